Source: an optimization exercise on an open RTL-to-GDS flow (aim: small area). Production flows keep margins and buffers that such runs may drop.
RTL that was checked went through simulation tests only; none was proved equivalent to the original.
Order is by start time. A run may have started before the one above it ended, and the first run may already hold edits.
Not every run is shown, and edits may drop behaviour that the tests do not exercise.
No functional check of the RTL was part of runs 1 and 2.
Power figures rest on the tool's default switching activity, not on a simulated workload.

==> design.v <==
`timescale 1ps / 1ps
module tv80_alu ( 
  Q, F_Out, 
  Arith16, Z16, ALU_Op, IR, ISet, BusA, BusB, F_In
  );
  parameter		Mode   = 0;
  parameter		Flag_C = 0;
  parameter		Flag_N = 1;
  parameter		Flag_P = 2;
  parameter		Flag_X = 3;
  parameter		Flag_H = 4;
  parameter		Flag_Y = 5;
  parameter		Flag_Z = 6;
  parameter		Flag_S = 7;
  input 		Arith16;
  input 		Z16;
  input [3:0]           ALU_Op ;
  input [5:0]           IR;
  input [1:0]           ISet;
  input [7:0]           BusA;
  input [7:0]           BusB;
  input [7:0]           F_In;
  output [7:0]          Q;
  output [7:0]          F_Out;
  reg [7:0]             Q;
  reg [7:0]             F_Out;
  function [4:0] AddSub4;
    input [3:0] A;
    input [3:0] B;
    input Sub;
    input Carry_In;
    begin
      AddSub4 = { 1'b0, A } + { 1'b0, (Sub)?~B:B } + {4'h0,Carry_In};
    end
  endfunction  
  function [3:0] AddSub3;
    input [2:0] A;
    input [2:0] B;
    input Sub;
    input Carry_In;
    begin
      AddSub3 = { 1'b0, A } + { 1'b0, (Sub)?~B:B } + {3'h0,Carry_In};
    end
  endfunction  
  function [1:0] AddSub1;
    input A;
    input B;
    input Sub;
    input Carry_In;
    begin
      AddSub1 = { 1'b0, A } + { 1'b0, (Sub)?~B:B } + {1'h0,Carry_In};
    end
  endfunction  
  reg UseCarry;
  reg Carry7_v;
  reg OverFlow_v;
  reg HalfCarry_v;
  reg Carry_v;
  reg [7:0] Q_v;
  reg [7:0] BitMask;
  always @( ALU_Op or BusA or BusB or F_In or IR)
    begin
      case (IR[5:3])
        3'b000 : BitMask = 8'b00000001;
        3'b001 : BitMask = 8'b00000010;
        3'b010 : BitMask = 8'b00000100; 
        3'b011 : BitMask = 8'b00001000; 
        3'b100 : BitMask = 8'b00010000; 
        3'b101 : BitMask = 8'b00100000; 
        3'b110 : BitMask = 8'b01000000; 
        default: BitMask = 8'b10000000; 
      endcase  
      UseCarry = ~ ALU_Op[2] && ALU_Op[0];
      { HalfCarry_v, Q_v[3:0] } = AddSub4(BusA[3:0], BusB[3:0], ALU_Op[1], ALU_Op[1] ^ (UseCarry && F_In[Flag_C]) );
      { Carry7_v, Q_v[6:4]  } = AddSub3(BusA[6:4], BusB[6:4], ALU_Op[1], HalfCarry_v);
      { Carry_v, Q_v[7] } = AddSub1(BusA[7], BusB[7], ALU_Op[1], Carry7_v);
      OverFlow_v = Carry_v ^ Carry7_v;
    end  
  reg [7:0] Q_t;
  reg [8:0] DAA_Q;
  always @ ( ALU_Op or Arith16 or BitMask or BusA or BusB
	    or Carry_v or F_In or HalfCarry_v or IR or ISet
	    or OverFlow_v or Q_v or Z16)
    begin
      Q_t = 8'hxx;
      DAA_Q = {9{1'bx}};
      F_Out = F_In;
      case (ALU_Op)
	4'b0000, 4'b0001,  4'b0010, 4'b0011, 4'b0100, 4'b0101, 4'b0110, 4'b0111 :
          begin
	    F_Out[Flag_N] = 1'b0;
	    F_Out[Flag_C] = 1'b0;
	    case (ALU_Op[2:0])
	      3'b000, 3'b001 :  
                begin
		  Q_t = Q_v;
		  F_Out[Flag_C] = Carry_v;
		  F_Out[Flag_H] = HalfCarry_v;
		  F_Out[Flag_P] = OverFlow_v;
                end
	      3'b010, 3'b011, 3'b111 :  
                begin
		  Q_t = Q_v;
		  F_Out[Flag_N] = 1'b1;
		  F_Out[Flag_C] = ~ Carry_v;
		  F_Out[Flag_H] = ~ HalfCarry_v;
		  F_Out[Flag_P] = OverFlow_v;
                end
	      3'b100 :  
                begin
		  Q_t[7:0] = BusA & BusB;
		  F_Out[Flag_H] = 1'b1;
                end
	      3'b101 :  
                begin
		  Q_t[7:0] = BusA ^ BusB;
		  F_Out[Flag_H] = 1'b0;
                end
	      default :  
                begin
		  Q_t[7:0] = BusA | BusB;
		  F_Out[Flag_H] = 1'b0;
                end
	    endcase  
	    if (ALU_Op[2:0] == 3'b111 ) 
              begin  
		F_Out[Flag_X] = BusB[3];
		F_Out[Flag_Y] = BusB[5];
	      end 
            else 
              begin
		F_Out[Flag_X] = Q_t[3];
		F_Out[Flag_Y] = Q_t[5];
	      end
	    if (Q_t[7:0] == 8'b00000000 ) 
              begin
		F_Out[Flag_Z] = 1'b1;
		if (Z16 == 1'b1 ) 
                  begin
		    F_Out[Flag_Z] = F_In[Flag_Z];	 
		  end
	      end 
            else 
              begin
		F_Out[Flag_Z] = 1'b0;
	      end  
	    F_Out[Flag_S] = Q_t[7];
	    case (ALU_Op[2:0])
	      3'b000, 3'b001, 3'b010, 3'b011, 3'b111 :  
                ;
	      default :
	        F_Out[Flag_P] = ~(^Q_t);                    
	    endcase  
	    if (Arith16 == 1'b1 ) 
              begin
		F_Out[Flag_S] = F_In[Flag_S];
		F_Out[Flag_Z] = F_In[Flag_Z];
		F_Out[Flag_P] = F_In[Flag_P];
	      end
          end  
	4'b1100 :
          begin
	    F_Out[Flag_H] = F_In[Flag_H];
	    F_Out[Flag_C] = F_In[Flag_C];
	    DAA_Q[7:0] = BusA;
	    DAA_Q[8] = 1'b0;
	    if (F_In[Flag_N] == 1'b0 ) 
              begin
		if (DAA_Q[3:0] > 9 || F_In[Flag_H] == 1'b1 ) 
                  begin
		    if ((DAA_Q[3:0] > 9) ) 
                      begin
			F_Out[Flag_H] = 1'b1;
		      end 
                    else 
                      begin
			F_Out[Flag_H] = 1'b0;
		      end
		    DAA_Q = DAA_Q + 6;
		  end  
		if (DAA_Q[8:4] > 9 || F_In[Flag_C] == 1'b1 ) 
                  begin
		    DAA_Q = DAA_Q + 96;  
		  end
	      end 
            else 
              begin
		if (DAA_Q[3:0] > 9 || F_In[Flag_H] == 1'b1 ) 
                  begin
		    if (DAA_Q[3:0] > 5 ) 
                      begin
			F_Out[Flag_H] = 1'b0;
		      end
		    DAA_Q[7:0] = DAA_Q[7:0] - 6;
		  end
		if (BusA > 153 || F_In[Flag_C] == 1'b1 ) 
                  begin
		    DAA_Q = DAA_Q - 352;  
		  end
	      end  
	    F_Out[Flag_X] = DAA_Q[3];
	    F_Out[Flag_Y] = DAA_Q[5];
	    F_Out[Flag_C] = F_In[Flag_C] || DAA_Q[8];
	    Q_t = DAA_Q[7:0];
	    if (DAA_Q[7:0] == 8'b00000000 ) 
              begin
		F_Out[Flag_Z] = 1'b1;
	      end 
            else 
              begin
		F_Out[Flag_Z] = 1'b0;
	      end
	    F_Out[Flag_S] = DAA_Q[7];
	    F_Out[Flag_P] = ~ (^DAA_Q);
          end  
	4'b1101, 4'b1110 :
          begin
	    Q_t[7:4] = BusA[7:4];
	    if (ALU_Op[0] == 1'b1 ) 
              begin
		Q_t[3:0] = BusB[7:4];
	      end 
            else 
              begin
		Q_t[3:0] = BusB[3:0];
	      end
	    F_Out[Flag_H] = 1'b0;
	    F_Out[Flag_N] = 1'b0;
	    F_Out[Flag_X] = Q_t[3];
	    F_Out[Flag_Y] = Q_t[5];
	    if (Q_t[7:0] == 8'b00000000 ) 
              begin
		F_Out[Flag_Z] = 1'b1;
	      end 
            else 
              begin
		F_Out[Flag_Z] = 1'b0;
	      end
	    F_Out[Flag_S] = Q_t[7];
            F_Out[Flag_P] = ~(^Q_t);
          end  
	4'b1001 :
          begin
	    Q_t[7:0] = BusB & BitMask;
	    F_Out[Flag_S] = Q_t[7];
	    if (Q_t[7:0] == 8'b00000000 ) 
              begin
		F_Out[Flag_Z] = 1'b1;
		F_Out[Flag_P] = 1'b1;
	      end 
            else 
              begin
		F_Out[Flag_Z] = 1'b0;
		F_Out[Flag_P] = 1'b0;
	      end
	    F_Out[Flag_H] = 1'b1;
	    F_Out[Flag_N] = 1'b0;
	    F_Out[Flag_X] = 1'b0;
	    F_Out[Flag_Y] = 1'b0;
	    if (IR[2:0] != 3'b110 ) 
              begin
		F_Out[Flag_X] = BusB[3];
		F_Out[Flag_Y] = BusB[5];
	      end
          end  
	4'b1010 :
	  Q_t[7:0] = BusB | BitMask;
	4'b1011 :
	  Q_t[7:0] = BusB & ~ BitMask;
	4'b1000 :
          begin
	    case (IR[5:3])
	      3'b000 :  
                begin
		  Q_t[7:1] = BusA[6:0];
		  Q_t[0] = BusA[7];
		  F_Out[Flag_C] = BusA[7];
                end
	      3'b010 :  
                begin
		  Q_t[7:1] = BusA[6:0];
		  Q_t[0] = F_In[Flag_C];
		  F_Out[Flag_C] = BusA[7];
                end
	      3'b001 :  
                begin
		  Q_t[6:0] = BusA[7:1];
		  Q_t[7] = BusA[0];
		  F_Out[Flag_C] = BusA[0];
                end
	      3'b011 :  
                begin                        
		  Q_t[6:0] = BusA[7:1];
		  Q_t[7] = F_In[Flag_C];
		  F_Out[Flag_C] = BusA[0];
                end
	      3'b100 :  
                begin
		  Q_t[7:1] = BusA[6:0];
		  Q_t[0] = 1'b0;
		  F_Out[Flag_C] = BusA[7];
                end
	      3'b110 :  
                begin
		  if (Mode == 3 ) 
                    begin
		      Q_t[7:4] = BusA[3:0];
		      Q_t[3:0] = BusA[7:4];
		      F_Out[Flag_C] = 1'b0;                            
		    end 
                  else 
                    begin
		      Q_t[7:1] = BusA[6:0];
		      Q_t[0] = 1'b1;
		      F_Out[Flag_C] = BusA[7];
		    end  
                end  
	      3'b101 :  
                begin
		  Q_t[6:0] = BusA[7:1];
		  Q_t[7] = BusA[7];
		  F_Out[Flag_C] = BusA[0];
                end
	      default :  
                begin
		  Q_t[6:0] = BusA[7:1];
		  Q_t[7] = 1'b0;
		  F_Out[Flag_C] = BusA[0];
                end
	    endcase  
	    F_Out[Flag_H] = 1'b0;
	    F_Out[Flag_N] = 1'b0;
	    F_Out[Flag_X] = Q_t[3];
	    F_Out[Flag_Y] = Q_t[5];
	    F_Out[Flag_S] = Q_t[7];
	    if (Q_t[7:0] == 8'b00000000 ) 
              begin
		F_Out[Flag_Z] = 1'b1;
	      end 
            else 
              begin
		F_Out[Flag_Z] = 1'b0;
	      end
            F_Out[Flag_P] = ~(^Q_t);
	    if (ISet == 2'b00 ) 
              begin
		F_Out[Flag_P] = F_In[Flag_P];
		F_Out[Flag_S] = F_In[Flag_S];
		F_Out[Flag_Z] = F_In[Flag_Z];
	      end
          end  
	default :
	  ;
      endcase  
      Q = Q_t;
    end  
endmodule  
`timescale 1ps / 1ps
module tv80_mcode 
  ( 
  MCycles, TStates, Prefix, Inc_PC, Inc_WZ, IncDec_16, Read_To_Reg, 
  Read_To_Acc, Set_BusA_To, Set_BusB_To, ALU_Op, Save_ALU, PreserveC, 
  Arith16, Set_Addr_To, IORQ, Jump, JumpE, JumpXY, Call, RstP, LDZ, 
  LDW, LDSPHL, Special_LD, ExchangeDH, ExchangeRp, ExchangeAF, 
  ExchangeRS, I_DJNZ, I_CPL, I_CCF, I_SCF, I_RETN, I_BT, I_BC, I_BTR, 
  I_RLD, I_RRD, I_INRC, SetDI, SetEI, IMode, Halt, NoRead, Write, 
  IR, ISet, MCycle, F, NMICycle, IntCycle
  );
  parameter             Mode   = 0;
  parameter             Flag_C = 0;
  parameter             Flag_N = 1;
  parameter             Flag_P = 2;
  parameter             Flag_X = 3;
  parameter             Flag_H = 4;
  parameter             Flag_Y = 5;
  parameter             Flag_Z = 6;
  parameter             Flag_S = 7;
  input [7:0]           IR;
  input [1:0]           ISet                    ;
  input [6:0]           MCycle                  ;
  input [7:0]           F                       ;
  input                 NMICycle                ;
  input                 IntCycle                ;
  output [2:0]          MCycles                 ;
  output [2:0]          TStates                 ;
  output [1:0]          Prefix                  ;  
  output                Inc_PC                  ;
  output                Inc_WZ                  ;
  output [3:0]          IncDec_16               ;  
  output                Read_To_Reg             ;
  output                Read_To_Acc             ;
  output [3:0]          Set_BusA_To     ;  
  output [3:0]          Set_BusB_To     ;  
  output [3:0]          ALU_Op                  ;
  output                Save_ALU                ;
  output                PreserveC               ;
  output                Arith16                 ;
  output [2:0]          Set_Addr_To             ;  
  output                IORQ                    ;
  output                Jump                    ;
  output                JumpE                   ;
  output                JumpXY                  ;
  output                Call                    ;
  output                RstP                    ;
  output                LDZ                     ;
  output                LDW                     ;
  output                LDSPHL                  ;
  output [2:0]          Special_LD              ;  
  output                ExchangeDH              ;
  output                ExchangeRp              ;
  output                ExchangeAF              ;
  output                ExchangeRS              ;
  output                I_DJNZ                  ;
  output                I_CPL                   ;
  output                I_CCF                   ;
  output                I_SCF                   ;
  output                I_RETN                  ;
  output                I_BT                    ;
  output                I_BC                    ;
  output                I_BTR                   ;
  output                I_RLD                   ;
  output                I_RRD                   ;
  output                I_INRC                  ;
  output                SetDI                   ;
  output                SetEI                   ;
  output [1:0]          IMode                   ;
  output                Halt                    ;
  output                NoRead                  ;
  output                Write   ;                
  reg [2:0]             MCycles                 ;
  reg [2:0]             TStates                 ;
  reg [1:0]             Prefix                  ;  
  reg                   Inc_PC                  ;
  reg                   Inc_WZ                  ;
  reg [3:0]             IncDec_16               ;  
  reg                   Read_To_Reg             ;
  reg                   Read_To_Acc             ;
  reg [3:0]             Set_BusA_To     ;  
  reg [3:0]             Set_BusB_To     ;  
  reg [3:0]             ALU_Op                  ;
  reg                   Save_ALU                ;
  reg                   PreserveC               ;
  reg                   Arith16                 ;
  reg [2:0]             Set_Addr_To             ;  
  reg                   IORQ                    ;
  reg                   Jump                    ;
  reg                   JumpE                   ;
  reg                   JumpXY                  ;
  reg                   Call                    ;
  reg                   RstP                    ;
  reg                   LDZ                     ;
  reg                   LDW                     ;
  reg                   LDSPHL                  ;
  reg [2:0]             Special_LD              ;  
  reg                   ExchangeDH              ;
  reg                   ExchangeRp              ;
  reg                   ExchangeAF              ;
  reg                   ExchangeRS              ;
  reg                   I_DJNZ                  ;
  reg                   I_CPL                   ;
  reg                   I_CCF                   ;
  reg                   I_SCF                   ;
  reg                   I_RETN                  ;
  reg                   I_BT                    ;
  reg                   I_BC                    ;
  reg                   I_BTR                   ;
  reg                   I_RLD                   ;
  reg                   I_RRD                   ;
  reg                   I_INRC                  ;
  reg                   SetDI                   ;
  reg                   SetEI                   ;
  reg [1:0]             IMode                   ;
  reg                   Halt                    ;
  reg                   NoRead                  ;
  reg                   Write   ;                
  parameter             aNone   = 3'b111;
  parameter             aBC     = 3'b000;
  parameter             aDE     = 3'b001;
  parameter             aXY     = 3'b010;
  parameter             aIOA    = 3'b100;
  parameter             aSP     = 3'b101;
  parameter             aZI     = 3'b110;
  function is_cc_true;
    input [7:0] FF;
    input [2:0] cc;
    begin
      if (Mode == 3 ) 
        begin
          case (cc)
            3'b000  : is_cc_true = FF[7] == 1'b0;  
            3'b001  : is_cc_true = FF[7] == 1'b1;  
            3'b010  : is_cc_true = FF[4] == 1'b0;  
            3'b011  : is_cc_true = FF[4] == 1'b1;  
            3'b100  : is_cc_true = 0;
            3'b101  : is_cc_true = 0;
            3'b110  : is_cc_true = 0;
            3'b111  : is_cc_true = 0;
          endcase
        end 
      else 
        begin
          case (cc)
            3'b000  : is_cc_true = FF[6] == 1'b0;  
            3'b001  : is_cc_true = FF[6] == 1'b1;  
            3'b010  : is_cc_true = FF[0] == 1'b0;  
            3'b011  : is_cc_true = FF[0] == 1'b1;  
            3'b100  : is_cc_true = FF[2] == 1'b0;  
            3'b101  : is_cc_true = FF[2] == 1'b1;  
            3'b110  : is_cc_true = FF[7] == 1'b0;  
            3'b111  : is_cc_true = FF[7] == 1'b1;  
          endcase
        end
    end
  endfunction  
  reg [2:0] DDD;
  reg [2:0] SSS;
  reg [1:0] DPAIR;
  always @ ( F or IR or ISet or IntCycle or MCycle
            or NMICycle)
    begin
      DDD = IR[5:3];
      SSS = IR[2:0];
      DPAIR = IR[5:4];
      MCycles = 3'b001;
      if (MCycle[0] ) 
        begin
          TStates = 3'b100;
        end 
      else 
        begin
          TStates = 3'b011;
        end
      Prefix = 2'b00;
      Inc_PC = 1'b0;
      Inc_WZ = 1'b0;
      IncDec_16 = 4'b0000;
      Read_To_Acc = 1'b0;
      Read_To_Reg = 1'b0;
      Set_BusB_To = 4'b0000;
      Set_BusA_To = 4'b0000;
      ALU_Op = { 1'b0, IR[5:3] };
      Save_ALU = 1'b0;
      PreserveC = 1'b0;
      Arith16 = 1'b0;
      IORQ = 1'b0;
      Set_Addr_To = aNone;
      Jump = 1'b0;
      JumpE = 1'b0;
      JumpXY = 1'b0;
      Call = 1'b0;
      RstP = 1'b0;
      LDZ = 1'b0;
      LDW = 1'b0;
      LDSPHL = 1'b0;
      Special_LD = 3'b000;
      ExchangeDH = 1'b0;
      ExchangeRp = 1'b0;
      ExchangeAF = 1'b0;
      ExchangeRS = 1'b0;
      I_DJNZ = 1'b0;
      I_CPL = 1'b0;
      I_CCF = 1'b0;
      I_SCF = 1'b0;
      I_RETN = 1'b0;
      I_BT = 1'b0;
      I_BC = 1'b0;
      I_BTR = 1'b0;
      I_RLD = 1'b0;
      I_RRD = 1'b0;
      I_INRC = 1'b0;
      SetDI = 1'b0;
      SetEI = 1'b0;
      IMode = 2'b11;
      Halt = 1'b0;
      NoRead = 1'b0;
      Write = 1'b0;
      case (ISet)
        2'b00  :
          begin
            casez (IR)
              8'b01zzzzzz :
                begin
                  if (IR[5:0] == 6'b110110)
                    Halt = 1'b1;
                  else if (IR[2:0] == 3'b110)
                    begin
                      MCycles = 3'b010;
                      if (MCycle[0])
                        Set_Addr_To = aXY;
                      if (MCycle[1])
                        begin
                          Set_BusA_To[2:0] = DDD;
                          Read_To_Reg = 1'b1;
                        end
                    end  
                  else if (IR[5:3] == 3'b110)
                    begin
                      MCycles = 3'b010;
                      if (MCycle[0])
                        begin
                          Set_Addr_To = aXY;
                          Set_BusB_To[2:0] = SSS;
                          Set_BusB_To[3] = 1'b0;
                        end
                      if (MCycle[1])
                        Write = 1'b1;
                    end  
                  else
                    begin
                      Set_BusB_To[2:0] = SSS;
                      ExchangeRp = 1'b1;
                      Set_BusA_To[2:0] = DDD;
                      Read_To_Reg = 1'b1;
                    end  
                end  
              8'b00zzz110 :
                begin
                  if (IR[5:3] == 3'b110)
                    begin
                      MCycles = 3'b011;
                      if (MCycle[1])
                        begin
                          Inc_PC = 1'b1;
                          Set_Addr_To = aXY;
                          Set_BusB_To[2:0] = SSS;
                          Set_BusB_To[3] = 1'b0;
                        end
                      if (MCycle[2])
                        Write = 1'b1;
                    end  
                  else
                    begin
                      MCycles = 3'b010;
                      if (MCycle[1])
                        begin
                          Inc_PC = 1'b1;
                          Set_BusA_To[2:0] = DDD;
                          Read_To_Reg = 1'b1;
                        end
                    end
                end
              8'b00001010  :
                begin
                  MCycles = 3'b010;
                  if (MCycle[0])
                    Set_Addr_To = aBC;
                  if (MCycle[1])
                    Read_To_Acc = 1'b1;
                end  
              8'b00011010  :
                begin
                  MCycles = 3'b010;
                  if (MCycle[0])
                    Set_Addr_To = aDE;
                  if (MCycle[1])
                    Read_To_Acc = 1'b1;
                end  
              8'b00111010  :
                begin
                  if (Mode == 3 ) 
                    begin
                      MCycles = 3'b010;
                      if (MCycle[0])
                        Set_Addr_To = aXY;
                      if (MCycle[1])
                        begin
                          Read_To_Acc = 1'b1;
                          IncDec_16 = 4'b1110;
                        end
                    end 
                  else 
                    begin
                      MCycles = 3'b100;
                      if (MCycle[1])
                        begin
                          Inc_PC = 1'b1;
                          LDZ = 1'b1;
                        end
                      if (MCycle[2])
                        begin
                          Set_Addr_To = aZI;
                          Inc_PC = 1'b1;
                        end
                      if (MCycle[3])
                        begin
                          Read_To_Acc = 1'b1;
                        end
                    end  
                end  
              8'b00000010  :
                begin
                  MCycles = 3'b010;
                  if (MCycle[0])
                    begin
                      Set_Addr_To = aBC;
                      Set_BusB_To = 4'b0111;
                    end
                  if (MCycle[1])
                    begin
                      Write = 1'b1;
                    end
                end  
              8'b00010010  :
                begin
                  MCycles = 3'b010;
                  case (1'b1)  
                    MCycle[0] :
                      begin
                        Set_Addr_To = aDE;
                        Set_BusB_To = 4'b0111;
                      end
                    MCycle[1] :
                      Write = 1'b1;
                    default :;
                  endcase  
                end  
              8'b00110010  :
                begin
                  if (Mode == 3 ) 
                    begin
                      MCycles = 3'b010;
                      case (1'b1)  
                        MCycle[0] :
                          begin
                            Set_Addr_To = aXY;
                            Set_BusB_To = 4'b0111;
                          end
                        MCycle[1] :
                          begin
                            Write = 1'b1;
                            IncDec_16 = 4'b1110;
                          end
                        default :;
                      endcase  
                    end 
                  else 
                    begin
                      MCycles = 3'b100;
                      case (1'b1)  
                        MCycle[1] :
                          begin
                            Inc_PC = 1'b1;
                            LDZ = 1'b1;
                          end
                        MCycle[2] :
                          begin
                            Set_Addr_To = aZI;
                            Inc_PC = 1'b1;
                            Set_BusB_To = 4'b0111;
                          end
                        MCycle[3] :
                          begin
                            Write = 1'b1;
                          end
                        default :;
                      endcase
                    end  
                end  
              8'b00000001,8'b00010001,8'b00100001,8'b00110001  :
                begin
                  MCycles = 3'b011;
                  case (1'b1)  
                    MCycle[1] :
                      begin
                        Inc_PC = 1'b1;
                        Read_To_Reg = 1'b1;
                        if (DPAIR == 2'b11 ) 
                          begin
                            Set_BusA_To[3:0] = 4'b1000;
                          end 
                        else 
                          begin
                            Set_BusA_To[2:1] = DPAIR;
                            Set_BusA_To[0] = 1'b1;
                          end
                      end  
                    MCycle[2] :
                      begin
                        Inc_PC = 1'b1;
                        Read_To_Reg = 1'b1;
                        if (DPAIR == 2'b11 ) 
                          begin
                            Set_BusA_To[3:0] = 4'b1001;
                          end 
                        else 
                          begin
                            Set_BusA_To[2:1] = DPAIR;
                            Set_BusA_To[0] = 1'b0;
                          end
                      end  
                    default :;
                  endcase  
                end  
              8'b00101010  :
                begin
                  if (Mode == 3 ) 
                    begin
                      MCycles = 3'b010;
                      case (1'b1)  
                        MCycle[0] :
                          Set_Addr_To = aXY;
                        MCycle[1] :
                          begin
                            Read_To_Acc = 1'b1;
                            IncDec_16 = 4'b0110;
                          end
                        default :;
                      endcase
                    end 
                  else 
                    begin
                      MCycles = 3'b101;
                      case (1'b1)  
                        MCycle[1] :
                          begin
                            Inc_PC = 1'b1;
                            LDZ = 1'b1;
                          end
                        MCycle[2] :
                          begin
                            Set_Addr_To = aZI;
                            Inc_PC = 1'b1;
                            LDW = 1'b1;
                          end
                        MCycle[3] :
                          begin
                            Set_BusA_To[2:0] = 3'b101;  
                            Read_To_Reg = 1'b1;
                            Inc_WZ = 1'b1;
                            Set_Addr_To = aZI;
                          end
                        MCycle[4] :
                          begin
                            Set_BusA_To[2:0] = 3'b100;  
                            Read_To_Reg = 1'b1;
                          end
                        default :;
                      endcase
                    end  
                end  
              8'b00100010  :
                begin
                  if (Mode == 3 ) 
                    begin
                      MCycles = 3'b010;
                      case (1'b1)  
                        MCycle[0] :
                          begin
                            Set_Addr_To = aXY;
                            Set_BusB_To = 4'b0111;
                          end
                        MCycle[1] :
                          begin
                            Write = 1'b1;
                            IncDec_16 = 4'b0110;
                          end
                        default :;
                      endcase
                    end 
                  else 
                    begin
                      MCycles = 3'b101;
                      case (1'b1)  
                        MCycle[1] :
                          begin
                            Inc_PC = 1'b1;
                            LDZ = 1'b1;
                          end
                        MCycle[2] :
                          begin
                            Set_Addr_To = aZI;
                            Inc_PC = 1'b1;
                            LDW = 1'b1;
                            Set_BusB_To = 4'b0101;  
                          end
                        MCycle[3] :
                          begin
                            Inc_WZ = 1'b1;
                            Set_Addr_To = aZI;
                            Write = 1'b1;
                            Set_BusB_To = 4'b0100;  
                          end
                        MCycle[4] :                          
                          Write = 1'b1;
                        default :;
                      endcase
                    end  
                end  
              8'b11111001  :
                begin
                  TStates = 3'b110;
                  LDSPHL = 1'b1;
                end
              8'b11zz0101 :
                begin
                  MCycles = 3'b011;
                  case (1'b1)  
                    MCycle[0] :
                      begin
                        TStates = 3'b101;
                        IncDec_16 = 4'b1111;
                        Set_Addr_To = aSP;
                        if (DPAIR == 2'b11 ) 
                          begin
                            Set_BusB_To = 4'b0111;
                          end 
                        else
                          begin
                            Set_BusB_To[2:1] = DPAIR;
                            Set_BusB_To[0] = 1'b0;
                            Set_BusB_To[3] = 1'b0;
                          end
                      end  
                    MCycle[1] :
                      begin
                        IncDec_16 = 4'b1111;
                        Set_Addr_To = aSP;
                        if (DPAIR == 2'b11 ) 
                          begin
                            Set_BusB_To = 4'b1011;
                          end 
                        else 
                          begin
                            Set_BusB_To[2:1] = DPAIR;
                            Set_BusB_To[0] = 1'b1;
                            Set_BusB_To[3] = 1'b0;
                          end
                        Write = 1'b1;
                      end  
                    MCycle[2] :
                      Write = 1'b1;
                    default :;
                  endcase  
                end  
              8'b11zz0001 :
                begin
                  MCycles = 3'b011;
                  case (1'b1)  
                    MCycle[0] :
                      Set_Addr_To = aSP;
                    MCycle[1] :
                      begin
                        IncDec_16 = 4'b0111;
                        Set_Addr_To = aSP;
                        Read_To_Reg = 1'b1;
                        if (DPAIR == 2'b11 ) 
                          begin
                            Set_BusA_To[3:0] = 4'b1011;
                          end 
                        else 
                          begin
                            Set_BusA_To[2:1] = DPAIR;
                            Set_BusA_To[0] = 1'b1;
                          end
                      end  
                    MCycle[2] :
                      begin
                        IncDec_16 = 4'b0111;
                        Read_To_Reg = 1'b1;
                        if (DPAIR == 2'b11 ) 
                          begin
                            Set_BusA_To[3:0] = 4'b0111;
                          end 
                        else 
                          begin
                            Set_BusA_To[2:1] = DPAIR;
                            Set_BusA_To[0] = 1'b0;
                          end
                      end  
                    default :;
                  endcase  
                end  
              8'b11101011  :
                begin
                  if (Mode != 3 ) 
                    begin
                      ExchangeDH = 1'b1;
                    end
                end
              8'b00001000  :
                begin
                  if (Mode == 3 ) 
                    begin
                      MCycles = 3'b101;
                      case (1'b1)  
                        MCycle[1] :
                          begin
                            Inc_PC = 1'b1;
                            LDZ = 1'b1;
                          end
                        MCycle[2] :
                          begin
                            Set_Addr_To = aZI;
                            Inc_PC = 1'b1;
                            LDW = 1'b1;
                            Set_BusB_To = 4'b1000;
                          end
                        MCycle[3] :
                          begin
                            Inc_WZ = 1'b1;
                            Set_Addr_To = aZI;
                            Write = 1'b1;
                            Set_BusB_To = 4'b1001;
                          end
                        MCycle[4] :
                          Write = 1'b1;
                        default :;
                      endcase
                    end 
                  else if (Mode < 2 ) 
                    begin
                      ExchangeAF = 1'b1;
                    end
                end  
              8'b11011001  :
                begin
                  if (Mode == 3 ) 
                    begin
                      MCycles = 3'b011;
                      case (1'b1)  
                        MCycle[0] :
                          Set_Addr_To = aSP;
                        MCycle[1] :
                          begin
                            IncDec_16 = 4'b0111;
                            Set_Addr_To = aSP;
                            LDZ = 1'b1;
                          end
                        MCycle[2] :
                          begin
                            Jump = 1'b1;
                            IncDec_16 = 4'b0111;
                            I_RETN = 1'b1;
                            SetEI = 1'b1;
                          end
                        default :;
                      endcase
                    end 
                  else if (Mode < 2 ) 
                    begin
                      ExchangeRS = 1'b1;
                    end
                end  
              8'b11100011  :
                begin
                  if (Mode != 3 ) 
                    begin
                      MCycles = 3'b101;
                      case (1'b1)  
                        MCycle[0] :
                          Set_Addr_To = aSP;
                        MCycle[1] :
                          begin
                            Read_To_Reg = 1'b1;
                            Set_BusA_To = 4'b0101;
                            Set_BusB_To = 4'b0101;
                            Set_Addr_To = aSP;
                          end
                        MCycle[2] :
                          begin
                            IncDec_16 = 4'b0111;
                            Set_Addr_To = aSP;
                            TStates = 3'b100;
                            Write = 1'b1;
                          end
                        MCycle[3] :
                          begin
                            Read_To_Reg = 1'b1;
                            Set_BusA_To = 4'b0100;
                            Set_BusB_To = 4'b0100;
                            Set_Addr_To = aSP;
                          end
                        MCycle[4] :
                          begin
                            IncDec_16 = 4'b1111;
                            TStates = 3'b101;
                            Write = 1'b1;
                          end
                        default :;
                      endcase
                    end  
                end  
              8'b10zzzzzz :
                begin
                  if (IR[2:0] == 3'b110)
                    begin
                      MCycles = 3'b010;
                      case (1'b1)  
                        MCycle[0] :
                          Set_Addr_To = aXY;
                        MCycle[1] :
                          begin
                            Read_To_Reg = 1'b1;
                            Save_ALU = 1'b1;
                            Set_BusB_To[2:0] = SSS;
                            Set_BusA_To[2:0] = 3'b111;
                          end
                        default :;
                      endcase  
                    end  
                  else
                    begin
                      Set_BusB_To[2:0] = SSS;
                      Set_BusA_To[2:0] = 3'b111;
                      Read_To_Reg = 1'b1;
                      Save_ALU = 1'b1;
                    end  
                end  
              8'b11zzz110 :
                begin
                  MCycles = 3'b010;
                  if (MCycle[1] ) 
                    begin
                      Inc_PC = 1'b1;
                      Read_To_Reg = 1'b1;
                      Save_ALU = 1'b1;
                      Set_BusB_To[2:0] = SSS;
                      Set_BusA_To[2:0] = 3'b111;
                    end
                end
              8'b00zzz100 :
                begin
                  if (IR[5:3] == 3'b110)
                    begin
                      MCycles = 3'b011;
                      case (1'b1)  
                        MCycle[0] :
                          Set_Addr_To = aXY;
                        MCycle[1] :
                          begin
                            TStates = 3'b100;
                            Set_Addr_To = aXY;
                            Read_To_Reg = 1'b1;
                            Save_ALU = 1'b1;
                            PreserveC = 1'b1;
                            ALU_Op = 4'b0000;
                            Set_BusB_To = 4'b1010;
                            Set_BusA_To[2:0] = DDD;
                          end  
                        MCycle[2] :
                          Write = 1'b1;
                        default :;
                      endcase  
                    end  
                  else
                    begin
                      Set_BusB_To = 4'b1010;
                      Set_BusA_To[2:0] = DDD;
                      Read_To_Reg = 1'b1;
                      Save_ALU = 1'b1;
                      PreserveC = 1'b1;
                      ALU_Op = 4'b0000;
                    end
                end
              8'b00zzz101 :
                begin               
                  if (IR[5:3] == 3'b110)
                    begin
                      MCycles = 3'b011;
                      case (1'b1)  
                        MCycle[0] :
                          Set_Addr_To = aXY;
                        MCycle[1] :
                          begin
                            TStates = 3'b100;
                            Set_Addr_To = aXY;
                            ALU_Op = 4'b0010;
                            Read_To_Reg = 1'b1;
                            Save_ALU = 1'b1;
                            PreserveC = 1'b1;
                            Set_BusB_To = 4'b1010;
                            Set_BusA_To[2:0] = DDD;
                          end  
                        MCycle[2] :
                          Write = 1'b1;
                        default :;
                      endcase  
                    end
                  else
                    begin
                      Set_BusB_To = 4'b1010;
                      Set_BusA_To[2:0] = DDD;
                      Read_To_Reg = 1'b1;
                      Save_ALU = 1'b1;
                      PreserveC = 1'b1;
                      ALU_Op = 4'b0010;
                    end
                end
              8'b00100111  :
                begin
                  Set_BusA_To[2:0] = 3'b111;
                  Read_To_Reg = 1'b1;
                  ALU_Op = 4'b1100;
                  Save_ALU = 1'b1;
                end
              8'b00101111  :
                I_CPL = 1'b1;
              8'b00111111  :
                I_CCF = 1'b1;
              8'b00110111  :
                I_SCF = 1'b1;
              8'b00000000  :
                begin
                  if (NMICycle == 1'b1 ) 
                    begin
                      MCycles = 3'b011;
                      case (1'b1)  
                        MCycle[0] :
                          begin
                            TStates = 3'b101;
                            IncDec_16 = 4'b1111;
                            Set_Addr_To = aSP;
                            Set_BusB_To = 4'b1101;
                          end
                        MCycle[1] :
                          begin
                            TStates = 3'b100;
                            Write = 1'b1;
                            IncDec_16 = 4'b1111;
                            Set_Addr_To = aSP;
                            Set_BusB_To = 4'b1100;
                          end
                        MCycle[2] :
                          begin
                            TStates = 3'b100;
                            Write = 1'b1;
                          end
                        default :;
                      endcase  
                    end 
                  else if (IntCycle == 1'b1 ) 
                    begin
                      MCycles = 3'b101;
                      case (1'b1)  
                        MCycle[0] :
                          begin
                            LDZ = 1'b1;
                            TStates = 3'b101;
                            IncDec_16 = 4'b1111;
                            Set_Addr_To = aSP;
                            Set_BusB_To = 4'b1101;
                          end
                        MCycle[1] :
                          begin
                            TStates = 3'b100;
                            Write = 1'b1;
                            IncDec_16 = 4'b1111;
                            Set_Addr_To = aSP;
                            Set_BusB_To = 4'b1100;
                          end
                        MCycle[2] :
                          begin
                            TStates = 3'b100;
                            Write = 1'b1;
                          end
                        MCycle[3] :
                          begin
                            Inc_PC = 1'b1;
                            LDZ = 1'b1;
                          end
                        MCycle[4] :
                          Jump = 1'b1;
                        default :;
                      endcase
                    end
                end  
              8'b11110011  :
                SetDI = 1'b1;
              8'b11111011  :
                SetEI = 1'b1;
              8'b00zz1001  :
                begin
                  MCycles = 3'b011;
                  case (1'b1)  
                    MCycle[1] :
                      begin
                        NoRead = 1'b1;
                        ALU_Op = 4'b0000;
                        Read_To_Reg = 1'b1;
                        Save_ALU = 1'b1;
                        Set_BusA_To[2:0] = 3'b101;
                        case (IR[5:4])
                          0,1,2  :
                            begin
                              Set_BusB_To[2:1] = IR[5:4];
                              Set_BusB_To[0] = 1'b1;
                            end
                          default :
                            Set_BusB_To = 4'b1000;
                        endcase  
                        TStates = 3'b100;
                        Arith16 = 1'b1;
                      end  
                    MCycle[2] :
                      begin
                        NoRead = 1'b1;
                        Read_To_Reg = 1'b1;
                        Save_ALU = 1'b1;
                        ALU_Op = 4'b0001;
                        Set_BusA_To[2:0] = 3'b100;
                        case (IR[5:4])
                          0,1,2  :
                            Set_BusB_To[2:1] = IR[5:4];
                          default :
                            Set_BusB_To = 4'b1001;
                        endcase
                        Arith16 = 1'b1;
                      end  
                    default :;
                  endcase  
                end  
              8'b00zz0011 :
                begin
                  TStates = 3'b110;
                  IncDec_16[3:2] = 2'b01;
                  IncDec_16[1:0] = DPAIR;
                end
              8'b00zz1011 :
                begin
                  TStates = 3'b110;
                  IncDec_16[3:2] = 2'b11;
                  IncDec_16[1:0] = DPAIR;
                end
              8'b00000111,
                  8'b00010111,
                  8'b00001111,
                  8'b00011111 :
                    begin
                      Set_BusA_To[2:0] = 3'b111;
                      ALU_Op = 4'b1000;
                      Read_To_Reg = 1'b1;
                      Save_ALU = 1'b1;
                    end  
              8'b11000011  :
                begin
                  MCycles = 3'b011;
                  if (MCycle[1])
                    begin
                      Inc_PC = 1'b1;
                      LDZ = 1'b1;
                    end
                  if (MCycle[2])
                    begin
                      Inc_PC = 1'b1;
                      Jump = 1'b1;
                    end
                end  
              8'b11zzz010  :
                begin
                  if (IR[5] == 1'b1 && Mode == 3 ) 
                    begin
                      case (IR[4:3])
                        2'b00  :
                          begin
                            MCycles = 3'b010;
                            case (1'b1)  
                              MCycle[0] :
                                begin
                                  Set_Addr_To = aBC;
                                  Set_BusB_To   = 4'b0111;
                                end
                              MCycle[1] :
                                begin
                                  Write = 1'b1;
                                  IORQ = 1'b1;
                                end
                              default :;
                            endcase  
                          end  
                        2'b01  :
                          begin
                            MCycles = 3'b100;
                            case (1'b1)  
                              MCycle[1] :
                                begin
                                  Inc_PC = 1'b1;
                                  LDZ = 1'b1;
                                end
                              MCycle[2] :
                                begin
                                  Set_Addr_To = aZI;
                                  Inc_PC = 1'b1;
                                  Set_BusB_To = 4'b0111;
                                end
                              MCycle[3] :
                                Write = 1'b1;
                              default :;
                            endcase  
                          end  
                        2'b10  :
                          begin
                            MCycles = 3'b010;
                            case (1'b1)  
                              MCycle[0] :
                                Set_Addr_To = aBC;
                              MCycle[1] :
                                begin
                                  Read_To_Acc = 1'b1;
                                  IORQ = 1'b1;
                                end
                              default :;
                            endcase  
                          end  
                        2'b11  :
                          begin
                            MCycles = 3'b100;
                            case (1'b1)  
                              MCycle[1] :
                                begin
                                  Inc_PC = 1'b1;
                                  LDZ = 1'b1;
                                end
                              MCycle[2] :
                                begin
                                  Set_Addr_To = aZI;
                                  Inc_PC = 1'b1;
                                end
                              MCycle[3] :
                                Read_To_Acc = 1'b1;
                              default :;
                            endcase  
                          end
                      endcase
                    end 
                  else 
                    begin
                      MCycles = 3'b011;
                      case (1'b1)  
                        MCycle[1] :
                          begin
                            Inc_PC = 1'b1;
                            LDZ = 1'b1;
                          end
                        MCycle[2] :
                          begin
                            Inc_PC = 1'b1;
                            if (is_cc_true(F, IR[5:3]) ) 
                              begin
                                Jump = 1'b1;
                              end
                          end
                        default :;
                      endcase
                    end  
                end  
              8'b00011000  :
                begin
                  if (Mode != 2 ) 
                    begin
                      MCycles = 3'b011;
                      case (1'b1)  
                        MCycle[1] :
                          Inc_PC = 1'b1;
                        MCycle[2] :
                          begin
                            NoRead = 1'b1;
                            JumpE = 1'b1;
                            TStates = 3'b101;
                          end
                        default :;
                      endcase
                    end  
                end  
              8'b001zz000  :
                begin
                  if (Mode != 2 ) 
                    begin
                      MCycles = 3'd3;
                      case (1'b1)  
                        MCycle[1] :
                          begin
                            Inc_PC = 1'b1;
                            case (IR[4:3])
                              0 : MCycles = (F[Flag_Z]) ? 3'd2 : 3'd3;
                              1 : MCycles = (!F[Flag_Z]) ? 3'd2 : 3'd3;
                              2 : MCycles = (F[Flag_C]) ? 3'd2 : 3'd3;
                              3 : MCycles = (!F[Flag_C]) ? 3'd2 : 3'd3;
                            endcase
                          end
                        MCycle[2] :
                          begin
                            NoRead = 1'b1;
                            JumpE = 1'b1;
                            TStates = 3'd5;
                          end
                        default :;
                      endcase
                    end  
                end  
              8'b11101001  :
                JumpXY = 1'b1;
              8'b00010000  :
                begin
                  if (Mode == 3 ) 
                    begin
                      I_DJNZ = 1'b1;
                    end 
                  else if (Mode < 2 ) 
                    begin
                      MCycles = 3'b011;
                      case (1'b1)  
                        MCycle[0] :
                          begin
                            TStates = 3'b101;
                            I_DJNZ = 1'b1;
                            Set_BusB_To = 4'b1010;
                            Set_BusA_To[2:0] = 3'b000;
                            Read_To_Reg = 1'b1;
                            Save_ALU = 1'b1;
                            ALU_Op = 4'b0010;
                          end
                        MCycle[1] :
                          begin
                            I_DJNZ = 1'b1;
                            Inc_PC = 1'b1;
                          end
                        MCycle[2] :
                          begin
                            NoRead = 1'b1;
                            JumpE = 1'b1;
                            TStates = 3'b101;
                          end
                        default :;
                      endcase
                    end  
                end  
              8'b11001101  :
                begin
                  MCycles = 3'b101;
                  case (1'b1)  
                    MCycle[1] :
                      begin
                        Inc_PC = 1'b1;
                        LDZ = 1'b1;
                      end
                    MCycle[2] :
                      begin
                        IncDec_16 = 4'b1111;
                        Inc_PC = 1'b1;
                        TStates = 3'b100;
                        Set_Addr_To = aSP;
                        LDW = 1'b1;
                        Set_BusB_To = 4'b1101;
                      end
                    MCycle[3] :
                      begin
                        Write = 1'b1;
                        IncDec_16 = 4'b1111;
                        Set_Addr_To = aSP;
                        Set_BusB_To = 4'b1100;
                      end
                    MCycle[4] :
                      begin
                        Write = 1'b1;
                        Call = 1'b1;
                      end
                    default :;
                  endcase  
                end  
              8'b11zzz100  :
                begin
                  if (IR[5] == 1'b0 || Mode != 3 ) 
                    begin
                      MCycles = 3'b101;
                      case (1'b1)  
                        MCycle[1] :
                          begin
                            Inc_PC = 1'b1;
                            LDZ = 1'b1;
                          end
                        MCycle[2] :
                          begin
                            Inc_PC = 1'b1;
                            LDW = 1'b1;
                            if (is_cc_true(F, IR[5:3]) ) 
                              begin
                                IncDec_16 = 4'b1111;
                                Set_Addr_To = aSP;
                                TStates = 3'b100;
                                Set_BusB_To = 4'b1101;
                              end 
                            else 
                              begin
                                MCycles = 3'b011;
                              end  
                          end  
                        MCycle[3] :
                          begin
                            Write = 1'b1;
                            IncDec_16 = 4'b1111;
                            Set_Addr_To = aSP;
                            Set_BusB_To = 4'b1100;
                          end
                        MCycle[4] :
                          begin
                            Write = 1'b1;
                            Call = 1'b1;
                          end
                        default :;
                      endcase
                    end  
                end  
              8'b11001001  :
                begin
                  MCycles = 3'b011;
                  case (1'b1)  
                    MCycle[0] :
                      begin
                        TStates = 3'b101;
                        Set_Addr_To = aSP;
                      end
                    MCycle[1] :
                      begin
                        IncDec_16 = 4'b0111;
                        Set_Addr_To = aSP;
                        LDZ = 1'b1;
                      end
                    MCycle[2] :
                      begin
                        Jump = 1'b1;
                        IncDec_16 = 4'b0111;
                      end
                    default :;
                  endcase  
                end  
              8'b11000000,8'b11001000,8'b11010000,8'b11011000,8'b11100000,8'b11101000,8'b11110000,8'b11111000  :
                begin                  
                  if (IR[5] == 1'b1 && Mode == 3 ) 
                    begin
                      case (IR[4:3])
                        2'b00  :
                          begin
                            MCycles = 3'b011;
                            case (1'b1)  
                              MCycle[1] :
                                begin
                                  Inc_PC = 1'b1;
                                  Set_Addr_To = aIOA;
                                  Set_BusB_To   = 4'b0111;
                                end
                              MCycle[2] :
                                Write = 1'b1;
                              default :;
                            endcase  
                          end  
                        2'b01  :
                          begin
                            MCycles = 3'b011;
                            case (1'b1)  
                              MCycle[1] :
                                begin
                                  ALU_Op = 4'b0000;
                                  Inc_PC = 1'b1;
                                  Read_To_Reg = 1'b1;
                                  Save_ALU = 1'b1;
                                  Set_BusA_To = 4'b1000;
                                  Set_BusB_To = 4'b0110;
                                end
                              MCycle[2] :
                                begin
                                  NoRead = 1'b1;
                                  Read_To_Reg = 1'b1;
                                  Save_ALU = 1'b1;
                                  ALU_Op = 4'b0001;
                                  Set_BusA_To = 4'b1001;
                                  Set_BusB_To = 4'b1110;         
                                end
                              default :;
                            endcase  
                          end  
                        2'b10  :
                          begin
                            MCycles = 3'b011;
                            case (1'b1)  
                              MCycle[1] :
                                begin
                                  Inc_PC = 1'b1;
                                  Set_Addr_To = aIOA;
                                end
                              MCycle[2] :
                                Read_To_Acc = 1'b1;
                              default :;
                            endcase  
                          end  
                        2'b11  :
                          begin
                            MCycles = 3'b101;
                            case (1'b1)  
                              MCycle[1] :
                                begin
                                  Inc_PC = 1'b1;
                                  LDZ = 1'b1;
                                end
                              MCycle[2] :
                                begin
                                  Set_Addr_To = aZI;
                                  Inc_PC = 1'b1;
                                  LDW = 1'b1;
                                end
                              MCycle[3] :
                                begin
                                  Set_BusA_To[2:0] = 3'b101;  
                                  Read_To_Reg = 1'b1;
                                  Inc_WZ = 1'b1;
                                  Set_Addr_To = aZI;
                                end
                              MCycle[4] :
                                begin
                                  Set_BusA_To[2:0] = 3'b100;  
                                  Read_To_Reg = 1'b1;
                                end
                              default :;
                            endcase  
                          end  
                      endcase  
                    end 
                  else 
                    begin
                      MCycles = 3'b011;
                      case (1'b1)  
                        MCycle[0] :
                          begin
                            if (is_cc_true(F, IR[5:3]) )                              
                              begin
                                Set_Addr_To = aSP;
                              end 
                            else 
                              begin
                                MCycles = 3'b001;
                              end
                            TStates = 3'b101;
                          end  
                        MCycle[1] :
                          begin
                            IncDec_16 = 4'b0111;
                            Set_Addr_To = aSP;
                            LDZ = 1'b1;
                          end
                        MCycle[2] :
                          begin
                            Jump = 1'b1;
                            IncDec_16 = 4'b0111;
                          end
                        default :;
                      endcase
                    end  
                end  
              8'b11000111,8'b11001111,8'b11010111,8'b11011111,8'b11100111,8'b11101111,8'b11110111,8'b11111111  :
                begin
                  MCycles = 3'b011;
                  case (1'b1)  
                    MCycle[0] :
                      begin
                        TStates = 3'b101;
                        IncDec_16 = 4'b1111;
                        Set_Addr_To = aSP;
                        Set_BusB_To = 4'b1101;
                      end
                    MCycle[1] :
                      begin
                        Write = 1'b1;
                        IncDec_16 = 4'b1111;
                        Set_Addr_To = aSP;
                        Set_BusB_To = 4'b1100;
                      end
                    MCycle[2] :
                      begin
                        Write = 1'b1;
                        RstP = 1'b1;
                      end
                    default :;
                  endcase  
                end  
              8'b11011011  :
                begin
                  if (Mode != 3 ) 
                    begin
                      MCycles = 3'b011;
                      case (1'b1)  
                        MCycle[1] :
                          begin
                            Inc_PC = 1'b1;
                            Set_Addr_To = aIOA;
                          end
                        MCycle[2] :
                          begin
                            Read_To_Acc = 1'b1;
                            IORQ = 1'b1;
                          end
                        default :;
                      endcase
                    end  
                end  
              8'b11010011  :
                begin
                  if (Mode != 3 ) 
                    begin
                      MCycles = 3'b011;
                      case (1'b1)  
                        MCycle[1] :
                          begin
                            Inc_PC = 1'b1;
                            Set_Addr_To = aIOA;
                            Set_BusB_To = 4'b0111;
                          end
                        MCycle[2] :
                          begin
                            Write = 1'b1;
                            IORQ = 1'b1;
                          end
                        default :;
                      endcase
                    end  
                end  
              8'b11001011  :
                begin
                  if (Mode != 2 ) 
                    begin
                      Prefix = 2'b01;
                    end
                end              
              8'b11101101  :
                begin
                  if (Mode < 2 ) 
                    begin
                      Prefix = 2'b10;
                    end
                end
              8'b11011101,8'b11111101  :
                begin
                  if (Mode < 2 ) 
                    begin
                      Prefix = 2'b11;
                    end
                end
            endcase  
          end  
        2'b01  :
          begin
            Set_BusA_To[2:0] = IR[2:0];
            Set_BusB_To[2:0] = IR[2:0];
            casez (IR)
              8'b00000000,8'b00000001,8'b00000010,8'b00000011,8'b00000100,8'b00000101,8'b00000111,
              8'b00010000,8'b00010001,8'b00010010,8'b00010011,8'b00010100,8'b00010101,8'b00010111,
              8'b00001000,8'b00001001,8'b00001010,8'b00001011,8'b00001100,8'b00001101,8'b00001111,
              8'b00011000,8'b00011001,8'b00011010,8'b00011011,8'b00011100,8'b00011101,8'b00011111,
              8'b00100000,8'b00100001,8'b00100010,8'b00100011,8'b00100100,8'b00100101,8'b00100111,
              8'b00101000,8'b00101001,8'b00101010,8'b00101011,8'b00101100,8'b00101101,8'b00101111,
              8'b00110000,8'b00110001,8'b00110010,8'b00110011,8'b00110100,8'b00110101,8'b00110111,
              8'b00111000,8'b00111001,8'b00111010,8'b00111011,8'b00111100,8'b00111101,8'b00111111 :
                begin
                  if (MCycle[0] ) begin
                    ALU_Op = 4'b1000;
                    Read_To_Reg = 1'b1;
                    Save_ALU = 1'b1;
                  end
                end  
              8'b00zzz110  :
                begin
                  MCycles = 3'b011;
                  case (1'b1)  
                    MCycle[0], MCycle[6] :
                      Set_Addr_To = aXY;
                    MCycle[1] :
                      begin
                        ALU_Op = 4'b1000;
                        Read_To_Reg = 1'b1;
                        Save_ALU = 1'b1;
                        Set_Addr_To = aXY;
                        TStates = 3'b100;
                      end
                    MCycle[2] :
                      Write = 1'b1;
                    default :;
                  endcase  
                end  
              8'b01000000,8'b01000001,8'b01000010,8'b01000011,8'b01000100,8'b01000101,8'b01000111,
                  8'b01001000,8'b01001001,8'b01001010,8'b01001011,8'b01001100,8'b01001101,8'b01001111,
                  8'b01010000,8'b01010001,8'b01010010,8'b01010011,8'b01010100,8'b01010101,8'b01010111,
                  8'b01011000,8'b01011001,8'b01011010,8'b01011011,8'b01011100,8'b01011101,8'b01011111,
                  8'b01100000,8'b01100001,8'b01100010,8'b01100011,8'b01100100,8'b01100101,8'b01100111,
                  8'b01101000,8'b01101001,8'b01101010,8'b01101011,8'b01101100,8'b01101101,8'b01101111,
                  8'b01110000,8'b01110001,8'b01110010,8'b01110011,8'b01110100,8'b01110101,8'b01110111,
                  8'b01111000,8'b01111001,8'b01111010,8'b01111011,8'b01111100,8'b01111101,8'b01111111 :
                    begin
                      if (MCycle[0] )
                        begin
                          Set_BusB_To[2:0] = IR[2:0];
                          ALU_Op = 4'b1001;
                        end
                    end  
              8'b01000110,8'b01001110,8'b01010110,8'b01011110,8'b01100110,8'b01101110,8'b01110110,8'b01111110  :
                begin
                  MCycles = 3'b010;
                  case (1'b1)  
                    MCycle[0], MCycle[6] :
                      Set_Addr_To = aXY;
                    MCycle[1] :
                      begin
                        ALU_Op = 4'b1001;
                        TStates = 3'b100;
                      end
                    default :;
                  endcase  
                end  
              8'b11000000,8'b11000001,8'b11000010,8'b11000011,8'b11000100,8'b11000101,8'b11000111,
                  8'b11001000,8'b11001001,8'b11001010,8'b11001011,8'b11001100,8'b11001101,8'b11001111,
                  8'b11010000,8'b11010001,8'b11010010,8'b11010011,8'b11010100,8'b11010101,8'b11010111,
                  8'b11011000,8'b11011001,8'b11011010,8'b11011011,8'b11011100,8'b11011101,8'b11011111,
                  8'b11100000,8'b11100001,8'b11100010,8'b11100011,8'b11100100,8'b11100101,8'b11100111,
                  8'b11101000,8'b11101001,8'b11101010,8'b11101011,8'b11101100,8'b11101101,8'b11101111,
                  8'b11110000,8'b11110001,8'b11110010,8'b11110011,8'b11110100,8'b11110101,8'b11110111,
                  8'b11111000,8'b11111001,8'b11111010,8'b11111011,8'b11111100,8'b11111101,8'b11111111 :
                    begin
                      if (MCycle[0] ) 
                        begin
                          ALU_Op = 4'b1010;
                          Read_To_Reg = 1'b1;
                          Save_ALU = 1'b1;
                        end
                    end  
              8'b11000110,8'b11001110,8'b11010110,8'b11011110,8'b11100110,8'b11101110,8'b11110110,8'b11111110  :
                begin
                  MCycles = 3'b011;
                  case (1'b1)  
                    MCycle[0], MCycle[6] :
                      Set_Addr_To = aXY;
                    MCycle[1] :
                      begin
                        ALU_Op = 4'b1010;
                        Read_To_Reg = 1'b1;
                        Save_ALU = 1'b1;
                        Set_Addr_To = aXY;
                        TStates = 3'b100;
                      end
                    MCycle[2] :
                      Write = 1'b1;
                    default :;
                  endcase  
                end  
              8'b10000000,8'b10000001,8'b10000010,8'b10000011,8'b10000100,8'b10000101,8'b10000111,
                  8'b10001000,8'b10001001,8'b10001010,8'b10001011,8'b10001100,8'b10001101,8'b10001111,
                  8'b10010000,8'b10010001,8'b10010010,8'b10010011,8'b10010100,8'b10010101,8'b10010111,
                  8'b10011000,8'b10011001,8'b10011010,8'b10011011,8'b10011100,8'b10011101,8'b10011111,
                  8'b10100000,8'b10100001,8'b10100010,8'b10100011,8'b10100100,8'b10100101,8'b10100111,
                  8'b10101000,8'b10101001,8'b10101010,8'b10101011,8'b10101100,8'b10101101,8'b10101111,
                  8'b10110000,8'b10110001,8'b10110010,8'b10110011,8'b10110100,8'b10110101,8'b10110111,
                  8'b10111000,8'b10111001,8'b10111010,8'b10111011,8'b10111100,8'b10111101,8'b10111111 :
                    begin
                      if (MCycle[0] ) 
                        begin
                          ALU_Op = 4'b1011;
                          Read_To_Reg = 1'b1;
                          Save_ALU = 1'b1;
                        end
                    end  
              8'b10000110,8'b10001110,8'b10010110,8'b10011110,8'b10100110,8'b10101110,8'b10110110,8'b10111110  :
                begin
                  MCycles = 3'b011;
                  case (1'b1)  
                    MCycle[0], MCycle[6] :
                      Set_Addr_To = aXY;
                    MCycle[1] :
                      begin
                        ALU_Op = 4'b1011;
                        Read_To_Reg = 1'b1;
                        Save_ALU = 1'b1;
                        Set_Addr_To = aXY;
                        TStates = 3'b100;
                      end
                    MCycle[2] :
                      Write = 1'b1;
                    default :;
                  endcase  
                end  
            endcase  
          end  
        default :
          begin : default_ed_block
            casez (IR)
              8'b01010111  :
                begin
                  Special_LD = 3'b100;
                  TStates = 3'b101;
                end
              8'b01011111  :
                begin
                  Special_LD = 3'b101;
                  TStates = 3'b101;
                end
              8'b01000111  :
                begin
                  Special_LD = 3'b110;
                  TStates = 3'b101;
                end
              8'b01001111  :
                begin
                  Special_LD = 3'b111;
                  TStates = 3'b101;
                end
              8'b01001011,8'b01011011,8'b01101011,8'b01111011  :
                begin
                  MCycles = 3'b101;
                  case (1'b1)  
                    MCycle[1] :
                      begin
                        Inc_PC = 1'b1;
                        LDZ = 1'b1;
                      end
                    MCycle[2] :
                      begin
                        Set_Addr_To = aZI;
                        Inc_PC = 1'b1;
                        LDW = 1'b1;
                      end
                    MCycle[3] :
                      begin
                        Read_To_Reg = 1'b1;
                        if (IR[5:4] == 2'b11 ) 
                          begin
                            Set_BusA_To = 4'b1000;
                          end 
                        else 
                          begin
                            Set_BusA_To[2:1] = IR[5:4];
                            Set_BusA_To[0] = 1'b1;
                          end
                        Inc_WZ = 1'b1;
                        Set_Addr_To = aZI;
                      end  
                    MCycle[4] :
                      begin
                        Read_To_Reg = 1'b1;
                        if (IR[5:4] == 2'b11 ) 
                          begin
                            Set_BusA_To = 4'b1001;
                          end 
                        else 
                          begin
                            Set_BusA_To[2:1] = IR[5:4];
                            Set_BusA_To[0] = 1'b0;
                          end
                      end  
                    default :;
                  endcase  
                end  
              8'b01000011,8'b01010011,8'b01100011,8'b01110011  :
                begin
                  MCycles = 3'b101;
                  case (1'b1)  
                    MCycle[1] :
                      begin
                        Inc_PC = 1'b1;
                        LDZ = 1'b1;
                      end
                    MCycle[2] :
                      begin
                        Set_Addr_To = aZI;
                        Inc_PC = 1'b1;
                        LDW = 1'b1;
                        if (IR[5:4] == 2'b11 ) 
                          begin
                            Set_BusB_To = 4'b1000;
                          end 
                        else 
                          begin
                            Set_BusB_To[2:1] = IR[5:4];
                            Set_BusB_To[0] = 1'b1;
                            Set_BusB_To[3] = 1'b0;
                          end
                      end  
                    MCycle[3] :
                      begin
                        Inc_WZ = 1'b1;
                        Set_Addr_To = aZI;
                        Write = 1'b1;
                        if (IR[5:4] == 2'b11 ) 
                          begin
                            Set_BusB_To = 4'b1001;
                          end 
                        else 
                          begin
                            Set_BusB_To[2:1] = IR[5:4];
                            Set_BusB_To[0] = 1'b0;
                            Set_BusB_To[3] = 1'b0;
                          end
                      end  
                    MCycle[4] :
                      begin
                        Write = 1'b1;
                      end
                    default :;
                  endcase  
                end  
              8'b10100000 , 8'b10101000 , 8'b10110000 , 8'b10111000  :
                begin
                  MCycles = 3'b100;
                  case (1'b1)  
                    MCycle[0] :
                      begin
                        Set_Addr_To = aXY;
                        IncDec_16 = 4'b1100;  
                      end
                    MCycle[1] :
                      begin
                        Set_BusB_To = 4'b0110;
                        Set_BusA_To[2:0] = 3'b111;
                        ALU_Op = 4'b0000;
                        Set_Addr_To = aDE;
                        if (IR[3] == 1'b0 ) 
                          begin
                            IncDec_16 = 4'b0110;  
                          end 
                        else 
                          begin
                            IncDec_16 = 4'b1110;
                          end
                      end  
                    MCycle[2] :
                      begin
                        I_BT = 1'b1;
                        TStates = 3'b101;
                        Write = 1'b1;
                        if (IR[3] == 1'b0 ) 
                          begin
                            IncDec_16 = 4'b0101;  
                          end 
                        else 
                          begin
                            IncDec_16 = 4'b1101;
                          end
                      end  
                    MCycle[3] :
                      begin
                        NoRead = 1'b1;
                        TStates = 3'b101;
                      end
                    default :;
                  endcase  
                end  
              8'b10100001 , 8'b10101001 , 8'b10110001 , 8'b10111001  :
                begin
                  MCycles = 3'b100;
                  case (1'b1)  
                    MCycle[0] :
                      begin
                        Set_Addr_To = aXY;
                        IncDec_16 = 4'b1100;  
                      end
                    MCycle[1] :
                      begin
                        Set_BusB_To = 4'b0110;
                        Set_BusA_To[2:0] = 3'b111;
                        ALU_Op = 4'b0111;
                        Save_ALU = 1'b1;
                        PreserveC = 1'b1;
                        if (IR[3] == 1'b0 ) 
                          begin
                            IncDec_16 = 4'b0110;
                          end 
                        else 
                          begin
                            IncDec_16 = 4'b1110;
                          end
                      end  
                    MCycle[2] :
                      begin
                        NoRead = 1'b1;
                        I_BC = 1'b1;
                        TStates = 3'b101;
                      end
                    MCycle[3] :
                      begin
                        NoRead = 1'b1;
                        TStates = 3'b101;
                      end
                    default :;
                  endcase  
                end  
              8'b01000100,8'b01001100,8'b01010100,8'b01011100,8'b01100100,8'b01101100,8'b01110100,8'b01111100  :
                begin
                  ALU_Op = 4'b0010;
                  Set_BusB_To = 4'b0111;
                  Set_BusA_To = 4'b1010;
                  Read_To_Acc = 1'b1;
                  Save_ALU = 1'b1;
                end
              8'b01000110,8'b01001110,8'b01100110,8'b01101110  :
                begin
                  IMode = 2'b00;
                end
              8'b01010110,8'b01110110  :
                IMode = 2'b01;
              8'b01011110,8'b01110111  :
                IMode = 2'b10;
              8'b01001010,8'b01011010,8'b01101010,8'b01111010  :
                begin
                  MCycles = 3'b011;
                  case (1'b1)  
                    MCycle[1] :
                      begin
                        NoRead = 1'b1;
                        ALU_Op = 4'b0001;
                        Read_To_Reg = 1'b1;
                        Save_ALU = 1'b1;
                        Set_BusA_To[2:0] = 3'b101;
                        case (IR[5:4])
                          0,1,2  :
                            begin
                              Set_BusB_To[2:1] = IR[5:4];
                              Set_BusB_To[0] = 1'b1;
                            end
                          default :
                            Set_BusB_To = 4'b1000;
                        endcase
                        TStates = 3'b100;
                      end  
                    MCycle[2] :
                      begin
                        NoRead = 1'b1;
                        Read_To_Reg = 1'b1;
                        Save_ALU = 1'b1;
                        ALU_Op = 4'b0001;
                        Set_BusA_To[2:0] = 3'b100;
                        case (IR[5:4])
                          0,1,2  :
                            begin
                              Set_BusB_To[2:1] = IR[5:4];
                              Set_BusB_To[0] = 1'b0;
                            end
                          default :
                            Set_BusB_To = 4'b1001;
                        endcase  
                      end  
                    default :;
                  endcase  
                end  
              8'b01000010,8'b01010010,8'b01100010,8'b01110010  :
                begin
                  MCycles = 3'b011;
                  case (1'b1)  
                    MCycle[1] :
                      begin
                        NoRead = 1'b1;
                        ALU_Op = 4'b0011;
                        Read_To_Reg = 1'b1;
                        Save_ALU = 1'b1;
                        Set_BusA_To[2:0] = 3'b101;
                        case (IR[5:4])
                          0,1,2  :
                            begin
                              Set_BusB_To[2:1] = IR[5:4];
                              Set_BusB_To[0] = 1'b1;
                            end
                          default :
                            Set_BusB_To = 4'b1000;
                        endcase
                        TStates = 3'b100;
                      end  
                    MCycle[2] :
                      begin
                        NoRead = 1'b1;
                        ALU_Op = 4'b0011;
                        Read_To_Reg = 1'b1;
                        Save_ALU = 1'b1;
                        Set_BusA_To[2:0] = 3'b100;
                        case (IR[5:4])
                          0,1,2  :
                            Set_BusB_To[2:1] = IR[5:4];
                          default :
                            Set_BusB_To = 4'b1001;
                        endcase
                      end  
                    default :;
                  endcase  
                end  
              8'b01101111  :
                begin
                  MCycles = 3'b100;
                  case (1'b1)  
                    MCycle[1] :
                      begin
                        NoRead = 1'b1;
                        Set_Addr_To = aXY;
                      end
                    MCycle[2] :
                      begin
                        Read_To_Reg = 1'b1;
                        Set_BusB_To[2:0] = 3'b110;
                        Set_BusA_To[2:0] = 3'b111;
                        ALU_Op = 4'b1101;
                        TStates = 3'b100;
                        Set_Addr_To = aXY;
                        Save_ALU = 1'b1;
                      end
                    MCycle[3] :
                      begin
                        I_RLD = 1'b1;
                        Write = 1'b1;
                      end
                    default :;
                  endcase  
                end  
              8'b01100111  :
                begin
                  MCycles = 3'b100;
                  case (1'b1)  
                    MCycle[1] :
                      Set_Addr_To = aXY;
                    MCycle[2] :
                      begin
                        Read_To_Reg = 1'b1;
                        Set_BusB_To[2:0] = 3'b110;
                        Set_BusA_To[2:0] = 3'b111;
                        ALU_Op = 4'b1110;
                        TStates = 3'b100;
                        Set_Addr_To = aXY;
                        Save_ALU = 1'b1;
                      end
                    MCycle[3] :
                      begin
                        I_RRD = 1'b1;
                        Write = 1'b1;
                      end
                    default :;
                  endcase  
                end  
              8'b01000101,8'b01001101,8'b01010101,8'b01011101,8'b01100101,8'b01101101,8'b01110101,8'b01111101  :
                begin
                  MCycles = 3'b011;
                  case (1'b1)  
                    MCycle[0] :
                      Set_Addr_To = aSP;
                    MCycle[1] :
                      begin
                        IncDec_16 = 4'b0111;
                        Set_Addr_To = aSP;
                        LDZ = 1'b1;
                      end
                    MCycle[2] :
                      begin
                        Jump = 1'b1;
                        IncDec_16 = 4'b0111;
                        I_RETN = 1'b1;
                      end
                    default :;
                  endcase  
                end  
              8'b01000000,8'b01001000,8'b01010000,8'b01011000,8'b01100000,8'b01101000,8'b01110000,8'b01111000  :
                begin
                  MCycles = 3'b010;
                  case (1'b1)  
                    MCycle[0] :
                      Set_Addr_To = aBC;
                    MCycle[1] :
                      begin
                        IORQ = 1'b1;
                        if (IR[5:3] != 3'b110 ) 
                          begin
                            Read_To_Reg = 1'b1;
                            Set_BusA_To[2:0] = IR[5:3];
                          end
                        I_INRC = 1'b1;
                      end
                    default :;
                  endcase  
                end  
              8'b01000001,8'b01001001,8'b01010001,8'b01011001,8'b01100001,8'b01101001,8'b01110001,8'b01111001  :
                begin
                  MCycles = 3'b010;
                  case (1'b1)  
                    MCycle[0] :
                      begin
                        Set_Addr_To = aBC;
                        Set_BusB_To[2:0]        = IR[5:3];
                        if (IR[5:3] == 3'b110 ) 
                          begin
                            Set_BusB_To[3] = 1'b1;
                          end
                      end
                    MCycle[1] :
                      begin
                        Write = 1'b1;
                        IORQ = 1'b1;
                      end
                    default :;
                  endcase  
                end  
              8'b10100010 , 8'b10101010 , 8'b10110010 , 8'b10111010  :
                begin
                  MCycles = 3'b100;
                  case (1'b1)  
                    MCycle[0] :
                      begin
                        Set_Addr_To = aBC;
                        Set_BusB_To = 4'b1010;
                        Set_BusA_To = 4'b0000;
                        Read_To_Reg = 1'b1;
                        Save_ALU = 1'b1;
                        ALU_Op = 4'b0010;
                      end
                    MCycle[1] :
                      begin
                        IORQ = 1'b1;
                        Set_BusB_To = 4'b0110;
                        Set_Addr_To = aXY;
                      end
                    MCycle[2] :
                      begin
                        if (IR[3] == 1'b0 ) 
                          begin
			    IncDec_16 = 4'b0110;
                          end 
                        else 
                          begin
			    IncDec_16 = 4'b1110;
                          end
                        TStates = 3'b100;
                        Write = 1'b1;
                        I_BTR = 1'b1;
                      end  
                    MCycle[3] :
                      begin
                        NoRead = 1'b1;
                        TStates = 3'b101;
                      end
                    default :;
                  endcase  
                end  
              8'b10100011 , 8'b10101011 , 8'b10110011 , 8'b10111011  :
                begin
                  MCycles = 3'b100;
                  case (1'b1)  
                    MCycle[0] :
                      begin
                        TStates = 3'b101;
                        Set_Addr_To = aXY;
                        Set_BusB_To = 4'b1010;
                        Set_BusA_To = 4'b0000;
                        Read_To_Reg = 1'b1;
                        Save_ALU = 1'b1;
                        ALU_Op = 4'b0010;
                      end
                    MCycle[1] :
                      begin
                        Set_BusB_To = 4'b0110;
                        Set_Addr_To = aBC;
                        if (IR[3] == 1'b0 ) 
                          begin
                            IncDec_16 = 4'b0110;
                          end 
                        else 
                          begin
                            IncDec_16 = 4'b1110;
                          end
                      end
                    MCycle[2] :
                      begin
                        if (IR[3] == 1'b0 ) 
                          begin
                            IncDec_16 = 4'b0010;
                          end 
                        else 
                          begin
                            IncDec_16 = 4'b1010;
                          end
                        IORQ = 1'b1;
                        Write = 1'b1;
                        I_BTR = 1'b1;
                      end  
                    MCycle[3] :
                      begin
                        NoRead = 1'b1;
                        TStates = 3'b101;
                      end
                    default :;
                  endcase  
                end  
              default : ;
            endcase  
          end  
      endcase  
      if (Mode == 1 ) 
        begin
          if (MCycle[0] ) 
            begin
            end 
          else 
            begin
              TStates = 3'b011;
            end
        end
      if (Mode == 3 ) 
        begin
          if (MCycle[0] ) 
            begin
            end 
          else 
            begin
              TStates = 3'b100;
            end
        end
      if (Mode < 2 ) 
        begin
          if (MCycle[5] ) 
            begin
              Inc_PC = 1'b1;
              if (Mode == 1 ) 
                begin
                  Set_Addr_To = aXY;
                  TStates = 3'b100;
                  Set_BusB_To[2:0] = SSS;
                  Set_BusB_To[3] = 1'b0;
                end
              if (IR == 8'b00110110 || IR == 8'b11001011 ) 
                begin
                  Set_Addr_To = aNone;
                end
            end
          if (MCycle[6] ) 
            begin
              if (Mode == 0 ) 
                begin
                  TStates = 3'b101;
                end
              if (ISet != 2'b01 ) 
                begin
                  Set_Addr_To = aXY;
                end
              Set_BusB_To[2:0] = SSS;
              Set_BusB_To[3] = 1'b0;
              if (IR == 8'b00110110 || ISet == 2'b01 ) 
                begin
                  Inc_PC = 1'b1;
                end 
              else 
                begin
                  NoRead = 1'b1;
                end
            end
        end  
    end  
endmodule  
`timescale 1ps / 1ps
module tv80_reg ( 
  DOBH, DOAL, DOCL, DOBL, DOCH, DOAH, 
  AddrC, AddrA, AddrB, DIH, DIL, clk, CEN, WEH, WEL
  );
    input  [2:0] AddrC;
    output [7:0] DOBH;
    input  [2:0] AddrA;
    input  [2:0] AddrB;
    input  [7:0] DIH;
    output [7:0] DOAL;
    output [7:0] DOCL;
    input  [7:0] DIL;
    output [7:0] DOBL;
    output [7:0] DOCH;
    output [7:0] DOAH;
    input  clk, CEN, WEH, WEL;
  reg [7:0] RegsH [0:7];
  reg [7:0] RegsL [0:7];
  always @(posedge clk)
    begin
      if (CEN)
        begin
          if (WEH) RegsH[AddrA] <= DIH;
          if (WEL) RegsL[AddrA] <= DIL;
        end
    end
  assign DOAH = RegsH[AddrA];
  assign DOAL = RegsL[AddrA];
  assign DOBH = RegsH[AddrB];
  assign DOBL = RegsL[AddrB];
  assign DOCH = RegsH[AddrC];
  assign DOCL = RegsL[AddrC];
  wire [7:0] B = RegsH[0];
  wire [7:0] C = RegsL[0];
  wire [7:0] D = RegsH[1];
  wire [7:0] E = RegsL[1];
  wire [7:0] H = RegsH[2];
  wire [7:0] L = RegsL[2];
  wire [15:0] IX = { RegsH[3], RegsL[3] };
  wire [15:0] IY = { RegsH[7], RegsL[7] };
endmodule
`timescale 1ps / 1ps
module tv80_core ( 
  m1_n, iorq, no_read, write, rfsh_n, halt_n, busak_n, A, dout, mc,
  ts, intcycle_n, IntE, stop,
  reset_n, clk, cen, wait_n, int_n, nmi_n, busrq_n, dinst, di
  );
  parameter Mode = 1;    
  parameter IOWait = 1;  
  parameter Flag_C = 0;
  parameter Flag_N = 1;
  parameter Flag_P = 2;
  parameter Flag_X = 3;
  parameter Flag_H = 4;
  parameter Flag_Y = 5;
  parameter Flag_Z = 6;
  parameter Flag_S = 7;
  input     reset_n;            
  input     clk;                
  input     cen;                
  input     wait_n;             
  input     int_n;              
  input     nmi_n;              
  input     busrq_n;            
  output    m1_n;               
  output    iorq;               
  output    no_read;            
  output    write;              
  output    rfsh_n;             
  output    halt_n;             
  output    busak_n;            
  output [15:0] A; 
  input [7:0]   dinst;  
  input [7:0]   di;     
  output [7:0]  dout;     
  output [6:0]  mc;     
  output [6:0]  ts;     
  output        intcycle_n;     
  output        IntE;           
  output        stop;           
  reg    m1_n;          
  reg    iorq; 
  reg    halt_n;                
  reg    busak_n;               
  reg [15:0] A; 
  reg [7:0]  dout;        
  reg [6:0]  mc;        
  reg [6:0]  ts;        
  reg   intcycle_n;     
  reg   IntE;           
  reg   stop;           
  parameter     aNone    = 3'b111;
  parameter     aBC      = 3'b000;
  parameter     aDE      = 3'b001;
  parameter     aXY      = 3'b010;
  parameter     aIOA     = 3'b100;
  parameter     aSP      = 3'b101;
  parameter     aZI      = 3'b110;
  reg [7:0]     ACC, F;
  reg [7:0]     Ap, Fp;
  reg [7:0]     I;
  reg [15:0]    SP, PC;
  reg [7:0]     RegDIH;
  reg [7:0]     RegDIL;
  wire [15:0]   RegBusA;
  wire [15:0]   RegBusB;
  wire [15:0]   RegBusC;
  reg [2:0]     RegAddrA_r;
  reg [2:0]     RegAddrA;
  reg [2:0]     RegAddrB_r;
  reg [2:0]     RegAddrB;
  reg [2:0]     RegAddrC;
  reg           RegWEH;
  reg           RegWEL;
  reg           Alternate;
  reg [15:0]    TmpAddr;         
  reg [7:0]     IR;              
  reg [1:0]     ISet;            
  reg [15:0]    RegBusA_r;
  reg [15:0]    ID16;
  reg [7:0]     Save_Mux;
  reg [6:0]     tstate;
  reg [6:0]     mcycle;
  reg           last_mcycle, last_tstate;
  reg           IntE_FF1;
  reg           IntE_FF2;
  reg           Halt_FF;
  reg           BusReq_s;
  reg           BusAck;
  reg           ClkEn;
  reg           NMI_s;
  reg           INT_s;
  reg [1:0]     IStatus;
  reg [7:0]     DI_Reg;
  reg           T_Res;
  reg [1:0]     XY_State;
  reg [2:0]     Pre_XY_F_M;
  reg           NextIs_XY_Fetch;
  reg           XY_Ind;
  reg           No_BTR;
  reg           BTR_r;
  reg           Auto_Wait;
  reg           Auto_Wait_t1;
  reg           Auto_Wait_t2;
  reg           IncDecZ;
  reg [7:0]     BusB;
  reg [7:0]     BusA;
  wire [7:0]    ALU_Q;
  wire [7:0]    F_Out;
  reg [4:0]     Read_To_Reg_r;
  reg           Arith16_r;
  reg           Z16_r;
  reg [3:0]     ALU_Op_r;
  reg           Save_ALU_r;
  reg           PreserveC_r;
  reg [2:0]     mcycles;
  wire [2:0]    mcycles_d;
  wire [2:0]    tstates;
  reg           IntCycle;
  reg           NMICycle;
  wire          Inc_PC;
  wire          Inc_WZ;
  wire [3:0]    IncDec_16;
  wire [1:0]    Prefix;
  wire          Read_To_Acc;
  wire          Read_To_Reg;
  wire [3:0]     Set_BusB_To;
  wire [3:0]     Set_BusA_To;
  wire [3:0]     ALU_Op;
  wire           Save_ALU;
  wire           PreserveC;
  wire           Arith16;
  wire [2:0]     Set_Addr_To;
  wire           Jump;
  wire           JumpE;
  wire           JumpXY;
  wire           Call;
  wire           RstP;
  wire           LDZ;
  wire           LDW;
  wire           LDSPHL;
  wire           iorq_i;
  wire [2:0]     Special_LD;
  wire           ExchangeDH;
  wire           ExchangeRp;
  wire           ExchangeAF;
  wire           ExchangeRS;
  wire           I_DJNZ;
  wire           I_CPL;
  wire           I_CCF;
  wire           I_SCF;
  wire           I_RETN;
  wire           I_BT;
  wire           I_BC;
  wire           I_BTR;
  wire           I_RLD;
  wire           I_RRD;
  wire           I_INRC;
  wire           SetDI;
  wire           SetEI;
  wire [1:0]     IMode;
  wire           Halt;
  reg [15:0]     PC16;
  reg [15:0]     PC16_B;
  reg [15:0]     SP16, SP16_A, SP16_B;
  reg [15:0]     ID16_B;
  reg            Oldnmi_n;
  tv80_mcode #(Mode, Flag_C, Flag_N, Flag_P, Flag_X, Flag_H, Flag_Y, Flag_Z, Flag_S) i_mcode
    (
     .IR                   (IR),
     .ISet                 (ISet),
     .MCycle               (mcycle),
     .F                    (F),
     .NMICycle             (NMICycle),
     .IntCycle             (IntCycle),
     .MCycles              (mcycles_d),
     .TStates              (tstates),
     .Prefix               (Prefix),
     .Inc_PC               (Inc_PC),
     .Inc_WZ               (Inc_WZ),
     .IncDec_16            (IncDec_16),
     .Read_To_Acc          (Read_To_Acc),
     .Read_To_Reg          (Read_To_Reg),
     .Set_BusB_To          (Set_BusB_To),
     .Set_BusA_To          (Set_BusA_To),
     .ALU_Op               (ALU_Op),
     .Save_ALU             (Save_ALU),
     .PreserveC            (PreserveC),
     .Arith16              (Arith16),
     .Set_Addr_To          (Set_Addr_To),
     .IORQ                 (iorq_i),
     .Jump                 (Jump),
     .JumpE                (JumpE),
     .JumpXY               (JumpXY),
     .Call                 (Call),
     .RstP                 (RstP),
     .LDZ                  (LDZ),
     .LDW                  (LDW),
     .LDSPHL               (LDSPHL),
     .Special_LD           (Special_LD),
     .ExchangeDH           (ExchangeDH),
     .ExchangeRp           (ExchangeRp),
     .ExchangeAF           (ExchangeAF),
     .ExchangeRS           (ExchangeRS),
     .I_DJNZ               (I_DJNZ),
     .I_CPL                (I_CPL),
     .I_CCF                (I_CCF),
     .I_SCF                (I_SCF),
     .I_RETN               (I_RETN),
     .I_BT                 (I_BT),
     .I_BC                 (I_BC),
     .I_BTR                (I_BTR),
     .I_RLD                (I_RLD),
     .I_RRD                (I_RRD),
     .I_INRC               (I_INRC),
     .SetDI                (SetDI),
     .SetEI                (SetEI),
     .IMode                (IMode),
     .Halt                 (Halt),
     .NoRead               (no_read),
     .Write                (write)
     );
  tv80_alu #(Mode, Flag_C, Flag_N, Flag_P, Flag_X, Flag_H, Flag_Y, Flag_Z, Flag_S) i_alu
    (
     .Arith16              (Arith16_r),
     .Z16                  (Z16_r),
     .ALU_Op               (ALU_Op_r),
     .IR                   (IR[5:0]),
     .ISet                 (ISet),
     .BusA                 (BusA),
     .BusB                 (BusB),
     .F_In                 (F),
     .Q                    (ALU_Q),
     .F_Out                (F_Out)
     );
  function [6:0] number_to_bitvec;
    input [2:0] num;
    begin
      case (num)
        1 : number_to_bitvec = 7'b0000001;
        2 : number_to_bitvec = 7'b0000010;
        3 : number_to_bitvec = 7'b0000100;
        4 : number_to_bitvec = 7'b0001000;
        5 : number_to_bitvec = 7'b0010000;
        6 : number_to_bitvec = 7'b0100000;
        7 : number_to_bitvec = 7'b1000000;
        default : number_to_bitvec = 7'bx;
      endcase  
    end
  endfunction  
  function [2:0] mcyc_to_number;
    input [6:0] mcyc;
    begin
      casez (mcyc)
        7'b1zzzzzz : mcyc_to_number = 3'h7;
        7'b01zzzzz : mcyc_to_number = 3'h6;
        7'b001zzzz : mcyc_to_number = 3'h5;
        7'b0001zzz : mcyc_to_number = 3'h4;
        7'b00001zz : mcyc_to_number = 3'h3;
        7'b000001z : mcyc_to_number = 3'h2;
        7'b0000001 : mcyc_to_number = 3'h1;
        default : mcyc_to_number = 3'h1;
      endcase
    end
  endfunction
  always @( mcycle or mcycles or tstate or tstates)
    begin
      case (mcycles)
        1 : last_mcycle = mcycle[0];
        2 : last_mcycle = mcycle[1];
        3 : last_mcycle = mcycle[2];
        4 : last_mcycle = mcycle[3];
        5 : last_mcycle = mcycle[4];
        6 : last_mcycle = mcycle[5];
        7 : last_mcycle = mcycle[6];
        default : last_mcycle = 1'bx;
      endcase  
      case (tstates)
        0 : last_tstate = tstate[0];
        1 : last_tstate = tstate[1];
        2 : last_tstate = tstate[2];
        3 : last_tstate = tstate[3];
        4 : last_tstate = tstate[4];
        5 : last_tstate = tstate[5];
        6 : last_tstate = tstate[6];
        default : last_tstate = 1'bx;
      endcase
    end  
  always @( ALU_Q or BusAck or BusB or DI_Reg
	   or ExchangeRp or IR or Save_ALU_r or Set_Addr_To or XY_Ind
	   or XY_State or cen or last_tstate or mcycle)
    begin
      ClkEn = cen && ~ BusAck;
      if (last_tstate)
        T_Res = 1'b1;
      else T_Res = 1'b0;
      if (XY_State != 2'b00 && XY_Ind == 1'b0 &&
          ((Set_Addr_To == aXY) ||
           (mcycle[0] && IR == 8'b11001011) ||
           (mcycle[0] && IR == 8'b00110110)))
        NextIs_XY_Fetch = 1'b1;
      else 
        NextIs_XY_Fetch = 1'b0;
      if (ExchangeRp)
        Save_Mux = BusB;
      else if (!Save_ALU_r)
        Save_Mux = DI_Reg;
      else
        Save_Mux = ALU_Q;
    end  
  always @ (posedge clk or negedge reset_n)
    begin
      if (reset_n == 1'b0 ) 
        begin
          PC <= 0;   
          A <= 0;
          TmpAddr <= 0;
          IR <= 8'b00000000;
          ISet <= 2'b00;
          XY_State <= 2'b00;
          IStatus <= 2'b00;
          mcycles <= 3'b000;
          dout <= 8'b00000000;
          ACC <= 8'hFF;
          F <= 8'hFF;
          Ap <= 8'hFF;
          Fp <= 8'hFF;
          I <= 0;
          SP <= 16'hFFFF;
          Alternate <= 1'b0;
          Read_To_Reg_r <= 5'b00000;
          Arith16_r <= 1'b0;
          BTR_r <= 1'b0;
          Z16_r <= 1'b0;
          ALU_Op_r <= 4'b0000;
          Save_ALU_r <= 1'b0;
          PreserveC_r <= 1'b0;
          XY_Ind <= 1'b0;
        end 
      else 
        begin
          if (ClkEn == 1'b1 ) 
            begin
              ALU_Op_r <= 4'b0000;
              Save_ALU_r <= 1'b0;
              Read_To_Reg_r <= 5'b00000;
              mcycles <= mcycles_d;
              if (IMode != 2'b11 ) 
                begin
                  IStatus <= IMode;
                end
              Arith16_r <= Arith16;
              PreserveC_r <= PreserveC;
              if (ISet == 2'b10 && ALU_Op[2] == 1'b0 && ALU_Op[0] == 1'b1 && mcycle[2] ) 
                begin
                  Z16_r <= 1'b1;
                end 
              else 
                begin
                  Z16_r <= 1'b0;
                end
              if (mcycle[0] && (tstate[1] | tstate[2] | tstate[3] )) 
                begin
                  if (tstate[2] && wait_n == 1'b1 ) 
                    begin
                      if (Jump == 1'b0 && Call == 1'b0 && NMICycle == 1'b0 && IntCycle == 1'b0 && ~ (Halt_FF == 1'b1 || Halt == 1'b1) ) 
                        begin
                          PC <= PC16;
                        end
                      if (IntCycle == 1'b1 && IStatus == 2'b01 ) 
                        begin
                          IR <= 8'b11111111;
                        end 
                      else if (Halt_FF == 1'b1 || (IntCycle == 1'b1 && IStatus == 2'b10) || NMICycle == 1'b1 ) 
                        begin
                          IR <= 8'b00000000;
			  TmpAddr[7:0] <= dinst;  
                        end 
                      else 
                        begin
                          IR <= dinst;
                        end
                      ISet <= 2'b00;
                      if (Prefix != 2'b00 ) 
                        begin
                          if (Prefix == 2'b11 ) 
                            begin
                              if (IR[5] == 1'b1 ) 
                                begin
                                  XY_State <= 2'b10;
                                end 
                              else 
                                begin
                                  XY_State <= 2'b01;
                                end
                            end 
                          else 
                            begin
                              if (Prefix == 2'b10 ) 
                                begin
                                  XY_State <= 2'b00;
                                  XY_Ind <= 1'b0;
                                end
                              ISet <= Prefix;
                            end
                        end 
                      else 
                        begin
                          XY_State <= 2'b00;
                          XY_Ind <= 1'b0;
                        end
                    end  
                end 
              else 
                begin
                  if (mcycle[5] ) 
                    begin
                      XY_Ind <= 1'b1;
                      if (Prefix == 2'b01 ) 
                        begin
                          ISet <= 2'b01;
                        end
                    end
                  if (T_Res == 1'b1 ) 
                    begin
                      BTR_r <= (I_BT || I_BC || I_BTR) && ~ No_BTR;
                      if (Jump == 1'b1 ) 
                        begin
                          A[15:8] <= DI_Reg;
                          A[7:0] <= TmpAddr[7:0];
                          PC[15:8] <= DI_Reg;
                          PC[7:0] <= TmpAddr[7:0];
                        end 
                      else if (JumpXY == 1'b1 ) 
                        begin
                          A <= RegBusC;
                          PC <= RegBusC;
                        end else if (Call == 1'b1 || RstP == 1'b1 ) 
                          begin
                            A <= TmpAddr;
                            PC <= TmpAddr;
                          end 
                        else if (last_mcycle && NMICycle == 1'b1 ) 
                          begin
                            A <= 16'b0000000001100110;
                            PC <= 16'b0000000001100110;
                          end 
                        else if (mcycle[2] && IntCycle == 1'b1 && IStatus == 2'b10 ) 
                          begin
                            A[15:8] <= I;
                            A[7:0] <= TmpAddr[7:0];
                            PC[15:8] <= I;
                            PC[7:0] <= TmpAddr[7:0];
                          end 
                        else 
                          begin
                            case (Set_Addr_To)
                              aXY :
                                begin
                                  if (XY_State == 2'b00 ) 
                                    begin
                                      A <= RegBusC;
                                    end 
                                  else 
                                    begin
                                      if (NextIs_XY_Fetch == 1'b1 )
                                        begin
                                          A <= PC;
                                        end 
                                      else 
                                        begin
                                          A <= TmpAddr;
                                        end
                                    end  
                                end  
                              aIOA :
                                begin
                                  if (Mode == 3 ) 
                                    begin
                                      A[15:8] <= 8'hFF;
                                    end 
                                  else if (Mode == 2 ) 
                                    begin
                                      A[15:8] <= DI_Reg;
                                    end 
                                  else 
                                    begin
                                      A[15:8] <= ACC;
                                    end
                                  A[7:0] <= DI_Reg;
                                end  
                              aSP :
                                begin
                                  A <= SP;
                                end
                              aBC :
                                begin
                                  if (Mode == 3 && iorq_i == 1'b1 ) 
                                    begin
                                      A[15:8] <= 8'hFF;
                                      A[7:0] <= RegBusC[7:0];
                                    end 
                                  else 
                                    begin
                                      A <= RegBusC;
                                    end
                                end  
                              aDE :
                                begin
                                  A <= RegBusC;
                                end
                              aZI :
                                begin                                  
                                  if (Inc_WZ == 1'b1 ) 
                                    begin
                                      A <= TmpAddr + 1;
                                    end 
                                  else 
                                    begin
                                      A[15:8] <= DI_Reg;
                                      A[7:0] <= TmpAddr[7:0];
                                    end
                                end  
                              default   :
                                begin                                    
                                  A <= PC;
                                end
                            endcase  
                          end  
                      Save_ALU_r <= Save_ALU;
                      ALU_Op_r <= ALU_Op;
                      if (I_CPL == 1'b1 ) 
                        begin
                          ACC <= ~ ACC;
                          F[Flag_Y] <= ~ ACC[5];
                          F[Flag_H] <= 1'b1;
                          F[Flag_X] <= ~ ACC[3];
                          F[Flag_N] <= 1'b1;
                        end
                      if (I_CCF == 1'b1 ) 
                        begin
                          F[Flag_C] <= ~ F[Flag_C];
                          F[Flag_Y] <= ACC[5];
                          F[Flag_H] <= F[Flag_C];
                          F[Flag_X] <= ACC[3];
                          F[Flag_N] <= 1'b0;
                        end
                      if (I_SCF == 1'b1 ) 
                        begin
                          F[Flag_C] <= 1'b1;
                          F[Flag_Y] <= ACC[5];
                          F[Flag_H] <= 1'b0;
                          F[Flag_X] <= ACC[3];
                          F[Flag_N] <= 1'b0;
                        end
                    end  
                  if (tstate[2] && wait_n == 1'b1 ) 
                    begin
                      if (ISet == 2'b01 && mcycle[6] ) 
                        begin
                          IR <= dinst;
                        end
                      if (JumpE == 1'b1 ) 
                        begin
                          PC <= PC16;
                        end 
                      else if (Inc_PC == 1'b1 ) 
                        begin
                          PC <= PC16;
                        end
                      if (BTR_r == 1'b1 ) 
                        begin
                          PC <= PC16;
                        end
                      if (RstP == 1'b1 ) 
                        begin
                          TmpAddr <= { 10'h0, IR[5:3], 3'h0 };
                        end
                    end
                  if (tstate[3] && mcycle[5] ) 
                    begin
                      TmpAddr <= SP16;
                    end
                  if ((tstate[2] && wait_n == 1'b1) || (tstate[4] && mcycle[0]) ) 
                    begin
                      if (IncDec_16[2:0] == 3'b111 ) 
                        begin
                          SP <= SP16;
                        end
                    end
                  if (LDSPHL == 1'b1 ) 
                    begin
                      SP <= RegBusC;
                    end
                  if (ExchangeAF == 1'b1 ) 
                    begin
                      Ap <= ACC;
                      ACC <= Ap;
                      Fp <= F;
                      F <= Fp;
                    end
                  if (ExchangeRS == 1'b1 ) 
                    begin
                      Alternate <= ~ Alternate;
                    end
                end  
              if (tstate[3] ) 
                begin
                  if (LDZ == 1'b1 ) 
                    begin
                      TmpAddr[7:0] <= DI_Reg;
                    end
                  if (LDW == 1'b1 ) 
                    begin
                      TmpAddr[15:8] <= DI_Reg;
                    end
                  if (Special_LD[2] == 1'b1 ) 
                    begin
                      case (Special_LD[1:0])
                        2'b00 :
                          begin
                            ACC <= I;
                            F[Flag_P] <= IntE_FF2;
			    F[Flag_Z] <= (I == 0);
			    F[Flag_S] <= I[7];
			    F[Flag_H] <= 0;
			    F[Flag_N] <= 0; 
                          end
                        2'b01 :
                          begin
                            ACC <= 0;
                            F[Flag_P] <= IntE_FF2;
			    F[Flag_Z] <= (I == 0);
			    F[Flag_S] <= I[7];
			    F[Flag_H] <= 0;
			    F[Flag_N] <= 0; 
                          end
                        2'b10 :
                          I <= ACC;
                        default : ;
                      endcase
                    end
                end  
              if ((I_DJNZ == 1'b0 && Save_ALU_r == 1'b1) || ALU_Op_r == 4'b1001 ) 
                begin
                  if (Mode == 3 ) 
                    begin
                      F[6] <= F_Out[6];
                      F[5] <= F_Out[5];
                      F[7] <= F_Out[7];
                      if (PreserveC_r == 1'b0 ) 
                        begin
                          F[4] <= F_Out[4];
                        end
                    end 
                  else 
                    begin
                      F[7:1] <= F_Out[7:1];
                      if (PreserveC_r == 1'b0 ) 
                        begin
                          F[Flag_C] <= F_Out[0];
                        end
                    end
                end  
              if (T_Res == 1'b1 && I_INRC == 1'b1 ) 
                begin
                  F[Flag_H] <= 1'b0;
                  F[Flag_N] <= 1'b0;
                  if (DI_Reg[7:0] == 8'b00000000 ) 
                    begin
                      F[Flag_Z] <= 1'b1;
                    end 
                  else 
                    begin
                      F[Flag_Z] <= 1'b0;
                    end
                  F[Flag_S] <= DI_Reg[7];
                  F[Flag_P] <= ~ (^DI_Reg[7:0]);
                end  
              if (tstate[1] && Auto_Wait_t1 == 1'b0 ) 
                begin
                  dout <= BusB;
                  if (I_RLD == 1'b1 ) 
                    begin
                      dout[3:0] <= BusA[3:0];
                      dout[7:4] <= BusB[3:0];
                    end
                  if (I_RRD == 1'b1 ) 
                    begin
                      dout[3:0] <= BusB[7:4];
                      dout[7:4] <= BusA[3:0];
                    end
                end
              if (T_Res == 1'b1 ) 
                begin
                  Read_To_Reg_r[3:0] <= Set_BusA_To;
                  Read_To_Reg_r[4] <= Read_To_Reg;
                  if (Read_To_Acc == 1'b1 ) 
                    begin
                      Read_To_Reg_r[3:0] <= 4'b0111;
                      Read_To_Reg_r[4] <= 1'b1;
                    end
                end
              if (tstate[1] && I_BT == 1'b1 ) 
                begin
                  F[Flag_X] <= ALU_Q[3];
                  F[Flag_Y] <= ALU_Q[1];
                  F[Flag_H] <= 1'b0;
                  F[Flag_N] <= 1'b0;
                end
              if (I_BC == 1'b1 || I_BT == 1'b1 ) 
                begin
                  F[Flag_P] <= IncDecZ;
                end
              if ((tstate[1] && Save_ALU_r == 1'b0 && Auto_Wait_t1 == 1'b0) ||
                  (Save_ALU_r == 1'b1 && ALU_Op_r != 4'b0111) ) 
                begin
                  case (Read_To_Reg_r)
                    5'b10111 :
                      ACC <= Save_Mux;
                    5'b10110 :
                      dout <= Save_Mux;
                    5'b11000 :
                      SP[7:0] <= Save_Mux;
                    5'b11001 :
                      SP[15:8] <= Save_Mux;
                    5'b11011 :
                      F <= Save_Mux;
                    default : ;
                  endcase
                end  
            end  
        end  
    end
  always @ (posedge clk)
    begin
      if (ClkEn == 1'b1 ) 
        begin
          RegAddrA_r <= { Alternate, Set_BusA_To[2:1] };
          if (XY_Ind == 1'b0 && XY_State != 2'b00 && Set_BusA_To[2:1] == 2'b10 ) 
            begin
              RegAddrA_r <= { XY_State[1],  2'b11 };
            end
          RegAddrB_r <= { Alternate, Set_BusB_To[2:1] };
          if (XY_Ind == 1'b0 && XY_State != 2'b00 && Set_BusB_To[2:1] == 2'b10 ) 
            begin
              RegAddrB_r <= { XY_State[1],  2'b11 };
            end
          RegAddrC <= { Alternate,  Set_Addr_To[1:0] };
          if ((JumpXY == 1'b1 || LDSPHL == 1'b1) ) 
            begin
              RegAddrC <= { Alternate, 2'b10 };
            end
          if (((JumpXY == 1'b1 || LDSPHL == 1'b1) && XY_State != 2'b00) || (mcycle[5]) ) 
            begin
              RegAddrC <= { XY_State[1],  2'b11 };
            end
          if (I_DJNZ == 1'b1 && Save_ALU_r == 1'b1 && Mode < 2 ) 
            begin
              IncDecZ <= F_Out[Flag_Z];
            end
          if ((tstate[2] || (tstate[3] && mcycle[0])) && IncDec_16[2:0] == 3'b100 ) 
            begin
              if (ID16 == 0 ) 
                begin
                  IncDecZ <= 1'b0;
                end 
              else 
                begin
                  IncDecZ <= 1'b1;
                end
            end
          RegBusA_r <= RegBusA;
        end
    end  
  always @( Alternate or ExchangeDH or IncDec_16
	   or RegAddrA_r or RegAddrB_r or XY_State or mcycle or tstate)
    begin
      if ((tstate[2] || (tstate[3] && mcycle[0] && IncDec_16[2] == 1'b1)) && XY_State == 2'b00)
        RegAddrA = { Alternate, IncDec_16[1:0] };
      else if ((tstate[2] || (tstate[3] && mcycle[0] && IncDec_16[2] == 1'b1)) && IncDec_16[1:0] == 2'b10)
        RegAddrA = { XY_State[1], 2'b11 };
      else if (ExchangeDH == 1'b1 && tstate[3])
        RegAddrA = { Alternate, 2'b10 };
      else if (ExchangeDH == 1'b1 && tstate[4])
        RegAddrA = { Alternate, 2'b01 };
      else
        RegAddrA = RegAddrA_r;
      if (ExchangeDH == 1'b1 && tstate[3])
        RegAddrB = { Alternate, 2'b01 };
      else
        RegAddrB = RegAddrB_r;
    end  
  always @( ALU_Op_r or Auto_Wait_t1 or ExchangeDH
	   or IncDec_16 or Read_To_Reg_r or Save_ALU_r or mcycle
	   or tstate or wait_n)
    begin
      RegWEH = 1'b0;
      RegWEL = 1'b0;
      if ((tstate[1] && ~Save_ALU_r && ~Auto_Wait_t1) ||
          (Save_ALU_r && (ALU_Op_r != 4'b0111)) ) 
        begin
          case (Read_To_Reg_r)
            5'b10000 , 5'b10001 , 5'b10010 , 5'b10011 , 5'b10100 , 5'b10101 :
              begin
                RegWEH = ~ Read_To_Reg_r[0];
                RegWEL = Read_To_Reg_r[0];
              end  
            default : ;
          endcase  
        end  
      if (ExchangeDH && (tstate[3] || tstate[4]) ) 
        begin
          RegWEH = 1'b1;
          RegWEL = 1'b1;
        end
      if (IncDec_16[2] && ((tstate[2] && wait_n && ~mcycle[0]) || (tstate[3] && mcycle[0])) ) 
        begin
          case (IncDec_16[1:0])
            2'b00 , 2'b01 , 2'b10 :
              begin
                RegWEH = 1'b1;
                RegWEL = 1'b1;
              end  
            default : ;
          endcase
        end
    end  
  always @( ExchangeDH or ID16 or IncDec_16 or RegBusA_r
	   or RegBusB or Save_Mux or mcycle or tstate)
    begin
      RegDIH = Save_Mux;
      RegDIL = Save_Mux;
      if (ExchangeDH == 1'b1 && tstate[3] ) 
        begin
          RegDIH = RegBusB[15:8];
          RegDIL = RegBusB[7:0];
        end
      else if (ExchangeDH == 1'b1 && tstate[4] ) 
        begin
          RegDIH = RegBusA_r[15:8];
          RegDIL = RegBusA_r[7:0];
        end
      else if (IncDec_16[2] == 1'b1 && ((tstate[2] && ~mcycle[0]) || (tstate[3] && mcycle[0])) ) 
        begin
          RegDIH = ID16[15:8];
          RegDIL = ID16[7:0];
        end
    end
  tv80_reg i_reg
    (
     .clk                  (clk),
     .CEN                  (ClkEn),
     .WEH                  (RegWEH),
     .WEL                  (RegWEL),
     .AddrA                (RegAddrA),
     .AddrB                (RegAddrB),
     .AddrC                (RegAddrC),
     .DIH                  (RegDIH),
     .DIL                  (RegDIL),
     .DOAH                 (RegBusA[15:8]),
     .DOAL                 (RegBusA[7:0]),
     .DOBH                 (RegBusB[15:8]),
     .DOBL                 (RegBusB[7:0]),
     .DOCH                 (RegBusC[15:8]),
     .DOCL                 (RegBusC[7:0])
     );
  always @ (posedge clk)
    begin
      if (ClkEn == 1'b1 ) 
        begin
          case (Set_BusB_To)
            4'b0111 :
              BusB <= ACC;
            4'b0000 , 4'b0001 , 4'b0010 , 4'b0011 , 4'b0100 , 4'b0101 :
              begin
                if (Set_BusB_To[0] == 1'b1 ) 
                  begin
                    BusB <= RegBusB[7:0];
                  end 
                else 
                  begin
                    BusB <= RegBusB[15:8];
                  end
              end
            4'b0110 :
              BusB <= DI_Reg;
            4'b1000 :
              BusB <= SP[7:0];
            4'b1001 :
              BusB <= SP[15:8];
            4'b1010 :
              BusB <= 8'b00000001;
            4'b1011 :
              BusB <= F;
            4'b1100 :
              BusB <= PC[7:0];
            4'b1101 :
              BusB <= PC[15:8];
            4'b1110 :
              BusB <= 8'b00000000;
            default :
              BusB <= 8'h0;
          endcase
          case (Set_BusA_To)
            4'b0111 :
              BusA <= ACC;
            4'b0000 , 4'b0001 , 4'b0010 , 4'b0011 , 4'b0100 , 4'b0101 :
              begin
                if (Set_BusA_To[0] == 1'b1 )
                  begin
                    BusA <= RegBusA[7:0];
                  end 
                else 
                  begin
                    BusA <= RegBusA[15:8];
                  end
              end
            4'b0110 :
              BusA <= DI_Reg;
            4'b1000 :
              BusA <= SP[7:0];
            4'b1001 :
              BusA <= SP[15:8];
            4'b1010 :
              BusA <= 8'b00000000;
            default :
              BusA <= 8'h0;
          endcase
        end
    end
  assign rfsh_n = 1'b1;
  always @( BusAck or Halt_FF or I_DJNZ or IntCycle
	   or IntE_FF1 or di or iorq_i or mcycle or tstate)
    begin
      mc = mcycle;
      ts = tstate;
      DI_Reg = di;
      halt_n = ~ Halt_FF;
      busak_n = ~ BusAck;
      intcycle_n = ~ IntCycle;
      IntE = IntE_FF1;
      iorq = iorq_i;
      stop = I_DJNZ;
    end
  always @ (posedge clk or negedge reset_n)
    begin : sync_inputs
      if (~reset_n) 
        begin
          BusReq_s <= 1'b0;
          INT_s <= 1'b0;
          NMI_s <= 1'b0;
          Oldnmi_n <= 1'b0;
        end 
      else
        begin
          if (cen == 1'b1 ) 
            begin
              BusReq_s <= ~ busrq_n;
              INT_s <= ~ int_n;
              if (NMICycle == 1'b1 ) 
                begin
                  NMI_s <= 1'b0;
                end 
              else if (nmi_n == 1'b0 && Oldnmi_n == 1'b1 ) 
                begin
                  NMI_s <= 1'b1;
                end
              Oldnmi_n <= nmi_n;
            end
        end
    end
  always @ (posedge clk or negedge reset_n)
    begin
      if (reset_n == 1'b0 ) 
        begin
          mcycle <= 7'b0000001;
          tstate <= 7'b0000001;
          Pre_XY_F_M <= 3'b000;
          Halt_FF <= 1'b0;
          BusAck <= 1'b0;
          NMICycle <= 1'b0;
          IntCycle <= 1'b0;
          IntE_FF1 <= 1'b0;
          IntE_FF2 <= 1'b0;
          No_BTR <= 1'b0;
          Auto_Wait_t1 <= 1'b0;
          Auto_Wait_t2 <= 1'b0;
          m1_n <= 1'b1;
        end 
      else
        begin
          if (cen == 1'b1 ) 
            begin
              if (T_Res == 1'b1 ) 
                begin
                  Auto_Wait_t1 <= 1'b0;
                end 
              else 
                begin
		  Auto_Wait_t1 <= Auto_Wait || (iorq_i & ~Auto_Wait_t2);
                end
              Auto_Wait_t2 <= Auto_Wait_t1 & !T_Res;
              No_BTR <= (I_BT && (~ IR[4] || ~ F[Flag_P])) ||
                        (I_BC && (~ IR[4] || F[Flag_Z] || ~ F[Flag_P])) ||
                        (I_BTR && (~ IR[4] || F[Flag_Z]));
              if (tstate[2] ) 
                begin
                  if (SetEI == 1'b1 ) 
                    begin
                      if (!NMICycle)
                        IntE_FF1 <= 1'b1;
                      IntE_FF2 <= 1'b1;
                    end
                  if (I_RETN == 1'b1 ) 
                    begin
                      IntE_FF1 <= IntE_FF2;
                    end
                end
              if (tstate[3] ) 
                begin
                  if (SetDI == 1'b1 ) 
                    begin
                      IntE_FF1 <= 1'b0;
                      IntE_FF2 <= 1'b0;
                    end
                end
              if (IntCycle == 1'b1 || NMICycle == 1'b1 ) 
                begin
                  Halt_FF <= 1'b0;
                end
              if (mcycle[0] && tstate[2] && wait_n == 1'b1 ) 
                begin
                  m1_n <= 1'b1;
                end
              if (BusReq_s == 1'b1 && BusAck == 1'b1 ) 
                begin
                end 
              else 
                begin
                  BusAck <= 1'b0;
                  if (tstate[2] && wait_n == 1'b0 ) 
                    begin
                    end 
                  else if (T_Res == 1'b1 ) 
                    begin
                      if (Halt == 1'b1 ) 
                        begin
                          Halt_FF <= 1'b1;
                        end
                      if (BusReq_s == 1'b1 ) 
                        begin
                          BusAck <= 1'b1;
                        end 
                      else 
                        begin
                          tstate <= 7'b0000010;
                          if (NextIs_XY_Fetch == 1'b1 ) 
                            begin
                              mcycle <= 7'b0100000;
                              Pre_XY_F_M <= mcyc_to_number(mcycle);
                              if (IR == 8'b00110110 && Mode == 0 ) 
                                begin
                                  Pre_XY_F_M <= 3'b010;
                                end
                            end 
                          else if ((mcycle[6]) || (mcycle[5] && Mode == 1 && ISet != 2'b01) ) 
                            begin
                              mcycle <= number_to_bitvec(Pre_XY_F_M + 1);
                            end 
                          else if ((last_mcycle) ||
                                   No_BTR == 1'b1 ||
                                   (mcycle[1] && I_DJNZ == 1'b1 && IncDecZ == 1'b1) ) 
                            begin
                              m1_n <= 1'b0;
                              mcycle <= 7'b0000001;
                              IntCycle <= 1'b0;
                              NMICycle <= 1'b0;
                              if (NMI_s == 1'b1 && Prefix == 2'b00 ) 
                                begin
                                  NMICycle <= 1'b1;
                                  IntE_FF1 <= 1'b0;
                                end 
                              else if ((IntE_FF1 == 1'b1 && INT_s == 1'b1) && Prefix == 2'b00 && SetEI == 1'b0 ) 
                                begin
                                  IntCycle <= 1'b1;
                                  IntE_FF1 <= 1'b0;
                                  IntE_FF2 <= 1'b0;
                                end
                            end 
                          else 
                            begin
                              mcycle <= { mcycle[5:0], mcycle[6] };
                            end
                        end
                    end 
                  else 
                    begin    
                      if ( ~(Auto_Wait == 1'b1 && Auto_Wait_t2 == 1'b0) &&
                           ~(IOWait == 1 && iorq_i == 1'b1 && Auto_Wait_t1 == 1'b0) ) 
                        begin
                          tstate <= { tstate[5:0], tstate[6] };
                        end
                    end
                end
              if (tstate[0]) 
                begin
                  m1_n <= 1'b0;
                end
            end
        end
    end
  always @( BTR_r or DI_Reg or IncDec_16 or JumpE or PC
	   or RegBusA or RegBusC or SP or tstate)
    begin
      if (JumpE == 1'b1 ) 
        begin
          PC16_B = { {8{DI_Reg[7]}}, DI_Reg };
        end 
      else if (BTR_r == 1'b1 ) 
        begin
          PC16_B = -2;
        end
      else
        begin
          PC16_B = 1;
        end
      if (tstate[3])
        begin
          SP16_A = RegBusC;
          SP16_B = { {8{DI_Reg[7]}}, DI_Reg };
        end
      else
        begin
          SP16_A = SP;
          if (IncDec_16[3] == 1'b1)
            SP16_B = -1;
          else
            SP16_B = 1;
        end
      if (IncDec_16[3])  
        ID16_B = -1;
      else
        ID16_B = 1;
      ID16 = RegBusA + ID16_B;
      PC16 = PC + PC16_B;
      SP16 = SP16_A + SP16_B;
    end  
  always @( IntCycle or NMICycle or mcycle)
    begin
      Auto_Wait = 1'b0;
      if (IntCycle == 1'b1 || NMICycle == 1'b1 ) 
        begin
          if (mcycle[0] ) 
            begin
              Auto_Wait = 1'b1;
            end
        end
    end  
endmodule  
`timescale 1ps / 1ps
module tv80e ( 
  m1_n, mreq_n, iorq_n, rd_n, wr_n, rfsh_n, halt_n, busak_n, A, dout, 
  reset_n, clk, cen, wait_n, int_n, nmi_n, busrq_n, di
  );
  parameter Mode = 0;     
  parameter T2Write = 1;  
  parameter IOWait  = 1;  
  input         reset_n;
  input         clk;
  input         cen;
  input         wait_n;
  input         int_n;
  input         nmi_n;
  input         busrq_n;
  output        m1_n;
  output        mreq_n;
  output        iorq_n;
  output        rd_n;
  output        wr_n;
  output        rfsh_n;
  output        halt_n;
  output        busak_n;
  output [15:0] A;
  input [7:0]   di;
  output [7:0]  dout;
  reg           mreq_n;
  reg           iorq_n;
  reg           rd_n;
  reg           wr_n;
  wire          intcycle_n;
  wire          no_read;
  wire          write;
  wire          iorq;
  reg [7:0]     di_reg;
  wire [6:0]    mcycle;
  wire [6:0]    tstate;
  tv80_core #(Mode, IOWait) i_tv80_core
    (
     .cen (cen),
     .m1_n (m1_n),
     .iorq (iorq),
     .no_read (no_read),
     .write (write),
     .rfsh_n (rfsh_n),
     .halt_n (halt_n),
     .wait_n (wait_n),
     .int_n (int_n),
     .nmi_n (nmi_n),
     .reset_n (reset_n),
     .busrq_n (busrq_n),
     .busak_n (busak_n),
     .clk (clk),
     .IntE (),
     .stop (),
     .A (A),
     .dinst (di),
     .di (di_reg),
     .dout (dout),
     .mc (mcycle),
     .ts (tstate),
     .intcycle_n (intcycle_n)
     );  
  always @(posedge clk or negedge reset_n)
    begin
      if (!reset_n)
        begin
          rd_n   <= 1'b1;
          wr_n   <= 1'b1;
          iorq_n <= 1'b1;
          mreq_n <= 1'b1;
          di_reg <= 0;
        end
      else if(cen)
        begin
          rd_n <= 1'b1;
          wr_n <= 1'b1;
          iorq_n <= 1'b1;
          mreq_n <= 1'b1;
          if (mcycle[0])
            begin
              if (tstate[1] || (tstate[2] && wait_n == 1'b0))
                begin
                  rd_n <= ~ intcycle_n;
                  mreq_n <= ~ intcycle_n;
                  iorq_n <= intcycle_n;
                end
            end  
          else
            begin
              if ((tstate[1] || (tstate[2] && wait_n == 1'b0)) && no_read == 1'b0 && write == 1'b0)
                begin
                  rd_n <= 1'b0;
                  iorq_n <= ~ iorq;
                  mreq_n <= iorq;
                end
              if (T2Write == 0)
                begin                          
                  if (tstate[2] && write == 1'b1)
                    begin
                      wr_n <= 1'b0;
                      iorq_n <= ~ iorq;
                      mreq_n <= iorq;
                    end
                end
              else
                begin
                  if ((tstate[1] || (tstate[2] && wait_n == 1'b0)) && write == 1'b1)
                    begin
                      wr_n <= 1'b0;
                      iorq_n <= ~ iorq;
                      mreq_n <= iorq;
                  end
                end  
            end  
          if (tstate[2] && wait_n == 1'b1)
            di_reg <= di;
        end  
    end  
endmodule  
module tv80_cpu (
  input         clk,
  input         reset_n,
  input         cen,
  input         wait_n,
  input         int_n,
  input         nmi_n,
  input         busrq_n,
  input  [7:0]  di,
  output        m1_n,
  output        mreq_n,
  output        iorq_n,
  output        rd_n,
  output        wr_n,
  output        rfsh_n,
  output        halt_n,
  output        busak_n,
  output [15:0] A,
  output [7:0]  dout
);
  tv80e #(
    .Mode(1),
    .IOWait(0)
  ) T80x (
    .reset_n (reset_n),
    .clk     (clk),
    .cen     (cen),
    .wait_n  (wait_n),
    .int_n   (int_n),
    .nmi_n   (nmi_n),
    .busrq_n (busrq_n),
    .mreq_n  (mreq_n),
    .rd_n    (rd_n),
    .wr_n    (wr_n),
    .A       (A),
    .di      (di),
    .dout    (dout),
    .m1_n    (m1_n),
    .iorq_n  (iorq_n),
    .rfsh_n  (rfsh_n),
    .halt_n  (halt_n),
    .busak_n (busak_n)
  );
endmodule
==> run.sh <==
#!/bin/bash
# synth_recipe.tcl (not shown) runs the flow's synth.tcl, then flattens the netlist and writes it again
# the make line also repeats each setting of config.mk as NAME=value (left out here)
make -C /OpenROAD-flow-scripts/flow DESIGN_CONFIG=/design/flow/config.mk WORK_HOME=/design/flow/orfs CLKGATE_MAP_FILE= SYNTH_SCRIPT=/design/flow/synth_recipe.tcl finish
==> config.mk <==
export PLATFORM = sky130hd
export DESIGN_NAME = tv80_cpu
export DESIGN_NICKNAME = tv80_cpu
export VERILOG_FILES = /design/flow/design.v
export SDC_FILE = /design/flow/constraint.sdc
export NUM_CORES = 4
export LEC_CHECK = 0
export CAP_MARGIN = 20
export CORE_MARGIN = 2
export CORE_UTILIZATION = 40
export SLEW_MARGIN = 20
==> constraint.sdc <==
create_clock -name core_clock -period 12.0 [get_ports {clk}]
set_input_delay 2.4000 -clock core_clock [delete_from_list [all_inputs] [get_ports {clk}]]
set_output_delay 2.4000 -clock core_clock [all_outputs]
set_load 0.01 [all_outputs]
==> metrics.cfg, run 1 <==
[status]
status=finished clean

[sta]
tns_ns=0
post-route-min-period_ns=9.626
setup_viol=0
worst_pin_slew_ns=1.232
max_freq_mhz=103.9
finalHoldViolCount=0
rsz0062_at_grt=no
relSlewSlack_pct=17.48
clock-skew-final_ns=0.03648
min_period_over_period_pct=80.22
drv_slew=0

[route]
drt-pass1-iter-count=8
viasPerCell=7.134
wl_um=188100
drc=0
drt-initial-drc-count=5937
routedWlPerCell_um=35.62
final_antenna_net_count=0
vias=37676

[logic_synthesis]
ys_async_sr_fraction_pct=52.51
ys.flop_type=edfxtp_1
synth.top_cell.area_share_pct=15.31
synthAdderAreaFrac_pct=4.121
synthTopCellsByCount=nand2_1, nor2_1, a21oi_1, o21ai_0, clkbuf_1
netlist-cell-type-count=115
synth.most_common_cell=nand2_1
synthSimpleGateAreaFrac_pct=21.46
synth_mux_area_share_pct=7.323
ys_ff_latch=358
synth_warnings=5
synthXorXnorAreaFrac_pct=2.702
synth-compound-area-share_pct=29.10
synth_area_um2=33340
synth_edf_count=170
syn_nets=4366
syn_area_per_cell_um2=7.851
synth_top_area_cell=edfxtp_1
synth_top_family_by_area=compound AO/OA/AOI/OAI gates
synth_top_cells_by_area=edfxtp_1, dfrtp_1, nand2_1
synth_seq_area_share_pct=29.63
synthCells=4246

[clocking]
htreeDepth=2
path_clk_slew_ns=0.06
cts_tree=done
cts_hold_buffers=0
max-clock-path-buffers=3
cts_buffers=45
cts_num_sinks=358
clk_latency_ns=0.63
cts_resized=0
cts_setup_buffers=0
cts-root-buf=clkbuf_16

[grt]
grt_pass1_vias=35115
grt_usage_pct=42.76
grt_antenna_before_repair=8
grt_overflow=0
grt_max_degree=88
grt_pass1_wl_um=266100

[die]
start_util_pct=40.53
die-height_um=292.7
io_pins=47
die_area_um2=85660
rows=105
die_w_um=292.7
core-area_um2=82240

[final_layout]
fin_nets=4293
reg.largest.list=T80x.i_tv80_core.i_reg.RegsH (64), T80x.i_tv80_core.i_reg.RegsL (64)
multi_input_area_um2=21720
utilization_pct=44.76
final-seq-area_um2=9889
fillers=8329
drive_above_1_share_pct=11.86
syn_to_final_growth_pct=10.42

[placed_design]
place.gp.congestion=1.071
io_buffers=45
dp_hpwl_um=141200

[setup_path]
cp_max_fo=27
cp_slowest_cell=dfrtp_2
crit_path_frequent_cell=o21ai_0
arrival_ns=9.93
required_ns=12.30
crit_type=flop to flop
cp-end-kind=flop
r2r_cells=30
critPathLaunchType=flop
crit_path_max_incr_delay_ns=0.63

[min_path]
min_path_cells=2
hold_class=flop to flop

[run]
drv_cap=0

[kinds of logic after synthesis]
| group | count (synthesis) |
|---|---|
| simple gates | 1555 |
| compound gates | 1469 |
| buf+inv | 462 |
| flops | 358 |
| mux | 194 |
| fa+ha+maj | 105 |
| xor+xnor | 102 |
| other cells | 1 |
[metrics by stage]
step                setup slack [ns]  hold WS [ns]  area [um2]  std cells
detailed placement             2.733        0.4721       35180       5195
floorplan                      5.365        0.4426       33340       4246
finish                         2.374        0.4788       36810       5281
CTS                            2.674        0.4814       36780       5278
global placement               2.957        0.4624       35170       5195
global route                   1.802        0.5020       36810       5279
[layer usage]
layer  global-route usage (%)  vias up  share of wire [%]
met5                   0.7374        -              0.083
met4                    25.87       10                7.3
met3                    12.51      724                 12
met2                    62.39     2818                 42
met1                    55.64    18324                 39
li1                         -    15800                  -
[area by class of cell]
type | instances | area share (%)
Clock inverter | 30 | 1.166
Tap cell | 1070 | 3.637
Sequential cell | 358 | 26.87
Timing Repair Buffer | 222 | 4.878
Inverter | 120 | 1.230
Antenna cell | 2 | 0.01360
Clock buffer | 53 | 3.195
Multi-Input combinational cell | 3426 | 59.01
[worst max-delay path, delay by kind of cell, from the launching register on]
kind | cells | cell delay, ns
buffers and inverters | 2 | 0.71
XOR/XNOR | 1 | 0.16
AND/OR/NAND/NOR | 8 | 2.44
adder cells (fa/ha/maj) | 1 | 0.32
flip-flops | 1 | 0.63
AO/OA/AOI/OAI | 18 | 5.01
[layout by cell type, fill, tap and decap left out, types with 41 or more instances in the layout]
cell type,n
nand2_1,523
nor2_1,450
a21oi_1,373
o21ai_0,291
buf_4,176
edfxtp_1,170
nand3_1,142
dfrtp_1,126
inv_1,115
nor3_1,114
o22ai_1,112
mux2i_1,99
ha_1,97
a31oi_1,75
xnor2_1,74
mux2_2,59
a211oi_1,56
dfstp_2,55
a22oi_1,54
a221oi_1,52
clkbuf_16,45
clkdlybuf4s50_1,44
and3_1,42
a21o_1,41
[path summary, 6_finish.rpt]
| path | startpoint | to | slack (ns) |
|---|---|---|---|
| setup / recovery | T80x.i_tv80_core.IR[2] | T80x.i_tv80_core.i_reg.RegsH[4][6] | 2.37 |
| hold / removal | T80x.rd_n | T80x.rd_n | 0.48 |
| setup reg to reg | T80x.i_tv80_core.IR[2] | T80x.i_tv80_core.i_reg.RegsH[4][6] | 2.37 |
| hold reg to reg | T80x.rd_n | T80x.rd_n | 0.48 |
| max in group asynchronous | reset_n | T80x.di_reg[2] | 8.75 |
| min in group asynchronous | reset_n | T80x.i_tv80_core.Halt_FF | 1.83 |
Power of run 1 is not shown: the default activity estimate is doubtful for this run.
==> inputs of run 2 (changes only) <==
==> flow/run.sh (new file) <==
#!/bin/bash
# Own layout flow: the standard synthesis, then an area-oriented re-mapping of
# the combinational logic only (every register instance is kept as synthesized),
# then the standard layout steps from floorplan to finish.
set -euo pipefail
WORK=$(pwd)
FLOWDIR=$(cd "$(dirname "${BASH_SOURCE[0]}")" && pwd)
R=$WORK/orfs/results/$FLOW_PLATFORM/tv80_cpu/base
YOSYS=$FLOW_HOME/../tools/install/yosys/bin/yosys
[ -x "$YOSYS" ] || YOSYS=yosys

bash standard.sh synth > $WORK/log_synth.txt 2>&1

cp $R/1_2_yosys.v $WORK/std_1_2_yosys.v
LIB=$FLOW_HOME/platforms/$FLOW_PLATFORM/lib/sky130_fd_sc_hd__tt_025C_1v80.lib \
IN=$WORK/std_1_2_yosys.v OUT=$WORK/reopt.v TOP=$FLOW_TOP \
  $YOSYS -c $FLOWDIR/reopt.tcl > $WORK/log_reopt.txt 2>&1
cp $WORK/reopt.v $R/1_2_yosys.v
rm -f $R/1_synth.odb $R/1_synth.sdc

bash standard.sh finish > $WORK/log_finish.txt 2>&1
==> flow/reopt.tcl (new file) <==
# Re-map the combinational cells of the standard synthesis netlist for area.
# Register cells are black boxes here, so their instances and names are kept.
yosys -import
set lib $::env(LIB)
read_liberty -ignore_miss_func $lib
set ffs [list]
foreach c [split [exec grep -o {cell *( *"\?sky130_fd_sc_hd__[a-z0-9_]*} $lib] "\n"] {
  regexp {(sky130_fd_sc_hd__[a-z0-9_]*)} $c -> name
  if {[regexp {__(df|edf|sdf|dl|sdl|conb|tap|fill|decap|diode)} $name]} { lappend ffs $name }
}
blackbox {*}$ffs
read_verilog $::env(IN)
hierarchy -top $::env(TOP)
flatten
opt_clean -purge
set M "strash; dch -f; map -a; mfs2"
abc -liberty $lib -dont_use *probe* -dont_use *lpflow* -script "+$M; $M; $M; $M; $M; strash; dch -f; amap"
opt_clean -purge
hilomap -singleton -hicell sky130_fd_sc_hd__conb_1 HI -locell sky130_fd_sc_hd__conb_1 LO
splitnets
opt_clean -purge
stat -liberty $lib
write_verilog -noattr -nohex -nodec $::env(OUT)
==> standard.sh (new file) <==
#!/bin/bash
# synth_recipe.tcl (not shown) runs the flow's synth.tcl, then flattens the netlist and writes it again
# the make line also repeats each setting of config.mk as NAME=value (left out here)
make -C /OpenROAD-flow-scripts/flow DESIGN_CONFIG=/design/flow/config.mk WORK_HOME=/design/flow/orfs CLKGATE_MAP_FILE= SYNTH_SCRIPT=/design/flow/synth_recipe.tcl "${@:-finish}"
removed: run.sh
==> metrics.cfg, run 2 <==
[status]
status=finished clean

[setup_path]
required_ns=12.34  ; +0.04 ns
cp-end-kind=flop
crit_type=flop to flop
cp-startpoint=T80x.i_tv80_core.IR[1]
critPathLaunchType=flop
cp_slowest_cell=or4_1
cp_max_fo=17  ; -37%
r2r_start=T80x.i_tv80_core.IR[1]
crit_path_max_incr_delay_ns=0.74  ; +0.11 ns
crit_path_frequent_cell=nor2_1
arrival_ns=11.45  ; +1.52 ns

[clocking]
htreeDepth=2  ; unchanged
cts_buffers=45  ; unchanged
cts-root-buf=clkbuf_16
cts_tree=done
path_clk_slew_ns=0.06  ; about the same
cts_num_sinks=358  ; unchanged
cts_hold_buffers=0  ; unchanged
max-clock-path-buffers=3  ; unchanged
clk_latency_ns=0.62  ; about the same

[logic_synthesis]
syn_nets=3699  ; -15%
synth_area_um2=27530  ; -17%
syn_area_per_cell_um2=7.474  ; -4.8%
synthCells=3684  ; -13%
synth_warnings=5  ; unchanged

[placed_design]
place.gp.congestion=1.134  ; +5.9%
dp_cells=4799  ; -7.6%
io_buffers=45  ; unchanged
dp_hpwl_um=137600  ; -2.5%

[sta]
drv_slew=0  ; unchanged
max_freq_mhz=89.98  ; -13%
clock-skew-final_ns=0.02929  ; -0.007190 ns
rsz0062_at_grt=no
min_period_over_period_pct=92.61  ; +12 points
setup_viol=0  ; unchanged
tns_ns=0  ; unchanged
finalHoldViolCount=0  ; unchanged
relSlewSlack_pct=13.21  ; -4.3 points
worst_pin_slew_ns=1.302  ; +0.06983 ns
post-route-min-period_ns=11.11  ; +1.487 ns

[grt]
grt_usage_pct=49.22  ; +6.5 points
grt_pass1_wl_um=249600  ; -6.2%
grt_max_degree=139  ; +58%
grt_antenna_before_repair=11  ; +3
grt_overflow=0  ; unchanged
grt_pass1_vias=32713  ; -6.8%

[die]
core-area_um2=68350  ; -17%
start_util_pct=40.29  ; -0.25 points
io_pins=47  ; unchanged
die_w_um=266.4  ; -9.0%
die_area_um2=70950  ; -17%
rows=96  ; -8.6%
die-height_um=266.4  ; -9.0%

[final_layout]
reg.largest.list=T80x.i_tv80_core.i_reg.RegsH (64), T80x.i_tv80_core.i_reg.RegsL (64)
utilization_pct=47.09  ; +2.3 points
layout_common_cells=nor2_1, clkinv_1, o21ai_0
final_cells=4886  ; -7.5%
layout_commonest_cell=nor2_1
fin_nets=3981  ; -7.3%
drive_above_1_share_pct=8.446  ; -3.4 points
syn_to_final_growth_pct=16.89

[route]
wl_um=178900  ; -4.9%
drt-pass1-iter-count=8  ; unchanged
viasPerCell=7.367  ; +3.3%
drt-initial-drc-count=6159  ; +3.7%
routedWlPerCell_um=36.61  ; +2.8%
final_antenna_net_count=0  ; unchanged
drc=0  ; unchanged
vias=35994  ; -4.5%

[run]
drv_cap=0  ; unchanged

[min_path]
worstHoldStart=T80x.rd_n
hold_class=flop to flop

## run 2: cell count changes in the layout (fill, tap and decap cells not counted), sizes merged, moves of 98 or more
cell    before  now
a21oi      377  256
clkinv      19  441
inv        120    3
mux2i      101    0
nand2      528  301
nor2       457  717
o22ai      113  211
## run 2: per-layer routing
metal,GRT usage [%],vias up,share of wire (%)
met5,0,-,0.049
met3,17.99,832,15
met2,70.14,3231,40
met4,32.65,14,8.7
met1,62.13,17086,36
li1,-,14831,-
## run 2: metrics by stage
| stage | instance area [um2] | setup WS [ns] | hold WS (ns) |
|---|---|---|---|
| 6_report | 32180 | 0.8868 | 0.4659 |
| 5_1_grt | 32180 | 0.08352 | 0.4842 |
| 4_1_cts | 32130 | 0.8606 | 0.4691 |
| 3_5_place_dp | 30650 | 0.9207 | 0.4594 |
| 3_3_place_gp | 30620 | 1.109 | 0.4572 |
| 2_1_floorplan | 27530 | 0.5548 | 0.4572 |
## run 2: worst max-delay path, delay by kind of cell (launching register included)
| family | cells | cell delay (ns) |
|---|---|---|
| simple gates | 25 | 4.76 |
| buf+inv | 11 | 2.28 |
| compound gates | 17 | 3.18 |
| flops | 1 | 0.62 |
## run 2: cell type report
type,count,area (um2)
fill,6955,36160
antenna,2,5.005
clock buffer,62,1210
clock inverter,21,270.3
multi-input combinational,2893,16200
timing repair buffer,235,1891
inverter,433,1629
sequential,358,9878
tap,882,1104
## run 2: final timing paths
check | end | slack, ns | cells after the start
setup reg to reg | T80x.i_tv80_core.i_reg.RegsH[7][7] | 0.89 | 53
max in group asynchronous | T80x.i_tv80_core.dout[2] | 8.92 | 2
hold reg to reg | T80x.rd_n | 0.47 | 2
hold / removal | T80x.rd_n | 0.47 | 2
setup / recovery | T80x.i_tv80_core.i_reg.RegsH[7][7] | 0.89 | 53
min in group asynchronous | T80x.i_tv80_core.Halt_FF | 1.78 | 1
## run 2: timing repair
action,4_1_cts,5_1_grt
endpoints found under the hold margin,0,0
setup buffers,0,0
setup endpoints to repair,0,16
resized for setup,0,4
Power of run 2 is not shown: the default activity estimate is doubtful for this run.
==> inputs of run 3 (changes only) <==
--- a/design.v
+++ b/design.v
@@ -2660,11 +2660,15 @@
   reg [15:0]    TmpAddr;         
   reg [7:0]     IR;              
   reg [1:0]     ISet;            
-  reg [15:0]    RegBusA_r;
+  reg           DHswap0, DHswap1;  
+  wire [1:0]    DHswap = {DHswap1, DHswap0};
+  wire [2:0]    RegAddrA_p, RegAddrB_p, RegAddrC_p;
   reg [15:0]    ID16;
   reg [7:0]     Save_Mux;
-  reg [6:0]     tstate;
-  reg [6:0]     mcycle;
+  reg [2:0]     tst;
+  reg [2:0]     mcyc;
+  wire [6:0]    tstate = 7'b0000001 << tst;
+  wire [6:0]    mcycle = 7'b0000001 << mcyc;
   reg           last_mcycle, last_tstate;
   reg           IntE_FF1;
   reg           IntE_FF2;
@@ -3345,16 +3349,8 @@
             end
           if ((tstate[2] || (tstate[3] && mcycle[0])) && IncDec_16[2:0] == 3'b100 ) 
             begin
-              if (ID16 == 0 ) 
-                begin
-                  IncDecZ <= 1'b0;
-                end 
-              else 
-                begin
-                  IncDecZ <= 1'b1;
-                end
+              IncDecZ <= IncDec_16[3] ? (RegBusA != 16'h0001) : (RegBusA != 16'hFFFF);
             end
-          RegBusA_r <= RegBusA;
         end
     end  
   always @( Alternate or ExchangeDH or IncDec_16
@@ -3364,16 +3360,9 @@
         RegAddrA = { Alternate, IncDec_16[1:0] };
       else if ((tstate[2] || (tstate[3] && mcycle[0] && IncDec_16[2] == 1'b1)) && IncDec_16[1:0] == 2'b10)
         RegAddrA = { XY_State[1], 2'b11 };
-      else if (ExchangeDH == 1'b1 && tstate[3])
-        RegAddrA = { Alternate, 2'b10 };
-      else if (ExchangeDH == 1'b1 && tstate[4])
-        RegAddrA = { Alternate, 2'b01 };
       else
         RegAddrA = RegAddrA_r;
-      if (ExchangeDH == 1'b1 && tstate[3])
-        RegAddrB = { Alternate, 2'b01 };
-      else
-        RegAddrB = RegAddrB_r;
+      RegAddrB = RegAddrB_r;
     end  
   always @( ALU_Op_r or Auto_Wait_t1 or ExchangeDH
 	   or IncDec_16 or Read_To_Reg_r or Save_ALU_r or mcycle
@@ -3393,11 +3382,6 @@
             default : ;
           endcase  
         end  
-      if (ExchangeDH && (tstate[3] || tstate[4]) ) 
-        begin
-          RegWEH = 1'b1;
-          RegWEL = 1'b1;
-        end
       if (IncDec_16[2] && ((tstate[2] && wait_n && ~mcycle[0]) || (tstate[3] && mcycle[0])) ) 
         begin
           case (IncDec_16[1:0])
@@ -3410,25 +3394,33 @@
           endcase
         end
     end  
-  always @( ExchangeDH or ID16 or IncDec_16 or RegBusA_r
-	   or RegBusB or Save_Mux or mcycle or tstate)
+  always @( ID16 or IncDec_16
+	   or Save_Mux or mcycle or tstate)
     begin
       RegDIH = Save_Mux;
       RegDIL = Save_Mux;
-      if (ExchangeDH == 1'b1 && tstate[3] ) 
+      if (IncDec_16[2] == 1'b1 && ((tstate[2] && ~mcycle[0]) || (tstate[3] && mcycle[0])) ) 
         begin
-          RegDIH = RegBusB[15:8];
-          RegDIL = RegBusB[7:0];
+          RegDIH = ID16[15:8];
+          RegDIL = ID16[7:0];
         end
-      else if (ExchangeDH == 1'b1 && tstate[4] ) 
+    end
+  assign RegAddrA_p = (DHswap[RegAddrA[2]] && (RegAddrA[1] ^ RegAddrA[0])) ? {RegAddrA[2], ~RegAddrA[1:0]} : RegAddrA;
+  assign RegAddrB_p = (DHswap[RegAddrB[2]] && (RegAddrB[1] ^ RegAddrB[0])) ? {RegAddrB[2], ~RegAddrB[1:0]} : RegAddrB;
+  assign RegAddrC_p = (DHswap[RegAddrC[2]] && (RegAddrC[1] ^ RegAddrC[0])) ? {RegAddrC[2], ~RegAddrC[1:0]} : RegAddrC;
+  always @ (posedge clk or negedge reset_n)
+    begin
+      if (reset_n == 1'b0)
         begin
-          RegDIH = RegBusA_r[15:8];
-          RegDIL = RegBusA_r[7:0];
+          DHswap0 <= 1'b0;
+          DHswap1 <= 1'b0;
         end
-      else if (IncDec_16[2] == 1'b1 && ((tstate[2] && ~mcycle[0]) || (tstate[3] && mcycle[0])) ) 
+      else if (ClkEn == 1'b1 && ExchangeDH == 1'b1 && tstate[4])
         begin
-          RegDIH = ID16[15:8];
-          RegDIL = ID16[7:0];
+          if (Alternate)
+            DHswap1 <= ~ DHswap1;
+          else
+            DHswap0 <= ~ DHswap0;
         end
     end
   tv80_reg i_reg
@@ -3437,9 +3429,9 @@
      .CEN                  (ClkEn),
      .WEH                  (RegWEH),
      .WEL                  (RegWEL),
-     .AddrA                (RegAddrA),
-     .AddrB                (RegAddrB),
-     .AddrC                (RegAddrC),
+     .AddrA                (RegAddrA_p),
+     .AddrB                (RegAddrB_p),
+     .AddrC                (RegAddrC_p),
      .DIH                  (RegDIH),
      .DIL                  (RegDIL),
      .DOAH                 (RegBusA[15:8]),
@@ -3558,8 +3550,8 @@
     begin
       if (reset_n == 1'b0 ) 
         begin
-          mcycle <= 7'b0000001;
-          tstate <= 7'b0000001;
+          mcyc <= 3'd0;
+          tst <= 3'd0;
           Pre_XY_F_M <= 3'b000;
           Halt_FF <= 1'b0;
           BusAck <= 1'b0;
@@ -3638,11 +3630,11 @@
                         end 
                       else 
                         begin
-                          tstate <= 7'b0000010;
+                          tst <= 3'd1;
                           if (NextIs_XY_Fetch == 1'b1 ) 
                             begin
-                              mcycle <= 7'b0100000;
-                              Pre_XY_F_M <= mcyc_to_number(mcycle);
+                              mcyc <= 3'd5;
+                              Pre_XY_F_M <= mcyc + 3'd1;
                               if (IR == 8'b00110110 && Mode == 0 ) 
                                 begin
                                   Pre_XY_F_M <= 3'b010;
@@ -3650,14 +3642,14 @@
                             end 
                           else if ((mcycle[6]) || (mcycle[5] && Mode == 1 && ISet != 2'b01) ) 
                             begin
-                              mcycle <= number_to_bitvec(Pre_XY_F_M + 1);
+                              mcyc <= Pre_XY_F_M;
                             end 
                           else if ((last_mcycle) ||
                                    No_BTR == 1'b1 ||
                                    (mcycle[1] && I_DJNZ == 1'b1 && IncDecZ == 1'b1) ) 
                             begin
                               m1_n <= 1'b0;
-                              mcycle <= 7'b0000001;
+                              mcyc <= 3'd0;
                               IntCycle <= 1'b0;
                               NMICycle <= 1'b0;
                               if (NMI_s == 1'b1 && Prefix == 2'b00 ) 
@@ -3674,7 +3666,7 @@
                             end 
                           else 
                             begin
-                              mcycle <= { mcycle[5:0], mcycle[6] };
+                              mcyc <= (mcyc == 3'd6) ? 3'd0 : mcyc + 3'd1;
                             end
                         end
                     end 
@@ -3683,7 +3675,7 @@
                       if ( ~(Auto_Wait == 1'b1 && Auto_Wait_t2 == 1'b0) &&
                            ~(IOWait == 1 && iorq_i == 1'b1 && Auto_Wait_t1 == 1'b0) ) 
                         begin
-                          tstate <= { tstate[5:0], tstate[6] };
+                          tst <= (tst == 3'd6) ? 3'd0 : tst + 3'd1;
                         end
                     end
                 end
@@ -3695,7 +3687,7 @@
         end
     end
   always @( BTR_r or DI_Reg or IncDec_16 or JumpE or PC
-	   or RegBusA or RegBusC or SP or tstate)
+	   or RegBusA or RegBusC or SP or tstate or Inc_WZ or TmpAddr)
     begin
       if (JumpE == 1'b1 ) 
         begin
--- a/flow/run.sh
+++ b/flow/run.sh
@@ -18,4 +18,6 @@
 cp $WORK/reopt.v $R/1_2_yosys.v
 rm -f $R/1_synth.odb $R/1_synth.sdc
 
-bash standard.sh finish > $WORK/log_finish.txt 2>&1
+# Clock tree: smaller buffers, larger sink clusters, no dummy loads.
+CTS="-sink_clustering_enable -repair_clock_nets -dont_use_dummy_load -buf_list sky130_fd_sc_hd__clkbuf_8 -sink_clustering_size 12 -sink_clustering_max_diameter 50"
+bash standard.sh "CTS_ARGS=$CTS" "BUFFER_PORTS_ARGS=-buffer_cell sky130_fd_sc_hd__buf_1" finish > $WORK/log_finish.txt 2>&1
--- a/flow/reopt.tcl
+++ b/flow/reopt.tcl
@@ -14,7 +14,7 @@
 flatten
 opt_clean -purge
 set M "strash; dch -f; map -a; mfs2"
-abc -liberty $lib -dont_use *probe* -dont_use *lpflow* -script "+$M; $M; $M; $M; $M; strash; dch -f; amap"
+abc -liberty $lib -dont_use *probe* -dont_use *lpflow* -script "+$M; strash; &get -n; &deepsyn -T 300; &put; $M; $M; strash; dch -f; amap"
 opt_clean -purge
 hilomap -singleton -hicell sky130_fd_sc_hd__conb_1 HI -locell sky130_fd_sc_hd__conb_1 LO
 splitnets
--- a/config.mk
+++ b/config.mk
@@ -8,4 +8,6 @@
 export CAP_MARGIN = 20
 export CORE_MARGIN = 2
 export CORE_UTILIZATION = 40
+export GPL_TIMING_DRIVEN = 0
+export SETUP_SLACK_MARGIN = 0.5
 export SLEW_MARGIN = 20
==> metrics.cfg, run 3 <==
[final_layout]
fin_nets=3255  ; -18%
fin_area_um2=26430  ; -18%
drive_above_1_share_pct=7.412  ; -1.0 points
fillers=6011  ; -14%
utilization_pct=45.03  ; -2.1 points
final-seq-area_um2=9265  ; -6.2%
layout_common_cells=nor2_1, clkinv_1, o22ai_1
syn_to_final_growth_pct=11.82
reg.largest.list=T80x.i_tv80_core.i_reg.RegsH (64), T80x.i_tv80_core.i_reg.RegsL (64)
layout_commonest_cell=nor2_1
multi_input_area_um2=13380  ; -17%

[sta]
post-route-min-period_ns=11.07  ; -0.03920 ns
finalHoldViolCount=0  ; unchanged
clock-skew-final_ns=0.1061  ; +0.07680 ns
worst_pin_slew_ns=1.264  ; -0.03828 ns
drv_slew=0  ; unchanged
min_period_over_period_pct=92.28  ; -0.33 points
relSlewSlack_pct=15.19  ; +2.0 points
max_freq_mhz=90.30  ; +0.35%
hold_ws_ns=0.4908  ; +0.02490 ns
setup_viol=0  ; unchanged
rsz0062_at_grt=no
tns_ns=0  ; unchanged

[grt]
grt_pass1_vias=26513  ; -19%
grt_max_degree=38  ; -73%
grt_overflow=0  ; unchanged
grt_usage_pct=43.74  ; -5.5 points
grt_antenna_before_repair=11  ; unchanged
grt_pass1_wl_um=192100  ; -23%

[route]
drt-initial-drc-count=4874  ; -21%
final_antenna_net_count=0  ; unchanged
viasPerCell=7.204  ; -2.2%
vias=28940  ; -20%
drt-pass1-iter-count=6  ; -2
wl_um=136100  ; -24%
routedWlPerCell_um=33.88  ; -7.4%
drc=0  ; unchanged

[clocking]
cts_num_sinks=336  ; -6.1%
clk_latency_ns=0.70  ; +0.08 ns
cts-root-buf=clkbuf_8
cts_buffers=48  ; +6.7%
cts_tree=done
htreeDepth=2  ; unchanged
max-clock-path-buffers=3  ; unchanged
path_clk_slew_ns=0.08  ; +0.02 ns

[setup_path]
cp_max_fo=17  ; unchanged
cp_slowest_cell=nor2_1
arrival_ns=11.47  ; +0.02 ns
timing.rr.end=T80x.i_tv80_core.i_reg.RegsH[7][7]
r2r_start=T80x.i_tv80_core.mcyc[1]
crit_path_frequent_cell=o21ai_0
critPathLaunchType=flop
r2r_cells=42  ; -21%
crit_path_max_incr_delay_ns=0.48  ; -0.26 ns
cp-end-kind=flop
required_ns=12.40  ; +0.06 ns
r2r_setup_slack_ns=0.93  ; +0.04 ns
crit_type=flop to flop

[die]
core-area_um2=58690  ; -14%
die_w_um=247.1  ; -7.2%
rows=89  ; -7.3%
die-height_um=247.1  ; -7.2%
start_util_pct=40.27  ; about the same
io_pins=47  ; unchanged
die_area_um2=61050  ; -14%

[status]
status=finished clean

[logic_synthesis]
synthCells=3101  ; -16%
syn_nets=3116  ; -16%
synth_area_um2=23630  ; -14%
syn_area_per_cell_um2=7.621  ; +2.0%
synth_warnings=5  ; unchanged

[power]
ir_worst_vdd_uv=238.6
p_leak_nw=8.404
power.total_mw=7.469
power.density_nw_per_um2=282.6

[placed_design]
io_buffers=45  ; unchanged
place.gp.congestion=1.056  ; -6.9%
place_area_um2=25320  ; -17%
dp_hpwl_um=103400  ; -25%

[min_path]
hold_end=T80x.i_tv80_core.BTR_r
worstHoldStart=T80x.i_tv80_core.BTR_r
min_path_cells=1  ; -1
hold_class=flop to flop

[run]
drv_cap=0  ; unchanged

==> run 3: where the power goes <==
part,internal (mW),leakage (nW),switching [mW]
clock,0.352,0.345,0.450
sequential,1.59,3.48,0.451
combinational,1.16,4.57,3.46
==> run 3: what timing repair did <==
item	CTS	global route
buffers inserted	3	10
endpoints found under the setup margin	104	60
hold buffers	0	0
resized for setup	42	42
pin swaps	0	1
==> run 3: worst max path at each step <==
stage,from,to,depth (start not counted),slack (ns)
6_report,T80x.i_tv80_core.mcyc[1],T80x.i_tv80_core.i_reg.RegsH[7][7],42,0.93
5_1_grt,T80x.i_tv80_core.mcyc[1],T80x.i_tv80_core.i_reg.RegsH[7][7],45,0.50
4_1_cts,T80x.i_tv80_core.IR[5],T80x.i_tv80_core.i_reg.RegsH[7][7],47,0.53
3_5_place_dp,T80x.i_tv80_core.IR[4],T80x.i_tv80_core.i_reg.RegsH[7][7],47,-2.16
3_3_place_gp,cen,T80x.i_tv80_core.A[14],13,-5.20
2_1_floorplan,cen,T80x.i_tv80_core.A[14],12,2.55
==> run 3: metrics by stage <==
stage | setup slack [ns] | std cells
6_report | 0.9260 | 4017
5_1_grt | 0.5001 | 4012
4_1_cts | 0.5275 | 3999
3_5_place_dp | -2.161 | 3948
3_3_place_gp | -5.196 | 3919
2_1_floorplan | 2.551 | 3101
==> run 3: layout make-up <==
| cell class | count | area share (%) |
|---|---|---|
| Multi-Input combinational cell | 2391 | 50.63 |
| Tap cell | 773 | 3.660 |
| Sequential cell | 336 | 35.06 |
| Clock buffer | 48 | 2.500 |
| Antenna cell | 6 | 0.05682 |
| Timing Repair Buffer | 89 | 2.557 |
| Inverter | 374 | 5.539 |
==> run 3: routing by layer <==
metal / share of wire (%) / GRT usage [%] / up-vias
met5: 0.072 / 0 / -
met3: 13 / 12.17 / 568
met1: 39 / 59.13 / 13963
met4: 5.9 / 20.91 / 12
li1: - / - / 12073
met2: 42 / 64.28 / 2324
==> run 3: critical path, delay by kind of cell (launching register included) <==
kind | cells | cell delay, ns
AOI/OAI and AO/OA | 20 | 4.25
buffers and inverters | 6 | 1.76
DFF | 1 | 0.42
and+or+nand+nor | 16 | 4.38
==> inputs of run 4 (changes only) <==
--- a/flow/run.sh
+++ b/flow/run.sh
@@ -12,9 +12,23 @@
 bash standard.sh synth > $WORK/log_synth.txt 2>&1
 
 cp $R/1_2_yosys.v $WORK/std_1_2_yosys.v
-LIB=$FLOW_HOME/platforms/$FLOW_PLATFORM/lib/sky130_fd_sc_hd__tt_025C_1v80.lib \
-IN=$WORK/std_1_2_yosys.v OUT=$WORK/reopt.v TOP=$FLOW_TOP \
-  $YOSYS -c $FLOWDIR/reopt.tcl > $WORK/log_reopt.txt 2>&1
+# Several independent runs of the re-mapping (different random seeds of
+# ABC's &deepsyn), in parallel; the smallest netlist is kept.
+LIB=$FLOW_HOME/platforms/$FLOW_PLATFORM/lib/sky130_fd_sc_hd__tt_025C_1v80.lib
+NRUN=${NUM_CORES:-4}
+for k in $(seq 1 $NRUN); do
+  LIB=$LIB IN=$WORK/std_1_2_yosys.v OUT=$WORK/reopt_$k.v TOP=$FLOW_TOP DS_T=420 DS_SEED=$((k * 11)) \
+    $YOSYS -c $FLOWDIR/reopt.tcl > $WORK/log_reopt_$k.txt 2>&1 &
+done
+wait
+best=""; bestA=""
+for k in $(seq 1 $NRUN); do
+  a=$(grep "Chip area" $WORK/log_reopt_$k.txt | awk '{print $NF}') || true
+  [ -n "$a" ] && [ -s $WORK/reopt_$k.v ] || continue
+  if [ -z "$best" ] || awk -v a=$a -v b=$bestA 'BEGIN{exit !(a<b)}'; then best=$k; bestA=$a; fi
+done
+echo "kept run $best, area $bestA" | tee $WORK/log_reopt_choice.txt
+cp $WORK/reopt_$best.v $WORK/reopt.v
 cp $WORK/reopt.v $R/1_2_yosys.v
 rm -f $R/1_synth.odb $R/1_synth.sdc
 
--- a/flow/reopt.tcl
+++ b/flow/reopt.tcl
@@ -14,7 +14,7 @@
 flatten
 opt_clean -purge
 set M "strash; dch -f; map -a; mfs2"
-abc -liberty $lib -dont_use *probe* -dont_use *lpflow* -script "+$M; strash; &get -n; &deepsyn -T 300; &put; $M; $M; strash; dch -f; amap"
+abc -liberty $lib -dont_use *probe* -dont_use *lpflow* -script "+$M; strash; &get -n; &deepsyn -T $::env(DS_T) -S $::env(DS_SEED); &put; $M; $M; strash; dch -f; amap"
 opt_clean -purge
 hilomap -singleton -hicell sky130_fd_sc_hd__conb_1 HI -locell sky130_fd_sc_hd__conb_1 LO
 splitnets
--- a/config.mk
+++ b/config.mk
@@ -9,5 +9,5 @@
 export CORE_MARGIN = 2
 export CORE_UTILIZATION = 40
 export GPL_TIMING_DRIVEN = 0
-export SETUP_SLACK_MARGIN = 0.5
+export SETUP_SLACK_MARGIN = 0.3
 export SLEW_MARGIN = 20
==> metrics.cfg, run 4 <==
[setup_path]
arrival_ns=11.58  ; +0.11 ns
crit_path_max_incr_delay_ns=0.88  ; +0.40 ns
critPathLaunchType=flop
crit_type=flop to flop
required_ns=12.43  ; +0.03 ns
crit_path_frequent_cell=clkinv_1
cp_max_fo=18  ; +1
cp-end-kind=flop
cp_slowest_cell=a2111oi_1

[placed_design]
place_area_um2=25290  ; -0.12%
dp_hpwl_um=104100  ; +0.76%
io_buffers=45  ; unchanged
dp_cells=3921  ; -0.68%
place.gp.congestion=1.043  ; -1.2%

[clocking]
cts_tree=done
htreeDepth=2  ; unchanged
cts_buffers=46  ; -4.2%
cts_num_sinks=336  ; unchanged
cts-root-buf=clkbuf_8
path_clk_slew_ns=0.06  ; -0.02 ns
max-clock-path-buffers=3  ; unchanged
clk_latency_ns=0.71  ; about the same
cts_hold_buffers=0  ; unchanged

[final_layout]
layout_common_cells=nor2_1, clkinv_1, o22ai_1
fin_area_um2=26130  ; -1.1%
fillers=5964  ; -0.78%
syn_to_final_growth_pct=11.09
final_cells=3980  ; -0.92%
layout_commonest_cell=nor2_1
utilization_pct=45.12  ; +0.093 points
drive_above_1_share_pct=6.445  ; -0.97 points
fin_nets=3229  ; -0.80%
reg.largest.list=T80x.i_tv80_core.i_reg.RegsH (64), T80x.i_tv80_core.i_reg.RegsL (64)

[die]
core-area_um2=57920  ; -1.3%
start_util_pct=40.62  ; +0.35 points
io_pins=47  ; unchanged
die-height_um=246.5  ; -0.23%
die_w_um=246.5  ; -0.23%
rows=88  ; -1.1%
die_area_um2=60770  ; -0.45%

[grt]
grt_usage_pct=44.05  ; +0.31 points
grt_pass1_vias=26482  ; -0.12%
grt_max_degree=37  ; -2.6%
grt_antenna_before_repair=8  ; -3
grt_overflow=0  ; unchanged
grt_pass1_wl_um=192800  ; +0.33%

[power]
p_leak_nw=8.335  ; -0.82%
power.density_nw_per_um2=275.1  ; -2.7%
ir_worst_vdd_uv=161.0  ; -33%
power.total_mw=7.189  ; -3.7%

[route]
top_layer=met5
drt-pass1-iter-count=9  ; +3
viasPerCell=7.255  ; +0.71%
final_antenna_net_count=0  ; unchanged
vias=28876  ; -0.22%
dr_wl_met3_um=19290  ; +5.3%
met1_length_um=52950  ; about the same
drc=0  ; unchanged
wl_um=135700  ; -0.31%
met2_length_um=54480  ; -3.9%
routedWlPerCell_um=34.09  ; +0.62%
drt-initial-drc-count=5055  ; +3.7%

[sta]
post-route-min-period_ns=11.15  ; +0.08001 ns
tns_ns=0  ; unchanged
worst_pin_slew_ns=1.261  ; -0.003048 ns
finalHoldViolCount=0  ; unchanged
max_freq_mhz=89.65  ; -0.72%
relSlewSlack_pct=15.07  ; -0.11 points
setup_viol=0  ; unchanged
clock-skew-final_ns=0.1060  ; -0.00007800 ns
rsz0062_at_grt=no
drv_slew=0  ; unchanged
min_period_over_period_pct=92.95  ; +0.67 points

[logic_synthesis]
synth_warnings=5  ; unchanged
synth_area_um2=23530  ; -0.46%
syn_nets=3095  ; -0.67%
synthCells=3080  ; -0.68%
syn_area_per_cell_um2=7.638  ; +0.22%

[min_path]
hold_class=flop to flop

[status]
status=finished clean

[run]
drv_cap=0  ; unchanged

==> run 4: cell count changes in the layout (fill, tap and decap cells not counted), sizes merged, moves of 10 or more <==
cell	before	now
clkinv	359	384
nor2	683	661
a221oi	51	31
a22oi	26	41
nand2	203	188
nor4	53	38
o21ai	227	212
o22a	28	15
o221ai	72	84
a21oi	198	208
nand4	15	25
==> run 4: per-layer routing <==
metal / up-vias / GRT usage, %
met4: 10 / 21.63
li1: 11984 / -
met5: - / 0
met3: 598 / 14.41
met1: 13728 / 59.69
met2: 2556 / 62.67
==> run 4: critical path: cells and delay by family (launching register included) <==
kind	cells	cell delay, ns
buffers and inverters	6	1.87
flip-flops	1	0.80
AND/OR/NAND/NOR	14	3.85
AO/OA/AOI/OAI	16	4.37
==> run 4: path summary, 6_finish.rpt <==
check,from,depth (start not counted),endpoint,slack [ns]
max,T80x.i_tv80_core.mcyc[0],36,T80x.i_tv80_core.i_reg.RegsH[5][4],0.85
min,T80x.mreq_n,2,T80x.mreq_n,0.49
max reg2reg,T80x.i_tv80_core.mcyc[0],36,T80x.i_tv80_core.i_reg.RegsH[5][4],0.85
min reg2reg,T80x.mreq_n,2,T80x.mreq_n,0.49
max in group asynchronous,reset_n,4,T80x.i_tv80_core.SP[13],9.06
min in group asynchronous,reset_n,1,T80x.i_tv80_core.BusReq_s,1.74
==> run 4: through the flow <==
step | setup slack (ns) | hold slack (ns)
2_1_floorplan | 2.556 | 0.4447
3_3_place_gp | -5.832 | 0.4658
3_5_place_dp | -0.1551 | 0.4784
4_1_cts | 0.3738 | 0.4875
5_1_grt | 0.2901 | 0.5118
6_report | 0.8460 | 0.4878
==> run 4: layout make-up <==
type                            instances  area, um2  area share, %
Antenna cell                            3      7.507        0.02873
Multi-Input combinational cell       2356      13120          50.20
Sequential cell                       336       9251          35.40
Clock buffer                           46      633.1          2.423
Tap cell                              765      957.2          3.663
Inverter                              388       1473          5.635
Timing Repair Buffer                   86      691.9          2.648
==> run 4: power breakdown <==
part	total (mW)	switching, mW	internal, mW
combinational	4.34	3.21	1.13
clock	0.791	0.454	0.337
sequential	2.06	0.524	1.54
==> run 4: what timing repair did <==
| item | in CTS | in global routing |
|---|---|---|
| setup buffers | 3 | 7 |
| resized for setup | 2 | 24 |
| cloned | 0 | 0 |
| setup endpoints to repair | 39 | 64 |
| pin swaps | 2 | 0 |
==> inputs of run 5 (changes only) <==
==> config.mk (replaced) <==
export PLATFORM = sky130hd
export DESIGN_NAME = tv80_cpu
export DESIGN_NICKNAME = tv80_cpu
export VERILOG_FILES = /design/flow/design.v
export SDC_FILE = /design/flow/constraint.sdc
export NUM_CORES = 4
export LEC_CHECK = 0
export CAP_MARGIN = 15
export CORE_MARGIN = 2
export CORE_UTILIZATION = 40
export GPL_TIMING_DRIVEN = 0
export SETUP_SLACK_MARGIN = 0.4
export SLEW_MARGIN = 15
==> metrics.cfg, run 5 <==
[sta]
drv_slew=0  ; unchanged
setup_ws_ns=0.7330  ; -0.1130 ns
min_period_over_period_pct=93.89  ; +0.94 points
setup_viol=0  ; unchanged
tns_ns=0  ; unchanged
relSlewSlack_pct=8.318  ; -6.8 points
max_freq_mhz=88.75  ; -1.0%
rsz0062_at_grt=no
worst_pin_slew_ns=1.369  ; +0.1083 ns
finalHoldViolCount=0  ; unchanged
hold_ws_ns=0.4661  ; -0.02173 ns
clock-skew-final_ns=0.1021  ; -0.003864 ns
post-route-min-period_ns=11.27  ; +0.1130 ns

[final_layout]
fin_area_um2=25980  ; -0.58%
final_cells=3979  ; -0.025%
fin_nets=3226  ; -0.093%
layout_commonest_cell=nor2_1
layout_common_cells=nor2_1, clkinv_1, o22ai_1
syn_to_final_growth_pct=10.44
drive_above_1_share_pct=6.014  ; -0.43 points
utilization_pct=44.86  ; -0.26 points
reg.largest.list=T80x.i_tv80_core.i_reg.RegsH (64), T80x.i_tv80_core.i_reg.RegsL (64)
fillers=6019  ; +0.92%

[logic_synthesis]
syn_area_per_cell_um2=7.638  ; unchanged
syn_nets=3095  ; unchanged
synthCells=3080  ; unchanged
synth_area_um2=23530  ; unchanged
synth_warnings=5  ; unchanged

[die]
rows=88  ; unchanged
die-height_um=246.5  ; unchanged
start_util_pct=40.62  ; unchanged
io_pins=47  ; unchanged
core-area_um2=57920  ; unchanged
die_area_um2=60770  ; unchanged
die_w_um=246.5  ; unchanged

[route]
drt-initial-drc-count=5483  ; +8.5%
viasPerCell=7.298  ; +0.59%
drt-pass1-iter-count=13  ; +4
drc=0  ; unchanged
wl_um=136000  ; +0.20%
final_antenna_net_count=0  ; unchanged
vias=29038  ; +0.56%
routedWlPerCell_um=34.17  ; +0.23%

[clocking]
cts_hold_buffers=0  ; unchanged
max-clock-path-buffers=3  ; unchanged
cts_buffers=45  ; -2.2%
htreeDepth=2  ; unchanged
cts-root-buf=clkbuf_8
cts_tree=done
cts_num_sinks=336  ; unchanged
clk_latency_ns=0.72  ; about the same
path_clk_slew_ns=0.09  ; +0.03 ns

[power]
p_leak_nw=8.278  ; -0.68%
power.density_nw_per_um2=275.4  ; +0.10%
ir_worst_vdd_uv=156.7  ; -2.7%
power.total_mw=7.154  ; -0.48%

[setup_path]
critPathLaunchType=flop
cp_max_fo=32  ; +14
crit_type=flop to flop
required_ns=12.39  ; -0.04 ns
cp-end-kind=flop
arrival_ns=11.66  ; +0.08 ns
cp_slowest_cell=or2_1
crit_path_max_incr_delay_ns=0.85  ; -0.03 ns

[placed_design]
place_area_um2=25170  ; -0.48%
io_buffers=45  ; unchanged
dp_hpwl_um=103800  ; -0.33%
pre_cts_slack_ns=-0.3043  ; -0.1493 ns
dp_cells=3918  ; -0.077%
place.gp.congestion=1.043  ; unchanged

[grt]
grt_max_degree=37  ; unchanged
grt_usage_pct=43.91  ; -0.14 points
grt_antenna_before_repair=12  ; +4
grt_pass1_vias=26281  ; -0.76%
grt_overflow=0  ; unchanged
grt_pass1_wl_um=192700  ; about the same

[run]
drv_cap=0  ; unchanged

[status]
status=finished clean

[min_path]
hold_class=flop to flop

run 5: changes by cell type in the layout (fill, tap and decap cells not counted), moves of 2 or more:
cell and delta:
buf_12 +2, buf_16 -4, clkinv_1 -2, diode_2 +2
inv_2 +2, nor2_1 +2, nor2_2 -2, nor3_1 +2
nor3_2 -2, o22ai_1 +3, o22ai_2 -3, o32ai_1 +3
o32ai_2 -3
run 5: final timing paths:
check,from,to,slack [ns],depth (start not counted)
setup / recovery,T80x.i_tv80_core.IR[3],T80x.i_tv80_core.i_reg.RegsH[3][3],0.73,44
hold / removal,T80x.i_tv80_core.No_BTR,T80x.i_tv80_core.BTR_r,0.47,1
setup reg to reg,T80x.i_tv80_core.IR[3],T80x.i_tv80_core.i_reg.RegsH[3][3],0.73,44
hold reg to reg,T80x.i_tv80_core.No_BTR,T80x.i_tv80_core.BTR_r,0.47,1
max in group asynchronous,reset_n,T80x.i_tv80_core.Fp[1],9.03,5
min in group asynchronous,reset_n,T80x.i_tv80_core.INT_s,1.70,1
run 5: routing by layer:
metal | GRT usage [%] | wire [um] | vias to the layer above
met1 | 60.75 | 52700 | 13888
li1 | - | - | 11984
met5 | 0 | 99 | -
met2 | 63.12 | 55330 | 2602
met3 | 12.54 | 19780 | 550
met4 | 19.99 | 8059 | 14
run 5: power by group:
part	switching [mW]	internal, mW	total [mW]
clock network	0.452	0.331	0.783
logic	3.21	1.11	4.32
registers	0.518	1.54	2.05
total	4.18	2.98	7.15
run 5: critical path, delay by kind of cell (launching register included):
kind / cells / cell delay [ns]
AO/OA/AOI/OAI: 21 / 5.02
AND/OR/NAND/NOR: 16 / 3.82
buffers and inverters: 7 / 1.43
flip-flops: 1 / 0.65
run 5: timing repair:
item | 4_1_cts | 5_1_grt
gates cloned | 0 | 0
pin swaps | 2 | 0
buffers inserted | 4 | 6
setup endpoints to repair | 56 | 64
resized for setup | 5 | 19
run 5: area by class of cell:
type                            count  area, um2  area share [%]
Multi-Input combinational cell   2356      13050           50.21
Antenna cell                        5      12.51         0.04816
Clock buffer                       45      619.3           2.384
Tap cell                          765      957.2           3.684
Sequential cell                   336       9253           35.61
Inverter                          388       1473           5.668
Timing Repair Buffer               84      621.8           2.393
==> inputs of run 6 (changes only) <==
--- a/flow/run.sh
+++ b/flow/run.sh
@@ -33,5 +33,5 @@
 rm -f $R/1_synth.odb $R/1_synth.sdc
 
 # Clock tree: smaller buffers, larger sink clusters, no dummy loads.
-CTS="-sink_clustering_enable -repair_clock_nets -dont_use_dummy_load -buf_list sky130_fd_sc_hd__clkbuf_8 -sink_clustering_size 12 -sink_clustering_max_diameter 50"
+CTS="-sink_clustering_enable -repair_clock_nets -dont_use_dummy_load -buf_list sky130_fd_sc_hd__clkbuf_8 -sink_clustering_size 14 -sink_clustering_max_diameter 55"
 bash standard.sh "CTS_ARGS=$CTS" "BUFFER_PORTS_ARGS=-buffer_cell sky130_fd_sc_hd__buf_1" finish > $WORK/log_finish.txt 2>&1
==> config.mk (replaced) <==
export PLATFORM = sky130hd
export DESIGN_NAME = tv80_cpu
export DESIGN_NICKNAME = tv80_cpu
export VERILOG_FILES = /design/flow/design.v
export SDC_FILE = /design/flow/constraint.sdc
export NUM_CORES = 4
export LEC_CHECK = 0
export CAP_MARGIN = 20
export CORE_MARGIN = 2
export CORE_UTILIZATION = 50
export GPL_TIMING_DRIVEN = 0
export SETUP_SLACK_MARGIN = 0.5
export SLEW_MARGIN = 20
==> metrics.cfg, run 6 <==
[placed_design]
io_buffers=45  ; unchanged
dp_cells=3757  ; -4.1%
place.gp.congestion=1.135  ; +8.8%
dp_hpwl_um=93500  ; -9.9%
place_area_um2=24960  ; -0.84%

[final_layout]
layout_commonest_cell=nor2_1
syn_to_final_growth_pct=9.398
reg.largest.list=T80x.i_tv80_core.i_reg.RegsH (64), T80x.i_tv80_core.i_reg.RegsL (64)
fin_nets=3220  ; -0.19%
fin_area_um2=25740  ; -0.94%
drive_above_1_share_pct=5.869  ; -0.14 points
utilization_pct=55.40  ; +11 points
final_cells=3816  ; -4.1%
layout_common_cells=nor2_1, clkinv_1, o22ai_1

[clocking]
cts_buffers=39  ; -13%
clk_latency_ns=0.66  ; -0.06 ns
cts_hold_buffers=0  ; unchanged
cts_tree=done
cts_num_sinks=336  ; unchanged
cts-root-buf=clkbuf_8
max-clock-path-buffers=3  ; unchanged
path_clk_slew_ns=0.09  ; about the same
htreeDepth=2  ; unchanged

[die]
die_area_um2=48800  ; -20%
die-height_um=220.9  ; -10%
rows=79  ; -10%
core-area_um2=46460  ; -20%
start_util_pct=50.64  ; +10 points
io_pins=47  ; unchanged
die_w_um=220.9  ; -10%

[grt]
grt_overflow=0  ; unchanged
grt_max_degree=37  ; unchanged
grt_antenna_before_repair=12  ; unchanged
grt_usage_pct=49.54  ; +5.6 points
grt_pass1_vias=26806  ; +2.0%
grt_pass1_wl_um=181000  ; -6.0%

[setup_path]
arrival_ns=11.59  ; -0.07 ns
required_ns=12.35  ; -0.04 ns
crit_type=flop to flop
timing.rr.end=T80x.i_tv80_core.i_reg.RegsH[6][4]
critPathLaunchType=flop
cp-end-kind=flop
cp_max_fo=18  ; -44%
crit_path_frequent_cell=nor2_1
r2r_setup_slack_ns=0.76  ; +0.03 ns
r2r_start=T80x.i_tv80_core.IR[1]
cp_slowest_cell=dfrtp_1
crit_path_max_incr_delay_ns=0.81  ; -0.04 ns
r2r_cells=42  ; -4.5%

[power]
switching_share_pct=58.02  ; -0.34 points
power.density_nw_per_um2=271.5  ; -1.4%
p_int_mw=2.933  ; -1.5%
comb_power_share_pct=61.3  ; +1.0 points
p_seq_share_pct=28.6  ; about the same
p_switching_mw=4.054  ; -2.9%
clkPwrFrac_pct=10.1  ; -0.8 points
p_leak_nw=8.246  ; -0.40%
ir_worst_vdd_uv=140.2  ; -11%

[min_path]
min_path_cells=2  ; +1
hold_end=T80x.mreq_n
hold_class=flop to flop
worstHoldStart=T80x.mreq_n

[route]
routedWlPerCell_um=32.93  ; -3.6%
viasPerCell=7.707  ; +5.6%
vias=29410  ; +1.3%
drt-pass1-iter-count=9  ; -4
drt-initial-drc-count=6233  ; +14%
final_antenna_net_count=0  ; unchanged
wl_um=125700  ; -7.6%
drc=0  ; unchanged

[logic_synthesis]
synth_area_um2=23530  ; unchanged
synth_warnings=5  ; unchanged
synthCells=3080  ; unchanged
syn_nets=3095  ; unchanged
syn_area_per_cell_um2=7.638  ; unchanged

[sta]
clock-skew-final_ns=0.07645  ; -0.02569 ns
hold_ws_ns=0.4916  ; +0.02551 ns
post-route-min-period_ns=11.24  ; -0.02632 ns
max_freq_mhz=88.96  ; +0.23%
worst_pin_slew_ns=1.252  ; -0.1170 ns
min_period_over_period_pct=93.67  ; -0.22 points
finalHoldViolCount=0  ; unchanged
relSlewSlack_pct=16.54  ; +8.2 points
rsz0062_at_grt=no
drv_slew=0  ; unchanged
tns_ns=0  ; unchanged
setup_viol=0  ; unchanged

[run]
drv_cap=0  ; unchanged

[status]
status=finished clean

-- run 6: metal layers --
| layer | track usage [%] | wire length [um] | vias to the layer above |
|---|---|---|---|
| li1 | - | - | 11970 |
| met1 | 60.91 | 42520 | 13562 |
| met2 | 70.55 | 50410 | 2963 |
| met3 | 20.06 | 20640 | 905 |
| met4 | 34.83 | 12050 | 10 |
| met5 | 0 | 57 | - |
-- run 6: what timing repair did --
item / 4_1_cts / 5_1_grt
setup buffers: 5 / 7
setup endpoints to repair: 40 / 64
pin swaps: 2 / 0
resized for setup: 2 / 24
-- run 6: how the worst max path moves through the flow --
stage | start | endpoint | cells after the start
after floorplan | cen | T80x.i_tv80_core.A[8] | 12
after global placement | cen | T80x.i_tv80_core.A[8] | 13
after detailed placement | T80x.i_tv80_core.IR[5] | T80x.i_tv80_core.i_reg.RegsH[0][5] | 40
after CTS | T80x.i_tv80_core.IR[5] | T80x.i_tv80_core.i_reg.RegsH[6][4] | 39
after global routing | T80x.i_tv80_core.IR[5] | T80x.i_tv80_core.i_reg.RegsH[3][5] | 44
final | T80x.i_tv80_core.IR[1] | T80x.i_tv80_core.i_reg.RegsH[6][4] | 42
-- run 6: power by group through the flow --
stage          clock network [mW]  registers [mW]  logic (mW)
3_5_place_dp                    0            1.96        3.88
6_report                    0.708            2.00        4.28
2_1_floorplan                   0            1.78        2.35
5_1_grt                     0.739            1.99        4.41
4_1_cts                     0.694            1.94        3.91
3_3_place_gp                    0            1.97        3.75
-- run 6: per-stage QoR --
stage	setup WS [ns]	total power, mW
6_report	0.7593	6.987
2_1_floorplan	2.556	4.139
5_1_grt	0.3797	7.142
3_5_place_dp	0.2302	5.841
4_1_cts	0.5754	6.541
3_3_place_gp	-5.588	5.721
-- run 6: worst max-delay path, delay by kind of cell, from the launching register on --
family,cells,cell delay (ns)
buffers and inverters,8,1.64
AOI/OAI and AO/OA,17,4.26
and+or+nand+nor,17,4.20
DFF,1,0.81
-- run 6: area by class of cell --
class | count | area (um2)
Multi-Input combinational cell | 2356 | 13060
Timing Repair Buffer | 84 | 639.4
Tap cell | 607 | 759.5
Clock buffer | 39 | 536.8
Fill cell | 4461 | 20720
Sequential cell | 336 | 9249
Inverter | 388 | 1475
Antenna cell | 6 | 15.01
==> inputs of run 7 (changes only) <==
==> config.mk (replaced) <==
export PLATFORM = sky130hd
export DESIGN_NAME = tv80_cpu
export DESIGN_NICKNAME = tv80_cpu
export VERILOG_FILES = /design/flow/design.v
export SDC_FILE = /design/flow/constraint.sdc
export NUM_CORES = 4
export LEC_CHECK = 0
export CAP_MARGIN = 15
export CORE_MARGIN = 2
export CORE_UTILIZATION = 50
export GPL_TIMING_DRIVEN = 0
export SETUP_SLACK_MARGIN = 0.45
export SLEW_MARGIN = 15
==> metrics.cfg, run 7 <==
[sta]
drv_slew=0  ; unchanged
rsz0062_at_grt=no
hold_ws_ns=0.4859  ; -0.005691 ns
setup_viol=0  ; unchanged
post-route-min-period_ns=11.21  ; -0.03324 ns
relSlewSlack_pct=8.811  ; -7.7 points
worst_pin_slew_ns=1.361  ; +0.1096 ns
max_freq_mhz=89.23  ; +0.30%
finalHoldViolCount=0  ; unchanged
min_period_over_period_pct=93.40  ; -0.28 points
clock-skew-final_ns=0.09990  ; +0.02345 ns
tns_ns=0  ; unchanged

[setup_path]
cp_top_family=compound AO/OA/AOI/OAI gates
crit_path_max_incr_delay_ns=0.88  ; +0.07 ns
crit_path_frequent_cell=o21ai_0
required_ns=12.22  ; -0.13 ns
arrival_ns=11.43  ; -0.16 ns
cp_max_fo=18  ; unchanged
critPathLaunchType=flop
r2r_setup_slack_ns=0.79  ; +0.03 ns
cp-end-kind=flop
cp_slowest_cell=dfrtp_1
crit_type=flop to flop
path_buf_inv=5  ; -3

[die]
die-height_um=220.9  ; unchanged
core-area_um2=46460  ; unchanged
die_area_um2=48800  ; unchanged
io_pins=47  ; unchanged
die_w_um=220.9  ; unchanged
rows=79  ; unchanged
start_util_pct=50.64  ; unchanged

[grt]
grt_usage_pct=49.33  ; -0.21 points
grt_antenna_before_repair=7  ; -5
grt_pass1_wl_um=179800  ; -0.71%
grt_max_degree=37  ; unchanged
grt_pass1_vias=26766  ; -0.15%
grt_overflow=0  ; unchanged

[final_layout]
drive_above_1_share_pct=5.509  ; -0.36 points
fillers=4479  ; +0.40%
syn_to_final_growth_pct=8.914
reg.largest.list=T80x.i_tv80_core.i_reg.RegsH (64), T80x.i_tv80_core.i_reg.RegsL (64)
layout_common_cells=nor2_1, clkinv_1, o22ai_1
final_cells=3810  ; -0.16%
layout_commonest_cell=nor2_1
fin_nets=3212  ; -0.25%

[clocking]
cts_tree=done
path_clk_slew_ns=0.09  ; about the same
cts-root-buf=clkbuf_8
htreeDepth=2  ; unchanged
cts_hold_buffers=0  ; unchanged
cts_num_sinks=336  ; unchanged
max-clock-path-buffers=3  ; unchanged
cts_buffers=37  ; -5.1%
clk_latency_ns=0.67  ; about the same

[placed_design]
dp_cells=3755  ; -0.053%
io_buffers=45  ; unchanged
dp_hpwl_um=93630  ; +0.15%
place.gp.congestion=1.135  ; unchanged

[route]
drc=0  ; unchanged
drt-initial-drc-count=5743  ; -7.9%
vias=29192  ; -0.74%
wl_um=124500  ; -0.91%
final_antenna_net_count=0  ; unchanged
routedWlPerCell_um=32.69  ; -0.75%
drt-pass1-iter-count=8  ; -1
viasPerCell=7.662  ; -0.58%

[run]
drv_cap=0  ; unchanged

[min_path]
hold_class=flop to flop

[logic_synthesis]
syn_area_per_cell_um2=7.638  ; unchanged
synthCells=3080  ; unchanged
synth_warnings=5  ; unchanged
synth_area_um2=23530  ; unchanged
syn_nets=3095  ; unchanged

[power]
ir_worst_vdd_uv=145.5  ; +3.8%
power.density_nw_per_um2=270.4  ; -0.39%
p_leak_nw=8.202  ; -0.53%

[status]
status=finished clean

-- run 7: what timing repair did --
action,4_1_cts,5_1_grt
setup endpoints to repair,16,64
cloned,0,0
pin swaps,1,0
resized for setup,2,22
buffers inserted,0,7
hold endpoints to repair,0,0
-- run 7: worst register-to-register path: cells and delay by family (launching register included) --
family,cells,cell delay [ns]
flip-flops,1,0.88
buffers and inverters,5,1.12
AO/OA/AOI/OAI,19,5.21
AND/OR/NAND/NOR,15,3.59
-- run 7: area by class of cell --
type / count / area, um2 / area share (%)
clock buffers: 37 / 509.2 / 1.987
flip-flops and latches: 336 / 9249 / 36.10
repair buffers: 78 / 581.8 / 2.271
inverters: 388 / 1479 / 5.772
diodes: 8 / 20.02 / 0.07813
multi-input cells: 2356 / 13020 / 50.83
well taps: 607 / 759.5 / 2.964
-- run 7: metal layers --
metal	wire length [um]	up-vias	part of all wire [%]	global-route usage, %
met3	19920	814	16	19.64
met5	42	-	0.034	0
li1	-	11941	-	-
met4	11730	6	9.4	34.75
met2	50520	2874	41	70.84
met1	42330	13557	34	60.35
-- run 7: final timing paths --
check                                  startpoint                                  to  cells past startpoint
min in group asynchronous                 reset_n            T80x.i_tv80_core.dout[0]                      1
setup reg to reg           T80x.i_tv80_core.IR[5]  T80x.i_tv80_core.i_reg.RegsH[3][5]                     39
max in group asynchronous                 reset_n             T80x.i_tv80_core.ACC[6]                      5
setup / recovery           T80x.i_tv80_core.IR[5]  T80x.i_tv80_core.i_reg.RegsH[3][5]                     39
hold reg to reg                       T80x.mreq_n                         T80x.mreq_n                      2
hold / removal                        T80x.mreq_n                         T80x.mreq_n                      2
-- run 7: power breakdown --
part	internal (mW)	switching [mW]	leakage (nW)	total, mW
combinational	1.10	3.15	4.48	4.24
sequential	1.53	0.460	3.46	1.99
clock	0.275	0.420	0.266	0.695
total	2.90	4.02	8.20	6.93
-- run 7: metrics by stage --
step | utilization [%] | power [mW] | cell area, um2 | worst slack, ns
after floorplan | - | 4.139 | 23530 | 2.556
after global placement | 52.64 | 5.721 | 24450 | -5.588
after detailed placement | 53.57 | 5.824 | 24890 | 0.2843
after CTS | 54.70 | 6.503 | 25410 | 0.4519
after global routing | 55.12 | 7.095 | 25610 | 0.5000
final | 55.15 | 6.929 | 25620 | 0.7925
==> inputs of run 8 (changes only) <==
--- a/config.mk
+++ b/config.mk
@@ -7,7 +7,7 @@
 export LEC_CHECK = 0
 export CAP_MARGIN = 15
 export CORE_MARGIN = 2
-export CORE_UTILIZATION = 50
+export CORE_UTILIZATION = 46
 export GPL_TIMING_DRIVEN = 0
 export SETUP_SLACK_MARGIN = 0.45
 export SLEW_MARGIN = 15
==> metrics.cfg, run 8 <==
[sta]
setup_ws_ns=0.9608  ; +0.1682 ns
finalHoldViolCount=0  ; unchanged
rsz0062_at_grt=no
drv_slew=0  ; unchanged
post-route-min-period_ns=11.04  ; -0.1682 ns
clock-skew-final_ns=0.1028  ; +0.002916 ns
worst_pin_slew_ns=1.423  ; +0.06135 ns
tns_ns=0  ; unchanged
max_freq_mhz=90.59  ; +1.5%
relSlewSlack_pct=4.572  ; -4.2 points
setup_viol=0  ; unchanged
min_period_over_period_pct=91.99  ; -1.4 points

[final_layout]
multi_input_area_um2=13060  ; +0.27%
drive_above_1_share_pct=5.754  ; +0.24 points
layout_common_cells=nor2_1, clkinv_1, o22ai_1
fillers=4993  ; +11%
final-seq-area_um2=9250  ; about the same
syn_to_final_growth_pct=9.510
reg.largest.list=T80x.i_tv80_core.i_reg.RegsH (64), T80x.i_tv80_core.i_reg.RegsL (64)
fin_nets=3215  ; +0.093%
layout_commonest_cell=nor2_1

[setup_path]
cp_slowest_cell=dfrtp_1
crit_type=flop to flop
arrival_ns=11.36  ; -0.07 ns
cp_max_fo=19  ; +1
critPathLaunchType=flop
crit_path_max_incr_delay_ns=0.92  ; +0.04 ns
required_ns=12.32  ; +0.10 ns
cp-end-kind=flop
r2r_setup_slack_ns=0.96  ; +0.17 ns

[grt]
grt_pass1_wl_um=186100  ; +3.5%
grt_overflow=0  ; unchanged
grt_pass1_vias=26812  ; +0.17%
grt_antenna_before_repair=9  ; +2
grt_usage_pct=48.02  ; -1.3 points
grt_max_degree=37  ; unchanged

[die]
io_pins=47  ; unchanged
die_area_um2=52970  ; +8.5%
rows=82  ; +3.8%
die-height_um=230.1  ; +4.2%
core-area_um2=50270  ; +8.2%
start_util_pct=46.79  ; -3.8 points
die_w_um=230.1  ; +4.2%

[route]
drc=0  ; unchanged
viasPerCell=7.563  ; -1.3%
drt-pass1-iter-count=9  ; +1
vias=29316  ; +0.42%
drt-initial-drc-count=5415  ; -5.7%
final_antenna_net_count=0  ; unchanged
routedWlPerCell_um=33.73  ; +3.2%
wl_um=130700  ; +5.0%

[run]
drv_cap=0  ; unchanged

[logic_synthesis]
synthCells=3080  ; unchanged
syn_area_per_cell_um2=7.638  ; unchanged
syn_nets=3095  ; unchanged
synth_area_um2=23530  ; unchanged
synth_warnings=5  ; unchanged

[placed_design]
io_buffers=45  ; unchanged
pre_cts_slack_ns=-0.4216  ; -0.7059 ns
place.gp.congestion=1.086  ; -4.3%
dp_hpwl_um=98200  ; +4.9%

[clocking]
cts_tree=done
cts_hold_buffers=0  ; unchanged
max-clock-path-buffers=3  ; unchanged
htreeDepth=2  ; unchanged
clk_latency_ns=0.71  ; +0.04 ns
cts_buffers=36  ; -2.7%
cts-root-buf=clkbuf_8
path_clk_slew_ns=0.08  ; about the same
cts_num_sinks=336  ; unchanged

[status]
status=finished clean

[min_path]
hold_class=flop to flop

[power]
power.density_nw_per_um2=274.2  ; +1.4%
ir_worst_vdd_uv=130.5  ; -10%
p_leak_nw=8.225  ; +0.29%
power.total_mw=7.065  ; +2.0%

## run 8: worst max-delay path: cells and delay by family (launching register included)
kind            cells  cell delay [ns]
buf+inv             7             1.57
flops               1             0.92
compound gates     18             4.52
simple gates       16             3.66
## run 8: worst paths after layout
path / endpoint / depth (start not counted) / from
setup / recovery: T80x.i_tv80_core.i_reg.RegsH[1][5] / 41 / T80x.i_tv80_core.IR[2]
hold / removal: T80x.i_tv80_core.BTR_r / 1 / T80x.i_tv80_core.No_BTR
setup reg to reg: T80x.i_tv80_core.i_reg.RegsH[1][5] / 41 / T80x.i_tv80_core.IR[2]
hold reg to reg: T80x.i_tv80_core.BTR_r / 1 / T80x.i_tv80_core.No_BTR
max in group asynchronous: T80x.i_tv80_core.SP[9] / 5 / reset_n
min in group asynchronous: T80x.i_tv80_core.BusReq_s / 1 / reset_n
## run 8: where the power goes
| group | switching [mW] | internal, mW |
|---|---|---|
| Sequential | 0.459 | 1.53 |
| Clock | 0.431 | 0.267 |
| Combinational | 3.27 | 1.10 |
| Total | 4.16 | 2.91 |
## run 8: what timing repair did
action	in CTS	in global routing
cloned	0	0
gates resized for setup	6	22
pin swaps	2	0
endpoints found under the setup margin	56	64
buffers inserted	4	3
hold endpoints to repair	0	0
## run 8: final cells by class
class / instances / area share, %
multi-input cells: 2356 / 50.69
flip-flops and latches: 336 / 35.91
inverters: 388 / 5.707
well taps: 672 / 3.264
repair buffers: 82 / 2.453
clock buffers: 36 / 1.923
diodes: 6 / 0.05828
## run 8: routing by layer
| layer | global-route usage [%] | part of all wire (%) |
|---|---|---|
| met5 | 0 | 0.059 |
| met3 | 16.70 | 15 |
| met2 | 69.21 | 40 |
| met1 | 59.83 | 35 |
| met4 | 34.11 | 9.6 |
## run 8: stage by stage
| step | instance area [um2] | util [%] | cells | hold slack [ns] |
|---|---|---|---|---|
| global route | 25750 | 51.22 | 3871 | 0.4700 |
| detailed placement | 25020 | 49.77 | 3821 | 0.4751 |
| floorplan | 23530 | - | 3080 | 0.4447 |
| global placement | 24530 | 48.80 | 3797 | 0.4640 |
| CTS | 25560 | 50.85 | 3861 | 0.4595 |
| finish | 25760 | 51.24 | 3876 | 0.4610 |

==> afterwards: timing with drivers on the ports <==
No port has a modelled driver above. Below, the same layouts with a new extraction and two added sets of constraints. Step 1 assumes that a clkbuf_16 drives the clock port and a buf_2 every other input. Step 2, shift: input delay + t, output delay - t, t = (earliest + latest rising clock arrival at the registers) / 2. This alone moves slack from input paths to output paths. Slacks: no drivers / after step 1 / after step 2; pairs: no drivers / after step 1.
run	shift t [ns]	setup slack, ns	worst hold slack (ns)
run 1	0.682	2.374 / 2.374 / 2.374	0.479 / 0.479 / 0.479
run 2	0.668	0.887 / 0.887 / 0.887	0.466 / 0.466 / 0.466
run 3	0.704	0.926 / 0.926 / 0.926	0.491 / 0.491 / 0.491
run 4	0.720	0.846 / 0.846 / 0.846	0.488 / 0.488 / 0.488
run 5	0.724	0.733 / 0.733 / 0.733	0.466 / 0.466 / 0.466
run 6	0.681	0.759 / 0.759 / 0.759	0.492 / 0.492 / 0.492
run 7	0.677	0.793 / 0.793 / 0.793	0.486 / 0.486 / 0.486
run 8	0.723	0.961 / 0.961 / 0.961	0.461 / 0.461 / 0.461
After both steps setup and hold are still met in every run listed.
